From an optimization exercise on the open Yosys and OpenROAD flow, aimed at small area and a short achievable clock period; shortcuts taken in it are not production practice.
At most, simulation tests tie the RTL to the original design; equivalence was not proved.
Order is by start time. A run may have started before the one above it ended, and the first run may already hold edits.
The series may have gaps, and a smaller design here may also do less where the tests do not look.
Only the layout flow was run in runs 2 and 3; the RTL was not checked for function there.
Power and IR drop assume default switching activity.

## flow/design.v

```verilog
module rv32i_instr_decoder (
    input  wire [31:0] instr,
    output wire [6:0]  opcode,
    output wire [4:0]  rd,
    output wire [2:0]  funct3,
    output wire [4:0]  rs1,
    output wire [4:0]  rs2,
    output wire [6:0]  funct7
);
    assign opcode = instr[6:0];
    assign rd     = instr[11:7];
    assign funct3 = instr[14:12];
    assign rs1    = instr[19:15];
    assign rs2    = instr[24:20];
    assign funct7 = instr[31:25];
endmodule
module rv32i_imm_gen (
    input  wire [31:0] instr,
    input  wire [1:0]  imm_type,     
    output reg  [31:0] imm_out
);
    always @(*) begin
        case (imm_type)
            2'b00: begin  
                imm_out = {{20{instr[31]}}, instr[31:20]};  
            end
            2'b01: begin  
                imm_out = {{20{instr[31]}}, instr[31:25], instr[11:7]};  
            end
            2'b10: begin  
                imm_out = {{20{instr[31]}}, instr[7], instr[30:25], instr[11:8], 1'b0};  
            end
            2'b11: begin  
                imm_out = {{12{instr[31]}},instr[19:12],instr[20],instr[30:21], 1'b0};
            end
            default: begin
                imm_out = 32'b0;  
            end
        endcase
    end
endmodule
module rv32i_control (
    input  wire [6:0]  opcode,
    output reg        alu_src,      
    output reg        mem_read,     
    output reg        mem_write,    
    output reg [1:0]  mem_to_reg,   
    output reg        reg_write,    
    output reg        branch,       
    output reg        jump,         
    output reg        is_jalr,      
    output reg [1:0]  imm_type,     
    output reg [1:0]  alu_op_main   
);
always @(*) begin
    alu_src = 0;
    mem_read = 0;
    mem_write = 0;
    mem_to_reg = 0;
    reg_write = 0;
    branch = 0;
    jump = 0;
    is_jalr = 0;
    imm_type = 0;
    alu_op_main = 0;
    case(opcode)    
        7'b0110011:begin
            alu_src = 0;
            mem_read = 0;
            mem_write = 0;
            mem_to_reg = 2'b01;
            reg_write = 1;
            branch = 0;
            jump = 0;
            is_jalr = 0;
            imm_type = 2'b00;
            alu_op_main = 2'b01;
        end
        7'b0100011:begin
            alu_src = 1;
            mem_read = 0;
            mem_write = 1;
            mem_to_reg = 2'b00;
            reg_write = 0;
            branch = 0;
            jump = 0;
            is_jalr = 0;
            imm_type = 2'b01;
            alu_op_main = 2'b00;
        end
        7'b0010011:begin
            alu_src = 1;
            mem_read = 0;
            mem_write = 0;
            mem_to_reg = 2'b01;
            reg_write = 1;
            branch = 0;
            jump = 0;
            is_jalr = 0;
            imm_type = 2'b00;
            alu_op_main = 2'b01;
        end
        7'b0000011:begin
            alu_src = 1;
            mem_read = 1;
            mem_write = 0;
            mem_to_reg = 2'b00;
            reg_write = 1;
            branch = 0;
            jump = 0;
            is_jalr = 0;
            imm_type = 2'b00;
            alu_op_main = 2'b00;
        end
        7'b1100111:begin
            alu_src = 0;
            mem_read = 0;
            mem_write = 0;
            mem_to_reg = 2'b10;
            reg_write = 1;
            branch = 0;
            jump = 1;
            is_jalr = 1;
            imm_type = 2'b00;
            alu_op_main = 2'b00;
        end
        7'b1100011:begin
            alu_src = 1;
            mem_read = 0;
            mem_write = 0;
            mem_to_reg = 2'b00;  
            reg_write = 0;
            branch = 1;
            jump = 0;
            is_jalr = 0;
            imm_type = 2'b10;
            alu_op_main = 2'b11;
        end
        7'b1101111:begin   
            alu_src = 0;
            mem_read = 0;
            mem_write = 0;
            mem_to_reg = 2'b10;
            reg_write = 1;
            branch = 0;
            jump = 1;
            is_jalr = 0;
            imm_type = 2'b11;
            alu_op_main = 2'b10;
        end
    endcase
end
endmodule
module rv32i_alu_control (
    input  wire [1:0]  alu_op_main,    
    input  wire [2:0]  funct3,         
    input  wire [6:0]  funct7,         
    output reg  [3:0]  alu_op          
);
    localparam ALU_OP_MAIN_S  = 2'b00; 
    localparam ALU_OP_MAIN_RI = 2'b01;
    localparam ALU_OP_MAIN_B  = 2'b10;   
    localparam ALU_OP_MAIN_J  = 2'b11;   
    always @(*) begin
        case (alu_op_main)
            ALU_OP_MAIN_S: 
            begin
                alu_op = 4'd0;
            end
            ALU_OP_MAIN_RI: begin      
                case (funct3)
                    3'b000: begin   
                        alu_op = (funct7 == 7'b0100000) ? 4'd1 : 4'd0;
                    end                      
                    3'b001: begin
                        alu_op = 4'd5;
                    end
                    3'b010: begin
                        alu_op = 4'd8;
                    end
                    3'b100: begin
                        alu_op = 4'd4;
                    end
                    3'b101: begin  
                        alu_op = (funct7 == 7'b0100000) ? 4'd7 : 4'd6;
                    end
                    3'b110: begin
                        alu_op = 4'd3;
                    end
                    3'b111: begin
                        alu_op = 4'd2;
                    end
                    default: begin
                        alu_op = 4'd0;   
                    end
                endcase
            end
            ALU_OP_MAIN_B: begin
                alu_op = 4'd1;    
            end
            ALU_OP_MAIN_J: begin         
                alu_op = 4'd0;    
            end 
            default: begin
                alu_op = 4'd15;
            end
        endcase
    end
endmodule
module rv32i_alu_opb_mux (
    input  wire        alu_src,      
    input  wire [31:0] rs2_data,     
    input  wire [31:0] imm,          
    output wire [31:0] op_b          
);
    assign op_b = (alu_src == 1'b1) ? imm : rs2_data;
endmodule
module rv32i_alu (
    input  wire [31:0] op_a,        
    input  wire [31:0] op_b,        
    input  wire [3:0]  alu_op,      
    output reg  [31:0] result,
    output wire        zero,        
    output wire        eq,          
    output wire        lt,          
    output wire        ltu          
);
    always @(*) begin
        result = 32'b0;
        case(alu_op)
            4'd1: result = op_a - op_b;
            4'd0: result = op_a + op_b;
            4'd2: result = op_a & op_b;
            4'd3 : result = op_a | op_b;
            4'd4: result = op_a ^ op_b;
            4'd5: result = op_a << op_b[4:0];
            4'd6: result = op_a >> op_b[4:0];
            4'd7: result = $signed(op_a) >>> op_b[4:0];
            4'd8: result = ($signed(op_a) < $signed(op_b)) ? 1'b1 : 1'b0;
            4'd15: ;
        endcase
    end
    assign zero = (result == 32'b0);
    assign eq = (op_a == op_b);
    assign lt = $signed(op_a) < $signed(op_b);
    assign ltu = op_a < op_b;
endmodule
module rv32i_branch_unit (
    input  wire        branch,         
    input  wire        jump,           
    input  wire [2:0]  funct3,         
    input  wire [31:0] pc_current,
    input  wire [31:0] rs1_data,
    input  wire [31:0] rs2_data,
    input  wire [31:0] imm,            
    input  wire        is_jalr,        
    output reg  [31:0] pc_next,
    output wire        pc_taken        
);
    reg condition;
    wire [31:0] pc_target;
    assign pc_taken = (branch && condition) || jump; 
    always @(*) begin
        if (branch) begin
            case(funct3)
                3'b000: condition = rs1_data == rs2_data;  
                3'b001: condition = rs1_data != rs2_data;  
                3'b100: condition = $signed(rs1_data) < $signed(rs2_data);     
                3'b101: condition = $signed(rs1_data) >= $signed(rs2_data);    
                default: condition = 0;  
            endcase
        end
        else 
            condition = 0;
    end
    assign pc_target = is_jalr ? ((rs1_data + imm) & ~32'b1) : (pc_current + imm);
    always @(*) begin
        if (pc_taken)
            pc_next = pc_target;  
        else
            pc_next = pc_current + 32'd4;  
    end
endmodule
module rv32i_pc_reg (
    input  wire        clk,
    input  wire        rst_n,       
    input  wire [31:0] next_pc,
    output reg  [31:0] pc   
);
    always @(posedge clk, negedge rst_n) begin
        if (!rst_n)
            pc <= 32'b0;
        else
            pc <= next_pc;
    end
endmodule
module rv32i_reg_file (
    input  wire        clk,
    input  wire        rst_n,
    input  wire [4:0]  rs1_addr,
    input  wire [4:0]  rs2_addr,
    output reg [31:0] rs1_data,
    output reg [31:0] rs2_data,
    input  wire        rd_we,       
    input  wire [4:0]  rd_addr,
    input  wire [31:0] rd_data,
    input                  calc_start,   
    input      [31:0]      gcd_a,        
    input      [31:0]      gcd_b,        
    output reg [31:0]      gcd_result    
);
localparam REG_GCD_A      = 5'd28;
localparam REG_GCD_B      = 5'd29;
localparam REG_GCD_RESULT = 5'd10;
localparam REG_GCD_START  = 5'd31;
    wire [31:0] reg_file [0:31];  
    assign reg_file[0]  = 32'b0;
    assign reg_file[28] = 32'b0;
    assign reg_file[29] = 32'b0;
    assign reg_file[31] = 32'b0;
    genvar g;
    generate
        for (g = 1; g < 31; g = g + 1) begin : gen_reg
            if (g != REG_GCD_A && g != REG_GCD_B) begin : gen_store
                reg [31:0] q;
                always @(negedge rst_n or posedge clk) begin
                    if (!rst_n)
                        q <= 32'b0;
                    else if (rd_we && (rd_addr == g))
                        q <= rd_data;
                end
                assign reg_file[g] = q;
            end
        end
    endgenerate
    always @(negedge rst_n or posedge clk) begin
        if (!rst_n)
            gcd_result <= 32'b0;  
        else if (rd_we && (rd_addr == REG_GCD_RESULT))
            gcd_result <= rd_data;
    end
always @(*) begin
    if(rs1_addr == 5'b0) begin
        rs1_data = 32'b0;  
    end
    else if (rs1_addr == REG_GCD_A) begin
        rs1_data = gcd_a;
    end
    else if (rs1_addr == REG_GCD_B) begin
        rs1_data = gcd_b;
    end
    else if (rs1_addr == REG_GCD_START) begin
        rs1_data = {{31{1'b0}}, calc_start};
    end
    else begin
        rs1_data = reg_file[rs1_addr];
    end
end
always @(*) begin
    if(rs2_addr == 5'b0) begin
        rs2_data = 32'b0;
    end
    else if (rs2_addr == REG_GCD_A) begin
        rs2_data = gcd_a;
    end
    else if (rs2_addr == REG_GCD_B) begin
        rs2_data = gcd_b;
    end
    else if (rs2_addr == REG_GCD_START) begin
        rs2_data = {{31{1'b0}}, calc_start};
    end
    else begin
        rs2_data = reg_file[rs2_addr];
    end
end
endmodule
module rv32i_cpu (
    input  wire        clk,
    input  wire        rst_n,
    input  wire             calc_start,   
    input  wire [31:0]      gcd_a,        
    input  wire [31:0]      gcd_b,        
    output wire [31:0]      gcd_result,   
    output wire [31:0]      imem_addr,    
    input  wire [31:0]      imem_data     
);
wire        pc_taken;
wire [31:0] next_pc;
wire [31:0] pc;
wire [31:0] instr;
wire [6:0]  opcode;
wire [2:0]  funct3;
wire [6:0]  funct7;
wire [4:0]  rs1;
wire [4:0]  rs2;
wire [4:0]  rd;
wire [1:0]  imm_type;
wire [31:0] imm;
wire        alu_src;  
wire        mem_read;  
wire        mem_write; 
wire [1:0]  mem_to_reg;
wire        reg_write; 
wire        branch;    
wire        jump;      
wire        is_jalr;     
wire [1:0]  alu_op_main;
wire [31:0] rs1_data;
wire [31:0] rs2_data;
wire [3:0] alu_op;
wire [31:0] op_b;
wire [31:0] alu_result;
wire        zero;
wire        eq;
wire        lt;
wire        ltu;
wire [31:0] mem_read_data;
wire [31:0] rd_data;
assign rd_data = alu_result;
rv32i_pc_reg rv32i_pc_reg(
    .clk(clk),
    .rst_n(rst_n),
    .next_pc(next_pc),
    .pc(pc)
);
assign imem_addr = pc;
assign instr     = imem_data;
rv32i_instr_decoder rv32i_instr_decoder(
    .instr(instr),
    .opcode(opcode),
    .funct3(funct3),
    .funct7(funct7),
    .rs1(rs1),
    .rs2(rs2),
    .rd(rd)
);
rv32i_imm_gen rv32i_imm_gen(
    .instr(instr),
    .imm_type(imm_type),
    .imm_out(imm)
);
rv32i_control rv32i_control(
    .opcode(opcode),
    .alu_src(alu_src),
    .mem_read(mem_read),
    .mem_write(mem_write),
    .mem_to_reg(mem_to_reg),
    .reg_write(reg_write),
    .branch(branch),
    .jump(jump),
    .is_jalr(is_jalr),
    .imm_type(imm_type),
    .alu_op_main(alu_op_main)
);
rv32i_alu_control rv32i_alu_control(
    .alu_op_main(alu_op_main),
    .funct3(funct3),
    .funct7(funct7),
    .alu_op(alu_op)
);
rv32i_alu_opb_mux rv32i_alu_opb_mux(
    .alu_src(alu_src),
    .rs2_data(rs2_data),
    .imm(imm),
    .op_b(op_b)
);
rv32i_reg_file rv32i_reg_file(
    .clk(clk),
    .rst_n(rst_n),
    .rs1_addr(rs1),
    .rs2_addr(rs2),
    .rs1_data(rs1_data),
    .rs2_data(rs2_data),
    .rd_we(reg_write),
    .rd_addr(rd),
    .rd_data(rd_data),
    .calc_start            (calc_start),
    .gcd_a                 (gcd_a),
    .gcd_b                 (gcd_b),
    .gcd_result            (gcd_result)
);
rv32i_alu rv32i_alu(
    .op_a(rs1_data),
    .op_b(op_b),
    .alu_op(alu_op),
    .result(alu_result),
    .zero(zero),
    .eq(eq),
    .lt(lt),
    .ltu(ltu)
);
rv32i_branch_unit rv32i_branch_unit(
       .branch(branch),
       .jump(jump),
       .funct3(funct3),
       .pc_current(pc),
       .rs1_data(rs1_data),
       .rs2_data(rs2_data),
       .imm(imm),
       .is_jalr(is_jalr),
       .pc_next(next_pc),
       .pc_taken(pc_taken)
);
endmodule
```

## flow/run.sh

```bash
#!/bin/bash
# synth_recipe.tcl (not shown) runs the flow's synth.tcl, then flattens the netlist and writes it again
# the make line also repeats each setting of config.mk as NAME=value (left out here)
make -C /OpenROAD-flow-scripts/flow DESIGN_CONFIG=/design/flow/config.mk WORK_HOME=/design/flow/orfs CLKGATE_MAP_FILE= SYNTH_SCRIPT=/design/flow/synth_recipe.tcl finish
```

## flow/config.mk

```make
export PLATFORM = sky130hd
export DESIGN_NAME = rv32i_cpu
export DESIGN_NICKNAME = rv32i_cpu
export VERILOG_FILES = /design/flow/design.v
export SDC_FILE = /design/flow/constraint.sdc
export NUM_CORES = 4
export LEC_CHECK = 0
export CAP_MARGIN = 20
export CORE_MARGIN = 2
export CORE_UTILIZATION = 40
export SETUP_SLACK_MARGIN = 0.2
export SLEW_MARGIN = 20
```

## flow/constraint.sdc

```tcl
create_clock -name core_clock -period 10.0 [get_ports {clk}]
set_input_delay 2.0000 -clock core_clock [delete_from_list [all_inputs] [get_ports {clk}]]
set_output_delay 2.0000 -clock core_clock [all_outputs]
set_load 0.01 [all_outputs]
```

==> results.json, run 1 <==
{
  "outcome": "complete, no violations",
  "place_congestion": 1.08,
  "drive_above_1_share_pct": 11.6,
  "crit_path_end_kind": "register",
  "met2_length_um": 147000,
  "grt_pass1_wl_um": 492000,
  "clk_latency_ns": 0.77,
  "yosysTopAreaCell": "dfrtp_1",
  "io_pins": 163,
  "port-buffer-count": 162,
  "clockRootBuffer": "clkbuf_16",
  "core_sq_um": 148000,
  "antenna_found_initial": 31,
  "start_util_pct": 40.3,
  "grt_remaining_overflow": 0,
  "setup_viol": 0,
  "synth_edf_count": 0,
  "clock_path_buffers": 3,
  "ys_types": 96,
  "ys_top_cells_by_area": "dfrtp_1 39%, a22oi_1 8.7%, o21ai_0 5.8%",
  "hold_end": "rv32i_reg_file.gen_reg[6].gen_store.q[2]",
  "avgSynthCellArea_sq_um": 8.12,
  "p_leak_nw": 30.3,
  "wl_met1_um": 129000,
  "fmax_mhz": 104,
  "ys_top_cells_by_count": "928 x dfrtp_1, 861 x nand2_1, 703 x nor2_1",
  "worstSetupStartpointType": "input port",
  "clk_pin_slew_ns": 0.06,
  "slew_headroom_pct": 13.9,
  "instances_no_fill": 9499,
  "dieArea_sq_um": 152000,
  "skew_ns": 0.0567,
  "fin_tns_setup_ns": 0,
  "crit_arrival_ns": 10.21,
  "synth_area_sq_um": 59700,
  "syn2layout_area_growth_pct": 17.4,
  "power.density_nw_per_um2": 163,
  "tightest_slew_ns": 1.28,
  "slew_viol_final": 0,
  "grt_use_total_pct": 45.6,
  "vdd_drop_max_mv": 0.120,
  "hold_viol_final": 0,
  "cts.sinks": 928,
  "drt_iter0_markers": 11640,
  "drc": 0,
  "rsz0062_at_grt": "no",
  "grt_max_degree": 180,
  "viasPerCell": 7.11,
  "worstReg2RegStart": "rv32i_reg_file.gen_reg[2].gen_store.q[7]",
  "max_cap_violations": 0,
  "vias": 67518,
  "cts-hold-fix-buffers": 0,
  "finalPower_mw": 11.4,
  "rows": 141,
  "dr_wl_met3_um": 49200,
  "synth.most_common_cell": "dfrtp_1",
  "hold_path.class": "register to register",
  "cts_tree": "built",
  "hold_start": "rv32i_reg_file.gen_reg[6].gen_store.q[2]",
  "first_pass_iters": 12,
  "dp.final_hpwl_um": 247000,
  "numCtsBuffers": 103,
  "routed.top_layer": "met5",
  "cp.required_ns": 10.58,
  "hold_depth": 2,
  "fillers": 14478,
  "fin_crit_sh_pct": 96.3,
  "wl_per_cell_um": 37.8,
  "synth_top_area_share_pct": 38.9,
  "setup.worst_path.class": "input port to register",
  "h-tree-depth": 3,
  "reg2reg_depth": 24,
  "ys_warn_count": 7,
  "period_minus_slack_ns": 9.63,
  "nets": 7766,
  "first_global_vias": 62103,
  "syn_inst": 7346,
  "async_reset_ff_share_pct": 100,
  "dp_cells": 9291,
  "ant_nets": 0,
  "ys_ff_latch": 928,
  "die_w_um": 390,
  "rr_endpoint": "rv32i_reg_file.gen_reg[11].gen_store.q[18]",
  "die_h_um": 390,
  "reg2reg_slack_ns": 2.67,
  "seq_area_frac_synth_pct": 38.9,
  "critPathMaxFanout": 28,
  "wl_um": 359000,
  "synth-main-ff-cell": "dfrtp_1"
}
## how the worst max path moves through the flow
| stage | start | to | slack [ns] | depth (start not counted) |
|---|---|---|---|---|
| 2_1_floorplan | imem_data[24] | rv32i_reg_file.gen_reg[11].gen_store.q[30] | 1.75 | 27 |
| 3_3_place_gp | imem_data[20] | rv32i_reg_file.gen_reg[11].gen_store.q[28] | -0.15 | 30 |
| 3_5_place_dp | imem_data[20] | rv32i_reg_file.gen_reg[8].gen_store.q[28] | -0.24 | 28 |
| 4_1_cts | imem_data[20] | rv32i_reg_file.gen_reg[1].gen_store.q[28] | 0.54 | 28 |
| 5_1_grt | imem_data[21] | rv32i_reg_file.gen_reg[11].gen_store.q[18] | 0.39 | 31 |
| 6_report | imem_data[16] | rv32i_reg_file.gen_reg[11].gen_store.q[18] | 0.37 | 28 |
## sequential cells by signal, indices dropped and copies added (netlist names)
signal / count
rv32i_reg_file.gcd_result: 32
rv32i_pc_reg.pc: 32
rv32i_reg_file.gen.gen_store.q: 864
## worst max-delay path, stage by stage
cell and delay, ns:
clkdlybuf4s50_1 0.63, buf_12 0.28, or3b_2 0.60, nor2_4 0.77, a22o_1 0.28, nor4_1 0.06, a31oi_1 0.63, nor2_1 0.25
inv_1 0.14, ha_1 0.26, fa_1 0.30, nand2b_1 0.07, a21oi_1 0.20, o21bai_1 0.15, a2111oi_1 0.73, buf_4 0.23
o21ai_0 0.09, buf_4 0.16, o21a_1 0.25, buf_4 0.17, o21ai_0 0.39, and3_1 0.28, xnor2_1 0.07, nand2_1 0.07
o221ai_1 0.23, a2111oi_4 0.49, buf_12 0.24, o21ai_0 0.12
## through the flow
stage	hold slack (ns)	setup slack, ns	area, sq um	utilization [%]
finish	0.484	0.370	70100	47.3
global route	0.511	0.390	70000	47.3
CTS	0.482	0.545	69900	47.2
detailed placement	0.470	-0.241	66300	44.8
global placement	0.462	-0.152	66200	44.8
floorplan	0.450	1.75	59700	-
## repair_timing
item	in CTS	in global routing
setup endpoints to repair	0	3
gates resized for setup	0	1
setup buffers	0	2
## routing by layer
metal	vias up	track usage (%)
met2	5847	65.7
met5	-	1.18
met1	32357	55.6
met3	1784	16.7
li1	27512	-
met4	18	34.1
## power breakdown
| part | internal [mW] | switching [mW] |
|---|---|---|
| combinational | 1.10 | 1.98 |
| clock | 2.39 | 1.70 |
| sequential | 3.97 | 0.295 |
| total | 7.46 | 3.97 |
## kinds of logic (layout without fill, tap and decap cells)
| logic type | after synthesis | in the layout | share of synthesized area, % |
|---|---|---|---|
| AO/OA/AOI/OAI | 2838 | 2838 | 30.7 |
| AND/OR/NAND/NOR | 2491 | 2491 | 19.1 |
| flip-flops | 928 | 928 | 38.9 |
| buffers and inverters | 754 | 960 | 5.04 |
| adder cells (fa/ha/maj) | 197 | 197 | 4.18 |
| XOR/XNOR | 109 | 109 | 1.60 |
| multiplexers | 29 | 29 | 0.518 |
| other | 0 | 17 | 0 |
## placed cells by master, fill, tap and decap left out, types with 31 or more instances in the layout
| cell | n |
|---|---|
| nand3_1 | 235 |
| o31ai_1 | 31 |
| nand2b_1 | 40 |
| a211oi_1 | 60 |
| nor3_1 | 111 |
| buf_4 | 427 |
| a21o_1 | 39 |
| xnor2_1 | 61 |
| xor2_1 | 48 |
| o211ai_1 | 86 |
| dfrtp_1 | 928 |
| clkdlybuf4s50_1 | 160 |
| a2111oi_0 | 43 |
| a31oi_1 | 87 |
| and3_1 | 164 |
| nor2_1 | 634 |
| nor2_4 | 57 |
| o21ai_1 | 72 |
| nand2_1 | 853 |
| nor2b_1 | 41 |
| a22oi_1 | 693 |
| ha_1 | 192 |
| a21oi_1 | 667 |
| inv_1 | 124 |
| o21ai_0 | 689 |
| buf_12 | 49 |
| nand4_1 | 153 |
| clkbuf_16 | 104 |
## layout make-up
type | count | area (sq um) | area share [%]
clock buffers | 140 | 2940 | 4.19
clock inverters | 46 | 652 | 0.930
inverters | 130 | 488 | 0.696
diodes | 17 | 42.5 | 0.0607
multi-input cells | 5664 | 34300 | 49.0
flip-flops and latches | 928 | 23200 | 33.1
repair buffers | 644 | 5960 | 8.51
well taps | 1930 | 2410 | 3.45
==> run 2, diff against run 1 <==
==> flow/design.v (replaced) <==
module rv32i_add (
    input  wire [31:0] a,
    input  wire [31:0] b,
    input  wire        cin,
    output wire [31:0] s
);
    wire [31:0] g, p, x, c;
    rv32i_pg  u_pg (.a(a), .b(b), .g(g), .p(p));
    rv32i_xor u_x  (.a(a), .b(b), .y(x));
    rv32i_ks  u_ks (.g(g), .p(p), .cin(cin), .c(c));
    rv32i_xor u_s  (.a(x), .b({c[30:0], cin}), .y(s));
endmodule
module rv32i_pg (
    input  wire [31:0] a,
    input  wire [31:0] b,
    output wire [31:0] g,
    output wire [31:0] p
);
    assign g = a & b;
    assign p = a | b;
endmodule
module rv32i_xor (
    input  wire [31:0] a,
    input  wire [31:0] b,
    output wire [31:0] y
);
    assign y = a ^ b;
endmodule
module rv32i_ks (
    input  wire [31:0] g,
    input  wire [31:0] p,
    input  wire        cin,
    output wire [31:0] c
);
    reg [31:0] G, P, Gn, Pn;
    integer l, i;
    always @(*) begin
        G = g;
        P = p;
        G[0] = g[0] | (p[0] & cin);
        for (l = 1; l < 32; l = l * 2) begin
            Gn = G;
            Pn = P;
            for (i = l; i < 32; i = i + 1) begin
                Gn[i] = G[i] | (P[i] & G[i-l]);
                Pn[i] = P[i] & P[i-l];
            end
            G = Gn;
            P = Pn;
        end
    end
    assign c = G;
endmodule
module rv32i_cmp (
    input  wire [31:0] a,
    input  wire [31:0] b,
    output wire        eq,
    output wire        lt
);
    wire [31:0] x;
    rv32i_xor u_x (.a(a), .b(b), .y(x));
    assign eq = ~|x;
    wire [31:0] aa = {~a[31], a[30:0]};
    wire [31:0] bb = {b[31], ~b[30:0]};
    reg  [31:0] G, P;
    reg  [31:0] Gn, Pn;
    integer l, i;
    always @(*) begin
        G = aa & bb;
        P = aa | bb;
        G[0] = G[0] | P[0];
        for (l = 1; l < 32; l = l * 2) begin
            Gn = G;
            Pn = P;
            for (i = 2*l - 1; i < 32; i = i + 2*l) begin
                Gn[i] = G[i] | (P[i] & G[i-l]);
                Pn[i] = P[i] & P[i-l];
            end
            G = Gn;
            P = Pn;
        end
    end
    assign lt = ~G[31];
endmodule
module rv32i_shr (
    input  wire [31:0] a,
    input  wire        fill,
    input  wire [4:0]  sh,
    output wire [31:0] y
);
    wire [32:0] t = $signed({fill, a}) >>> sh;
    assign y = t[31:0];
endmodule
module rv32i_rf_mux (
    input  wire [30:0] sel,
    input  wire [30:0] d,
    output wire        y
);
    assign y = |(sel & d);
endmodule
module rv32i_cpu (
    input  wire        clk,
    input  wire        rst_n,
    input  wire        calc_start,
    input  wire [31:0] gcd_a,
    input  wire [31:0] gcd_b,
    output wire [31:0] gcd_result,
    output wire [31:0] imem_addr,
    input  wire [31:0] imem_data
);
    wire [31:0] instr = imem_data;
    wire [6:0]  opcode = instr[6:0];
    wire [4:0]  rd     = instr[11:7];
    wire [2:0]  f3     = instr[14:12];
    wire [4:0]  rs1    = instr[19:15];
    wire [4:0]  rs2    = instr[24:20];
    wire        f7sub  = (instr[31:25] == 7'b0100000);
    wire is_op   = (opcode == 7'b0110011);
    wire is_opi  = (opcode == 7'b0010011);
    wire is_load = (opcode == 7'b0000011);
    wire is_br   = (opcode == 7'b1100011);
    wire is_jal  = (opcode == 7'b1101111);
    wire is_jalr = (opcode == 7'b1100111);
    wire is_alu  = is_op | is_opi;
    wire use_imm = is_opi | is_load;
    wire reg_we  = is_alu | is_load | is_jal | is_jalr;
    wire [31:0] imm_i = {{20{instr[31]}}, instr[31:20]};
    wire [31:0] imm_b = {{20{instr[31]}}, instr[7], instr[30:25], instr[11:8], 1'b0};
    wire [31:0] imm_j = {{12{instr[31]}}, instr[19:12], instr[20], instr[30:21], 1'b0};
    reg  [31:1] pc_q;
    wire [31:0] pc = {pc_q, 1'b0};
    wire [31:0] next_pc;
    always @(posedge clk or negedge rst_n) begin
        if (!rst_n)
            pc_q <= 31'b0;
        else
            pc_q <= next_pc[31:1];
    end
    assign imem_addr = pc;
    wire [31:0] rf [0:31];
    wire [31:0] valid;
    wire [31:0] wsel = reg_we ? (32'b1 << rd) : 32'b0;
    wire [31:0] wdata;
    assign rf[0]  = 32'b0;
    assign rf[28] = gcd_a;
    assign rf[29] = gcd_b;
    assign rf[31] = {31'b0, calc_start};
    assign valid[0]  = 1'b0;
    assign valid[28] = 1'b1;
    assign valid[29] = 1'b1;
    assign valid[31] = 1'b1;
    reg [31:0] x10_q;
    always @(posedge clk or negedge rst_n) begin
        if (!rst_n)
            x10_q <= 32'b0;
        else if (wsel[10])
            x10_q <= wdata;
    end
    assign rf[10]    = x10_q;
    assign valid[10] = 1'b1;
    assign gcd_result = x10_q;
    genvar g;
    generate
        for (g = 1; g < 31; g = g + 1) begin : gen_reg
            if (g != 10 && g != 28 && g != 29) begin : gen_store
                reg [31:0] q;
                reg        v;
                always @(posedge clk) begin
                    if (wsel[g])
                        q <= wdata;
                end
                always @(posedge clk or negedge rst_n) begin
                    if (!rst_n)
                        v <= 1'b0;
                    else if (wsel[g])
                        v <= 1'b1;
                end
                assign rf[g]    = q;
                assign valid[g] = v;
            end
        end
    endgenerate
    wire [31:0] sel1 = (32'b1 << rs1) & valid;
    wire [31:0] sel2 = (32'b1 << rs2) & valid;
    wire [31:0] r1, r2;
    genvar bi, ri;
    generate
        for (bi = 0; bi < 32; bi = bi + 1) begin : gen_rd
            wire [30:0] col;
            for (ri = 1; ri < 32; ri = ri + 1) begin : gen_col
                assign col[ri-1] = rf[ri][bi];
            end
            rv32i_rf_mux u_m1 (.sel(sel1[31:1]), .d(col), .y(r1[bi]));
            rv32i_rf_mux u_m2 (.sel(sel2[31:1]), .d(col), .y(r2[bi]));
        end
    endgenerate
    wire        sub = (is_alu & (((f3 == 3'b000) & f7sub) | (f3 == 3'b010)))
                    | is_br | is_jal;
    wire [31:0] b   = use_imm ? imm_i : r2;
    wire [31:0] bx  = use_imm ? (imm_i ^ {32{sub}}) : (r2 ^ {32{sub}});
    wire [31:0] sum;
    rv32i_add u_add (.a(r1), .b(bx), .cin(sub), .s(sum));
    wire        lt  = (r1[31] ^ b[31]) ? r1[31] : sum[31];
    wire        eq;
    wire        lt_br;
    rv32i_cmp u_cmp (.a(r1), .b(r2), .eq(eq), .lt(lt_br));
    wire        shl = (f3 == 3'b001);
    reg  [31:0] a_rev, sr_rev;
    wire [31:0] sh_in = shl ? a_rev : r1;
    wire        fill  = f7sub & r1[31] & ~shl;
    wire [31:0] sr;
    rv32i_shr u_shr (.a(sh_in), .fill(fill), .sh(b[4:0]), .y(sr));
    integer m;
    always @(*) begin
        for (m = 0; m < 32; m = m + 1) begin
            a_rev[m]  = r1[31 - m];
            sr_rev[m] = sr[31 - m];
        end
    end
    reg [31:0] alu_out;
    always @(*) begin
        if (is_alu) begin
            case (f3)
                3'b001:  alu_out = sr_rev;
                3'b010:  alu_out = {31'b0, lt};
                3'b100:  alu_out = r1 ^ b;
                3'b101:  alu_out = sr;
                3'b110:  alu_out = r1 | b;
                3'b111:  alu_out = r1 & b;
                default: alu_out = sum;
            endcase
        end else begin
            alu_out = sum;
        end
    end
    assign wdata = alu_out;
    reg cond;
    always @(*) begin
        case (f3)
            3'b000:  cond = eq;
            3'b001:  cond = ~eq;
            3'b100:  cond = lt_br;
            3'b101:  cond = ~lt_br;
            default: cond = 1'b0;
        endcase
    end
    wire        taken  = is_br & cond;
    wire [31:0] pc4    = pc + 32'd4;
    wire [31:0] tgt    = pc + (is_jal ? imm_j : imm_b);
    wire [31:0] jtgt;
    rv32i_add u_jadd (.a(r1), .b(imm_i), .cin(1'b0), .s(jtgt));
    assign next_pc = is_jalr ? {jtgt[31:1], 1'b0}
                   : (taken | is_jal) ? tgt : pc4;
endmodule
--- a/flow/config.mk
+++ b/flow/config.mk
@@ -7,6 +7,7 @@
 export LEC_CHECK = 0
 export CAP_MARGIN = 20
 export CORE_MARGIN = 2
-export CORE_UTILIZATION = 40
-export SETUP_SLACK_MARGIN = 0.2
+export CORE_UTILIZATION = 30
+export SETUP_SLACK_MARGIN = 4.0
 export SLEW_MARGIN = 20
+export SYNTH_HIERARCHICAL = 1
==> run 2 against run 1 <==
Effect of this change:
- final cell count is 20% lower
- fmax increased by 35%
- worst setup slack gained 2.5 ns
- highest routed layer unchanged
- register-to-register slack improved by 1.3 ns
- clock-buffer cell count is 5 lower
- clock skew increased by 0.0076 ns
- synthesized area shrank 11%
- synthesized cell count decreased by 42%
==> results.json, run 2 <==
{
  "nets": 5356,
  "cts.sinks": 954,
  "place_congestion": 0.954,
  "clock_path_buffers": 3,
  "start_util_pct": 30.1,
  "hold_path.class": "register to register",
  "drc": 0,
  "die_w_um": 424,
  "antenna_found_initial": 39,
  "hold_end": "gen_reg[2].gen_store.v",
  "fin_tns_setup_ns": 0,
  "grt_remaining_overflow": 0,
  "cp_num_buf_inv": 2,
  "rr_endpoint": "gen_reg[27].gen_store.q[13]",
  "finalWorstSetupSlack_ns": 2.89,
  "drive_above_1_share_pct": 32.2,
  "largest_reg_flops": 864,
  "dieArea_sq_um": 180000,
  "hold_viol_final": 0,
  "wl_um": 288000,
  "first_global_vias": 46264,
  "cts-hold-fix-buffers": 0,
  "fin_crit_sh_pct": 71.1,
  "crit_arrival_ns": 7.82,
  "ys_warn_count": 9,
  "dp_slack_ns": 0.827,
  "outcome": "complete, no violations",
  "vias": 50944,
  "synth_area_sq_um": 52900,
  "worstReg2RegStart": "gen_reg[8].gen_store.v",
  "io_pins": 163,
  "period_minus_slack_ns": 7.11,
  "slew_viol_final": 0,
  "viasPerCell": 6.69,
  "dp.final_hpwl_um": 155000,
  "die_h_um": 424,
  "clk_pin_slew_ns": 0.07,
  "rows": 154,
  "clk_latency_ns": 0.81,
  "max_cap_violations": 0,
  "syn_inst": 4290,
  "numCtsBuffers": 102,
  "fmax_mhz": 141,
  "ant_nets": 0,
  "grt_max_degree": 87,
  "drt_iter0_markers": 9446,
  "hold_depth": 1,
  "core_sq_um": 176000,
  "critPathMaxFanout": 28,
  "top_regs": "gen.gen_store.q (864), x10_q (32), pc_q (31)",
  "setup_viol": 0,
  "final_common_cell": "edfxtp_1",
  "max_stage_delay_ns": 0.68,
  "h-tree-depth": 3,
  "crit_path_end_kind": "register",
  "avgSynthCellArea_sq_um": 12.3,
  "vdd_drop_max_mv": 0.160,
  "hold_start": "gen_reg[2].gen_store.v",
  "syn2layout_area_growth_pct": 36.6,
  "clockRootBuffer": "clkbuf_16",
  "critPathTopFamily": "simple AND/OR/NAND/NOR gates",
  "port-buffer-count": 161,
  "crit_chain": "buf_4 -> nor2b_4 -> and3_4 -> a22oi_1 -> nand4_1 -> or4_4 -> inv_1 -> o21ai_1 -> mux2i_1 -> mux4_2 -> and2_0 -> o32ai_2 -> mux4_2 -> a22oi_2 -> o21ai_4 -> mux2_2",
  "cpMostUsedCell": "mux4_2",
  "instances_no_fill": 7620,
  "cp.required_ns": 10.71,
  "dp_cells": 6866,
  "skew_ns": 0.0643,
  "slew_headroom_pct": 36.6,
  "cts_tree": "built",
  "reg2reg_slack_ns": 3.96,
  "grt_use_total_pct": 29.8,
  "setup.worst_path.class": "input port to register",
  "cp_slowest_cell": "o21ai_4",
  "rsz0062_at_grt": "yes",
  "reg2reg_depth": 25,
  "regMostFlops": "gen.gen_store.q",
  "first_pass_iters": 12,
  "tightest_slew_ns": 0.946,
  "final_cell_mix": "864 x edfxtp_1, 765 x a22oi_1, 348 x buf_4",
  "grt_pass1_wl_um": 376000,
  "worstSetupStartpointType": "input port",
  "finalPower_mw": 11.2,
  "wl_per_cell_um": 37.7,
  "power.density_nw_per_um2": 154,
  "p_leak_nw": 26.9
}
[run 2: cell count changes in the layout (fill, tap and decap cells not counted), moves of 92 or more]
cell | before | now
and3_1 | 164 | 9
edfxtp_1 | 0 | 864
a21oi_1 | 667 | 69
nand2_1 | 853 | 149
dfrtp_1 | 928 | 90
nor3_1 | 111 | 19
ha_1 | 192 | 98
nand3_1 | 235 | 127
o21ai_0 | 689 | 52
nor2_1 | 634 | 74
xor2_1 | 48 | 182
[run 2: where the power goes]
group	internal [mW]	switching (mW)
Clock	2.23	1.79
Sequential	4.47	0.142
Combinational	1.05	1.47
[run 2: per-layer routing]
| layer | share of wire, % | up-vias | GRT usage (%) | routed length [um] |
|---|---|---|---|---|
| met2 | 41 | 4890 | 42.8 | 118000 |
| met3 | 16 | 1488 | 13.6 | 46700 |
| met4 | 9.6 | 40 | 21.6 | 27700 |
| met5 | 0.31 | - | 1.56 | 905 |
| met1 | 33 | 24941 | 34.7 | 94400 |
| li1 | - | 19585 | - | - |
[run 2: layout make-up]
type / count / area, sq um
clock buffers: 135 / 2800
clock inverters: 58 / 707
repair buffers: 766 / 8930
flip-flops and latches: 954 / 28200
diodes: 33 / 82.6
multi-input cells: 3184 / 28000
repair inverters: 4 / 32.5
well taps: 2340 / 2930
inverters: 146 / 603
fillers: 16114 / 103000
[run 2: worst max-delay path by stage]
stage                     slack, ns  depth (start not counted)           from                           to
after floorplan                3.35                         22  imem_data[24]                     x10_q[0]
after global placement         0.94                         22  imem_data[20]                     x10_q[0]
after detailed placement       0.83                         23  imem_data[20]                     x10_q[0]
after CTS                      3.09                         26  imem_data[24]                     x10_q[0]
after global routing           2.97                         30  imem_data[24]  gen_reg[27].gen_store.q[13]
final                          2.89                         16  imem_data[17]                     x10_q[8]
[run 2: through the flow]
| step | util (%) | area, sq um | hold WS [ns] |
|---|---|---|---|
| CTS | 39.6 | 69600 | 0.514 |
| floorplan | - | 54700 | 0.438 |
| finish | 41.1 | 72300 | 0.510 |
| detailed placement | 34.0 | 59700 | 0.467 |
| global placement | 34.0 | 59700 | 0.466 |
| global route | 41.1 | 72200 | 0.525 |
[run 2: timing repair]
| action | in CTS | in global routing |
|---|---|---|
| pin swaps | 197 | 122 |
| setup buffers | 295 | 119 |
| endpoints found under the hold margin | 0 | 0 |
| cloned | 85 | 29 |
| gates resized for setup | 614 | 206 |
| endpoints found under the setup margin | 927 | 927 |
--- run 3: outline of the changes from run 2 ---
flow/design.v: 254 -> 3517 lines; modules unchanged: 0
  rv32i_c_inv: new, 3 lines
  rv32i_c_nand2: new, 3 lines
  rv32i_c_nand3: new, 3 lines
  rv32i_c_nand4: new, 3 lines
  rv32i_c_nor2: new, 3 lines
  rv32i_c_nor3: new, 3 lines
  rv32i_c_nor4: new, 3 lines
  rv32i_c_nor2b: new, 3 lines
  rv32i_c_nand2b: new, 3 lines
  rv32i_c_a21oi: new, 3 lines
  rv32i_c_o21ai: new, 3 lines
  rv32i_c_a22oi: new, 3 lines
  rv32i_c_a222oi: new, 3 lines
  rv32i_c_xor2: new, 3 lines
  rv32i_c_xnor2: new, 3 lines
  rv32i_c_mux2i: new, 3 lines
  rv32i_rdport1: new, 802 lines, not shown
  rv32i_rdport2: new, 804 lines, shown in part
  rv32i_add_alu: new, 547 lines, not shown
  rv32i_add_jalr: new, 401 lines, not shown
  rv32i_cmp: edited, 31 -> 193 lines, not shown
  rv32i_shift: new, 290 lines, not shown
  rv32i_wmux: new, 267 lines, not shown
  rv32i_cpu: edited, 154 -> 165 lines
  removed: rv32i_add, rv32i_pg, rv32i_xor, rv32i_ks, rv32i_shr, rv32i_rf_mux
==> module rv32i_c_inv as of run 3 <==
module rv32i_c_inv (input wire a, output wire y);
    assign y = ~a;
endmodule
==> module rv32i_c_nand2 as of run 3 <==
module rv32i_c_nand2 (input wire a, b, output wire y);
    assign y = ~(a & b);
endmodule
==> module rv32i_c_nand3 as of run 3 <==
module rv32i_c_nand3 (input wire a, b, c, output wire y);
    assign y = ~(a & b & c);
endmodule
==> module rv32i_c_nand4 as of run 3 <==
module rv32i_c_nand4 (input wire a, b, c, d, output wire y);
    assign y = ~(a & b & c & d);
endmodule
==> module rv32i_c_nor2 as of run 3 <==
module rv32i_c_nor2 (input wire a, b, output wire y);
    assign y = ~(a | b);
endmodule
==> module rv32i_c_nor3 as of run 3 <==
module rv32i_c_nor3 (input wire a, b, c, output wire y);
    assign y = ~(a | b | c);
endmodule
==> module rv32i_c_nor4 as of run 3 <==
module rv32i_c_nor4 (input wire a, b, c, d, output wire y);
    assign y = ~(a | b | c | d);
endmodule
==> module rv32i_c_nor2b as of run 3 <==
module rv32i_c_nor2b (input wire a, bn, output wire y);
    assign y = ~(a | ~bn);
endmodule
==> module rv32i_c_nand2b as of run 3 <==
module rv32i_c_nand2b (input wire an, b, output wire y);
    assign y = ~(~an & b);
endmodule
==> module rv32i_c_a21oi as of run 3 <==
module rv32i_c_a21oi (input wire a1, a2, b1, output wire y);
    assign y = ~((a1 & a2) | b1);
endmodule
==> module rv32i_c_o21ai as of run 3 <==
module rv32i_c_o21ai (input wire a1, a2, b1, output wire y);
    assign y = ~((a1 | a2) & b1);
endmodule
==> module rv32i_c_a22oi as of run 3 <==
module rv32i_c_a22oi (input wire a1, a2, b1, b2, output wire y);
    assign y = ~((a1 & a2) | (b1 & b2));
endmodule
==> module rv32i_c_a222oi as of run 3 <==
module rv32i_c_a222oi (input wire a1, a2, b1, b2, c1, c2, output wire y);
    assign y = ~((a1 & a2) | (b1 & b2) | (c1 & c2));
endmodule
==> module rv32i_c_xor2 as of run 3 <==
module rv32i_c_xor2 (input wire a, b, output wire y);
    assign y = a ^ b;
endmodule
==> module rv32i_c_xnor2 as of run 3 <==
module rv32i_c_xnor2 (input wire a, b, output wire y);
    assign y = ~(a ^ b);
endmodule
==> module rv32i_c_mux2i as of run 3 <==
module rv32i_c_mux2i (input wire a0, a1, s, output wire y);
    assign y = ~(s ? a1 : a0);
endmodule
==> module rv32i_rdport2 as of run 3, first 35 of 804 lines <==
module rv32i_rdport2 (
    input wire [27:0] sel,
    input wire sel_a,
    input wire sel_b,
    input wire sel_c,
    input wire sel_w,
    input wire [895:0] d,
    input wire [31:0] gcd_a,
    input wire [31:0] gcd_b,
    input wire calc_start,
    input wire [31:0] wb_d,
    input wire sel_i,
    input wire [31:0] imm,
    output wire [31:0] y_n
);
    wire b0_1, b0_3, b0_5, b0_7, b0_9, b0_11, b0_13, b0_15;
    wire b0_17, b0_19, b0_21, b0_23, b0_25, b0_27, b0_29, b0_31;
    wire b0_33, b0_35, b0_37, b0_39, b0_41, b1_43, b1_45, b1_47;
    wire b1_49, b1_51, b1_53, b1_55, b1_57, b1_59, b1_61, b1_63;
    wire b1_65, b1_67, b1_69, b1_71, b1_73, b1_75, b1_77, b1_79;
    wire b1_81, b1_83, b2_85, b2_87, b2_89, b2_91, b2_93, b2_95;
    wire b2_97, b2_99, b2_101, b2_103, b2_105, b2_107, b2_109, b2_111;
    wire b2_113, b2_115, b2_117, b2_119, b2_121, b2_123, b2_125, b3_127;
    wire b3_129, b3_131, b3_133, b3_135, b3_137, b3_139, b3_141, b3_143;
    wire b3_145, b3_147, b3_149, b3_151, b3_153, b3_155, b3_157, b3_159;
    wire b3_161, b3_163, b3_165, b3_167, b4_169, b4_171, b4_173, b4_175;
    wire b4_177, b4_179, b4_181, b4_183, b4_185, b4_187, b4_189, b4_191;
    wire b4_193, b4_195, b4_197, b4_199, b4_201, b4_203, b4_205, b4_207;
    wire b4_209, b5_211, b5_213, b5_215, b5_217, b5_219, b5_221, b5_223;
    wire b5_225, b5_227, b5_229, b5_231, b5_233, b5_235, b5_237, b5_239;
    wire b5_241, b5_243, b5_245, b5_247, b5_249, b5_251, b6_253, b6_255;
    wire b6_257, b6_259, b6_261, b6_263, b6_265, b6_267, b6_269, b6_271;
    wire b6_273, b6_275, b6_277, b6_279, b6_281, b6_283, b6_285, b6_287;
    wire b6_289, b6_291, b6_293, b7_295, b7_297, b7_299, b7_301, b7_303;
    wire b7_305, b7_307, b7_309, b7_311, b7_313, b7_315, b7_317, b7_319;
==> module rv32i_cpu as of run 3 <==
module rv32i_cpu (
    input  wire        clk,
    input  wire        rst_n,
    input  wire        calc_start,
    input  wire [31:0] gcd_a,
    input  wire [31:0] gcd_b,
    output wire [31:0] gcd_result,
    output wire [31:0] imem_addr,
    input  wire [31:0] imem_data
);
    wire [31:0] instr = imem_data;
    wire [6:0]  opcode = instr[6:0];
    wire [4:0]  rd     = instr[11:7];
    wire [2:0]  f3     = instr[14:12];
    wire [4:0]  rs1    = instr[19:15];
    wire [4:0]  rs2    = instr[24:20];
    wire        f7sub  = (instr[31:25] == 7'b0100000);
    wire is_op   = (opcode == 7'b0110011);
    wire is_opi  = (opcode == 7'b0010011);
    wire is_load = (opcode == 7'b0000011);
    wire is_br   = (opcode == 7'b1100011);
    wire is_jal  = (opcode == 7'b1101111);
    wire is_jalr = (opcode == 7'b1100111);
    wire is_alu  = is_op | is_opi;
    wire use_imm = is_opi | is_load;
    wire reg_we  = is_alu | is_load | is_jal | is_jalr;
    wire [31:0] imm_i = {{20{instr[31]}}, instr[31:20]};
    wire [31:0] imm_b = {{20{instr[31]}}, instr[7], instr[30:25], instr[11:8], 1'b0};
    wire [31:0] imm_j = {{12{instr[31]}}, instr[19:12], instr[20], instr[30:21], 1'b0};
    reg  [31:1] pc_q;
    wire [31:0] pc = {pc_q, 1'b0};
    wire [31:0] next_pc;
    always @(posedge clk or negedge rst_n) begin
        if (!rst_n)
            pc_q <= 31'b0;
        else
            pc_q <= next_pc[31:1];
    end
    assign imem_addr = pc;
    localparam [31:0] BUFFERED = 32'h4FFF_FBFE;
    wire [31:0] wdata;
    wire [31:0] x10_d;
    wire        we10 = reg_we && (rd == 5'd10);
    reg [31:0] x10_q;
    always @(posedge clk or negedge rst_n) begin
        if (!rst_n)
            x10_q <= 32'b0;
        else
            x10_q <= x10_d;      
    end
    assign gcd_result = x10_q;
    reg         wb_v;
    reg  [4:0]  wb_rd;
    reg  [31:0] wb_d;
    always @(posedge clk or negedge rst_n) begin
        if (!rst_n)
            wb_v <= 1'b0;
        else
            wb_v <= reg_we && BUFFERED[rd];
    end
    always @(posedge clk) begin
        wb_rd <= rd;
        wb_d  <= wdata;
    end
    wire [31:0] csel = wb_v ? (32'b1 << wb_rd) : 32'b0;
    wire [31:0] rf [0:31];
    wire [31:0] valid;
    assign rf[10]    = x10_q;
    assign valid[10] = 1'b1;
    genvar g;
    generate
        for (g = 0; g < 32; g = g + 1) begin : gen_reg
            if (BUFFERED[g]) begin : gen_store
                reg [31:0] q;
                reg        v;
                always @(posedge clk) begin
                    if (csel[g])
                        q <= wb_d;
                end
                always @(posedge clk or negedge rst_n) begin
                    if (!rst_n)
                        v <= 1'b0;
                    else if (csel[g])
                        v <= 1'b1;
                end
                assign rf[g]    = q;
                assign valid[g] = v;
            end else if (g != 10) begin : gen_none
                assign rf[g]    = 32'b0;
                assign valid[g] = 1'b0;
            end
        end
    endgenerate
    wire [31:0] rmask = valid & ~csel;
    wire [31:0] dec1  = 32'b1 << rs1;
    wire [31:0] dec2  = 32'b1 << rs2;
    wire        byp1  = wb_v && (wb_rd == rs1);
    wire        byp2  = wb_v && (wb_rd == rs2);
    wire [27:0]     sel1, sel2;
    wire [28*32-1:0] dvec;
    genvar r;
    generate
        for (r = 0; r < 28; r = r + 1) begin : gen_sel
            localparam integer X = (r < 27) ? r + 1 : 30;
            assign sel1[r] = dec1[X] & rmask[X];
            assign sel2[r] = dec2[X] & rmask[X] & ~use_imm;
            assign dvec[r*32 +: 32] = rf[X];
        end
    endgenerate
    wire [31:0] r1_n;    
    wire [31:0] b_n;     
    rv32i_rdport1 u_rp1 (
        .sel(sel1), .sel_a(dec1[28]), .sel_b(dec1[29]), .sel_c(dec1[31]), .sel_w(byp1),
        .d(dvec), .gcd_a(gcd_a), .gcd_b(gcd_b), .calc_start(calc_start), .wb_d(wb_d),
        .y_n(r1_n)
    );
    rv32i_rdport2 u_rp2 (
        .sel(sel2), .sel_a(dec2[28] & ~use_imm), .sel_b(dec2[29] & ~use_imm),
        .sel_c(dec2[31] & ~use_imm), .sel_w(byp2 & ~use_imm),
        .d(dvec), .gcd_a(gcd_a), .gcd_b(gcd_b), .calc_start(calc_start), .wb_d(wb_d),
        .sel_i(use_imm), .imm(imm_i),
        .y_n(b_n)
    );
    wire sub = (is_alu & (((f3 == 3'b000) & f7sub) | (f3 == 3'b010))) | is_br | is_jal;
    wire [31:0] sum, lg, lp, lx;     
    rv32i_add_alu u_add (.a_n(r1_n), .b_n(b_n), .cin(sub), .s(sum), .g(lg), .p(lp), .x(lx));
    wire lt = (r1_n[31] ^ b_n[31]) ? ~r1_n[31] : sum[31];
    wire eq, lt_br;
    rv32i_cmp u_cmp (.a_n(r1_n), .b_n(b_n), .eq(eq), .lt(lt_br));
    wire shl  = (f3 == 3'b001);
    wire fill = (f3 == 3'b101) & f7sub & ~r1_n[31];
    wire [31:0] sr, sl;
    rv32i_shift u_sh (.a_n(r1_n), .sh_n(b_n[4:0]), .rev(shl), .fill(fill), .fill_n(~fill),
                      .sr(sr), .sl(sl));
    wire en_s  = ~is_alu | (f3 == 3'b000) | (f3 == 3'b011);
    wire en_sl = is_alu & (f3 == 3'b001);
    wire en_lt = is_alu & (f3 == 3'b010);
    wire en_x  = is_alu & (f3 == 3'b100);
    wire en_sr = is_alu & (f3 == 3'b101);
    wire en_p  = is_alu & (f3 == 3'b110);
    wire en_g  = is_alu & (f3 == 3'b111);
    rv32i_wmux u_wm (
        .s(sum), .sr(sr), .sl(sl), .x(lx), .p(lp), .g(lg), .q10(x10_q),
        .en_s(en_s), .en_sr(en_sr), .en_sl(en_sl), .en_x(en_x), .en_p(en_p), .en_g(en_g),
        .slt(en_lt & lt), .we10(we10), .we10_n(~we10),
        .wd(wdata), .d10(x10_d)
    );
    reg cond;
    always @(*) begin
        case (f3)
            3'b000:  cond = eq;
            3'b001:  cond = ~eq;
            3'b100:  cond = lt_br;
            3'b101:  cond = ~lt_br;
            default: cond = 1'b0;
        endcase
    end
    wire        taken = is_br & cond;
    wire [31:0] pc4   = pc + 32'd4;
    wire [31:0] tgt   = pc + (is_jal ? imm_j : imm_b);
    wire [31:0] jtgt;
    rv32i_add_jalr u_jadd (.a_n(r1_n), .b(imm_i), .s(jtgt));
    wire [31:0] nt    = is_jalr ? {jtgt[31:1], 1'b0} : is_jal ? tgt : pc4;
    assign next_pc = taken ? tgt : nt;
endmodule
removed: flow/run.sh
==> flow/flow/run.sh (new file) <==
#!/bin/bash
# Layout flow: the standard synthesis, then every combinational cell is
# set to the smallest cell of its family (the synthesis maps many small
# hierarchical blocks and sizes their outputs for a generic load), then the
# standard flow from floorplan on, whose timing repair sizes cells up again
# where the timing needs it.
set -euo pipefail
W=$(pwd)
bash standard.sh synth > "$W/log_synth.txt" 2>&1
ODB=$W/orfs/results/$FLOW_PLATFORM/rv32i_cpu/base/1_synth.odb
OR=$(command -v openroad || echo /OpenROAD-flow-scripts/tools/install/OpenROAD/bin/openroad)
ODB=$ODB "$OR" -no_splash -exit "$W/flow/downsize.tcl" > "$W/log_downsize.txt" 2>&1
bash standard.sh > "$W/log_finish.txt" 2>&1
==> flow/flow/downsize.tcl (new file) <==
# Set every combinational standard cell to the smallest cell of its family
# (same function and pins, drive strength suffix _N); at equal area take the
# stronger one.  Flip-flops keep the cell synthesis gave them.
read_db $::env(ODB)
set db [ord::get_db]
set block [ord::get_db_block]
set n 0
foreach inst [$block getInsts] {
  set m [$inst getMaster]
  set name [$m getName]
  if {![regexp {^(sky130_fd_sc_hd__[a-z0-9]+)_([0-9]+)$} $name -> base sz]} { continue }
  if {[regexp {__(df|dl|sdf|edf|sedf|conb|tap|fill|decap|clk)} $base]} { continue }
  set best $m
  set bw [$m getWidth]
  foreach s {0 1 2 3 4 6 8 12 16} {
    set c [$db findMaster "${base}_$s"]
    if {$c eq "NULL"} { continue }
    set w [$c getWidth]
    if {$w < $bw || ($w == $bw && $s > [regsub {.*_} [$best getName] {}])} {
      set best $c
      set bw $w
    }
  }
  if {$best ne $m} {
    $inst swapMaster $best
    incr n
  }
}
puts "downsize: swapped $n instances"
write_db $::env(ODB)
==> flow/standard.sh (new file) <==
#!/bin/bash
# synth_recipe.tcl (not shown) runs the flow's synth.tcl, then flattens the netlist and writes it again
# the make line also repeats each setting of config.mk as NAME=value (left out here)
make -C /OpenROAD-flow-scripts/flow DESIGN_CONFIG=/design/flow/config.mk WORK_HOME=/design/flow/orfs CLKGATE_MAP_FILE= SYNTH_SCRIPT=/design/flow/synth_recipe.tcl "${@:-finish}"
==> run 3 against run 2 <==
Effect of this change:
- still clean
- critical path depth grew 16
- worst setup slack gained 0.52 ns
- sequential share of layout area grew 3.7 points
- synthesized cell count grew 8.4%
- fmax grew 8.0%
- clock-buffer cell count grew 2
- power shrank 6.7%
- sequential cell count grew 38
- largest power group unchanged
==> results.json, run 3 <==
{
  "dieArea_sq_um": 177000,
  "wl_um": 229000,
  "synth_area_sq_um": 52200,
  "drive_above_1_share_pct": 25.1,
  "dp.final_hpwl_um": 159000,
  "rows": 153,
  "wl_per_cell_um": 30.1,
  "skew_ns": 0.0282,
  "crit_arrival_ns": 7.16,
  "vias": 46657,
  "placed_area_sq_um": 59000,
  "die_w_um": 421,
  "period_minus_slack_ns": 6.59,
  "ant_nets": 0,
  "clk_latency_ns": 0.72,
  "tightest_slew_ns": 1.16,
  "syn_inst": 4650,
  "cts_tree": "built",
  "drt_iter0_markers": 6849,
  "intPower_mw": 7.51,
  "hold_path.class": "register to register",
  "holdWs_ns": 0.466,
  "start_util_pct": 30.1,
  "pwr-share-seq_pct": 46.2,
  "h-tree-depth": 3,
  "clk_pin_slew_ns": 0.06,
  "clock_path_buffers": 3,
  "top_regs": "gen.gen_store.q (864), wb_d (32), x10_q (32)",
  "syn2layout_area_growth_pct": 30.1,
  "finalWorstSetupSlack_ns": 3.41,
  "avgSynthCellArea_sq_um": 11.2,
  "crit_path_end_kind": "register",
  "cp.required_ns": 10.57,
  "first_pass_iters": 12,
  "setup_viol": 0,
  "instances_no_fill": 7590,
  "p_leak_nw": 23.7,
  "power.density_nw_per_um2": 153,
  "clkPwrFrac_pct": 36.8,
  "dp_slack_ns": 1.18,
  "max_cap_violations": 0,
  "core_sq_um": 173000,
  "switchingPower_mw": 2.90,
  "viasPerCell": 6.15,
  "met2_length_um": 106000,
  "vdd_drop_max_mv": 0.135,
  "critPathMaxFanout": 6,
  "fin_tns_setup_ns": 0,
  "place_congestion": 0.999,
  "stdcell_area_sq_um": 67900,
  "drc": 0,
  "worstSetupStartpointType": "input port",
  "numCtsBuffers": 101,
  "post-route-util_pct": 39.2,
  "cts-hold-fix-buffers": 0,
  "port-buffer-count": 161,
  "fmax_mhz": 152,
  "p_comb_share_pct": 17.0,
  "fin_crit_sh_pct": 65.9,
  "first_global_vias": 43995,
  "routed.top_layer": "met4",
  "cpMostUsedCell": "buf_6",
  "swShare_pct": 27.9,
  "hold_viol_final": 0,
  "die_h_um": 421,
  "regMostFlops": "gen.gen_store.q",
  "dr_wl_met3_um": 22900,
  "nets": 5312,
  "largest_reg_flops": 864,
  "setup.worst_path.class": "input port to register",
  "ys_warn_count": 7,
  "final_common_cell": "a22oi_1",
  "clockRootBuffer": "clkbuf_16",
  "dp_cells": 7118,
  "cts.sinks": 992,
  "wl_met1_um": 82900,
  "grt_max_degree": 73,
  "rsz0062_at_grt": "yes",
  "final_cell_mix": "965 x a22oi_1, 864 x edfxtp_1, 387 x buf_4",
  "grt_use_total_pct": 24.4,
  "outcome": "complete, no violations",
  "slew_headroom_pct": 21.9,
  "antenna_found_initial": 3,
  "max_stage_delay_ns": 0.38,
  "grt_remaining_overflow": 0,
  "io_pins": 163,
  "finalPower_mw": 10.4,
  "cp_slowest_cell": "mux2_4",
  "grt_pass1_wl_um": 319000,
  "slew_viol_final": 0
}
run 3: cell types whose count changed in the layout (fill, tap and decap cells not counted), moves of 104 or more:
cell | previous run | this run
o21ai_1 | 42 | 151
nand2_1 | 149 | 361
nand3_1 | 127 | 23
a22oi_1 | 765 | 965
inv_1 | 137 | 0
nand4_1 | 150 | 277
mux2i_1 | 24 | 140
run 3: metal layers:
| layer | track usage (%) | vias to the layer above |
|---|---|---|
| met2 | 39.4 | 3151 |
| met3 | 4.51 | 636 |
| met5 | 0 | - |
| li1 | - | 19678 |
| met4 | 15.8 | 0 |
| met1 | 30.1 | 23192 |
run 3: layout make-up:
type	instances	area, sq um
multi-input cells	3320	25600
fillers	16348	105000
inverters	75	297
diodes	3	7.51
flip-flops and latches	992	29000
clock buffers	137	2820
clock inverters	50	483
repair buffers	688	6780
well taps	2325	2910
run 3: critical path: cells and delay by family:
kind / cells / cell delay [ns]
muxes: 2 / 0.59
buffers and inverters: 11 / 1.57
and+or+nand+nor: 11 / 1.92
AOI/OAI and AO/OA: 8 / 1.00
run 3: power groups by stage:
stage	clock, mW	sequential (mW)	combinational (mW)
2_1_floorplan	0	4.88	0.888
3_3_place_gp	0	4.89	1.53
3_5_place_dp	0	4.89	1.54
4_1_cts	3.86	4.81	1.65
5_1_grt	4.02	4.82	1.87
6_report	3.83	4.81	1.77
run 3: repair_timing:
action                                  CTS  global route
gates resized for setup                 335           282
endpoints found under the setup margin   95            95
cloned                                   10             2
pin swaps                               135           160
hold endpoints to repair                  0             0
setup buffers                           209            60
run 3: final timing paths:
check	startpoint	endpoint	slack (ns)	cells past startpoint
max	imem_data[2]	pc_q[25]	3.41	32
min	gen_reg[18].gen_store.v	gen_reg[18].gen_store.v	0.47	1
max reg2reg	wb_rd[1]	pc_q[25]	3.71	26
min reg2reg	gen_reg[18].gen_store.v	gen_reg[18].gen_store.v	0.47	1
max in group asynchronous	rst_n	gen_reg[18].gen_store.v	7.36	2
min in group asynchronous	rst_n	x10_q[20]	1.25	1
--- run 4: outline of the changes from run 3 ---
flow/design.v: 3517 -> 4365 lines; modules unchanged: 20
  rv32i_c_o2111ai: new, 3 lines
  rv32i_rdport1: edited, 802 -> 871 lines, not shown
  rv32i_rdport2: edited, 804 -> 873 lines, shown in part
  rv32i_add_pc: new, 401 lines, not shown
  rv32i_cmp: edited, 193 -> 197 lines, not shown
  rv32i_dec: new, 178 lines, not shown
  rv32i_branch: new, 17 lines
  rv32i_npc: new, 111 lines
  rv32i_cpu: edited, 165 -> 161 lines
==> module rv32i_c_o2111ai as of run 4 <==
module rv32i_c_o2111ai (input wire a1, a2, b1, c1, d1, output wire y);
    assign y = ~((a1 | a2) & b1 & c1 & d1);
endmodule
==> module rv32i_rdport2, changes in run 4, first 30 of 1603 lines <==
@@ -11,92 +11,97 @@
     input wire [31:0] wb_d,
     input wire sel_i,
     input wire [31:0] imm,
-    output wire [31:0] y_n
+    output wire [31:0] y_n,
+    output wire [31:0] z_n
 );
     wire b0_1, b0_3, b0_5, b0_7, b0_9, b0_11, b0_13, b0_15;
     wire b0_17, b0_19, b0_21, b0_23, b0_25, b0_27, b0_29, b0_31;
-    wire b0_33, b0_35, b0_37, b0_39, b0_41, b1_43, b1_45, b1_47;
+    wire b0_33, b0_35, b0_37, b0_39, b0_41, b0_43, b1_45, b1_47;
     wire b1_49, b1_51, b1_53, b1_55, b1_57, b1_59, b1_61, b1_63;
     wire b1_65, b1_67, b1_69, b1_71, b1_73, b1_75, b1_77, b1_79;
-    wire b1_81, b1_83, b2_85, b2_87, b2_89, b2_91, b2_93, b2_95;
+    wire b1_81, b1_83, b1_85, b1_87, b2_89, b2_91, b2_93, b2_95;
     wire b2_97, b2_99, b2_101, b2_103, b2_105, b2_107, b2_109, b2_111;
-    wire b2_113, b2_115, b2_117, b2_119, b2_121, b2_123, b2_125, b3_127;
-    wire b3_129, b3_131, b3_133, b3_135, b3_137, b3_139, b3_141, b3_143;
+    wire b2_113, b2_115, b2_117, b2_119, b2_121, b2_123, b2_125, b2_127;
+    wire b2_129, b2_131, b3_133, b3_135, b3_137, b3_139, b3_141, b3_143;
     wire b3_145, b3_147, b3_149, b3_151, b3_153, b3_155, b3_157, b3_159;
-    wire b3_161, b3_163, b3_165, b3_167, b4_169, b4_171, b4_173, b4_175;
+    wire b3_161, b3_163, b3_165, b3_167, b3_169, b3_171, b3_173, b3_175;
     wire b4_177, b4_179, b4_181, b4_183, b4_185, b4_187, b4_189, b4_191;
     wire b4_193, b4_195, b4_197, b4_199, b4_201, b4_203, b4_205, b4_207;
-    wire b4_209, b5_211, b5_213, b5_215, b5_217, b5_219, b5_221, b5_223;
+    wire b4_209, b4_211, b4_213, b4_215, b4_217, b4_219, b5_221, b5_223;
     wire b5_225, b5_227, b5_229, b5_231, b5_233, b5_235, b5_237, b5_239;
-    wire b5_241, b5_243, b5_245, b5_247, b5_249, b5_251, b6_253, b6_255;
==> module rv32i_branch as of run 4 <==
module rv32i_branch (
    input wire eq,
    input wire eq_n,
    input wire lt,
    input wire lt_n,
    input wire sel_eq,
    input wire sel_ne,
    input wire sel_lt,
    input wire sel_ge,
    input wire jal_n,
    output wire taken
);
    wire t_1, t_3;
    rv32i_c_a22oi g2 (.a1(sel_eq), .a2(eq), .b1(sel_ne), .b2(eq_n), .y(t_1));
    rv32i_c_a22oi g4 (.a1(sel_lt), .a2(lt), .b1(sel_ge), .b2(lt_n), .y(t_3));
    rv32i_c_nand3 g5 (.a(t_1), .b(t_3), .c(jal_n), .y(taken));
endmodule
==> module rv32i_npc as of run 4 <==
module rv32i_npc (
    input wire [31:0] jt,
    input wire [31:0] tgt,
    input wire [31:0] alt,
    input wire jalr,
    input wire taken,
    output wire [31:0] pc
);
    wire m_1, j_3, m_6, j_8, m_11, j_13, m_16, j_18;
    wire m_21, j_23, m_26, j_28, m_31, j_33, m_36, j_38;
    wire m_41, j_43, m_46, j_48, m_51, j_53, m_56, j_58;
    wire m_61, j_63, m_66, j_68, m_71, j_73, m_76, j_78;
    wire m_81, j_83, m_86, j_88, m_91, j_93, m_96, j_98;
    wire m_101, j_103, m_106, j_108, m_111, j_113, m_116, j_118;
    wire m_121, j_123, m_126, j_128, m_131, j_133, m_136, j_138;
    wire m_141, j_143, m_146, j_148, m_151, j_153;
    assign pc[0] = 1'b0;
    rv32i_c_mux2i g2 (.a0(alt[1]), .a1(tgt[1]), .s(taken), .y(m_1));
    rv32i_c_nand2 g4 (.a(jalr), .b(jt[1]), .y(j_3));
    rv32i_c_o21ai g5 (.a1(jalr), .a2(m_1), .b1(j_3), .y(pc[1]));
    rv32i_c_mux2i g7 (.a0(alt[2]), .a1(tgt[2]), .s(taken), .y(m_6));
    rv32i_c_nand2 g9 (.a(jalr), .b(jt[2]), .y(j_8));
    rv32i_c_o21ai g10 (.a1(jalr), .a2(m_6), .b1(j_8), .y(pc[2]));
    rv32i_c_mux2i g12 (.a0(alt[3]), .a1(tgt[3]), .s(taken), .y(m_11));
    rv32i_c_nand2 g14 (.a(jalr), .b(jt[3]), .y(j_13));
    rv32i_c_o21ai g15 (.a1(jalr), .a2(m_11), .b1(j_13), .y(pc[3]));
    rv32i_c_mux2i g17 (.a0(alt[4]), .a1(tgt[4]), .s(taken), .y(m_16));
    rv32i_c_nand2 g19 (.a(jalr), .b(jt[4]), .y(j_18));
    rv32i_c_o21ai g20 (.a1(jalr), .a2(m_16), .b1(j_18), .y(pc[4]));
    rv32i_c_mux2i g22 (.a0(alt[5]), .a1(tgt[5]), .s(taken), .y(m_21));
    rv32i_c_nand2 g24 (.a(jalr), .b(jt[5]), .y(j_23));
    rv32i_c_o21ai g25 (.a1(jalr), .a2(m_21), .b1(j_23), .y(pc[5]));
    rv32i_c_mux2i g27 (.a0(alt[6]), .a1(tgt[6]), .s(taken), .y(m_26));
    rv32i_c_nand2 g29 (.a(jalr), .b(jt[6]), .y(j_28));
    rv32i_c_o21ai g30 (.a1(jalr), .a2(m_26), .b1(j_28), .y(pc[6]));
    rv32i_c_mux2i g32 (.a0(alt[7]), .a1(tgt[7]), .s(taken), .y(m_31));
    rv32i_c_nand2 g34 (.a(jalr), .b(jt[7]), .y(j_33));
    rv32i_c_o21ai g35 (.a1(jalr), .a2(m_31), .b1(j_33), .y(pc[7]));
    rv32i_c_mux2i g37 (.a0(alt[8]), .a1(tgt[8]), .s(taken), .y(m_36));
    rv32i_c_nand2 g39 (.a(jalr), .b(jt[8]), .y(j_38));
    rv32i_c_o21ai g40 (.a1(jalr), .a2(m_36), .b1(j_38), .y(pc[8]));
    rv32i_c_mux2i g42 (.a0(alt[9]), .a1(tgt[9]), .s(taken), .y(m_41));
    rv32i_c_nand2 g44 (.a(jalr), .b(jt[9]), .y(j_43));
    rv32i_c_o21ai g45 (.a1(jalr), .a2(m_41), .b1(j_43), .y(pc[9]));
    rv32i_c_mux2i g47 (.a0(alt[10]), .a1(tgt[10]), .s(taken), .y(m_46));
    rv32i_c_nand2 g49 (.a(jalr), .b(jt[10]), .y(j_48));
    rv32i_c_o21ai g50 (.a1(jalr), .a2(m_46), .b1(j_48), .y(pc[10]));
    rv32i_c_mux2i g52 (.a0(alt[11]), .a1(tgt[11]), .s(taken), .y(m_51));
    rv32i_c_nand2 g54 (.a(jalr), .b(jt[11]), .y(j_53));
    rv32i_c_o21ai g55 (.a1(jalr), .a2(m_51), .b1(j_53), .y(pc[11]));
    rv32i_c_mux2i g57 (.a0(alt[12]), .a1(tgt[12]), .s(taken), .y(m_56));
    rv32i_c_nand2 g59 (.a(jalr), .b(jt[12]), .y(j_58));
    rv32i_c_o21ai g60 (.a1(jalr), .a2(m_56), .b1(j_58), .y(pc[12]));
    rv32i_c_mux2i g62 (.a0(alt[13]), .a1(tgt[13]), .s(taken), .y(m_61));
    rv32i_c_nand2 g64 (.a(jalr), .b(jt[13]), .y(j_63));
    rv32i_c_o21ai g65 (.a1(jalr), .a2(m_61), .b1(j_63), .y(pc[13]));
    rv32i_c_mux2i g67 (.a0(alt[14]), .a1(tgt[14]), .s(taken), .y(m_66));
    rv32i_c_nand2 g69 (.a(jalr), .b(jt[14]), .y(j_68));
    rv32i_c_o21ai g70 (.a1(jalr), .a2(m_66), .b1(j_68), .y(pc[14]));
    rv32i_c_mux2i g72 (.a0(alt[15]), .a1(tgt[15]), .s(taken), .y(m_71));
    rv32i_c_nand2 g74 (.a(jalr), .b(jt[15]), .y(j_73));
    rv32i_c_o21ai g75 (.a1(jalr), .a2(m_71), .b1(j_73), .y(pc[15]));
    rv32i_c_mux2i g77 (.a0(alt[16]), .a1(tgt[16]), .s(taken), .y(m_76));
    rv32i_c_nand2 g79 (.a(jalr), .b(jt[16]), .y(j_78));
    rv32i_c_o21ai g80 (.a1(jalr), .a2(m_76), .b1(j_78), .y(pc[16]));
    rv32i_c_mux2i g82 (.a0(alt[17]), .a1(tgt[17]), .s(taken), .y(m_81));
    rv32i_c_nand2 g84 (.a(jalr), .b(jt[17]), .y(j_83));
    rv32i_c_o21ai g85 (.a1(jalr), .a2(m_81), .b1(j_83), .y(pc[17]));
    rv32i_c_mux2i g87 (.a0(alt[18]), .a1(tgt[18]), .s(taken), .y(m_86));
    rv32i_c_nand2 g89 (.a(jalr), .b(jt[18]), .y(j_88));
    rv32i_c_o21ai g90 (.a1(jalr), .a2(m_86), .b1(j_88), .y(pc[18]));
    rv32i_c_mux2i g92 (.a0(alt[19]), .a1(tgt[19]), .s(taken), .y(m_91));
    rv32i_c_nand2 g94 (.a(jalr), .b(jt[19]), .y(j_93));
    rv32i_c_o21ai g95 (.a1(jalr), .a2(m_91), .b1(j_93), .y(pc[19]));
    rv32i_c_mux2i g97 (.a0(alt[20]), .a1(tgt[20]), .s(taken), .y(m_96));
    rv32i_c_nand2 g99 (.a(jalr), .b(jt[20]), .y(j_98));
    rv32i_c_o21ai g100 (.a1(jalr), .a2(m_96), .b1(j_98), .y(pc[20]));
    rv32i_c_mux2i g102 (.a0(alt[21]), .a1(tgt[21]), .s(taken), .y(m_101));
    rv32i_c_nand2 g104 (.a(jalr), .b(jt[21]), .y(j_103));
    rv32i_c_o21ai g105 (.a1(jalr), .a2(m_101), .b1(j_103), .y(pc[21]));
    rv32i_c_mux2i g107 (.a0(alt[22]), .a1(tgt[22]), .s(taken), .y(m_106));
    rv32i_c_nand2 g109 (.a(jalr), .b(jt[22]), .y(j_108));
    rv32i_c_o21ai g110 (.a1(jalr), .a2(m_106), .b1(j_108), .y(pc[22]));
    rv32i_c_mux2i g112 (.a0(alt[23]), .a1(tgt[23]), .s(taken), .y(m_111));
    rv32i_c_nand2 g114 (.a(jalr), .b(jt[23]), .y(j_113));
    rv32i_c_o21ai g115 (.a1(jalr), .a2(m_111), .b1(j_113), .y(pc[23]));
    rv32i_c_mux2i g117 (.a0(alt[24]), .a1(tgt[24]), .s(taken), .y(m_116));
    rv32i_c_nand2 g119 (.a(jalr), .b(jt[24]), .y(j_118));
    rv32i_c_o21ai g120 (.a1(jalr), .a2(m_116), .b1(j_118), .y(pc[24]));
    rv32i_c_mux2i g122 (.a0(alt[25]), .a1(tgt[25]), .s(taken), .y(m_121));
    rv32i_c_nand2 g124 (.a(jalr), .b(jt[25]), .y(j_123));
    rv32i_c_o21ai g125 (.a1(jalr), .a2(m_121), .b1(j_123), .y(pc[25]));
    rv32i_c_mux2i g127 (.a0(alt[26]), .a1(tgt[26]), .s(taken), .y(m_126));
    rv32i_c_nand2 g129 (.a(jalr), .b(jt[26]), .y(j_128));
    rv32i_c_o21ai g130 (.a1(jalr), .a2(m_126), .b1(j_128), .y(pc[26]));
    rv32i_c_mux2i g132 (.a0(alt[27]), .a1(tgt[27]), .s(taken), .y(m_131));
    rv32i_c_nand2 g134 (.a(jalr), .b(jt[27]), .y(j_133));
    rv32i_c_o21ai g135 (.a1(jalr), .a2(m_131), .b1(j_133), .y(pc[27]));
    rv32i_c_mux2i g137 (.a0(alt[28]), .a1(tgt[28]), .s(taken), .y(m_136));
    rv32i_c_nand2 g139 (.a(jalr), .b(jt[28]), .y(j_138));
    rv32i_c_o21ai g140 (.a1(jalr), .a2(m_136), .b1(j_138), .y(pc[28]));
    rv32i_c_mux2i g142 (.a0(alt[29]), .a1(tgt[29]), .s(taken), .y(m_141));
    rv32i_c_nand2 g144 (.a(jalr), .b(jt[29]), .y(j_143));
    rv32i_c_o21ai g145 (.a1(jalr), .a2(m_141), .b1(j_143), .y(pc[29]));
    rv32i_c_mux2i g147 (.a0(alt[30]), .a1(tgt[30]), .s(taken), .y(m_146));
    rv32i_c_nand2 g149 (.a(jalr), .b(jt[30]), .y(j_148));
    rv32i_c_o21ai g150 (.a1(jalr), .a2(m_146), .b1(j_148), .y(pc[30]));
    rv32i_c_mux2i g152 (.a0(alt[31]), .a1(tgt[31]), .s(taken), .y(m_151));
    rv32i_c_nand2 g154 (.a(jalr), .b(jt[31]), .y(j_153));
    rv32i_c_o21ai g155 (.a1(jalr), .a2(m_151), .b1(j_153), .y(pc[31]));
endmodule
==> module rv32i_cpu as of run 4 <==
module rv32i_cpu (
    input  wire        clk,
    input  wire        rst_n,
    input  wire        calc_start,
    input  wire [31:0] gcd_a,
    input  wire [31:0] gcd_b,
    output wire [31:0] gcd_result,
    output wire [31:0] imem_addr,
    input  wire [31:0] imem_data
);
    wire [31:0] instr = imem_data;
    wire [6:0]  opcode = instr[6:0];
    wire [4:0]  rd     = instr[11:7];
    wire [2:0]  f3     = instr[14:12];
    wire [4:0]  rs1    = instr[19:15];
    wire [4:0]  rs2    = instr[24:20];
    wire        f7sub  = (instr[31:25] == 7'b0100000);
    wire is_op   = (opcode == 7'b0110011);
    wire is_opi  = (opcode == 7'b0010011);
    wire is_load = (opcode == 7'b0000011);
    wire is_br   = (opcode == 7'b1100011);
    wire is_jal  = (opcode == 7'b1101111);
    wire is_jalr = (opcode == 7'b1100111);
    wire is_alu  = is_op | is_opi;
    wire use_imm;    
    wire reg_we  = is_alu | is_load | is_jal | is_jalr;
    wire [31:0] imm_i = {{20{instr[31]}}, instr[31:20]};
    wire [31:0] imm_b = {{20{instr[31]}}, instr[7], instr[30:25], instr[11:8], 1'b0};
    wire [31:0] imm_j = {{12{instr[31]}}, instr[19:12], instr[20], instr[30:21], 1'b0};
    reg  [31:1] pc_q;
    wire [31:0] pc = {pc_q, 1'b0};
    wire [31:0] next_pc;
    always @(posedge clk or negedge rst_n) begin
        if (!rst_n)
            pc_q <= 31'b0;
        else
            pc_q <= next_pc[31:1];
    end
    assign imem_addr = pc;
    localparam [31:0] BUFFERED = 32'h4FFF_FBFE;
    wire [31:0] wdata;
    wire [31:0] x10_d;
    wire        we10 = reg_we && (rd == 5'd10);
    reg [31:0] x10_q;
    always @(posedge clk or negedge rst_n) begin
        if (!rst_n)
            x10_q <= 32'b0;
        else
            x10_q <= x10_d;      
    end
    assign gcd_result = x10_q;
    reg         wb_v;
    reg  [4:0]  wb_rd;
    reg  [31:0] wb_d;
    always @(posedge clk or negedge rst_n) begin
        if (!rst_n)
            wb_v <= 1'b0;
        else
            wb_v <= reg_we && BUFFERED[rd];
    end
    always @(posedge clk) begin
        wb_rd <= rd;
        wb_d  <= wdata;
    end
    wire [31:0] csel = wb_v ? (32'b1 << wb_rd) : 32'b0;
    wire [31:0] rf [0:31];
    wire [31:0] valid;
    assign rf[10]    = x10_q;
    assign valid[10] = 1'b1;
    genvar g;
    generate
        for (g = 0; g < 32; g = g + 1) begin : gen_reg
            if (BUFFERED[g]) begin : gen_store
                reg [31:0] q;
                reg        v;
                always @(posedge clk) begin
                    if (csel[g])
                        q <= wb_d;
                end
                always @(posedge clk or negedge rst_n) begin
                    if (!rst_n)
                        v <= 1'b0;
                    else if (csel[g])
                        v <= 1'b1;
                end
                assign rf[g]    = q;
                assign valid[g] = v;
            end else if (g != 10) begin : gen_none
                assign rf[g]    = 32'b0;
                assign valid[g] = 1'b0;
            end
        end
    endgenerate
    wire [31:0] rmask = valid & ~csel;
    wire [27:0]      rmask_s, sel1, sel2;
    wire [28*32-1:0] dvec;
    genvar r;
    generate
        for (r = 0; r < 28; r = r + 1) begin : gen_sel
            localparam integer X = (r < 27) ? r + 1 : 30;
            assign rmask_s[r] = rmask[X];
            assign dvec[r*32 +: 32] = rf[X];
        end
    endgenerate
    wire sel1_a, sel1_b, sel1_c, sel1_w, sel2_a, sel2_b, sel2_c, sel2_w;
    rv32i_dec u_dec (
        .rs1(rs1), .rs2(rs2), .rmask(rmask_s), .op(opcode), .use_imm(use_imm), .wb_v(wb_v), .wb_rd(wb_rd),
        .sel1(sel1), .sel1_a(sel1_a), .sel1_b(sel1_b), .sel1_c(sel1_c), .sel1_w(sel1_w),
        .sel2(sel2), .sel2_a(sel2_a), .sel2_b(sel2_b), .sel2_c(sel2_c), .sel2_w(sel2_w)
    );
    wire [31:0] r1_n, r1z_n;     
    wire [31:0] b_n, bz_n;       
    rv32i_rdport1 u_rp1 (
        .sel(sel1), .sel_a(sel1_a), .sel_b(sel1_b), .sel_c(sel1_c), .sel_w(sel1_w),
        .d(dvec), .gcd_a(gcd_a), .gcd_b(gcd_b), .calc_start(calc_start), .wb_d(wb_d),
        .y_n(r1_n), .z_n(r1z_n)
    );
    rv32i_rdport2 u_rp2 (
        .sel(sel2), .sel_a(sel2_a), .sel_b(sel2_b), .sel_c(sel2_c), .sel_w(sel2_w),
        .d(dvec), .gcd_a(gcd_a), .gcd_b(gcd_b), .calc_start(calc_start), .wb_d(wb_d),
        .sel_i(use_imm), .imm(imm_i),
        .y_n(b_n), .z_n(bz_n)
    );
    wire sub = (is_alu & (f3 == 3'b000) & f7sub) | is_jal;
    wire [31:0] sum, lg, lp, lx;     
    rv32i_add_alu u_add (.a_n(r1_n), .b_n(b_n), .cin(sub), .s(sum), .g(lg), .p(lp), .x(lx));
    wire eq, eq_n, lt_br, lt_br_n;
    rv32i_cmp u_cmp (.a_n(r1_n), .b_n(b_n), .eq(eq), .eq_n(eq_n), .lt(lt_br), .lt_n(lt_br_n));
    wire shl  = (f3 == 3'b001);
    wire fill = (f3 == 3'b101) & f7sub & ~r1z_n[31];
    wire [31:0] sr, sl;
    rv32i_shift u_sh (.a_n(r1z_n), .sh_n(bz_n[4:0]), .rev(shl), .fill(fill), .fill_n(~fill),
                      .sr(sr), .sl(sl));
    wire en_s  = ~is_alu | (f3 == 3'b000) | (f3 == 3'b011);
    wire en_sl = is_alu & (f3 == 3'b001);
    wire en_lt = is_alu & (f3 == 3'b010);
    wire en_x  = is_alu & (f3 == 3'b100);
    wire en_sr = is_alu & (f3 == 3'b101);
    wire en_p  = is_alu & (f3 == 3'b110);
    wire en_g  = is_alu & (f3 == 3'b111);
    rv32i_wmux u_wm (
        .s(sum), .sr(sr), .sl(sl), .x(lx), .p(lp), .g(lg), .q10(x10_q),
        .en_s(en_s), .en_sr(en_sr), .en_sl(en_sl), .en_x(en_x), .en_p(en_p), .en_g(en_g),
        .slt(en_lt & lt_br), .we10(we10), .we10_n(~we10),
        .wd(wdata), .d10(x10_d)
    );
    wire taken;      
    rv32i_branch u_br (
        .eq(eq), .eq_n(eq_n), .lt(lt_br), .lt_n(lt_br_n),
        .sel_eq(is_br & (f3 == 3'b000)), .sel_ne(is_br & (f3 == 3'b001)),
        .sel_lt(is_br & (f3 == 3'b100)), .sel_ge(is_br & (f3 == 3'b101)),
        .jal_n(~is_jal), .taken(taken)
    );
    wire [31:0] pc4   = pc + 32'd4;
    wire [31:0] tgt;
    rv32i_add_pc u_tadd (.a(pc), .b(is_jal ? imm_j : imm_b), .s(tgt));
    wire [31:0] jtgt;
    rv32i_add_jalr u_jadd (.a_n(r1z_n), .b(imm_i), .s(jtgt));
    rv32i_npc u_npc (.jt(jtgt), .tgt(tgt), .alt(pc4), .jalr(is_jalr),
                     .taken(taken), .pc(next_pc));
endmodule
--- a/flow/config.mk
+++ b/flow/config.mk
@@ -8,6 +8,7 @@
 export CAP_MARGIN = 20
 export CORE_MARGIN = 2
 export CORE_UTILIZATION = 30
-export SETUP_SLACK_MARGIN = 4.0
+export SETUP_SLACK_MARGIN = 4.5
 export SLEW_MARGIN = 20
 export SYNTH_HIERARCHICAL = 1
+export TNS_END_PERCENT = 10
==> run 4 against run 3 <==
Effect of this change:
- critical endpoint is now pc_q[4]
- non-clock buffer count decreased by 91
- sequential power is 2% higher
- highest routed layer is now met5
- clock-buffer cell count fell by 13
- final cell count rose by 1.5%
- hold slack lost 0.0043 ns
- largest power group unchanged
- still clean
- synthesized cell count increased by 4.4%
- clock power is 9.4% higher
- register-to-register slack better by 0.43 ns
- synthesized area grew 1.1%
==> results.json, run 4 <==
{
  "reg2reg_depth": 24,
  "slew_headroom_pct": 18.8,
  "cp.required_ns": 10.59,
  "hold_path.class": "register to register",
  "final_cell_mix": "990 x a22oi_1, 864 x edfxtp_1, 437 x nand2_1",
  "nets": 5388,
  "clock_path_buffers": 3,
  "clk_pin_slew_ns": 0.06,
  "max_cap_violations": 0,
  "tightest_slew_ns": 1.22,
  "setup.worst_path.class": "input port to register",
  "clk_latency_ns": 0.76,
  "ys_warn_count": 7,
  "synth_area_sq_um": 52700,
  "intPower_mw": 7.71,
  "cts-hold-fix-buffers": 0,
  "dieArea_sq_um": 179000,
  "fin_tns_setup_ns": 0,
  "swShare_pct": 29.2,
  "skew_ns": 0.0753,
  "grt_max_degree": 63,
  "reg2reg_slack_ns": 4.14,
  "cts.sinks": 992,
  "slew_viol_final": 0,
  "final_common_cell": "a22oi_1",
  "viasPerCell": 6.24,
  "place_congestion": 1.03,
  "regMostFlops": "gen.gen_store.q",
  "largest_reg_flops": 864,
  "critPathMaxFanout": 13,
  "wl_per_cell_um": 32.7,
  "setup_viol": 0,
  "vdd_drop_max_mv": 0.147,
  "grt_use_total_pct": 26.8,
  "fmax_mhz": 165,
  "grt_pass1_wl_um": 345000,
  "power.density_nw_per_um2": 162,
  "crit_path_end_kind": "register",
  "port-buffer-count": 161,
  "avgSynthCellArea_sq_um": 10.9,
  "drc": 0,
  "worstReg2RegStart": "wb_v",
  "grt_remaining_overflow": 0,
  "fin_crit_sh_pct": 60.5,
  "crit_arrival_ns": 6.63,
  "p_comb_share_pct": 16.5,
  "syn2layout_area_growth_pct": 27.9,
  "rr_endpoint": "pc_q[4]",
  "period_minus_slack_ns": 6.05,
  "holdWs_ns": 0.461,
  "crit_start": "imem_data[18]",
  "rsz0062_at_grt": "yes",
  "clockRootBuffer": "clkbuf_16",
  "start_util_pct": 30.3,
  "p_leak_nw": 23.6,
  "ant_nets": 0,
  "vias": 48115,
  "die_w_um": 423,
  "core_sq_um": 174000,
  "antenna_found_initial": 8,
  "dp.final_hpwl_um": 177000,
  "io_pins": 163,
  "first_pass_iters": 10,
  "outcome": "complete, no violations",
  "syn_inst": 4853,
  "numCtsBuffers": 105,
  "drive_above_1_share_pct": 21.2,
  "worstSetupStartpointType": "input port",
  "switchingPower_mw": 3.18,
  "rows": 153,
  "first_global_vias": 45320,
  "top_regs": "gen.gen_store.q (864), wb_d (32), x10_q (32)",
  "wl_um": 252000,
  "dp_cells": 7305,
  "die_h_um": 423,
  "pwr-share-seq_pct": 45.0,
  "cts_tree": "built",
  "instances_no_fill": 7706,
  "hold_viol_final": 0,
  "num_antenna_cells": 0,
  "drt_iter0_markers": 8079,
  "clkPwrFrac_pct": 38.4,
  "h-tree-depth": 3,
  "endpoint": "pc_q[4]"
}
[run 4: stage by stage]
| stage | area (sq um) | util [%] | setup WS [ns] | total power [mW] |
|---|---|---|---|---|
| final | 67400 | 38.7 | 3.96 | 10.9 |
| after global routing | 67400 | 38.7 | 3.99 | 11.2 |
| after CTS | 66400 | 38.1 | 4.22 | 10.8 |
| after detailed placement | 59500 | 34.2 | 1.40 | 6.62 |
| after global placement | 59500 | 34.1 | 1.47 | 6.60 |
| after floorplan | 53700 | - | 4.37 | 5.87 |
[run 4: worst min-delay path by stage]
| stage | end | depth (start not counted) | start | slack [ns] |
|---|---|---|---|---|
| after floorplan | gen_reg[12].gen_store.v | 1 | gen_reg[12].gen_store.v | 0.43 |
| after global placement | gen_reg[2].gen_store.v | 1 | gen_reg[2].gen_store.v | 0.44 |
| after detailed placement | gen_reg[9].gen_store.v | 1 | gen_reg[9].gen_store.v | 0.44 |
| after CTS | gen_reg[1].gen_store.v | 1 | gen_reg[1].gen_store.v | 0.46 |
| after global routing | gen_reg[1].gen_store.v | 1 | gen_reg[1].gen_store.v | 0.46 |
| final | gen_reg[1].gen_store.v | 1 | gen_reg[1].gen_store.v | 0.46 |
[run 4: worst max-delay path, cell delays in order]
cell and delay [ns]:
clkdlybuf4s18_2 0.34, nand3_2 0.31, nor2_4 0.48, buf_4 0.41, buf_4 0.25, a22oi_1 0.10
nand4_1 0.23, nor4_4 0.10, buf_4 0.20, xor2_1 0.16, nor4_2 0.38, nand4_1 0.38
nor2_4 0.32, inv_2 0.05, a22oi_2 0.13, buf_6 0.16, nand3_4 0.13, buf_12 0.19
mux2i_2 0.19, o21ai_1 0.08
[run 4: metal layers]
layer	GRT usage [%]	vias to the layer above	share of wire, %
met5	0	-	0.012
met4	17.8	4	8.2
met3	7.55	833	12
met2	41.9	3625	44
met1	32.2	23655	35
li1	-	19998	-
[run 4: power groups by stage]
stage	Sequential [mW]	Combinational [mW]	Clock, mW
floorplan	4.92	0.952	0
global placement	4.98	1.62	0
detailed placement	4.98	1.63	0
CTS	4.90	1.73	4.20
global route	4.92	1.92	4.37
finish	4.91	1.80	4.19
[run 4: final cells by class]
cell class                 instances  area [sq um]
clock buffer                     124          2730
clock inverter                    76           958
timing repair buffer             597          5910
multi-input combinational       3471         25500
sequential                       992         29000
inverter                         121           482
tap                             2325          2910
fill                           16691        107000
[run 4: what timing repair did]
item                                    4_1_cts  5_1_grt
resized for setup                           311      163
endpoints found under the hold margin         0        0
cloned                                        5        2
endpoints found under the setup margin       95       95
pin swaps                                   125       91
buffers inserted                            145       49
## Run 5: large edit since run 4, in outline
flow/design.v: 4365 -> 4462 lines; modules unchanged: 24
  rv32i_rdport1: edited, 871 -> 871 lines, not shown
  rv32i_rdport2: edited, 873 -> 873 lines, shown in part
  rv32i_shift: edited, 290 -> 293 lines, not shown
  rv32i_dec: edited, 178 -> 270 lines, not shown
  rv32i_cpu: edited, 161 -> 163 lines
==> module rv32i_rdport2, changes in run 5, first 37 of 824 lines <==
@@ -1,15 +1,15 @@
 module rv32i_rdport2 (
-    input wire [27:0] sel,
-    input wire sel_a,
-    input wire sel_b,
-    input wire sel_c,
-    input wire sel_w,
+    input wire [55:0] sel,
+    input wire [1:0] sel_a,
+    input wire [1:0] sel_b,
+    input wire [1:0] sel_c,
+    input wire [1:0] sel_w,
     input wire [895:0] d,
     input wire [31:0] gcd_a,
     input wire [31:0] gcd_b,
     input wire calc_start,
     input wire [31:0] wb_d,
-    input wire sel_i,
+    input wire [1:0] sel_i,
     input wire [31:0] imm,
     output wire [31:0] y_n,
     output wire [31:0] z_n
@@ -115,9 +115,9 @@
     rv32i_c_a22oi g22 (.a1(sel[21]), .a2(d[672]), .b1(sel[22]), .b2(d[704]), .y(b0_21));
     rv32i_c_a22oi g24 (.a1(sel[23]), .a2(d[736]), .b1(sel[24]), .b2(d[768]), .y(b0_23));
     rv32i_c_a22oi g26 (.a1(sel[25]), .a2(d[800]), .b1(sel[26]), .b2(d[832]), .y(b0_25));
-    rv32i_c_a22oi g28 (.a1(sel[27]), .a2(d[864]), .b1(sel_a), .b2(gcd_a[0]), .y(b0_27));
-    rv32i_c_a22oi g30 (.a1(sel_b), .a2(gcd_b[0]), .b1(sel_w), .b2(wb_d[0]), .y(b0_29));
-    rv32i_c_a22oi g32 (.a1(sel_c), .a2(calc_start), .b1(sel_i), .b2(imm[0]), .y(b0_31));
+    rv32i_c_a22oi g28 (.a1(sel[27]), .a2(d[864]), .b1(sel_a[0]), .b2(gcd_a[0]), .y(b0_27));
+    rv32i_c_a22oi g30 (.a1(sel_b[0]), .a2(gcd_b[0]), .b1(sel_w[0]), .b2(wb_d[0]), .y(b0_29));
+    rv32i_c_a22oi g32 (.a1(sel_c[0]), .a2(calc_start), .b1(sel_i[0]), .b2(imm[0]), .y(b0_31));
     rv32i_c_nand4 g34 (.a(b0_1), .b(b0_3), .c(b0_5), .d(b0_7), .y(b0_33));
     rv32i_c_nand4 g36 (.a(b0_9), .b(b0_11), .c(b0_13), .d(b0_15), .y(b0_35));
     rv32i_c_nand4 g38 (.a(b0_17), .b(b0_19), .c(b0_21), .d(b0_23), .y(b0_37));
@@ -140,8 +140,8 @@
     rv32i_c_a22oi g68 (.a1(sel[22]), .a2(d[705]), .b1(sel[23]), .b2(d[737]), .y(b1_67));
==> module rv32i_cpu, changes in run 5 <==
@@ -22,7 +22,8 @@
     wire is_jal  = (opcode == 7'b1101111);
     wire is_jalr = (opcode == 7'b1100111);
     wire is_alu  = is_op | is_opi;
-    wire use_imm;    
+    wire [1:0] use_imm2;     
+    wire use_imm = use_imm2[0];
     wire reg_we  = is_alu | is_load | is_jal | is_jalr;
     wire [31:0] imm_i = {{20{instr[31]}}, instr[31:20]};
     wire [31:0] imm_b = {{20{instr[31]}}, instr[7], instr[30:25], instr[11:8], 1'b0};
@@ -92,7 +93,8 @@
         end
     endgenerate
     wire [31:0] rmask = valid & ~csel;
-    wire [27:0]      rmask_s, sel1, sel2;
+    wire [27:0]      rmask_s;
+    wire [55:0]      sel1, sel2;
     wire [28*32-1:0] dvec;
     genvar r;
     generate
@@ -102,9 +104,9 @@
             assign dvec[r*32 +: 32] = rf[X];
         end
     endgenerate
-    wire sel1_a, sel1_b, sel1_c, sel1_w, sel2_a, sel2_b, sel2_c, sel2_w;
+    wire [1:0] sel1_a, sel1_b, sel1_c, sel1_w, sel2_a, sel2_b, sel2_c, sel2_w;
     rv32i_dec u_dec (
-        .rs1(rs1), .rs2(rs2), .rmask(rmask_s), .op(opcode), .use_imm(use_imm), .wb_v(wb_v), .wb_rd(wb_rd),
+        .rs1(rs1), .rs2(rs2), .rmask(rmask_s), .op(opcode), .use_imm(use_imm2), .wb_v(wb_v), .wb_rd(wb_rd),
         .sel1(sel1), .sel1_a(sel1_a), .sel1_b(sel1_b), .sel1_c(sel1_c), .sel1_w(sel1_w),
         .sel2(sel2), .sel2_a(sel2_a), .sel2_b(sel2_b), .sel2_c(sel2_c), .sel2_w(sel2_w)
     );
@@ -118,7 +120,7 @@
     rv32i_rdport2 u_rp2 (
         .sel(sel2), .sel_a(sel2_a), .sel_b(sel2_b), .sel_c(sel2_c), .sel_w(sel2_w),
         .d(dvec), .gcd_a(gcd_a), .gcd_b(gcd_b), .calc_start(calc_start), .wb_d(wb_d),
-        .sel_i(use_imm), .imm(imm_i),
+        .sel_i(use_imm2), .imm(imm_i),
         .y_n(b_n), .z_n(bz_n)
     );
     wire sub = (is_alu & (f3 == 3'b000) & f7sub) | is_jal;
@@ -127,9 +129,9 @@
     wire eq, eq_n, lt_br, lt_br_n;
     rv32i_cmp u_cmp (.a_n(r1_n), .b_n(b_n), .eq(eq), .eq_n(eq_n), .lt(lt_br), .lt_n(lt_br_n));
     wire shl  = (f3 == 3'b001);
-    wire fill = (f3 == 3'b101) & f7sub & ~r1z_n[31];
+    wire arith = (f3 == 3'b101) & f7sub;     
     wire [31:0] sr, sl;
-    rv32i_shift u_sh (.a_n(r1z_n), .sh_n(bz_n[4:0]), .rev(shl), .fill(fill), .fill_n(~fill),
+    rv32i_shift u_sh (.a_n(r1z_n), .sh_n(bz_n[4:0]), .rev(shl), .arith(arith), .arith_n(~arith),
                       .sr(sr), .sl(sl));
     wire en_s  = ~is_alu | (f3 == 3'b000) | (f3 == 3'b011);
     wire en_sl = is_alu & (f3 == 3'b001);
==> run 5 against run 4 <==
Effect of this change:
- power down 1.1%
- sequential share of layout area down 1.3 points
- global-route usage down 0.39 points
- fmax up 0.29%
- combinational power up 5%
- critical endpoint is now x10_q[31]
==> results.json, run 5 <==
{
  "cts_tree": "built",
  "numCtsBuffers": 100,
  "avgSynthCellArea_sq_um": 10.8,
  "endpoint": "x10_q[31]",
  "hold_depth": 1,
  "regMostFlops": "gen.gen_store.q",
  "worstReg2RegStart": "wb_rd[0]",
  "first_global_vias": 47105,
  "start_util_pct": 30.2,
  "nets": 5623,
  "hold_viol_final": 0,
  "drc": 0,
  "crit_arrival_ns": 6.71,
  "setup_viol": 0,
  "crit_start": "imem_data[2]",
  "power.density_nw_per_um2": 155,
  "io_pins": 163,
  "cts.sinks": 992,
  "first_pass_iters": 14,
  "period_minus_slack_ns": 6.03,
  "fin_crit_sh_pct": 60.3,
  "wl_um": 250000,
  "grt_max_degree": 67,
  "syn2layout_area_growth_pct": 30.8,
  "crit_path_end_kind": "register",
  "rr_endpoint": "x10_q[6]",
  "setup.worst_path.class": "input port to register",
  "grt_pass1_wl_um": 347000,
  "hold_start": "gen_reg[6].gen_store.v",
  "core_sq_um": 176000,
  "clock_path_buffers": 3,
  "fin_tns_setup_ns": 0,
  "hold_path.class": "register to register",
  "reg2reg_slack_ns": 4.07,
  "skew_ns": 0.0799,
  "reg2reg_depth": 22,
  "ant_nets": 0,
  "worstSetupStartpointType": "input port",
  "synth_area_sq_um": 53200,
  "grt_remaining_overflow": 0,
  "vdd_drop_max_mv": 0.135,
  "port-buffer-count": 161,
  "fmax_mhz": 166,
  "dp.final_hpwl_um": 168000,
  "slew_headroom_pct": 21.3,
  "grt_use_total_pct": 26.4,
  "fillers": 16777,
  "syn_inst": 4942,
  "vias": 50110,
  "post-route-util_pct": 39.5,
  "slew_viol_final": 0,
  "wl_per_cell_um": 31.5,
  "largest_reg_flops": 864,
  "h-tree-depth": 3,
  "rsz0062_at_grt": "yes",
  "clk_latency_ns": 0.77,
  "outcome": "complete, no violations",
  "place_congestion": 1.01,
  "rows": 154,
  "clk_pin_slew_ns": 0.06,
  "cp.required_ns": 10.68,
  "top_regs": "gen.gen_store.q (864), wb_d (32), x10_q (32)",
  "drive_above_1_share_pct": 24.3,
  "die_w_um": 425,
  "viasPerCell": 6.30,
  "clockRootBuffer": "clkbuf_16",
  "final_cell_mix": "975 x a22oi_1, 864 x edfxtp_1, 453 x nand2_1",
  "tightest_slew_ns": 1.18,
  "dieArea_sq_um": 181000,
  "p_leak_nw": 24.6,
  "final_common_cell": "a22oi_1",
  "cts-hold-fix-buffers": 0,
  "critPathMaxFanout": 8,
  "drt_iter0_markers": 8167,
  "finalPower_mw": 10.8,
  "max_cap_violations": 0,
  "die_h_um": 425,
  "ys_warn_count": 7,
  "antenna_found_initial": 3
}
==> run 5: changes by cell type in the layout (fill, tap and decap cells not counted), sizes merged, moves of 8 or more <==
cell     previous run  this run
o2111ai             8        16
nand2             453       474
buf               444       588
clkbuf            130       118
nor3               67       125
==> run 5: report_power, final <==
part / switching [mW] / internal (mW) / total (mW)
Sequential: 0.244 / 4.65 / 4.89
Combinational: 1.19 / 0.696 / 1.89
Clock: 1.77 / 2.23 / 4.00
Total: 3.20 / 7.57 / 10.8
==> run 5: worst min path at each step <==
stage                              end  slack (ns)
6_report        gen_reg[6].gen_store.v        0.46
3_3_place_gp   gen_reg[24].gen_store.v        0.44
5_1_grt         gen_reg[6].gen_store.v        0.47
2_1_floorplan  gen_reg[12].gen_store.v        0.43
4_1_cts        gen_reg[14].gen_store.v        0.46
3_5_place_dp   gen_reg[24].gen_store.v        0.44
==> run 5: stage by stage <==
step | worst slack (ns) | hold slack (ns) | area, sq um | instances
6_report | 3.97 | 0.460 | 69500 | 7950
5_1_grt | 3.98 | 0.470 | 69500 | 7948
4_1_cts | 4.20 | 0.460 | 68600 | 7897
3_5_place_dp | 1.58 | 0.444 | 59800 | 7399
3_3_place_gp | 1.39 | 0.441 | 59700 | 7396
2_1_floorplan | 4.12 | 0.425 | 53600 | 4944
==> run 5: per-layer routing <==
layer  global-route usage [%]  share of wire [%]
met1                     33.2                 36
met2                     40.9                 44
met3                     7.25                 13
met4                     15.1                6.8
met5                        0                  0
==> run 5: area by class of cell <==
type | instances | area, sq um | area share, %
Clock inverter | 73 | 896 | 1.29
Clock buffer | 114 | 2590 | 3.72
Tap cell | 2340 | 2930 | 4.21
Inverter | 115 | 457 | 0.657
Multi-Input combinational cell | 3572 | 26500 | 38.1
Timing Repair Buffer | 742 | 7200 | 10.4
Antenna cell | 2 | 5.00 | 0.00720
Sequential cell | 992 | 29000 | 41.7
==> run 5: what timing repair did <==
| action | CTS | global route |
|---|---|---|
| buffers inserted | 293 | 50 |
| resized for setup | 447 | 106 |
| gates cloned | 18 | 1 |
| pin swaps | 185 | 84 |
| endpoints found under the setup margin | 95 | 95 |
==> run 5: critical path, stage by stage <==
cell and delay, ns:
buf_8 0.10, inv_4 0.05, nand3_4 0.16, buf_12 0.20, buf_16 0.14, o2111ai_4 0.21
buf_12 0.16, nor3_2 0.05, buf_6 0.16, buf_4 0.14, a22oi_1 0.21, nand4_1 0.37
nor4_2 0.45, buf_4 0.20, buf_4 0.12, xor2_1 0.30, nand2_1 0.22, a21oi_1 0.28
o21ai_1 0.14, a21oi_1 0.17, o21ai_1 0.13, a21oi_4 0.20, xnor2_1 0.14, nand2_1 0.08
nand3_1 0.13, nand2_1 0.07, nand2_1 0.08
## Run 6: large edit since run 5, in outline
flow/design.v: 4462 -> 4661 lines; modules unchanged: 24
  rv32i_c_or2: new, 3 lines
  rv32i_rdport1: edited, 871 -> 871 lines, not shown
  rv32i_rdport2: edited, 873 -> 873 lines, shown in part
  rv32i_cmp: edited, 197 -> 210 lines
  rv32i_dec: edited, 270 -> 454 lines, not shown
  rv32i_cpu: edited, 163 -> 162 lines
==> module rv32i_c_or2 as of run 6 <==
module rv32i_c_or2 (input wire a, b, output wire y);
    assign y = a | b;
endmodule
==> module rv32i_rdport2, changes in run 6, first 37 of 958 lines <==
@@ -1,15 +1,15 @@
 module rv32i_rdport2 (
-    input wire [55:0] sel,
-    input wire [1:0] sel_a,
-    input wire [1:0] sel_b,
-    input wire [1:0] sel_c,
-    input wire [1:0] sel_w,
+    input wire [111:0] sel,
+    input wire [3:0] sel_a,
+    input wire [3:0] sel_b,
+    input wire [3:0] sel_c,
+    input wire [3:0] sel_w,
     input wire [895:0] d,
     input wire [31:0] gcd_a,
     input wire [31:0] gcd_b,
     input wire calc_start,
     input wire [31:0] wb_d,
-    input wire [1:0] sel_i,
+    input wire [3:0] sel_i,
     input wire [31:0] imm,
     output wire [31:0] y_n,
     output wire [31:0] z_n
@@ -294,22 +294,22 @@
     rv32i_c_nor4 g352 (.a(b7_341), .b(b7_343), .c(b7_345), .d(b7_347), .y(b7_351));
     assign y_n[7] = b7_349;
     assign z_n[7] = b7_351;
-    rv32i_c_a22oi g354 (.a1(sel[0]), .a2(d[8]), .b1(sel[1]), .b2(d[40]), .y(b8_353));
-    rv32i_c_a22oi g356 (.a1(sel[2]), .a2(d[72]), .b1(sel[3]), .b2(d[104]), .y(b8_355));
-    rv32i_c_a22oi g358 (.a1(sel[4]), .a2(d[136]), .b1(sel[5]), .b2(d[168]), .y(b8_357));
-    rv32i_c_a22oi g360 (.a1(sel[6]), .a2(d[200]), .b1(sel[7]), .b2(d[232]), .y(b8_359));
-    rv32i_c_a22oi g362 (.a1(sel[8]), .a2(d[264]), .b1(sel[9]), .b2(d[296]), .y(b8_361));
-    rv32i_c_a22oi g364 (.a1(sel[10]), .a2(d[328]), .b1(sel[11]), .b2(d[360]), .y(b8_363));
-    rv32i_c_a22oi g366 (.a1(sel[12]), .a2(d[392]), .b1(sel[13]), .b2(d[424]), .y(b8_365));
-    rv32i_c_a22oi g368 (.a1(sel[14]), .a2(d[456]), .b1(sel[15]), .b2(d[488]), .y(b8_367));
-    rv32i_c_a22oi g370 (.a1(sel[16]), .a2(d[520]), .b1(sel[17]), .b2(d[552]), .y(b8_369));
-    rv32i_c_a22oi g372 (.a1(sel[18]), .a2(d[584]), .b1(sel[19]), .b2(d[616]), .y(b8_371));
-    rv32i_c_a22oi g374 (.a1(sel[20]), .a2(d[648]), .b1(sel[21]), .b2(d[680]), .y(b8_373));
==> module rv32i_cmp as of run 6 <==
module rv32i_cmp (
    input wire [31:0] a_n,
    input wire [31:0] b_n,
    output wire eq,
    output wire eq_n,
    output wire lt,
    output wire lt_n
);
    wire e_1, e_3, e_5, e_7, e_9, e_11, e_13, e_15;
    wire e_17, e_19, e_21, e_23, e_25, e_27, e_29, e_31;
    wire e_33, e_35, e_37, e_39, e_41, e_43, e_45, e_47;
    wire e_49, e_51, e_53, e_55, e_57, e_59, e_61, e_63;
    wire e_65, e_67, e_69, e_71, e_73, e_75, e_77, e_79;
    wire e_81, e_83, e_85, e_87, e_89, e_91, e_93, e_95;
    wire e_97, e_99, e_101, e_103, e_105, e_107, cg_111, cp_113;
    wire cg_115, cp_117, cg_119, cp_121, cg_123, cp_125, cg_127, cp_129;
    wire cg_131, cp_133, cg_135, cp_137, cg_139, cp_141, cg_143, cp_145;
    wire cg_147, cp_149, cg_151, cp_153, cg_155, cp_157, cg_159, cp_161;
    wire cg_163, cp_165, cg_167, cp_169, cg_171, cp_173, cg_175, cp_177;
    wire cg_179, cp_181, cg_183, cp_185, cg_187, cp_189, cg_191, cp_193;
    wire cg_195, cp_197, cg_199, cp_201, cg_203, cp_205, cg_207, cp_209;
    wire cg_211, cp_213, cg_215, cp_217, cg_219, cp_221, cg_223, cp_225;
    wire cg_227, cp_229, cg_231, cp_233, cg_235, cp_237, g_239, g_241;
    wire p_243, g_245, p_247, g_249, p_251, g_253, p_255, g_257;
    wire p_259, g_261, p_263, g_265, p_267, g_269, p_271, g_273;
    wire p_275, g_277, p_279, g_281, p_283, g_285, p_287, g_289;
    wire p_291, g_293, p_295, g_297, p_299, g_301, g_303, p_305;
    wire g_307, p_309, g_311, p_313, g_315, p_317, g_319, p_321;
    wire g_323, p_325, g_327, p_329, g_331, g_333, p_335, g_337;
    wire p_339, g_341, p_343, g_345, g_347, p_349, g_351;
    rv32i_c_xnor2 g2 (.a(a_n[0]), .b(b_n[0]), .y(e_1));
    rv32i_c_xnor2 g4 (.a(a_n[1]), .b(b_n[1]), .y(e_3));
    rv32i_c_xnor2 g6 (.a(a_n[2]), .b(b_n[2]), .y(e_5));
    rv32i_c_xnor2 g8 (.a(a_n[3]), .b(b_n[3]), .y(e_7));
    rv32i_c_xnor2 g10 (.a(a_n[4]), .b(b_n[4]), .y(e_9));
    rv32i_c_xnor2 g12 (.a(a_n[5]), .b(b_n[5]), .y(e_11));
    rv32i_c_xnor2 g14 (.a(a_n[6]), .b(b_n[6]), .y(e_13));
    rv32i_c_xnor2 g16 (.a(a_n[7]), .b(b_n[7]), .y(e_15));
    rv32i_c_xnor2 g18 (.a(a_n[8]), .b(b_n[8]), .y(e_17));
    rv32i_c_xnor2 g20 (.a(a_n[9]), .b(b_n[9]), .y(e_19));
    rv32i_c_xnor2 g22 (.a(a_n[10]), .b(b_n[10]), .y(e_21));
    rv32i_c_xnor2 g24 (.a(a_n[11]), .b(b_n[11]), .y(e_23));
    rv32i_c_xnor2 g26 (.a(a_n[12]), .b(b_n[12]), .y(e_25));
    rv32i_c_xnor2 g28 (.a(a_n[13]), .b(b_n[13]), .y(e_27));
    rv32i_c_xnor2 g30 (.a(a_n[14]), .b(b_n[14]), .y(e_29));
    rv32i_c_xnor2 g32 (.a(a_n[15]), .b(b_n[15]), .y(e_31));
    rv32i_c_xnor2 g34 (.a(a_n[16]), .b(b_n[16]), .y(e_33));
    rv32i_c_xnor2 g36 (.a(a_n[17]), .b(b_n[17]), .y(e_35));
    rv32i_c_xnor2 g38 (.a(a_n[18]), .b(b_n[18]), .y(e_37));
    rv32i_c_xnor2 g40 (.a(a_n[19]), .b(b_n[19]), .y(e_39));
    rv32i_c_xnor2 g42 (.a(a_n[20]), .b(b_n[20]), .y(e_41));
    rv32i_c_xnor2 g44 (.a(a_n[21]), .b(b_n[21]), .y(e_43));
    rv32i_c_xnor2 g46 (.a(a_n[22]), .b(b_n[22]), .y(e_45));
    rv32i_c_xnor2 g48 (.a(a_n[23]), .b(b_n[23]), .y(e_47));
    rv32i_c_xnor2 g50 (.a(a_n[24]), .b(b_n[24]), .y(e_49));
    rv32i_c_xnor2 g52 (.a(a_n[25]), .b(b_n[25]), .y(e_51));
    rv32i_c_xnor2 g54 (.a(a_n[26]), .b(b_n[26]), .y(e_53));
    rv32i_c_xnor2 g56 (.a(a_n[27]), .b(b_n[27]), .y(e_55));
    rv32i_c_xnor2 g58 (.a(a_n[28]), .b(b_n[28]), .y(e_57));
    rv32i_c_xnor2 g60 (.a(a_n[29]), .b(b_n[29]), .y(e_59));
    rv32i_c_xnor2 g62 (.a(a_n[30]), .b(b_n[30]), .y(e_61));
    rv32i_c_xnor2 g64 (.a(a_n[31]), .b(b_n[31]), .y(e_63));
    rv32i_c_nand2 g66 (.a(e_1), .b(e_3), .y(e_65));
    rv32i_c_nand2 g68 (.a(e_5), .b(e_7), .y(e_67));
    rv32i_c_nand2 g70 (.a(e_9), .b(e_11), .y(e_69));
    rv32i_c_nand2 g72 (.a(e_13), .b(e_15), .y(e_71));
    rv32i_c_nand2 g74 (.a(e_17), .b(e_19), .y(e_73));
    rv32i_c_nand2 g76 (.a(e_21), .b(e_23), .y(e_75));
    rv32i_c_nand2 g78 (.a(e_25), .b(e_27), .y(e_77));
    rv32i_c_nand2 g80 (.a(e_29), .b(e_31), .y(e_79));
    rv32i_c_nand2 g82 (.a(e_33), .b(e_35), .y(e_81));
    rv32i_c_nand2 g84 (.a(e_37), .b(e_39), .y(e_83));
    rv32i_c_nand2 g86 (.a(e_41), .b(e_43), .y(e_85));
    rv32i_c_nand2 g88 (.a(e_45), .b(e_47), .y(e_87));
    rv32i_c_nand2 g90 (.a(e_49), .b(e_51), .y(e_89));
    rv32i_c_nand2 g92 (.a(e_53), .b(e_55), .y(e_91));
    rv32i_c_nand2 g94 (.a(e_57), .b(e_59), .y(e_93));
    rv32i_c_nand2 g96 (.a(e_61), .b(e_63), .y(e_95));
    rv32i_c_nor4 g98 (.a(e_65), .b(e_67), .c(e_69), .d(e_71), .y(e_97));
    rv32i_c_nor4 g100 (.a(e_73), .b(e_75), .c(e_77), .d(e_79), .y(e_99));
    rv32i_c_nor4 g102 (.a(e_81), .b(e_83), .c(e_85), .d(e_87), .y(e_101));
    rv32i_c_nor4 g104 (.a(e_89), .b(e_91), .c(e_93), .d(e_95), .y(e_103));
    rv32i_c_nand2 g106 (.a(e_97), .b(e_99), .y(e_105));
    rv32i_c_nand2 g108 (.a(e_101), .b(e_103), .y(e_107));
    rv32i_c_nor2 g109 (.a(e_105), .b(e_107), .y(eq));
    rv32i_c_or2 g110 (.a(e_105), .b(e_107), .y(eq_n));
    rv32i_c_nor2b g112 (.a(a_n[0]), .bn(b_n[0]), .y(cg_111));
    rv32i_c_nand2b g114 (.an(b_n[0]), .b(a_n[0]), .y(cp_113));
    rv32i_c_nor2b g116 (.a(a_n[1]), .bn(b_n[1]), .y(cg_115));
    rv32i_c_nand2b g118 (.an(b_n[1]), .b(a_n[1]), .y(cp_117));
    rv32i_c_nor2b g120 (.a(a_n[2]), .bn(b_n[2]), .y(cg_119));
    rv32i_c_nand2b g122 (.an(b_n[2]), .b(a_n[2]), .y(cp_121));
    rv32i_c_nor2b g124 (.a(a_n[3]), .bn(b_n[3]), .y(cg_123));
    rv32i_c_nand2b g126 (.an(b_n[3]), .b(a_n[3]), .y(cp_125));
    rv32i_c_nor2b g128 (.a(a_n[4]), .bn(b_n[4]), .y(cg_127));
    rv32i_c_nand2b g130 (.an(b_n[4]), .b(a_n[4]), .y(cp_129));
    rv32i_c_nor2b g132 (.a(a_n[5]), .bn(b_n[5]), .y(cg_131));
    rv32i_c_nand2b g134 (.an(b_n[5]), .b(a_n[5]), .y(cp_133));
    rv32i_c_nor2b g136 (.a(a_n[6]), .bn(b_n[6]), .y(cg_135));
    rv32i_c_nand2b g138 (.an(b_n[6]), .b(a_n[6]), .y(cp_137));
    rv32i_c_nor2b g140 (.a(a_n[7]), .bn(b_n[7]), .y(cg_139));
    rv32i_c_nand2b g142 (.an(b_n[7]), .b(a_n[7]), .y(cp_141));
    rv32i_c_nor2b g144 (.a(a_n[8]), .bn(b_n[8]), .y(cg_143));
    rv32i_c_nand2b g146 (.an(b_n[8]), .b(a_n[8]), .y(cp_145));
    rv32i_c_nor2b g148 (.a(a_n[9]), .bn(b_n[9]), .y(cg_147));
    rv32i_c_nand2b g150 (.an(b_n[9]), .b(a_n[9]), .y(cp_149));
    rv32i_c_nor2b g152 (.a(a_n[10]), .bn(b_n[10]), .y(cg_151));
    rv32i_c_nand2b g154 (.an(b_n[10]), .b(a_n[10]), .y(cp_153));
    rv32i_c_nor2b g156 (.a(a_n[11]), .bn(b_n[11]), .y(cg_155));
    rv32i_c_nand2b g158 (.an(b_n[11]), .b(a_n[11]), .y(cp_157));
    rv32i_c_nor2b g160 (.a(a_n[12]), .bn(b_n[12]), .y(cg_159));
    rv32i_c_nand2b g162 (.an(b_n[12]), .b(a_n[12]), .y(cp_161));
    rv32i_c_nor2b g164 (.a(a_n[13]), .bn(b_n[13]), .y(cg_163));
    rv32i_c_nand2b g166 (.an(b_n[13]), .b(a_n[13]), .y(cp_165));
    rv32i_c_nor2b g168 (.a(a_n[14]), .bn(b_n[14]), .y(cg_167));
    rv32i_c_nand2b g170 (.an(b_n[14]), .b(a_n[14]), .y(cp_169));
    rv32i_c_nor2b g172 (.a(a_n[15]), .bn(b_n[15]), .y(cg_171));
    rv32i_c_nand2b g174 (.an(b_n[15]), .b(a_n[15]), .y(cp_173));
    rv32i_c_nor2b g176 (.a(a_n[16]), .bn(b_n[16]), .y(cg_175));
    rv32i_c_nand2b g178 (.an(b_n[16]), .b(a_n[16]), .y(cp_177));
    rv32i_c_nor2b g180 (.a(a_n[17]), .bn(b_n[17]), .y(cg_179));
    rv32i_c_nand2b g182 (.an(b_n[17]), .b(a_n[17]), .y(cp_181));
    rv32i_c_nor2b g184 (.a(a_n[18]), .bn(b_n[18]), .y(cg_183));
    rv32i_c_nand2b g186 (.an(b_n[18]), .b(a_n[18]), .y(cp_185));
    rv32i_c_nor2b g188 (.a(a_n[19]), .bn(b_n[19]), .y(cg_187));
    rv32i_c_nand2b g190 (.an(b_n[19]), .b(a_n[19]), .y(cp_189));
    rv32i_c_nor2b g192 (.a(a_n[20]), .bn(b_n[20]), .y(cg_191));
    rv32i_c_nand2b g194 (.an(b_n[20]), .b(a_n[20]), .y(cp_193));
    rv32i_c_nor2b g196 (.a(a_n[21]), .bn(b_n[21]), .y(cg_195));
    rv32i_c_nand2b g198 (.an(b_n[21]), .b(a_n[21]), .y(cp_197));
    rv32i_c_nor2b g200 (.a(a_n[22]), .bn(b_n[22]), .y(cg_199));
    rv32i_c_nand2b g202 (.an(b_n[22]), .b(a_n[22]), .y(cp_201));
    rv32i_c_nor2b g204 (.a(a_n[23]), .bn(b_n[23]), .y(cg_203));
    rv32i_c_nand2b g206 (.an(b_n[23]), .b(a_n[23]), .y(cp_205));
    rv32i_c_nor2b g208 (.a(a_n[24]), .bn(b_n[24]), .y(cg_207));
    rv32i_c_nand2b g210 (.an(b_n[24]), .b(a_n[24]), .y(cp_209));
    rv32i_c_nor2b g212 (.a(a_n[25]), .bn(b_n[25]), .y(cg_211));
    rv32i_c_nand2b g214 (.an(b_n[25]), .b(a_n[25]), .y(cp_213));
    rv32i_c_nor2b g216 (.a(a_n[26]), .bn(b_n[26]), .y(cg_215));
    rv32i_c_nand2b g218 (.an(b_n[26]), .b(a_n[26]), .y(cp_217));
    rv32i_c_nor2b g220 (.a(a_n[27]), .bn(b_n[27]), .y(cg_219));
    rv32i_c_nand2b g222 (.an(b_n[27]), .b(a_n[27]), .y(cp_221));
    rv32i_c_nor2b g224 (.a(a_n[28]), .bn(b_n[28]), .y(cg_223));
    rv32i_c_nand2b g226 (.an(b_n[28]), .b(a_n[28]), .y(cp_225));
    rv32i_c_nor2b g228 (.a(a_n[29]), .bn(b_n[29]), .y(cg_227));
    rv32i_c_nand2b g230 (.an(b_n[29]), .b(a_n[29]), .y(cp_229));
    rv32i_c_nor2b g232 (.a(a_n[30]), .bn(b_n[30]), .y(cg_231));
    rv32i_c_nand2b g234 (.an(b_n[30]), .b(a_n[30]), .y(cp_233));
    rv32i_c_nor2b g236 (.a(b_n[31]), .bn(a_n[31]), .y(cg_235));
    rv32i_c_nand2b g238 (.an(a_n[31]), .b(b_n[31]), .y(cp_237));
    rv32i_c_a21oi g240 (.a1(cp_117), .a2(cp_113), .b1(cg_115), .y(g_239));
    rv32i_c_a21oi g242 (.a1(cp_125), .a2(cg_119), .b1(cg_123), .y(g_241));
    rv32i_c_nand2 g244 (.a(cp_125), .b(cp_121), .y(p_243));
    rv32i_c_a21oi g246 (.a1(cp_133), .a2(cg_127), .b1(cg_131), .y(g_245));
    rv32i_c_nand2 g248 (.a(cp_133), .b(cp_129), .y(p_247));
    rv32i_c_a21oi g250 (.a1(cp_141), .a2(cg_135), .b1(cg_139), .y(g_249));
    rv32i_c_nand2 g252 (.a(cp_141), .b(cp_137), .y(p_251));
    rv32i_c_a21oi g254 (.a1(cp_149), .a2(cg_143), .b1(cg_147), .y(g_253));
    rv32i_c_nand2 g256 (.a(cp_149), .b(cp_145), .y(p_255));
    rv32i_c_a21oi g258 (.a1(cp_157), .a2(cg_151), .b1(cg_155), .y(g_257));
    rv32i_c_nand2 g260 (.a(cp_157), .b(cp_153), .y(p_259));
    rv32i_c_a21oi g262 (.a1(cp_165), .a2(cg_159), .b1(cg_163), .y(g_261));
    rv32i_c_nand2 g264 (.a(cp_165), .b(cp_161), .y(p_263));
    rv32i_c_a21oi g266 (.a1(cp_173), .a2(cg_167), .b1(cg_171), .y(g_265));
    rv32i_c_nand2 g268 (.a(cp_173), .b(cp_169), .y(p_267));
    rv32i_c_a21oi g270 (.a1(cp_181), .a2(cg_175), .b1(cg_179), .y(g_269));
    rv32i_c_nand2 g272 (.a(cp_181), .b(cp_177), .y(p_271));
    rv32i_c_a21oi g274 (.a1(cp_189), .a2(cg_183), .b1(cg_187), .y(g_273));
    rv32i_c_nand2 g276 (.a(cp_189), .b(cp_185), .y(p_275));
    rv32i_c_a21oi g278 (.a1(cp_197), .a2(cg_191), .b1(cg_195), .y(g_277));
    rv32i_c_nand2 g280 (.a(cp_197), .b(cp_193), .y(p_279));
    rv32i_c_a21oi g282 (.a1(cp_205), .a2(cg_199), .b1(cg_203), .y(g_281));
    rv32i_c_nand2 g284 (.a(cp_205), .b(cp_201), .y(p_283));
    rv32i_c_a21oi g286 (.a1(cp_213), .a2(cg_207), .b1(cg_211), .y(g_285));
    rv32i_c_nand2 g288 (.a(cp_213), .b(cp_209), .y(p_287));
    rv32i_c_a21oi g290 (.a1(cp_221), .a2(cg_215), .b1(cg_219), .y(g_289));
    rv32i_c_nand2 g292 (.a(cp_221), .b(cp_217), .y(p_291));
    rv32i_c_a21oi g294 (.a1(cp_229), .a2(cg_223), .b1(cg_227), .y(g_293));
    rv32i_c_nand2 g296 (.a(cp_229), .b(cp_225), .y(p_295));
    rv32i_c_a21oi g298 (.a1(cp_237), .a2(cg_231), .b1(cg_235), .y(g_297));
    rv32i_c_nand2 g300 (.a(cp_237), .b(cp_233), .y(p_299));
    rv32i_c_o21ai g302 (.a1(p_243), .a2(g_239), .b1(g_241), .y(g_301));
    rv32i_c_o21ai g304 (.a1(p_251), .a2(g_245), .b1(g_249), .y(g_303));
    rv32i_c_nor2 g306 (.a(p_251), .b(p_247), .y(p_305));
    rv32i_c_o21ai g308 (.a1(p_259), .a2(g_253), .b1(g_257), .y(g_307));
    rv32i_c_nor2 g310 (.a(p_259), .b(p_255), .y(p_309));
    rv32i_c_o21ai g312 (.a1(p_267), .a2(g_261), .b1(g_265), .y(g_311));
    rv32i_c_nor2 g314 (.a(p_267), .b(p_263), .y(p_313));
    rv32i_c_o21ai g316 (.a1(p_275), .a2(g_269), .b1(g_273), .y(g_315));
    rv32i_c_nor2 g318 (.a(p_275), .b(p_271), .y(p_317));
    rv32i_c_o21ai g320 (.a1(p_283), .a2(g_277), .b1(g_281), .y(g_319));
    rv32i_c_nor2 g322 (.a(p_283), .b(p_279), .y(p_321));
    rv32i_c_o21ai g324 (.a1(p_291), .a2(g_285), .b1(g_289), .y(g_323));
    rv32i_c_nor2 g326 (.a(p_291), .b(p_287), .y(p_325));
    rv32i_c_o21ai g328 (.a1(p_299), .a2(g_293), .b1(g_297), .y(g_327));
    rv32i_c_nor2 g330 (.a(p_299), .b(p_295), .y(p_329));
    rv32i_c_a21oi g332 (.a1(p_305), .a2(g_301), .b1(g_303), .y(g_331));
    rv32i_c_a21oi g334 (.a1(p_313), .a2(g_307), .b1(g_311), .y(g_333));
    rv32i_c_nand2 g336 (.a(p_313), .b(p_309), .y(p_335));
    rv32i_c_a21oi g338 (.a1(p_321), .a2(g_315), .b1(g_319), .y(g_337));
    rv32i_c_nand2 g340 (.a(p_321), .b(p_317), .y(p_339));
    rv32i_c_a21oi g342 (.a1(p_329), .a2(g_323), .b1(g_327), .y(g_341));
    rv32i_c_nand2 g344 (.a(p_329), .b(p_325), .y(p_343));
    rv32i_c_o21ai g346 (.a1(p_335), .a2(g_331), .b1(g_333), .y(g_345));
    rv32i_c_o21ai g348 (.a1(p_343), .a2(g_337), .b1(g_341), .y(g_347));
    rv32i_c_nor2 g350 (.a(p_343), .b(p_339), .y(p_349));
    rv32i_c_a21oi g352 (.a1(p_349), .a2(g_345), .b1(g_347), .y(g_351));
    assign lt = g_351;
    rv32i_c_inv g353 (.a(g_351), .y(lt_n));
endmodule
==> module rv32i_cpu, changes in run 6 <==
@@ -22,8 +22,7 @@
     wire is_jal  = (opcode == 7'b1101111);
     wire is_jalr = (opcode == 7'b1100111);
     wire is_alu  = is_op | is_opi;
-    wire [1:0] use_imm2;     
-    wire use_imm = use_imm2[0];
+    wire [3:0] use_imm4;     
     wire reg_we  = is_alu | is_load | is_jal | is_jalr;
     wire [31:0] imm_i = {{20{instr[31]}}, instr[31:20]};
     wire [31:0] imm_b = {{20{instr[31]}}, instr[7], instr[30:25], instr[11:8], 1'b0};
@@ -94,7 +93,7 @@
     endgenerate
     wire [31:0] rmask = valid & ~csel;
     wire [27:0]      rmask_s;
-    wire [55:0]      sel1, sel2;
+    wire [111:0]     sel1, sel2;
     wire [28*32-1:0] dvec;
     genvar r;
     generate
@@ -104,9 +103,9 @@
             assign dvec[r*32 +: 32] = rf[X];
         end
     endgenerate
-    wire [1:0] sel1_a, sel1_b, sel1_c, sel1_w, sel2_a, sel2_b, sel2_c, sel2_w;
+    wire [3:0] sel1_a, sel1_b, sel1_c, sel1_w, sel2_a, sel2_b, sel2_c, sel2_w;
     rv32i_dec u_dec (
-        .rs1(rs1), .rs2(rs2), .rmask(rmask_s), .op(opcode), .use_imm(use_imm2), .wb_v(wb_v), .wb_rd(wb_rd),
+        .rs1(rs1), .rs2(rs2), .rmask(rmask_s), .op(opcode), .use_imm(use_imm4), .wb_v(wb_v), .wb_rd(wb_rd),
         .sel1(sel1), .sel1_a(sel1_a), .sel1_b(sel1_b), .sel1_c(sel1_c), .sel1_w(sel1_w),
         .sel2(sel2), .sel2_a(sel2_a), .sel2_b(sel2_b), .sel2_c(sel2_c), .sel2_w(sel2_w)
     );
@@ -120,7 +119,7 @@
     rv32i_rdport2 u_rp2 (
         .sel(sel2), .sel_a(sel2_a), .sel_b(sel2_b), .sel_c(sel2_c), .sel_w(sel2_w),
         .d(dvec), .gcd_a(gcd_a), .gcd_b(gcd_b), .calc_start(calc_start), .wb_d(wb_d),
-        .sel_i(use_imm2), .imm(imm_i),
+        .sel_i(use_imm4), .imm(imm_i),
         .y_n(b_n), .z_n(bz_n)
     );
     wire sub = (is_alu & (f3 == 3'b000) & f7sub) | is_jal;
==> flow/flow/run.sh (replaced) <==
#!/bin/bash
# Layout flow: the standard synthesis, then every combinational cell is
# set to the smallest cell of its family (the synthesis maps many small
# hierarchical blocks and sizes their outputs for a generic load), then the
# standard flow from floorplan on, whose timing repair sizes cells up again
# where the timing needs it.  Port buffers are plain buffers.
set -euo pipefail
W=$(pwd)
bash standard.sh synth > "$W/log_synth.txt" 2>&1
ODB=$W/orfs/results/$FLOW_PLATFORM/rv32i_cpu/base/1_synth.odb
OR=$(command -v openroad || echo /OpenROAD-flow-scripts/tools/install/OpenROAD/bin/openroad)
ODB=$ODB "$OR" -no_splash -exit "$W/flow/downsize.tcl" > "$W/log_downsize.txt" 2>&1
# port buffers: a plain buffer (the default pick is a slow delay cell); the
# timing repair sizes them up where needed
bash standard.sh "BUFFER_PORTS_ARGS=-buffer_cell sky130_fd_sc_hd__buf_2" finish > "$W/log_finish.txt" 2>&1
==> run 6 against run 5 <==
Effect of this change:
- largest cell class unchanged
- routed wire length grew 3.4%
- critical path depth fell by 7
- die area is 1.7% higher
- first-iteration DRC count increased by 5.5%
- final cell count about the same
- synthesized cell count rose by 3.8%
- worst setup slack improved by 0.12 ns
- synthesized area is 1.7% higher
- sequential share of layout area grew 1.6 points
- critical endpoint is now x10_q[7]
- core utilization is 2.0 points lower
- sequential cell count is the same
- register-to-register slack improved by 0.10 ns
==> results.json, run 6 <==
{
  "vdd_drop_max_mv": 0.140,
  "cts.sinks": 992,
  "syn2layout_area_growth_pct": 23.8,
  "wl_um": 259000,
  "vias": 50672,
  "grt_use_total_pct": 27.0,
  "critPathMaxFanout": 10,
  "fin_tns_setup_ns": 0,
  "skew_ns": 0.0743,
  "dp.final_hpwl_um": 180000,
  "syn_inst": 5128,
  "place_congestion": 1.03,
  "tightest_slew_ns": 1.01,
  "regMostFlops": "gen.gen_store.q",
  "cp.required_ns": 10.67,
  "rows": 155,
  "multi_input_area_sq_um": 27100,
  "largest_reg_flops": 864,
  "drt_iter0_markers": 8615,
  "numCtsBuffers": 106,
  "final_cell_mix": "1,002 x a22oi_1, 864 x edfxtp_1, 477 x nand2_1",
  "grt_pass1_wl_um": 359000,
  "slew_headroom_pct": 32.8,
  "setup.worst_path.class": "input port to register",
  "clockRootBuffer": "clkbuf_16",
  "seqCellArea_sq_um": 29000,
  "h-tree-depth": 3,
  "drc": 0,
  "cts_tree": "built",
  "clk_pin_slew_ns": 0.06,
  "crit_arrival_ns": 6.58,
  "dp_cells": 7641,
  "die_h_um": 429,
  "fillers": 17422,
  "cts-hold-fix-buffers": 0,
  "grt_remaining_overflow": 0,
  "port-buffer-count": 161,
  "max_cap_violations": 0,
  "fin_crit_sh_pct": 59.1,
  "holdWs_ns": 0.458,
  "clock_path_buffers": 3,
  "core_sq_um": 179000,
  "first_global_vias": 48174,
  "ys_warn_count": 7,
  "io_pins": 163,
  "power.density_nw_per_um2": 160,
  "wl_per_cell_um": 32.5,
  "first_pass_iters": 12,
  "fmax_mhz": 169,
  "instances_no_fill": 7954,
  "worstSetupStartpointType": "input port",
  "dieArea_sq_um": 184000,
  "crit_path_end_kind": "register",
  "final_common_cell": "a22oi_1",
  "top_regs": "gen.gen_store.q (864), wb_d (32), x10_q (32)",
  "slew_viol_final": 0,
  "hold_path.class": "register to register",
  "dp_slack_ns": 1.87,
  "nets": 5603,
  "ant_nets": 0,
  "period_minus_slack_ns": 5.91,
  "start_util_pct": 30.2,
  "antenna_found_initial": 11,
  "clk_latency_ns": 0.78,
  "die_w_um": 429,
  "outcome": "complete, no violations",
  "synth_area_sq_um": 54100,
  "setup_viol": 0,
  "grt_max_degree": 88,
  "rsz0062_at_grt": "yes",
  "drive_above_1_share_pct": 22.1,
  "avgSynthCellArea_sq_um": 10.5,
  "viasPerCell": 6.37,
  "hold_viol_final": 0,
  "p_leak_nw": 23.4,
  "finalWorstSetupSlack_ns": 4.09
}
## run 6: layout make-up
cell class,instances,area share [%]
Antenna cell,6,0.0224
Clock buffer,127,4.19
Clock inverter,71,1.06
Inverter,114,0.688
Multi-Input combinational cell,3756,40.5
Sequential cell,992,43.3
Tap cell,2355,4.40
Timing Repair Buffer,533,5.87
## run 6: metrics by stage
| step | instance area (sq um) | power, mW | utilization [%] |
|---|---|---|---|
| detailed placement | 59600 | 6.61 | 33.3 |
| floorplan | 54200 | 5.90 | - |
| global route | 66900 | 11.1 | 37.4 |
| finish | 66900 | 10.7 | 37.4 |
| CTS | 66700 | 10.7 | 37.3 |
| global placement | 59500 | 6.60 | 33.2 |
## run 6: critical path, stage by stage
cell     delay [ns]
buf_2          0.18
buf_4          0.27
nand2_1        0.47
nor3_1         0.13
buf_4          0.21
a22oi_1        0.23
nand4_1        0.36
nor4_1         0.43
buf_4          0.27
mux2i_1        0.13
mux2i_1        0.23
mux2i_1        0.14
mux2i_1        0.23
mux2i_1        0.15
mux2i_1        0.23
inv_2          0.06
a22oi_1        0.37
nand3_1        0.28
nand2_1        0.13
nand2_1        0.06
## run 6: final timing paths
| kind | start | slack, ns | to | cells after the start |
|---|---|---|---|---|
| setup reg to reg | wb_rd[0] | 4.17 | x10_q[8] | 21 |
| hold / removal | gen_reg[18].gen_store.v | 0.46 | gen_reg[18].gen_store.v | 1 |
| hold reg to reg | gen_reg[18].gen_store.v | 0.46 | gen_reg[18].gen_store.v | 1 |
| setup / recovery | imem_data[16] | 4.09 | x10_q[7] | 20 |
| max in group asynchronous | rst_n | 7.38 | x10_q[23] | 2 |
| min in group asynchronous | rst_n | 1.22 | pc_q[5] | 1 |
## run 6: report_power, final
part           leakage [nW]  internal (mW)  switching [mW]
registers              9.48           4.65           0.179
logic                  12.2          0.607            1.29
clock network          1.71           2.27            1.74
## run 6: metal layers
layer | global-route usage [%] | share of wire [%]
met1 | 33.4 | 37
met2 | 40.3 | 43
met3 | 9.33 | 13
met4 | 16.4 | 7.0
met5 | 0 | 0.062
## run 6: repair_timing
action,CTS,global route
setup endpoints to repair,95,95
gates cloned,4,0
pin swaps,85,19
setup buffers,101,4
endpoints found under the hold margin,0,0
gates resized for setup,454,44
==> run 7, diff against run 6 <==
--- a/flow/design.v
+++ b/flow/design.v
@@ -4379,19 +4379,28 @@
     input wire sel_lt,
     input wire sel_ge,
     input wire jal_n,
-    output wire taken
+    output wire [3:0] taken
 );
-    wire t_1, t_3;
+    wire t_1, t_3, t_6, t_8, t_11, t_13, t_16, t_18;
     rv32i_c_a22oi g2 (.a1(sel_eq), .a2(eq), .b1(sel_ne), .b2(eq_n), .y(t_1));
     rv32i_c_a22oi g4 (.a1(sel_lt), .a2(lt), .b1(sel_ge), .b2(lt_n), .y(t_3));
-    rv32i_c_nand3 g5 (.a(t_1), .b(t_3), .c(jal_n), .y(taken));
+    rv32i_c_nand3 g5 (.a(t_1), .b(t_3), .c(jal_n), .y(taken[0]));
+    rv32i_c_a22oi g7 (.a1(sel_eq), .a2(eq), .b1(sel_ne), .b2(eq_n), .y(t_6));
+    rv32i_c_a22oi g9 (.a1(sel_lt), .a2(lt), .b1(sel_ge), .b2(lt_n), .y(t_8));
+    rv32i_c_nand3 g10 (.a(t_6), .b(t_8), .c(jal_n), .y(taken[1]));
+    rv32i_c_a22oi g12 (.a1(sel_eq), .a2(eq), .b1(sel_ne), .b2(eq_n), .y(t_11));
+    rv32i_c_a22oi g14 (.a1(sel_lt), .a2(lt), .b1(sel_ge), .b2(lt_n), .y(t_13));
+    rv32i_c_nand3 g15 (.a(t_11), .b(t_13), .c(jal_n), .y(taken[2]));
+    rv32i_c_a22oi g17 (.a1(sel_eq), .a2(eq), .b1(sel_ne), .b2(eq_n), .y(t_16));
+    rv32i_c_a22oi g19 (.a1(sel_lt), .a2(lt), .b1(sel_ge), .b2(lt_n), .y(t_18));
+    rv32i_c_nand3 g20 (.a(t_16), .b(t_18), .c(jal_n), .y(taken[3]));
 endmodule
 module rv32i_npc (
     input wire [31:0] jt,
     input wire [31:0] tgt,
     input wire [31:0] alt,
     input wire jalr,
-    input wire taken,
+    input wire [3:0] taken,
     output wire [31:0] pc
 );
     wire m_1, j_3, m_6, j_8, m_11, j_13, m_16, j_18;
@@ -4403,97 +4412,97 @@
     wire m_121, j_123, m_126, j_128, m_131, j_133, m_136, j_138;
     wire m_141, j_143, m_146, j_148, m_151, j_153;
     assign pc[0] = 1'b0;
-    rv32i_c_mux2i g2 (.a0(alt[1]), .a1(tgt[1]), .s(taken), .y(m_1));
+    rv32i_c_mux2i g2 (.a0(alt[1]), .a1(tgt[1]), .s(taken[0]), .y(m_1));
     rv32i_c_nand2 g4 (.a(jalr), .b(jt[1]), .y(j_3));
     rv32i_c_o21ai g5 (.a1(jalr), .a2(m_1), .b1(j_3), .y(pc[1]));
-    rv32i_c_mux2i g7 (.a0(alt[2]), .a1(tgt[2]), .s(taken), .y(m_6));
+    rv32i_c_mux2i g7 (.a0(alt[2]), .a1(tgt[2]), .s(taken[0]), .y(m_6));
     rv32i_c_nand2 g9 (.a(jalr), .b(jt[2]), .y(j_8));
     rv32i_c_o21ai g10 (.a1(jalr), .a2(m_6), .b1(j_8), .y(pc[2]));
-    rv32i_c_mux2i g12 (.a0(alt[3]), .a1(tgt[3]), .s(taken), .y(m_11));
+    rv32i_c_mux2i g12 (.a0(alt[3]), .a1(tgt[3]), .s(taken[0]), .y(m_11));
     rv32i_c_nand2 g14 (.a(jalr), .b(jt[3]), .y(j_13));
     rv32i_c_o21ai g15 (.a1(jalr), .a2(m_11), .b1(j_13), .y(pc[3]));
-    rv32i_c_mux2i g17 (.a0(alt[4]), .a1(tgt[4]), .s(taken), .y(m_16));
+    rv32i_c_mux2i g17 (.a0(alt[4]), .a1(tgt[4]), .s(taken[0]), .y(m_16));
     rv32i_c_nand2 g19 (.a(jalr), .b(jt[4]), .y(j_18));
     rv32i_c_o21ai g20 (.a1(jalr), .a2(m_16), .b1(j_18), .y(pc[4]));
-    rv32i_c_mux2i g22 (.a0(alt[5]), .a1(tgt[5]), .s(taken), .y(m_21));
+    rv32i_c_mux2i g22 (.a0(alt[5]), .a1(tgt[5]), .s(taken[0]), .y(m_21));
     rv32i_c_nand2 g24 (.a(jalr), .b(jt[5]), .y(j_23));
     rv32i_c_o21ai g25 (.a1(jalr), .a2(m_21), .b1(j_23), .y(pc[5]));
-    rv32i_c_mux2i g27 (.a0(alt[6]), .a1(tgt[6]), .s(taken), .y(m_26));
+    rv32i_c_mux2i g27 (.a0(alt[6]), .a1(tgt[6]), .s(taken[0]), .y(m_26));
     rv32i_c_nand2 g29 (.a(jalr), .b(jt[6]), .y(j_28));
     rv32i_c_o21ai g30 (.a1(jalr), .a2(m_26), .b1(j_28), .y(pc[6]));
-    rv32i_c_mux2i g32 (.a0(alt[7]), .a1(tgt[7]), .s(taken), .y(m_31));
+    rv32i_c_mux2i g32 (.a0(alt[7]), .a1(tgt[7]), .s(taken[0]), .y(m_31));
     rv32i_c_nand2 g34 (.a(jalr), .b(jt[7]), .y(j_33));
     rv32i_c_o21ai g35 (.a1(jalr), .a2(m_31), .b1(j_33), .y(pc[7]));
-    rv32i_c_mux2i g37 (.a0(alt[8]), .a1(tgt[8]), .s(taken), .y(m_36));
+    rv32i_c_mux2i g37 (.a0(alt[8]), .a1(tgt[8]), .s(taken[1]), .y(m_36));
     rv32i_c_nand2 g39 (.a(jalr), .b(jt[8]), .y(j_38));
     rv32i_c_o21ai g40 (.a1(jalr), .a2(m_36), .b1(j_38), .y(pc[8]));
-    rv32i_c_mux2i g42 (.a0(alt[9]), .a1(tgt[9]), .s(taken), .y(m_41));
+    rv32i_c_mux2i g42 (.a0(alt[9]), .a1(tgt[9]), .s(taken[1]), .y(m_41));
     rv32i_c_nand2 g44 (.a(jalr), .b(jt[9]), .y(j_43));
     rv32i_c_o21ai g45 (.a1(jalr), .a2(m_41), .b1(j_43), .y(pc[9]));
-    rv32i_c_mux2i g47 (.a0(alt[10]), .a1(tgt[10]), .s(taken), .y(m_46));
+    rv32i_c_mux2i g47 (.a0(alt[10]), .a1(tgt[10]), .s(taken[1]), .y(m_46));
     rv32i_c_nand2 g49 (.a(jalr), .b(jt[10]), .y(j_48));
     rv32i_c_o21ai g50 (.a1(jalr), .a2(m_46), .b1(j_48), .y(pc[10]));
-    rv32i_c_mux2i g52 (.a0(alt[11]), .a1(tgt[11]), .s(taken), .y(m_51));
+    rv32i_c_mux2i g52 (.a0(alt[11]), .a1(tgt[11]), .s(taken[1]), .y(m_51));
     rv32i_c_nand2 g54 (.a(jalr), .b(jt[11]), .y(j_53));
     rv32i_c_o21ai g55 (.a1(jalr), .a2(m_51), .b1(j_53), .y(pc[11]));
-    rv32i_c_mux2i g57 (.a0(alt[12]), .a1(tgt[12]), .s(taken), .y(m_56));
+    rv32i_c_mux2i g57 (.a0(alt[12]), .a1(tgt[12]), .s(taken[1]), .y(m_56));
     rv32i_c_nand2 g59 (.a(jalr), .b(jt[12]), .y(j_58));
     rv32i_c_o21ai g60 (.a1(jalr), .a2(m_56), .b1(j_58), .y(pc[12]));
-    rv32i_c_mux2i g62 (.a0(alt[13]), .a1(tgt[13]), .s(taken), .y(m_61));
+    rv32i_c_mux2i g62 (.a0(alt[13]), .a1(tgt[13]), .s(taken[1]), .y(m_61));
     rv32i_c_nand2 g64 (.a(jalr), .b(jt[13]), .y(j_63));
     rv32i_c_o21ai g65 (.a1(jalr), .a2(m_61), .b1(j_63), .y(pc[13]));
-    rv32i_c_mux2i g67 (.a0(alt[14]), .a1(tgt[14]), .s(taken), .y(m_66));
+    rv32i_c_mux2i g67 (.a0(alt[14]), .a1(tgt[14]), .s(taken[1]), .y(m_66));
     rv32i_c_nand2 g69 (.a(jalr), .b(jt[14]), .y(j_68));
     rv32i_c_o21ai g70 (.a1(jalr), .a2(m_66), .b1(j_68), .y(pc[14]));
-    rv32i_c_mux2i g72 (.a0(alt[15]), .a1(tgt[15]), .s(taken), .y(m_71));
+    rv32i_c_mux2i g72 (.a0(alt[15]), .a1(tgt[15]), .s(taken[1]), .y(m_71));
     rv32i_c_nand2 g74 (.a(jalr), .b(jt[15]), .y(j_73));
     rv32i_c_o21ai g75 (.a1(jalr), .a2(m_71), .b1(j_73), .y(pc[15]));
-    rv32i_c_mux2i g77 (.a0(alt[16]), .a1(tgt[16]), .s(taken), .y(m_76));
+    rv32i_c_mux2i g77 (.a0(alt[16]), .a1(tgt[16]), .s(taken[2]), .y(m_76));
     rv32i_c_nand2 g79 (.a(jalr), .b(jt[16]), .y(j_78));
     rv32i_c_o21ai g80 (.a1(jalr), .a2(m_76), .b1(j_78), .y(pc[16]));
-    rv32i_c_mux2i g82 (.a0(alt[17]), .a1(tgt[17]), .s(taken), .y(m_81));
+    rv32i_c_mux2i g82 (.a0(alt[17]), .a1(tgt[17]), .s(taken[2]), .y(m_81));
     rv32i_c_nand2 g84 (.a(jalr), .b(jt[17]), .y(j_83));
     rv32i_c_o21ai g85 (.a1(jalr), .a2(m_81), .b1(j_83), .y(pc[17]));
-    rv32i_c_mux2i g87 (.a0(alt[18]), .a1(tgt[18]), .s(taken), .y(m_86));
+    rv32i_c_mux2i g87 (.a0(alt[18]), .a1(tgt[18]), .s(taken[2]), .y(m_86));
     rv32i_c_nand2 g89 (.a(jalr), .b(jt[18]), .y(j_88));
     rv32i_c_o21ai g90 (.a1(jalr), .a2(m_86), .b1(j_88), .y(pc[18]));
-    rv32i_c_mux2i g92 (.a0(alt[19]), .a1(tgt[19]), .s(taken), .y(m_91));
+    rv32i_c_mux2i g92 (.a0(alt[19]), .a1(tgt[19]), .s(taken[2]), .y(m_91));
     rv32i_c_nand2 g94 (.a(jalr), .b(jt[19]), .y(j_93));
     rv32i_c_o21ai g95 (.a1(jalr), .a2(m_91), .b1(j_93), .y(pc[19]));
-    rv32i_c_mux2i g97 (.a0(alt[20]), .a1(tgt[20]), .s(taken), .y(m_96));
+    rv32i_c_mux2i g97 (.a0(alt[20]), .a1(tgt[20]), .s(taken[2]), .y(m_96));
     rv32i_c_nand2 g99 (.a(jalr), .b(jt[20]), .y(j_98));
     rv32i_c_o21ai g100 (.a1(jalr), .a2(m_96), .b1(j_98), .y(pc[20]));
-    rv32i_c_mux2i g102 (.a0(alt[21]), .a1(tgt[21]), .s(taken), .y(m_101));
+    rv32i_c_mux2i g102 (.a0(alt[21]), .a1(tgt[21]), .s(taken[2]), .y(m_101));
     rv32i_c_nand2 g104 (.a(jalr), .b(jt[21]), .y(j_103));
     rv32i_c_o21ai g105 (.a1(jalr), .a2(m_101), .b1(j_103), .y(pc[21]));
-    rv32i_c_mux2i g107 (.a0(alt[22]), .a1(tgt[22]), .s(taken), .y(m_106));
+    rv32i_c_mux2i g107 (.a0(alt[22]), .a1(tgt[22]), .s(taken[2]), .y(m_106));
     rv32i_c_nand2 g109 (.a(jalr), .b(jt[22]), .y(j_108));
     rv32i_c_o21ai g110 (.a1(jalr), .a2(m_106), .b1(j_108), .y(pc[22]));
-    rv32i_c_mux2i g112 (.a0(alt[23]), .a1(tgt[23]), .s(taken), .y(m_111));
+    rv32i_c_mux2i g112 (.a0(alt[23]), .a1(tgt[23]), .s(taken[2]), .y(m_111));
     rv32i_c_nand2 g114 (.a(jalr), .b(jt[23]), .y(j_113));
     rv32i_c_o21ai g115 (.a1(jalr), .a2(m_111), .b1(j_113), .y(pc[23]));
-    rv32i_c_mux2i g117 (.a0(alt[24]), .a1(tgt[24]), .s(taken), .y(m_116));
+    rv32i_c_mux2i g117 (.a0(alt[24]), .a1(tgt[24]), .s(taken[3]), .y(m_116));
     rv32i_c_nand2 g119 (.a(jalr), .b(jt[24]), .y(j_118));
     rv32i_c_o21ai g120 (.a1(jalr), .a2(m_116), .b1(j_118), .y(pc[24]));
-    rv32i_c_mux2i g122 (.a0(alt[25]), .a1(tgt[25]), .s(taken), .y(m_121));
+    rv32i_c_mux2i g122 (.a0(alt[25]), .a1(tgt[25]), .s(taken[3]), .y(m_121));
     rv32i_c_nand2 g124 (.a(jalr), .b(jt[25]), .y(j_123));
     rv32i_c_o21ai g125 (.a1(jalr), .a2(m_121), .b1(j_123), .y(pc[25]));
-    rv32i_c_mux2i g127 (.a0(alt[26]), .a1(tgt[26]), .s(taken), .y(m_126));
+    rv32i_c_mux2i g127 (.a0(alt[26]), .a1(tgt[26]), .s(taken[3]), .y(m_126));
     rv32i_c_nand2 g129 (.a(jalr), .b(jt[26]), .y(j_128));
     rv32i_c_o21ai g130 (.a1(jalr), .a2(m_126), .b1(j_128), .y(pc[26]));
-    rv32i_c_mux2i g132 (.a0(alt[27]), .a1(tgt[27]), .s(taken), .y(m_131));
+    rv32i_c_mux2i g132 (.a0(alt[27]), .a1(tgt[27]), .s(taken[3]), .y(m_131));
     rv32i_c_nand2 g134 (.a(jalr), .b(jt[27]), .y(j_133));
     rv32i_c_o21ai g135 (.a1(jalr), .a2(m_131), .b1(j_133), .y(pc[27]));
-    rv32i_c_mux2i g137 (.a0(alt[28]), .a1(tgt[28]), .s(taken), .y(m_136));
+    rv32i_c_mux2i g137 (.a0(alt[28]), .a1(tgt[28]), .s(taken[3]), .y(m_136));
     rv32i_c_nand2 g139 (.a(jalr), .b(jt[28]), .y(j_138));
     rv32i_c_o21ai g140 (.a1(jalr), .a2(m_136), .b1(j_138), .y(pc[28]));
-    rv32i_c_mux2i g142 (.a0(alt[29]), .a1(tgt[29]), .s(taken), .y(m_141));
+    rv32i_c_mux2i g142 (.a0(alt[29]), .a1(tgt[29]), .s(taken[3]), .y(m_141));
     rv32i_c_nand2 g144 (.a(jalr), .b(jt[29]), .y(j_143));
     rv32i_c_o21ai g145 (.a1(jalr), .a2(m_141), .b1(j_143), .y(pc[29]));
-    rv32i_c_mux2i g147 (.a0(alt[30]), .a1(tgt[30]), .s(taken), .y(m_146));
+    rv32i_c_mux2i g147 (.a0(alt[30]), .a1(tgt[30]), .s(taken[3]), .y(m_146));
     rv32i_c_nand2 g149 (.a(jalr), .b(jt[30]), .y(j_148));
     rv32i_c_o21ai g150 (.a1(jalr), .a2(m_146), .b1(j_148), .y(pc[30]));
-    rv32i_c_mux2i g152 (.a0(alt[31]), .a1(tgt[31]), .s(taken), .y(m_151));
+    rv32i_c_mux2i g152 (.a0(alt[31]), .a1(tgt[31]), .s(taken[3]), .y(m_151));
     rv32i_c_nand2 g154 (.a(jalr), .b(jt[31]), .y(j_153));
     rv32i_c_o21ai g155 (.a1(jalr), .a2(m_151), .b1(j_153), .y(pc[31]));
 endmodule
@@ -4644,7 +4653,7 @@
         .slt(en_lt & lt_br), .we10(we10), .we10_n(~we10),
         .wd(wdata), .d10(x10_d)
     );
-    wire taken;      
+    wire [3:0] taken;    
     rv32i_branch u_br (
         .eq(eq), .eq_n(eq_n), .lt(lt_br), .lt_n(lt_br_n),
         .sel_eq(is_br & (f3 == 3'b000)), .sel_ne(is_br & (f3 == 3'b001)),
--- a/flow/config.mk
+++ b/flow/config.mk
@@ -8,6 +8,7 @@
 export CAP_MARGIN = 20
 export CORE_MARGIN = 2
 export CORE_UTILIZATION = 30
+export PLACE_DENSITY = 0.75
 export SETUP_SLACK_MARGIN = 4.5
 export SLEW_MARGIN = 20
 export SYNTH_HIERARCHICAL = 1
==> run 7 against run 6 <==
Effect of this change:
- sequential power increased by 1%
- still clean
- final cell count decreased by 0.41%
- die area up 0.11%
- critical endpoint is now pc_q[29]
- highest routed layer unchanged
==> results.json, run 7 <==
{
  "die_h_um": 429,
  "clk_pin_slew_ns": 0.06,
  "critPathMaxFanout": 13,
  "numCtsBuffers": 101,
  "wl_per_cell_um": 32.7,
  "cp_slowest_cell": "nor4_4",
  "hold_depth": 1,
  "place_congestion": 1.03,
  "setup_viol": 0,
  "nets": 5574,
  "grt_pass1_wl_um": 358000,
  "largest_reg_flops": 864,
  "slew_viol_final": 0,
  "hold_start": "gen_reg[7].gen_store.v",
  "cp.required_ns": 10.63,
  "period_minus_slack_ns": 6.00,
  "stdcell_area_sq_um": 66600,
  "setup.worst_path.class": "input port to register",
  "die_w_um": 429,
  "port-buffer-count": 161,
  "drt_iter0_markers": 8695,
  "syn_inst": 5137,
  "hold_path.class": "register to register",
  "regMostFlops": "gen.gen_store.q",
  "grt_use_total_pct": 26.8,
  "clockRootBuffer": "clkbuf_16",
  "placed_area_sq_um": 59500,
  "reg2reg_slack_ns": 4.11,
  "p_leak_nw": 23.1,
  "rsz0062_at_grt": "yes",
  "avgSynthCellArea_sq_um": 10.5,
  "ys_warn_count": 7,
  "viasPerCell": 6.49,
  "grt_remaining_overflow": 0,
  "top_regs": "gen.gen_store.q (864), wb_d (32), x10_q (32)",
  "core_sq_um": 179000,
  "cpMostUsedCell": "buf_4",
  "rows": 155,
  "cts_tree": "built",
  "synth_area_sq_um": 54100,
  "wl_um": 259000,
  "finalWorstSetupSlack_ns": 4.00,
  "grt_max_degree": 63,
  "cts-hold-fix-buffers": 0,
  "clock_path_buffers": 3,
  "worstSetupStartpointType": "input port",
  "hold_end": "gen_reg[7].gen_store.v",
  "syn2layout_area_growth_pct": 22.9,
  "ant_nets": 0,
  "dp.final_hpwl_um": 179000,
  "final_cell_mix": "1,002 x a22oi_1, 864 x edfxtp_1, 477 x nand2_1",
  "skew_ns": 0.0497,
  "crit_chain": "buf_4 -> inv_2 -> nand2_2 -> nor3_1 -> buf_4 -> a22oi_1 -> nand4_1 -> nor4_4 -> xnor2_1 -> nand2_1 -> nor4_4 -> buf_4 -> nand2_2 -> or2_4 -> a22oi_2 -> nand3_4 -> mux2i_1 -> o21ai_1",
  "crit_arrival_ns": 6.64,
  "antenna_found_initial": 6,
  "cts.sinks": 992,
  "max_stage_delay_ns": 0.61,
  "drc": 0,
  "h-tree-depth": 3,
  "post-route-util_pct": 37.2,
  "rr_endpoint": "x10_q[26]",
  "clk_latency_ns": 0.78,
  "slew_headroom_pct": 24.0,
  "final_common_cell": "a22oi_1",
  "hold_viol_final": 0,
  "drive_above_1_share_pct": 22.2,
  "fmax_mhz": 167,
  "fin_tns_setup_ns": 0,
  "fin_crit_sh_pct": 60.0,
  "worstReg2RegStart": "wb_rd[1]",
  "outcome": "complete, no violations",
  "vias": 51385,
  "dp_slack_ns": 1.13,
  "start_util_pct": 30.3,
  "dieArea_sq_um": 184000,
  "vdd_drop_max_mv": 0.140,
  "first_global_vias": 48719,
  "max_cap_violations": 0,
  "holdWs_ns": 0.459,
  "crit_path_end_kind": "register",
  "tightest_slew_ns": 1.14,
  "io_pins": 163,
  "reg2reg_depth": 21,
  "first_pass_iters": 13,
  "power.density_nw_per_um2": 161
}
==> run 7: area by class of cell <==
type	instances	area, sq um
diodes	4	10.0
clock buffers	127	2700
clock inverters	64	722
fillers	17350	112000
inverters	114	465
multi-input cells	3764	27100
flip-flops and latches	992	29000
well taps	2355	2950
repair buffers	501	3680
==> run 7: worst max-delay path by stage <==
stage | from | to
2_1_floorplan | imem_data[28] | x10_q[31]
3_3_place_gp | imem_data[3] | pc_q[28]
3_5_place_dp | imem_data[3] | pc_q[26]
4_1_cts | imem_data[3] | pc_q[26]
5_1_grt | imem_data[3] | pc_q[27]
6_report | imem_data[20] | pc_q[29]
==> run 7: metal layers <==
| metal | vias to the layer above | track usage [%] | share of wire [%] |
|---|---|---|---|
| met1 | 24963 | 32.4 | 36 |
| li1 | 20948 | - | - |
| met2 | 4412 | 40.0 | 42 |
| met3 | 1045 | 9.81 | 14 |
| met5 | - | 1.01 | 0.20 |
| met4 | 17 | 17.4 | 7.9 |
==> run 7: per-stage QoR <==
step	std cells	total power [mW]
after floorplan	5139	5.91
after global placement	7636	6.59
after detailed placement	7640	6.61
after CTS	7894	10.6
after global routing	7919	11.0
final	7921	10.7
==> run 7: where the power goes <==
group	total [mW]	internal (mW)	switching (mW)
sequential	4.88	4.65	0.233
clock	3.95	2.22	1.73
combinational	1.87	0.605	1.26
==> run 7: worst max-delay path: cells and delay by family <==
kind	cells	cell delay (ns)
simple gates	9	2.62
buf+inv	4	1.05
mux	1	0.22
compound gates	3	0.52
xor+xnor	1	0.18
==> run 7: timing repair <==
| item | 4_1_cts | 5_1_grt |
|---|---|---|
| setup buffers | 61 | 22 |
| gates resized for setup | 469 | 49 |
| gates cloned | 2 | 1 |
| endpoints found under the setup margin | 95 | 95 |
| pin swaps | 69 | 34 |
==> run 8, diff against run 7 <==
--- a/flow/config.mk
+++ b/flow/config.mk
@@ -8,7 +8,6 @@
 export CAP_MARGIN = 20
 export CORE_MARGIN = 2
 export CORE_UTILIZATION = 30
-export PLACE_DENSITY = 0.75
 export SETUP_SLACK_MARGIN = 4.5
 export SLEW_MARGIN = 20
 export SYNTH_HIERARCHICAL = 1
==> run 8 against run 7 <==
Effect of this change:
- still clean
- first-iteration DRC count fell by 7.5%
- clock-buffer cell count up 5
- power is 2.2% higher
- final area up 3.8%
- final cell count up 1.7%
- sequential share of layout area shrank 1.6 points
- sequential cell count did not move
- critical path depth increased by 2
- hold slack worse by 0.0025 ns
- largest cell class unchanged
- largest power group unchanged
==> results.json, run 8 <==
{
  "outcome": "complete, no violations",
  "final_common_cell": "a22oi_1",
  "hold_viol_final": 0,
  "tightest_slew_ns": 1.15,
  "setup.worst_path.class": "input port to register",
  "drive_above_1_share_pct": 25.6,
  "reg2reg_slack_ns": 4.23,
  "skew_ns": 0.0584,
  "clock_path_buffers": 3,
  "drt_iter0_markers": 8042,
  "clk_pin_slew_ns": 0.06,
  "die_w_um": 429,
  "crit_arrival_ns": 6.49,
  "vdd_drop_max_mv": 0.140,
  "cts.sinks": 992,
  "drc": 0,
  "crit_path_end_kind": "register",
  "h-tree-depth": 3,
  "core_sq_um": 179000,
  "ant_nets": 0,
  "worstSetupStartpointType": "input port",
  "power.density_nw_per_um2": 158,
  "hold_path.class": "register to register",
  "finalPower_mw": 10.9,
  "syn2layout_area_growth_pct": 27.6,
  "hold_end": "gen_reg[18].gen_store.v",
  "io_pins": 163,
  "antenna_found_initial": 5,
  "synth_area_sq_um": 54100,
  "grt_pass1_wl_um": 360000,
  "die_h_um": 429,
  "hold_start": "gen_reg[18].gen_store.v",
  "wl_um": 260000,
  "slew_headroom_pct": 23.5,
  "numCtsBuffers": 105,
  "p_leak_nw": 24.5,
  "clk_latency_ns": 0.78,
  "reg2reg_depth": 20,
  "fmax_mhz": 171,
  "first_global_vias": 48141,
  "first_pass_iters": 10,
  "syn_inst": 5137,
  "vias": 51123,
  "final_cell_mix": "955 x a22oi_1, 864 x edfxtp_1, 469 x nand2_1",
  "cts_tree": "built",
  "multi_input_area_sq_um": 28100,
  "fin_tns_setup_ns": 0,
  "largest_reg_flops": 864,
  "port-buffer-count": 161,
  "fin_crit_sh_pct": 58.6,
  "dp.final_hpwl_um": 182000,
  "rsz0062_at_grt": "yes",
  "period_minus_slack_ns": 5.86,
  "seqCellArea_sq_um": 29000,
  "ys_warn_count": 7,
  "hold_depth": 1,
  "clockRootBuffer": "clkbuf_16",
  "rows": 155,
  "grt_remaining_overflow": 0,
  "avgSynthCellArea_sq_um": 10.5,
  "nets": 5704,
  "worstReg2RegStart": "wb_rd[1]",
  "place_congestion": 1.04,
  "dieArea_sq_um": 184000,
  "setup_viol": 0,
  "start_util_pct": 30.3,
  "max_cap_violations": 0,
  "top_regs": "gen.gen_store.q (864), wb_d (32), x10_q (32)",
  "cp.required_ns": 10.63,
  "grt_max_degree": 63,
  "rr_endpoint": "x10_q[10]",
  "wl_per_cell_um": 32.3,
  "slew_viol_final": 0,
  "fillers": 17173,
  "cts-hold-fix-buffers": 0,
  "viasPerCell": 6.35,
  "critPathMaxFanout": 8,
  "grt_use_total_pct": 27.1,
  "regMostFlops": "gen.gen_store.q"
}
run 8: routing by layer:
layer / part of all wire (%) / track usage, % / vias to the layer above
li1: - / - / 21211
met1: 37 / 33.7 / 25203
met2: 43 / 40.4 / 3848
met3: 13 / 8.79 / 859
met4: 7.4 / 17.2 / 2
met5: 0.0050 / 0 / -
run 8: metrics by stage:
stage / std cells / util (%) / area, sq um / worst slack [ns] / hold slack [ns]
after global routing: 8051 / 38.6 / 69100 / 4.18 / 0.464
after floorplan: 5139 / - / 54300 / 4.14 / 0.425
after detailed placement: 7653 / 33.3 / 59600 / 1.68 / 0.443
after global placement: 7646 / 33.2 / 59400 / 1.20 / 0.441
after CTS: 7998 / 37.9 / 67700 / 4.45 / 0.457
final: 8056 / 38.6 / 69100 / 4.14 / 0.456
run 8: critical path: stages:
cell and delay, ns:
buf_2 0.23, inv_2 0.28, nand2_2 0.42, nor3_2 0.14
buf_4 0.21, a22oi_1 0.18, nand4_1 0.35, nor4_2 0.44
buf_4 0.23, mux2i_1 0.10, mux2i_1 0.26, mux2i_1 0.16
mux2i_1 0.24, mux2i_1 0.14, mux2i_1 0.25, inv_2 0.08
a22oi_2 0.38, nand3_2 0.20, nand2_1 0.11, nand2_1 0.06
run 8: area by class of cell:
| type | instances | area share [%] |
|---|---|---|
| antenna | 5 | 0.0181 |
| clock buffer | 132 | 4.12 |
| clock inverter | 67 | 1.10 |
| inverter | 114 | 0.693 |
| multi-input combinational | 3762 | 40.6 |
| sequential | 992 | 41.9 |
| tap | 2355 | 4.26 |
| timing repair buffer | 629 | 7.24 |
run 8: where the power goes:
group | switching (mW) | total, mW | internal [mW] | leakage (nW)
Combinational | 1.35 | 2.00 | 0.647 | 13.3
Clock | 1.75 | 4.12 | 2.36 | 1.73
Sequential | 0.172 | 4.82 | 4.65 | 9.48
run 8: worst max-delay path by stage:
stage | depth (start not counted) | slack [ns] | end | startpoint
final | 20 | 4.14 | x10_q[10] | imem_data[15]
after global routing | 20 | 4.18 | x10_q[10] | imem_data[15]
after CTS | 24 | 4.45 | x10_q[11] | imem_data[3]
after detailed placement | 19 | 1.68 | pc_q[29] | imem_data[3]
after global placement | 19 | 1.20 | pc_q[25] | imem_data[3]
after floorplan | 16 | 4.14 | x10_q[31] | imem_data[28]
run 8: what timing repair did:
action	4_1_cts	5_1_grt
endpoints found under the setup margin	95	95
pin swaps	134	91
cloned	2	3
setup buffers	144	50
resized for setup	579	169
==> run 9, diff against run 8 <==
--- a/flow/config.mk
+++ b/flow/config.mk
@@ -11,4 +11,4 @@
 export SETUP_SLACK_MARGIN = 4.5
 export SLEW_MARGIN = 20
 export SYNTH_HIERARCHICAL = 1
-export TNS_END_PERCENT = 10
+export TNS_END_PERCENT = 100
==> run 9 against run 8 <==
Effect of this change:
- power is 0.14% higher
- clock skew is 0.034 ns higher
- synthesized cell count stayed put
- critical endpoint is now pc_q[8]
- largest power group unchanged
- highest routed layer unchanged
==> results.json, run 9 <==
{
  "grt_busiest_layer": "met2",
  "numCtsBuffers": 107,
  "syn2layout_area_growth_pct": 27.8,
  "wl_per_cell_um": 32.7,
  "setup.worst_path.class": "input port to register",
  "grt_remaining_overflow": 0,
  "power.density_nw_per_um2": 158,
  "crit_path_end_kind": "register",
  "ys_warn_count": 7,
  "hold_path.class": "register to register",
  "dp_cells": 7629,
  "avgSynthCellArea_sq_um": 10.5,
  "vias": 51230,
  "grt_util_met3_pct": 8.60,
  "hold_viol_final": 0,
  "first_pass_iters": 14,
  "largest_reg_flops": 864,
  "final_common_cell": "a22oi_1",
  "tightest_slew_ns": 1.16,
  "critPathMaxFanout": 15,
  "cp_slowest_cell": "nor4_4",
  "crit_chain": "buf_2 -> inv_6 -> nand3_4 -> buf_12 -> o2111ai_4 -> nor3_1 -> buf_4 -> a22oi_1 -> nand4_1 -> nor4_4 -> nand2b_1 -> nand2_1 -> nor2_2 -> nand2_2 -> o21ai_4 -> a21oi_1 -> buf_4 -> a22oi_2 -> nand3_4 -> mux2i_2 -> o21ai_1",
  "outcome": "complete, no violations",
  "max_cap_violations": 0,
  "grt_pass1_wl_um": 360000,
  "place_congestion": 1.05,
  "max_stage_delay_ns": 0.47,
  "stdcell_area_sq_um": 69200,
  "reg2reg_slack_ns": 4.29,
  "core_sq_um": 179000,
  "placed_area_sq_um": 59600,
  "syn_inst": 5137,
  "cts_tree": "built",
  "grt_max_degree": 69,
  "start_util_pct": 30.3,
  "dieArea_sq_um": 184000,
  "h-tree-depth": 3,
  "rsz0062_at_grt": "yes",
  "fin_tns_setup_ns": 0,
  "fin_crit_sh_pct": 58.5,
  "clockRootBuffer": "clkbuf_16",
  "cts-hold-fix-buffers": 0,
  "top_regs": "gen.gen_store.q (864), wb_d (32), x10_q (32)",
  "drc": 0,
  "cp.required_ns": 10.55,
  "synth_area_sq_um": 54100,
  "worstSetupStartpointType": "input port",
  "skew_ns": 0.0926,
  "finalPower_mw": 11.0,
  "io_pins": 163,
  "slew_headroom_pct": 22.6,
  "wl_um": 262000,
  "viasPerCell": 6.39,
  "clk_latency_ns": 0.78,
  "grtUsageMet1_pct": 34.5,
  "ant_nets": 0,
  "regMostFlops": "gen.gen_store.q",
  "cts.sinks": 992,
  "dp.final_hpwl_um": 182000,
  "die_h_um": 429,
  "drive_above_1_share_pct": 26.2,
  "antenna_found_initial": 4,
  "period_minus_slack_ns": 5.85,
  "met2_usage_pct": 39.7,
  "first_global_vias": 48239,
  "clk_pin_slew_ns": 0.06,
  "setup_viol": 0,
  "fmax_mhz": 171,
  "final_cell_mix": "989 x a22oi_1, 864 x edfxtp_1, 455 x nand2_1",
  "instances_no_fill": 8018,
  "crit_arrival_ns": 6.41,
  "drt_iter0_markers": 8911,
  "rows": 155,
  "grt_use_total_pct": 27.1,
  "slew_viol_final": 0,
  "vdd_drop_max_mv": 0.123,
  "p_leak_nw": 24.3,
  "nets": 5667,
  "clock_path_buffers": 3,
  "die_w_um": 429,
  "port-buffer-count": 161
}
## run 9: per-stage QoR
| stage | setup WS, ns | hold slack, ns | utilization, % |
|---|---|---|---|
| 2_1_floorplan | 4.14 | 0.425 | - |
| 3_3_place_gp | 1.34 | 0.440 | 33.2 |
| 3_5_place_dp | 1.79 | 0.444 | 33.4 |
| 4_1_cts | 4.45 | 0.459 | 37.7 |
| 5_1_grt | 4.14 | 0.473 | 38.7 |
| 6_report | 4.15 | 0.460 | 38.7 |
## run 9: repair_timing
item,CTS,global route
setup buffers,118,58
pin swaps,123,43
gates resized for setup,541,247
cloned,3,5
endpoints found under the setup margin,95,95
## run 9: worst paths after layout
| path | from | endpoint | cells after the start |
|---|---|---|---|
| worst max-delay path | imem_data[2] | pc_q[8] | 21 |
| worst min-delay path | gen_reg[24].gen_store.v | gen_reg[24].gen_store.v | 1 |
| worst max register to register | wb_v | pc_q[8] | 23 |
| worst min register to register | gen_reg[24].gen_store.v | gen_reg[24].gen_store.v | 1 |
| max in group asynchronous | rst_n | x10_q[23] | 2 |
| min in group asynchronous | rst_n | wb_v | 1 |
## run 9: worst max-delay path: cells and delay by family
family	cells	cell delay (ns)
AO/OA/AOI/OAI	6	1.43
buffers and inverters	5	0.84
AND/OR/NAND/NOR	9	1.78
multiplexers	1	0.26
## run 9: area by class of cell
class / count / area [sq um]
fillers: 17205 / 110000
flip-flops and latches: 992 / 29000
multi-input cells: 3765 / 28400
repair buffers: 587 / 4640
well taps: 2355 / 2950
clock buffers: 128 / 2860
clock inverters: 74 / 776
inverters: 114 / 533
diodes: 3 / 7.51
## run 9: per-layer routing
layer | routed length [um] | vias up
met5 | 117 | -
met4 | 19700 | 10
met3 | 35600 | 891
met2 | 110000 | 4161
met1 | 96800 | 25046
li1 | - | 21122
## run 9: report_power, final
| part | switching (mW) | internal (mW) | leakage, nW |
|---|---|---|---|
| clock network | 1.77 | 2.34 | 1.75 |
| registers | 0.202 | 4.65 | 9.48 |
| logic | 1.35 | 0.644 | 13.0 |
==> run 10, diff against run 9 <==
==> flow/flow/downsize.tcl (replaced) <==
# Set every combinational standard cell to the smallest cell of its family
# (same function and pins, drive strength suffix _N); at equal area take the
# stronger one.  Flip-flops keep the cell synthesis gave them.
# The read-select decoder (nets u_dec.*) drives the whole register file: its
# predecode gates get drive 4 and its final gates drive 2.
read_db $::env(ODB)
set db [ord::get_db]
set block [ord::get_db_block]
set n 0
proc out_net {inst} {
  foreach it [$inst getITerms] {
    if {[$it isOutputSignal] && [$it getNet] ne "NULL"} { return [[$it getNet] getName] }
  }
  return ""
}
foreach inst [$block getInsts] {
  set m [$inst getMaster]
  set name [$m getName]
  if {![regexp {^(sky130_fd_sc_hd__[a-z0-9]+)_([0-9]+)$} $name -> base sz]} { continue }
  if {[regexp {__(df|dl|sdf|edf|sedf|conb|tap|fill|decap|clk)} $base]} { continue }
  set want 0
  if {[string match "u_dec.*" [out_net $inst]]} {
    if {[regexp {__(nor2|nor3)$} $base]} { set want 2 } else { set want 4 }
  }
  set best ""
  set bw 0
  foreach s {0 1 2 3 4 6 8 12 16} {
    if {$s < $want} { continue }
    set c [$db findMaster "${base}_$s"]
    if {$c eq "NULL"} { continue }
    set w [$c getWidth]
    if {$best eq "" || $w < $bw || ($w == $bw && $s > [regsub {.*_} [$best getName] {}])} {
      set best $c
      set bw $w
    }
  }
  if {$best ne "" && $best ne $m} {
    $inst swapMaster $best
    incr n
  }
}
puts "downsize: swapped $n instances"
write_db $::env(ODB)
--- a/flow/config.mk
+++ b/flow/config.mk
@@ -8,7 +8,8 @@
 export CAP_MARGIN = 20
 export CORE_MARGIN = 2
 export CORE_UTILIZATION = 30
+export PLACE_DENSITY = 0.75
 export SETUP_SLACK_MARGIN = 4.5
 export SLEW_MARGIN = 20
 export SYNTH_HIERARCHICAL = 1
-export TNS_END_PERCENT = 100
+export TNS_END_PERCENT = 10
==> run 10 against run 9 <==
Effect of this change:
- still clean on timing, DRC and antenna
- final area up 1.1%
- sequential cell count unchanged
- via count up 1.2%
==> results.json, run 10 <==
{
  "outcome": "complete, no violations",
  "crit_path_end_kind": "register",
  "port-buffer-count": 161,
  "period_minus_slack_ns": 5.83,
  "cp.required_ns": 10.68,
  "first_global_vias": 48929,
  "p_leak_nw": 24.6,
  "fin_tns_setup_ns": 0,
  "slew_headroom_pct": 22.3,
  "hold_viol_final": 0,
  "fmax_mhz": 172,
  "vias": 51843,
  "cts_tree": "built",
  "h-tree-depth": 3,
  "start_util_pct": 30.1,
  "clk_pin_slew_ns": 0.06,
  "critPathMaxFanout": 16,
  "first_pass_iters": 9,
  "post-route-util_pct": 37.8,
  "instances_no_fill": 8171,
  "ys_warn_count": 7,
  "clockRootBuffer": "clkbuf_16",
  "ant_nets": 0,
  "nets": 5700,
  "fin_crit_sh_pct": 58.3,
  "reg2reg_slack_ns": 4.33,
  "drt_iter0_markers": 9195,
  "rsz0062_at_grt": "yes",
  "hold_path.class": "register to register",
  "core_sq_um": 185000,
  "grt_pass1_wl_um": 362000,
  "stdcell_area_sq_um": 69900,
  "switchingPower_mw": 3.30,
  "viasPerCell": 6.34,
  "pwr-share-seq_pct": 44.2,
  "grt_max_degree": 73,
  "intPower_mw": 7.70,
  "worstSetupStartpointType": "input port",
  "rows": 158,
  "clkPwrFrac_pct": 37.7,
  "vdd_drop_max_mv": 0.148,
  "avgSynthCellArea_sq_um": 10.8,
  "fillers": 17794,
  "syn2layout_area_growth_pct": 25.5,
  "clk_latency_ns": 0.76,
  "final_common_cell": "a22oi_1",
  "holdWs_ns": 0.457,
  "top_regs": "gen.gen_store.q (864), wb_d (32), x10_q (32)",
  "dp_cells": 7774,
  "p_comb_share_pct": 18.2,
  "wl_per_cell_um": 32.0,
  "slew_viol_final": 0,
  "die_h_um": 435,
  "cts.sinks": 992,
  "setup.worst_path.class": "input port to register",
  "final_cell_mix": "993 x a22oi_1, 864 x edfxtp_1, 462 x nand2_1",
  "numCtsBuffers": 103,
  "wl_um": 261000,
  "crit_arrival_ns": 6.51,
  "syn_inst": 5137,
  "dp_slack_ns": 1.70,
  "antenna_found_initial": 7,
  "setup_viol": 0,
  "clock_path_buffers": 3,
  "grt_use_total_pct": 26.2,
  "skew_ns": 0.0629,
  "io_pins": 163,
  "placed_area_sq_um": 61300,
  "finalWorstSetupSlack_ns": 4.17,
  "drive_above_1_share_pct": 25.9,
  "regMostFlops": "gen.gen_store.q",
  "dp.final_hpwl_um": 180000,
  "place_congestion": 1.03,
  "synth_area_sq_um": 55700,
  "tightest_slew_ns": 1.16,
  "max_cap_violations": 0,
  "grt_remaining_overflow": 0,
  "drc": 0,
  "finalPower_mw": 11.0,
  "largest_reg_flops": 864,
  "die_w_um": 435,
  "power.density_nw_per_um2": 157,
  "dieArea_sq_um": 189000,
  "swShare_pct": 30.0
}
[run 10: worst paths after layout]
path | start | end | cells after the start
setup / recovery | imem_data[17] | x10_q[9] | 20
hold / removal | gen_reg[19].gen_store.v | gen_reg[19].gen_store.v | 1
setup reg to reg | wb_v | x10_q[16] | 23
hold reg to reg | gen_reg[19].gen_store.v | gen_reg[19].gen_store.v | 1
max in group asynchronous | rst_n | x10_q[20] | 2
min in group asynchronous | rst_n | x10_q[3] | 1
[run 10: metal layers]
metal  track usage, %  up-vias  part of all wire (%)
met5            0.554        -                 0.060
met3             8.88     1042                    13
met1             31.9    25405                    36
li1                 -    21229                     -
met2             38.9     4161                    43
met4             18.4        6                   8.6
[run 10: what timing repair did]
| item | in CTS | in global routing |
|---|---|---|
| gates cloned | 3 | 3 |
| hold buffers | 0 | 0 |
| pin swaps | 112 | 149 |
| gates resized for setup | 405 | 198 |
| setup buffers | 109 | 86 |
| setup endpoints to repair | 95 | 95 |
[run 10: cell type report]
class / instances / area [sq um] / share of cell area [%]
inverters: 114 / 596 / 0.852
repair buffers: 625 / 4980 / 7.12
clock inverters: 71 / 878 / 1.26
multi-input cells: 3764 / 28700 / 41.0
diodes: 2 / 5.00 / 0.00716
well taps: 2480 / 3100 / 4.44
clock buffers: 123 / 2740 / 3.91
flip-flops and latches: 992 / 29000 / 41.4
[run 10: power groups by stage]
stage / combinational [mW] / sequential, mW / clock [mW]
6_report: 2.00 / 4.85 / 4.14
5_1_grt: 2.10 / 4.87 / 4.33
4_1_cts: 1.87 / 4.85 / 4.17
3_5_place_dp: 1.75 / 4.93 / 0
3_3_place_gp: 1.74 / 4.93 / 0
2_1_floorplan: 1.03 / 4.93 / 0
[run 10: worst max-delay path: stages]
cell and delay, ns:
buf_2 0.16, inv_4 0.54, nand3_4 0.19, nor3_4 0.61, a22oi_1 0.26, nand4_1 0.31
nor4_2 0.10, buf_4 0.21, mux2i_1 0.37, mux2i_4 0.12, mux2i_1 0.27, mux2i_1 0.17
buf_4 0.18, mux2i_1 0.21, mux2i_1 0.12, inv_2 0.10, a22oi_2 0.11, nand3_1 0.22
nand2_1 0.09, nand2_1 0.10
==> run 11, diff against run 10 <==
--- a/flow/config.mk
+++ b/flow/config.mk
@@ -8,8 +8,7 @@
 export CAP_MARGIN = 20
 export CORE_MARGIN = 2
 export CORE_UTILIZATION = 30
-export PLACE_DENSITY = 0.75
-export SETUP_SLACK_MARGIN = 4.5
+export SETUP_SLACK_MARGIN = 3.5
 export SLEW_MARGIN = 20
 export SYNTH_HIERARCHICAL = 1
 export TNS_END_PERCENT = 10
==> run 11 against run 10 <==
Effect of this change:
- still clean
- fmax is 11% lower
- synthesized cell count stayed put
- die area stayed put
- register-to-register slack worse by 0.77 ns
- first-iteration DRC count is 10% lower
- critical path depth is 3 lower
- non-clock buffer count is 201 lower
- sequential power hardly changed
- clock power is 2% lower
- clock skew is 0.0034 ns lower
- final area is 5.5% lower
- critical endpoint is now pc_q[28]
==> results.json, run 11 <==
{
  "nets": 5500,
  "wl_um": 265000,
  "wl_per_cell_um": 33.2,
  "vdd_drop_max_mv": 0.135,
  "port-buffer-count": 161,
  "slew_headroom_pct": 19.2,
  "first_pass_iters": 10,
  "largest_reg_flops": 864,
  "fillers": 18345,
  "grt_pass1_wl_um": 366000,
  "slew_viol_final": 0,
  "drc": 0,
  "synth_area_sq_um": 55700,
  "setup_viol": 0,
  "critPathTopFamily": "simple AND/OR/NAND/NOR gates",
  "cts-hold-fix-buffers": 0,
  "critPathMaxFanout": 12,
  "p_leak_nw": 22.5,
  "numCtsBuffers": 106,
  "rsz0062_at_grt": "yes",
  "grt_remaining_overflow": 0,
  "clk_pin_slew_ns": 0.06,
  "dp_cells": 7751,
  "skew_ns": 0.0595,
  "cp.required_ns": 10.62,
  "drt_iter0_markers": 8274,
  "h-tree-depth": 3,
  "cp_num_buf_inv": 3,
  "cts_tree": "built",
  "finalPower_mw": 10.8,
  "fin_crit_sh_pct": 65.6,
  "hold_viol_final": 0,
  "finalWorstSetupSlack_ns": 3.44,
  "io_pins": 163,
  "place_congestion": 1.06,
  "regMostFlops": "gen.gen_store.q",
  "syn_inst": 5137,
  "dieArea_sq_um": 189000,
  "fin_tns_setup_ns": 0,
  "ys_warn_count": 7,
  "hold_path.class": "register to register",
  "viasPerCell": 6.25,
  "die_w_um": 435,
  "grt_use_total_pct": 26.9,
  "period_minus_slack_ns": 6.56,
  "max_cap_violations": 0,
  "clk_latency_ns": 0.78,
  "max_stage_delay_ns": 1.02,
  "start_util_pct": 30.1,
  "crit_path_end_kind": "register",
  "final_cell_mix": "1,032 x a22oi_1, 864 x edfxtp_1, 475 x nand2_1",
  "crit_arrival_ns": 7.18,
  "dp.final_hpwl_um": 189000,
  "fmax_mhz": 152,
  "die_h_um": 435,
  "ant_nets": 0,
  "clockRootBuffer": "clkbuf_16",
  "crit_chain": "buf_2 -> buf_4 -> nand3_4 -> nor3_1 -> a22oi_1 -> nand4_1 -> nor4_1 -> buf_4 -> xnor2_1 -> nand2_1 -> nor4_1 -> nand2_1 -> or2_2 -> a22oi_1 -> nand3_2 -> mux2i_1 -> o21ai_1",
  "drive_above_1_share_pct": 20.0,
  "core_sq_um": 185000,
  "vias": 49820,
  "antenna_found_initial": 9,
  "outcome": "complete, no violations",
  "top_regs": "gen.gen_store.q (864), wb_d (32), x10_q (32)",
  "setup.worst_path.class": "input port to register",
  "avgSynthCellArea_sq_um": 10.8,
  "final_common_cell": "a22oi_1",
  "grt_max_degree": 66,
  "dp_slack_ns": 1.37,
  "syn2layout_area_growth_pct": 18.6,
  "power.density_nw_per_um2": 164,
  "cp_slowest_cell": "nor3_1",
  "clock_path_buffers": 3,
  "rows": 158,
  "cts.sinks": 992,
  "worstSetupStartpointType": "input port",
  "first_global_vias": 47149,
  "instances_no_fill": 7977,
  "tightest_slew_ns": 1.20
}
[run 11: path summary, 6_finish.rpt]
| path | end | cells after the start | startpoint | slack, ns |
|---|---|---|---|---|
| worst min-delay path | gen_reg[19].gen_store.v | 1 | gen_reg[19].gen_store.v | 0.46 |
| worst max register to register | pc_q[28] | 21 | wb_rd[3] | 3.56 |
| worst max-delay path | pc_q[28] | 17 | imem_data[17] | 3.44 |
| max in group asynchronous | x10_q[17] | 2 | rst_n | 7.42 |
| min in group asynchronous | x10_q[5] | 1 | rst_n | 1.25 |
| worst min register to register | gen_reg[19].gen_store.v | 1 | gen_reg[19].gen_store.v | 0.46 |
[run 11: power breakdown]
group	switching (mW)	internal, mW
sequential	0.208	4.65
clock	1.78	2.28
combinational	1.30	0.589
total	3.29	7.51
[run 11: per-stage QoR]
stage / cell area [sq um] / hold WS (ns) / util, %
final: 66100 / 0.460 / 35.7
after floorplan: 55800 / 0.425 / -
after global placement: 60900 / 0.440 / 32.9
after global routing: 66000 / 0.472 / 35.7
after CTS: 65400 / 0.463 / 35.3
after detailed placement: 61100 / 0.445 / 33.0
[run 11: repair_timing]
item,4_1_cts,5_1_grt
buffers inserted,11,8
gates resized for setup,113,87
pin swaps,4,7
endpoints found under the setup margin,95,84
[run 11: metal layers]
layer  global-route usage (%)  vias up  routed length [um]
li1                         -    20809                   -
met1                     34.6    24770              102000
met2                     41.1     3509              116000
met3                     7.14      722               29400
met4                     14.9       10               17300
met5                        0        -                 167
[run 11: layout make-up]
type / count / area, sq um / area share, %
Multi-Input combinational cell: 3762 / 27000 / 40.8
Tap cell: 2480 / 3100 / 4.70
Clock inverter: 75 / 776 / 1.17
Sequential cell: 992 / 29000 / 43.9
Antenna cell: 10 / 25.0 / 0.0379
Timing Repair Buffer: 424 / 2920 / 4.41
Clock buffer: 120 / 2750 / 4.16
Inverter: 114 / 541 / 0.818
==> run 12, diff against run 11 <==
==> flow/design.v: back to that of run 6 <==
==> flow/flow/downsize.tcl (replaced) <==
# Set every combinational standard cell to the smallest cell of its family
# (same function and pins, drive strength suffix _N); at equal area take the
# stronger one.  Flip-flops keep the cell synthesis gave them.
read_db $::env(ODB)
set db [ord::get_db]
set block [ord::get_db_block]
set n 0
foreach inst [$block getInsts] {
  set m [$inst getMaster]
  set name [$m getName]
  if {![regexp {^(sky130_fd_sc_hd__[a-z0-9]+)_([0-9]+)$} $name -> base sz]} { continue }
  if {[regexp {__(df|dl|sdf|edf|sedf|conb|tap|fill|decap|clk)} $base]} { continue }
  set best $m
  set bw [$m getWidth]
  foreach s {0 1 2 3 4 6 8 12 16} {
    set c [$db findMaster "${base}_$s"]
    if {$c eq "NULL"} { continue }
    set w [$c getWidth]
    if {$w < $bw || ($w == $bw && $s > [regsub {.*_} [$best getName] {}])} {
      set best $c
      set bw $w
    }
  }
  if {$best ne $m} {
    $inst swapMaster $best
    incr n
  }
}
puts "downsize: swapped $n instances"
write_db $::env(ODB)
--- a/flow/config.mk
+++ b/flow/config.mk
@@ -7,8 +7,8 @@
 export LEC_CHECK = 0
 export CAP_MARGIN = 20
 export CORE_MARGIN = 2
-export CORE_UTILIZATION = 30
-export SETUP_SLACK_MARGIN = 3.5
+export CORE_UTILIZATION = 45
+export SETUP_SLACK_MARGIN = 4.5
 export SLEW_MARGIN = 20
 export SYNTH_HIERARCHICAL = 1
 export TNS_END_PERCENT = 10
==> run 12 against run 11 <==
Effect of this change:
- still clean on timing, DRC and antenna
- routed wire length is 2.4% lower
- global-route usage is 14 points higher
- non-clock buffer count is 117 higher
- sequential cell count stayed put
- core utilization is 20 points higher
- first-iteration DRC count is 3.4% higher
- die area is 35% lower
- synthesized cell count is 0.18% lower
- clock power is 5% higher
==> results.json, run 12 <==
{
  "outcome": "complete, no violations",
  "final_cell_mix": "989 x a22oi_1, 864 x edfxtp_1, 480 x nand2_1",
  "wl_um": 259000,
  "regMostFlops": "gen.gen_store.q",
  "largest_reg_flops": 864,
  "worstSetupStartpointType": "input port",
  "period_minus_slack_ns": 5.89,
  "fillers": 10393,
  "numCtsBuffers": 107,
  "synth_area_sq_um": 54100,
  "vias": 50824,
  "first_pass_iters": 9,
  "stdcell_area_sq_um": 66500,
  "die_h_um": 351,
  "avgSynthCellArea_sq_um": 10.5,
  "cp.required_ns": 10.64,
  "grt_pass1_wl_um": 356000,
  "cts.sinks": 992,
  "post-route-util_pct": 55.6,
  "die_w_um": 351,
  "start_util_pct": 45.3,
  "crit_start": "imem_data[15]",
  "rr_endpoint": "x10_q[2]",
  "finalPower_mw": 11.0,
  "dp_slack_ns": 1.83,
  "slew_viol_final": 0,
  "top_regs": "gen.gen_store.q (864), wb_d (32), x10_q (32)",
  "reg2reg_slack_ns": 4.18,
  "wl_per_cell_um": 35.8,
  "power.density_nw_per_um2": 166,
  "clockRootBuffer": "clkbuf_16",
  "finalWorstSetupSlack_ns": 4.11,
  "final_common_cell": "a22oi_1",
  "critPathMaxFanout": 11,
  "grt_use_total_pct": 41.0,
  "drc": 0,
  "max_cap_violations": 0,
  "fin_crit_sh_pct": 58.9,
  "syn2layout_area_growth_pct": 22.9,
  "syn_inst": 5128,
  "drt_iter0_markers": 8558,
  "dp.final_hpwl_um": 178000,
  "hold_viol_final": 0,
  "crit_path_end_kind": "register",
  "place_congestion": 1.06,
  "antenna_found_initial": 9,
  "ys_warn_count": 7,
  "grt_max_degree": 73,
  "placed_area_sq_um": 58700,
  "fmax_mhz": 170,
  "dp_cells": 6913,
  "skew_ns": 0.0635,
  "endpoint": "x10_q[2]",
  "setup.worst_path.class": "input port to register",
  "dieArea_sq_um": 123000,
  "crit_arrival_ns": 6.53,
  "h-tree-depth": 3,
  "clk_pin_slew_ns": 0.06,
  "worstReg2RegStart": "wb_v",
  "rsz0062_at_grt": "yes",
  "reg2reg_depth": 23,
  "core_sq_um": 119000,
  "viasPerCell": 7.04,
  "io_pins": 163,
  "nets": 5612,
  "ant_nets": 0,
  "grt_remaining_overflow": 0,
  "clk_latency_ns": 0.78,
  "first_global_vias": 47331,
  "drive_above_1_share_pct": 23.1,
  "clock_path_buffers": 3,
  "rows": 127,
  "p_leak_nw": 23.5,
  "fin_tns_setup_ns": 0,
  "holdWs_ns": 0.461,
  "hold_path.class": "register to register",
  "cts_tree": "built",
  "port-buffer-count": 161,
  "slew_headroom_pct": 17.4,
  "setup_viol": 0,
  "instances_no_fill": 7223,
  "tightest_slew_ns": 1.24,
  "vdd_drop_max_mv": 0.144
}
-- run 12: cell count changes in the layout (fill, tap and decap cells not counted), sizes merged --
cell	delta
clkinv	+8
clkdlybuf4s15	+1
a22oi	-6
diode	-3
bufinv	+6
inv	-7
clkinvlp	+2
buf	+116
clkbuf	-3
-- run 12: worst min-delay path by stage --
stage                                  from                       to  slack [ns]  cells past startpoint
floorplan           gen_reg[12].gen_store.v  gen_reg[12].gen_store.v        0.43                      1
global placement     gen_reg[1].gen_store.v   gen_reg[1].gen_store.v        0.44                      1
detailed placement  gen_reg[24].gen_store.v  gen_reg[24].gen_store.v        0.44                      1
CTS                 gen_reg[24].gen_store.v  gen_reg[24].gen_store.v        0.46                      1
global route         gen_reg[9].gen_store.v   gen_reg[9].gen_store.v        0.47                      1
finish              gen_reg[20].gen_store.v  gen_reg[20].gen_store.v        0.46                      1
-- run 12: per-layer routing --
metal,GRT usage (%),up-vias,share of wire [%]
met4,23.5,10,7.2
met5,0,-,0.14
li1,-,21008,-
met1,52.4,24959,37
met3,14.4,882,13
met2,60.3,3965,42
-- run 12: power by group --
| part | leakage [nW] | switching [mW] | internal, mW | total (mW) |
|---|---|---|---|---|
| logic | 12.2 | 1.32 | 0.609 | 1.93 |
| clock network | 1.81 | 1.82 | 2.44 | 4.25 |
| registers | 9.48 | 0.202 | 4.65 | 4.85 |
-- run 12: cell type report --
cell class / instances / area, sq um / share of cell area (%)
sequential: 992 / 29000 / 43.6
timing repair buffer: 541 / 4040 / 6.07
clock inverter: 84 / 1060 / 1.59
multi-input combinational: 3756 / 27200 / 40.9
antenna: 7 / 17.5 / 0.0263
clock buffer: 117 / 2720 / 4.08
inverter: 114 / 483 / 0.726
tap: 1612 / 2020 / 3.03
-- run 12: worst max-delay path: stages --
cell	delay, ns
buf_4	0.31
inv_2	0.26
nand2_4	0.30
nor3_1	0.09
buf_4	0.20
a22oi_1	0.21
nand4_1	0.49
nor4_2	0.48
buf_4	0.26
mux2i_1	0.11
mux2i_1	0.22
mux2i_1	0.14
mux2i_1	0.24
mux2i_1	0.15
mux2i_1	0.22
inv_2	0.06
a22oi_2	0.26
nand3_2	0.23
nand2_1	0.16
nand2_1	0.06
-- run 12: what timing repair did --
item,CTS,global route
cloned,4,1
buffers inserted,62,35
hold buffers,0,0
setup endpoints to repair,95,95
resized for setup,430,146
hold endpoints to repair,0,0
pin swaps,79,57
==> run 13, diff against run 12 <==
--- a/flow/config.mk
+++ b/flow/config.mk
@@ -7,8 +7,8 @@
 export LEC_CHECK = 0
 export CAP_MARGIN = 20
 export CORE_MARGIN = 2
-export CORE_UTILIZATION = 45
-export SETUP_SLACK_MARGIN = 4.5
+export CORE_UTILIZATION = 30
+export SETUP_SLACK_MARGIN = 5.0
 export SLEW_MARGIN = 20
 export SYNTH_HIERARCHICAL = 1
-export TNS_END_PERCENT = 10
+export TNS_END_PERCENT = 100
==> run 13 against run 12 <==
Effect of this change:
- still clean
- global-route usage fell by 14 points
- combinational power grew 2%
- fmax is 2.0% higher
- largest cell class unchanged
- sequential power barely moved
==> results.json, run 13 <==
{
  "wl_um": 258000,
  "nets": 5651,
  "ant_nets": 0,
  "rsz0062_at_grt": "yes",
  "critPathMaxFanout": 16,
  "post-route-util_pct": 39.0,
  "final_common_cell": "a22oi_1",
  "avgSynthCellArea_sq_um": 10.5,
  "hold_path.class": "register to register",
  "drc": 0,
  "setup.worst_path.class": "input port to register",
  "skew_ns": 0.0482,
  "fillers": 17052,
  "drt_iter0_markers": 8230,
  "port-buffer-count": 161,
  "finalWorstSetupSlack_ns": 4.22,
  "dp_slack_ns": 1.78,
  "clk_pin_slew_ns": 0.07,
  "cts_tree": "built",
  "numCtsBuffers": 108,
  "place_congestion": 1.05,
  "final_cell_mix": "967 x a22oi_1, 864 x edfxtp_1, 461 x nand2_1",
  "dp.final_hpwl_um": 178000,
  "worstSetupStartpointType": "input port",
  "syn_inst": 5128,
  "cts.sinks": 992,
  "cp.required_ns": 10.65,
  "viasPerCell": 6.39,
  "die_h_um": 429,
  "worstReg2RegStart": "wb_v",
  "grt_remaining_overflow": 0,
  "vdd_drop_max_mv": 0.135,
  "grt_pass1_wl_um": 357000,
  "crit_start": "imem_data[17]",
  "power.density_nw_per_um2": 159,
  "crit_arrival_ns": 6.43,
  "antenna_found_initial": 12,
  "syn2layout_area_growth_pct": 29.0,
  "period_minus_slack_ns": 5.78,
  "slew_headroom_pct": 24.9,
  "crit_path_end_kind": "register",
  "synth_area_sq_um": 54100,
  "dp_cells": 7613,
  "max_cap_violations": 0,
  "grt_use_total_pct": 26.7,
  "finalPower_mw": 11.1,
  "clock_path_buffers": 3,
  "regMostFlops": "gen.gen_store.q",
  "clk_latency_ns": 0.79,
  "h-tree-depth": 3,
  "p_leak_nw": 24.5,
  "drive_above_1_share_pct": 26.9,
  "die_w_um": 429,
  "ys_warn_count": 7,
  "largest_reg_flops": 864,
  "io_pins": 163,
  "endpoint": "pc_q[13]",
  "vias": 51145,
  "cts-hold-fix-buffers": 0,
  "top_regs": "gen.gen_store.q (864), wb_d (32), x10_q (32)",
  "hold_viol_final": 0,
  "wl_per_cell_um": 32.2,
  "fin_tns_setup_ns": 0,
  "core_sq_um": 179000,
  "slew_viol_final": 0,
  "setup_viol": 0,
  "start_util_pct": 30.2,
  "reg2reg_slack_ns": 4.31,
  "instances_no_fill": 8007,
  "fmax_mhz": 173,
  "first_global_vias": 48141,
  "clockRootBuffer": "clkbuf_16",
  "grt_max_degree": 63,
  "dieArea_sq_um": 184000,
  "fin_crit_sh_pct": 57.8,
  "rows": 155,
  "reg2reg_depth": 25,
  "rr_endpoint": "pc_q[13]",
  "first_pass_iters": 10,
  "tightest_slew_ns": 1.12,
  "outcome": "complete, no violations"
}
==> run 13: power breakdown <==
group / leakage [nW] / switching, mW / internal (mW)
combinational: 13.2 / 1.32 / 0.653
sequential: 9.48 / 0.212 / 4.65
clock: 1.84 / 1.81 / 2.47
==> run 13: worst min-delay path by stage <==
| stage | start | to | depth (start not counted) | slack [ns] |
|---|---|---|---|---|
| after global routing | gen_reg[3].gen_store.v | gen_reg[3].gen_store.v | 1 | 0.47 |
| final | gen_reg[14].gen_store.v | gen_reg[14].gen_store.v | 1 | 0.46 |
| after floorplan | gen_reg[12].gen_store.v | gen_reg[12].gen_store.v | 1 | 0.43 |
| after CTS | gen_reg[14].gen_store.v | gen_reg[14].gen_store.v | 1 | 0.46 |
| after detailed placement | gen_reg[14].gen_store.v | gen_reg[14].gen_store.v | 1 | 0.44 |
| after global placement | gen_reg[4].gen_store.v | gen_reg[4].gen_store.v | 1 | 0.44 |
==> run 13: per-layer routing <==
layer  vias to the layer above  global-route usage [%]  part of all wire (%)
met1                     25376                    32.8                    36
li1                      21104                       -                     -
met3                       890                    9.14                    13
met5                         -                       0                 0.039
met2                      3761                    40.7                    43
met4                        14                    15.7                   7.2
==> run 13: final cells by class <==
cell class	count	area, sq um	share of cell area [%]
diodes	6	15.0	0.0215
clock buffers	130	2880	4.12
clock inverters	75	898	1.29
inverters	114	512	0.733
multi-input cells	3756	28800	41.2
flip-flops and latches	992	29000	41.5
well taps	2355	2950	4.22
repair buffers	579	4780	6.85
==> run 13: timing repair <==
| action | 4_1_cts | 5_1_grt |
|---|---|---|
| endpoints found under the setup margin | 95 | 95 |
| setup buffers | 123 | 51 |
| gates cloned | 5 | 4 |
| hold endpoints to repair | 0 | 0 |
| pin swaps | 132 | 78 |
| resized for setup | 620 | 181 |
==> run 13: per-stage QoR <==
step / instance area [sq um] / hold slack, ns
2_1_floorplan: 54700 / 0.425
3_3_place_gp: 59600 / 0.440
3_5_place_dp: 59800 / 0.443
4_1_cts: 68300 / 0.458
5_1_grt: 69800 / 0.470
6_report: 69800 / 0.458
==> run 13: critical path: stages <==
cell	delay (ns)
buf_4	0.32
inv_4	0.28
nand3_1	0.29
nor3_1	0.09
buf_4	0.21
a22oi_1	0.22
nand4_1	0.31
nor4_2	0.50
buf_4	0.26
nand2b_1	0.10
a21oi_1	0.18
o21ai_1	0.10
a21oi_1	0.19
o21ai_2	0.12
a21oi_2	0.28
inv_2	0.06
a22oi_2	0.14
buf_4	0.17
nand3_4	0.10
clkbuf_16	0.20
mux2i_1	0.18
o21ai_1	0.07
==> run 14, diff against run 13 <==
--- a/flow/config.mk
+++ b/flow/config.mk
@@ -7,8 +7,8 @@
 export LEC_CHECK = 0
 export CAP_MARGIN = 20
 export CORE_MARGIN = 2
-export CORE_UTILIZATION = 30
-export SETUP_SLACK_MARGIN = 5.0
+export CORE_UTILIZATION = 55
+export SETUP_SLACK_MARGIN = 4.5
 export SLEW_MARGIN = 20
 export SYNTH_HIERARCHICAL = 1
-export TNS_END_PERCENT = 100
+export TNS_END_PERCENT = 10
==> run 14 against run 13 <==
Effect of this change:
- still clean
- sequential cell count did not move
- sequential share of layout area rose by 2.9 points
- clock power fell by 5.4%
- die area fell by 45%
- first-iteration DRC count rose by 17%
- combinational power fell by 8%
- core utilization rose by 27 points
- critical path depth fell by 1
- register-to-register slack got worse by 0.36 ns
- worst setup slack got worse by 0.32 ns
- non-clock buffer count fell by 87
- via count rose by 1.1%
- largest power group unchanged
==> results.json, run 14 <==
{
  "numCtsBuffers": 102,
  "ys_warn_count": 7,
  "rr_endpoint": "pc_q[30]",
  "drc": 0,
  "hold_path.class": "register to register",
  "swShare_pct": 29.4,
  "crit_chain": "buf_2 -> inv_4 -> nand3_4 -> buf_12 -> o2111ai_2 -> nor2_1 -> a22oi_1 -> nand4_1 -> nor4_4 -> xor2_1 -> nand2_1 -> a21oi_2 -> o21ai_2 -> a21oi_4 -> o21ai_2 -> a21oi_2 -> xnor2_1 -> nand2_1 -> nand3_1 -> nand2_1 -> nand2_1",
  "cp_num_buf_inv": 3,
  "grt_use_total_pct": 47.1,
  "fmax_mhz": 164,
  "start_util_pct": 55.2,
  "vias": 51705,
  "clkPwrFrac_pct": 37.7,
  "grt_remaining_overflow": 0,
  "syn_inst": 5128,
  "period_minus_slack_ns": 6.10,
  "port-buffer-count": 161,
  "nets": 5558,
  "post-route-util_pct": 66.5,
  "cp.depth": 21,
  "tightest_slew_ns": 1.23,
  "first_global_vias": 48141,
  "worstSetupStartpointType": "input port",
  "critPathTopFamily": "compound AO/OA/AOI/OAI gates",
  "avgSynthCellArea_sq_um": 10.5,
  "ant_nets": 0,
  "dp_cells": 6552,
  "regMostFlops": "gen.gen_store.q",
  "hold_viol_final": 0,
  "antenna_found_initial": 11,
  "outcome": "complete, no violations",
  "crit_path_end_kind": "register",
  "setup_viol": 0,
  "finalWorstSetupSlack_ns": 3.90,
  "clk_latency_ns": 0.75,
  "h-tree-depth": 3,
  "wl_um": 246000,
  "final_cell_mix": "1,006 x a22oi_1, 864 x edfxtp_1, 479 x nand2_1",
  "clockRootBuffer": "clkbuf_16",
  "endpoint": "x10_q[30]",
  "reg2reg_depth": 22,
  "synth_area_sq_um": 54100,
  "pwr-share-seq_pct": 45.4,
  "dieArea_sq_um": 101000,
  "power.density_nw_per_um2": 164,
  "wl_per_cell_um": 35.9,
  "place_congestion": 1.06,
  "rows": 115,
  "grt_pass1_wl_um": 341000,
  "top_regs": "gen.gen_store.q (864), wb_d (32), x10_q (32)",
  "slew_headroom_pct": 18.3,
  "fin_crit_sh_pct": 61.0,
  "first_pass_iters": 11,
  "clk_pin_slew_ns": 0.06,
  "multi_input_area_sq_um": 26800,
  "drt_iter0_markers": 9632,
  "die_w_um": 318,
  "syn2layout_area_growth_pct": 20.5,
  "skew_ns": 0.0711,
  "fin_tns_setup_ns": 0,
  "instances_no_fill": 6843,
  "switchingPower_mw": 3.15,
  "dp.final_hpwl_um": 166000,
  "cts_tree": "built",
  "dp_slack_ns": 1.32,
  "cpMostUsedCell": "nand2_1",
  "setup.worst_path.class": "input port to register",
  "critPathMaxFanout": 11,
  "final_common_cell": "a22oi_1",
  "viasPerCell": 7.56,
  "p_leak_nw": 23.3,
  "core_sq_um": 98000,
  "reg2reg_slack_ns": 3.95,
  "crit_start": "imem_data[6]",
  "p_comb_share_pct": 16.9,
  "rsz0062_at_grt": "yes",
  "grt_max_degree": 49,
  "worstReg2RegStart": "wb_v",
  "clock_path_buffers": 3,
  "largest_reg_flops": 864,
  "max_stage_delay_ns": 0.48,
  "cts.sinks": 992,
  "max_cap_violations": 0,
  "intPower_mw": 7.56,
  "vdd_drop_max_mv": 0.154,
  "crit_arrival_ns": 6.75,
  "drive_above_1_share_pct": 21.2,
  "die_h_um": 318,
  "cp_slowest_cell": "nor4_4",
  "fillers": 7439,
  "cp.required_ns": 10.65,
  "io_pins": 163,
  "seqCellArea_sq_um": 29000,
  "slew_viol_final": 0
}
run 14: layout make-up:
class / count / area share, %
antenna: 10 / 0.0384
clock buffer: 126 / 4.18
clock inverter: 66 / 1.27
inverter: 114 / 0.733
multi-input combinational: 3756 / 41.2
sequential: 992 / 44.5
tap: 1287 / 2.47
timing repair buffer: 492 / 5.67
run 14: repair_timing:
action	CTS	global route
cloned	3	1
setup endpoints to repair	95	95
gates resized for setup	401	95
hold buffers	0	0
hold endpoints to repair	0	0
pin swaps	61	40
setup buffers	52	33
run 14: worst min path at each step:
stage / startpoint / to / slack (ns) / cells past startpoint
after floorplan: gen_reg[12].gen_store.v / gen_reg[12].gen_store.v / 0.43 / 1
after global placement: gen_reg[12].gen_store.v / gen_reg[12].gen_store.v / 0.44 / 1
after detailed placement: gen_reg[27].gen_store.v / gen_reg[27].gen_store.v / 0.44 / 1
after CTS: gen_reg[15].gen_store.v / gen_reg[15].gen_store.v / 0.46 / 1
after global routing: gen_reg[15].gen_store.v / gen_reg[15].gen_store.v / 0.47 / 1
final: gen_reg[27].gen_store.v / gen_reg[27].gen_store.v / 0.46 / 1
run 14: metal layers:
metal / global-route usage (%) / part of all wire [%]
met4: 27.9 / 7.7
met5: 0 / 0.10
met2: 67.3 / 41
met1: 59.7 / 35
met3: 19.7 / 16
run 14: power groups by stage:
stage                     clock [mW]  combinational, mW  sequential, mW
after detailed placement           0               1.61            4.94
final                           4.04               1.81            4.86
after floorplan                    0              0.972            4.93
after global placement             0               1.59            4.94
after global routing            4.19               1.89            4.87
after CTS                       4.04               1.71            4.85
run 14: metrics by stage:
| step | instance area [sq um] | total power, mW | hold slack (ns) |
|---|---|---|---|
| 2_1_floorplan | 54200 | 5.90 | 0.425 |
| 3_3_place_gp | 57800 | 6.53 | 0.440 |
| 3_5_place_dp | 58000 | 6.54 | 0.444 |
| 4_1_cts | 64300 | 10.6 | 0.459 |
| 5_1_grt | 65100 | 10.9 | 0.467 |
| 6_report | 65200 | 10.7 | 0.458 |
==> run 15, diff against run 14 <==
--- a/flow/config.mk
+++ b/flow/config.mk
@@ -7,8 +7,8 @@
 export LEC_CHECK = 0
 export CAP_MARGIN = 20
 export CORE_MARGIN = 2
-export CORE_UTILIZATION = 55
+export CORE_UTILIZATION = 45
 export SETUP_SLACK_MARGIN = 4.5
 export SLEW_MARGIN = 20
 export SYNTH_HIERARCHICAL = 1
-export TNS_END_PERCENT = 10
+export TNS_END_PERCENT = 25
==> run 15 against run 14 <==
Effect of this change:
- fmax up 3.6%
- sequential cell count unchanged
- combinational power is 6% higher
- clock-buffer cell count fell by 2
- die area rose by 22%
- worst setup slack improved by 0.21 ns
- critical endpoint is now pc_q[23]
- non-clock buffer count grew 85
- core utilization is 11 points lower
- sequential share of layout area down 1.0 points
- synthesized cell count unchanged
- register-to-register slack better by 0.27 ns
- largest power group unchanged
- first-iteration DRC count is 6.5% lower
==> results.json, run 15 <==
{
  "die_h_um": 351,
  "cpMostUsedCell": "buf_4",
  "critPathTopFamily": "simple AND/OR/NAND/NOR gates",
  "ant_nets": 0,
  "vdd_drop_max_mv": 0.162,
  "period_minus_slack_ns": 5.88,
  "cts_tree": "built",
  "vias": 51397,
  "clockRootBuffer": "clkbuf_16",
  "crit_arrival_ns": 6.47,
  "fin_tns_setup_ns": 0,
  "grt_remaining_overflow": 0,
  "wl_um": 261000,
  "slew_viol_final": 0,
  "reg2reg_slack_ns": 4.22,
  "dp.final_hpwl_um": 177000,
  "cts-hold-fix-buffers": 0,
  "wl_per_cell_um": 35.9,
  "die_w_um": 351,
  "clk_latency_ns": 0.79,
  "hold_start": "gen_reg[19].gen_store.v",
  "nets": 5648,
  "dieArea_sq_um": 123000,
  "reg2reg_depth": 23,
  "clock_path_buffers": 3,
  "cts.sinks": 992,
  "synth_area_sq_um": 54100,
  "first_pass_iters": 13,
  "hold_viol_final": 0,
  "ys_warn_count": 7,
  "io_pins": 163,
  "avgSynthCellArea_sq_um": 10.5,
  "rows": 127,
  "rr_endpoint": "x10_q[10]",
  "grt_max_degree": 78,
  "max_stage_delay_ns": 0.47,
  "seqCellArea_sq_um": 29000,
  "antenna_found_initial": 7,
  "fillers": 10301,
  "drc": 0,
  "multi_input_area_sq_um": 27200,
  "worstSetupStartpointType": "input port",
  "final_common_cell": "a22oi_1",
  "top_regs": "gen.gen_store.q (864), wb_d (32), x10_q (32)",
  "setup_viol": 0,
  "viasPerCell": 7.08,
  "start_util_pct": 45.3,
  "place_congestion": 1.06,
  "power.density_nw_per_um2": 165,
  "skew_ns": 0.0773,
  "h-tree-depth": 3,
  "regMostFlops": "gen.gen_store.q",
  "core_sq_um": 119000,
  "numCtsBuffers": 107,
  "cp_slowest_cell": "nor4_4",
  "setup.worst_path.class": "input port to register",
  "fmax_mhz": 170,
  "first_global_vias": 47354,
  "p_leak_nw": 23.7,
  "largest_reg_flops": 864,
  "grt_pass1_wl_um": 358000,
  "hold_depth": 1,
  "cp_num_buf_inv": 6,
  "fin_crit_sh_pct": 58.8,
  "syn_inst": 5128,
  "critPathMaxFanout": 16,
  "cp.required_ns": 10.58,
  "post-route-util_pct": 55.8,
  "syn2layout_area_growth_pct": 23.4,
  "hold_path.class": "register to register",
  "clk_pin_slew_ns": 0.06,
  "crit_chain": "buf_4 -> inv_4 -> nand3_1 -> nor3_1 -> buf_4 -> a22oi_1 -> nand4_1 -> nor4_2 -> buf_4 -> xnor2_1 -> nand2_1 -> nor4_4 -> nand2_1 -> or2_2 -> a22oi_2 -> buf_6 -> nand3_4 -> buf_12 -> mux2i_1 -> o21ai_1",
  "rsz0062_at_grt": "yes",
  "drive_above_1_share_pct": 23.7,
  "tightest_slew_ns": 1.17,
  "port-buffer-count": 161,
  "drt_iter0_markers": 9003,
  "slew_headroom_pct": 22.1,
  "grt_use_total_pct": 41.3,
  "final_cell_mix": "993 x a22oi_1, 864 x edfxtp_1, 471 x nand2_1",
  "hold_end": "gen_reg[19].gen_store.v",
  "max_cap_violations": 0,
  "outcome": "complete, no violations",
  "crit_path_end_kind": "register",
  "worstReg2RegStart": "wb_rd[3]"
}
==> run 15: cell count changes in the layout (fill, tap and decap cells not counted), sizes merged <==
cell,before,now
clkinvlp,5,10
clkbuf,130,125
inv,114,120
bufbuf,1,0
diode,10,5
buf,487,576
==> run 15: repair_timing <==
action / CTS / global route
setup buffers: 103 / 25
resized for setup: 454 / 98
cloned: 4 / 0
pin swaps: 97 / 50
endpoints found under the setup margin: 95 / 95
==> run 15: final cells by class <==
| type | count | share of cell area [%] |
|---|---|---|
| antenna | 5 | 0.0188 |
| clock buffer | 124 | 4.19 |
| clock inverter | 77 | 1.44 |
| inverter | 114 | 0.720 |
| multi-input combinational | 3756 | 40.8 |
| sequential | 992 | 43.4 |
| tap | 1612 | 3.02 |
| timing repair buffer | 577 | 6.38 |
==> run 15: how the worst max path moves through the flow <==
stage | from | end | slack [ns] | depth (start not counted)
after global routing | imem_data[3] | x10_q[23] | 4.15 | 23
after detailed placement | imem_data[3] | pc_q[23] | 1.49 | 18
after CTS | imem_data[3] | x10_q[26] | 4.40 | 23
after global placement | imem_data[3] | pc_q[31] | 0.93 | 17
final | imem_data[18] | pc_q[23] | 4.12 | 20
after floorplan | imem_data[28] | x10_q[31] | 4.14 | 16
==> run 15: through the flow <==
step	setup slack, ns	instances	hold WS [ns]	area [sq um]	power, mW
global placement	0.930	6916	0.440	58600	6.63
global route	4.15	7252	0.471	66700	11.3
detailed placement	1.49	6918	0.444	58800	6.64
CTS	4.40	7226	0.462	66000	10.9
finish	4.12	7257	0.460	66700	11.0
floorplan	4.14	5130	0.425	54300	5.90
==> run 15: power by group <==
group / internal [mW] / total, mW / switching [mW]
Clock: 2.40 / 4.22 / 1.82
Sequential: 4.65 / 4.87 / 0.221
Combinational: 0.609 / 1.92 / 1.31
==> run 15: metal layers <==
| layer | global-route usage [%] | up-vias | routed length [um] | share of wire (%) |
|---|---|---|---|---|
| met5 | 0 | - | 160 | 0.061 |
| li1 | - | 21061 | - | - |
| met1 | 53.5 | 25165 | 96100 | 37 |
| met2 | 60.0 | 4181 | 108000 | 42 |
| met3 | 13.1 | 986 | 35600 | 14 |
| met4 | 25.8 | 4 | 20400 | 7.8 |

[port drivers added, routing unchanged]
The flow's constraints put no driver on any port. The routed layouts listed below were extracted and timed again, unchanged, in two steps.
Step 1 (the two cells are an assumption about what drives the block):
set clk [get_ports {clk}]
set_driving_cell -lib_cell sky130_fd_sc_hd__clkbuf_16 $clk
set_driving_cell -lib_cell sky130_fd_sc_hd__buf_2 [delete_from_list [all_inputs] $clk]
Step 2 moves the port delays by t, midway between the first and last clock arrival at a register: inputs arrive t later, outputs are due t later. That takes back most of the time a late clock gives input paths.
a / b / c = ideal ports / drivers / drivers and shift; a / b = the first two.
| run | t, ns | setup WS [ns] | clock arrival spread, ns | worst slew at a driven data input, ns | pins driven straight from the clock port |
|---|---|---|---|---|---|
| run 1 | 0.818 | 0.370 / 0.424 / -0.393 | 0.056 / 0.057 | 0.16 | 1 |
| run 2 | 0.854 | 2.888 / 2.857 / 2.003 | 0.064 / 0.064 | 0.25 | 1 |
| run 3 | 0.786 | 3.412 / 3.455 / 2.669 | 0.029 / 0.029 | 0.10 | 1 |
| run 4 | 0.798 | 3.955 / 3.977 / 3.178 | 0.077 / 0.077 | 0.08 | 1 |
| run 5 | 0.804 | 3.973 / 4.006 / 3.202 | 0.080 / 0.080 | 0.08 | 1 |
| run 6 | 0.838 | 4.089 / 4.001 / 3.163 | 0.075 / 0.076 | 0.22 | 1 |
| run 7 | 0.845 | 3.996 / 4.002 / 3.157 | 0.050 / 0.049 | 0.14 | 1 |
| run 8 | 0.841 | 4.142 / 4.181 / 3.340 | 0.058 / 0.059 | 0.07 | 1 |
| run 9 | 0.818 | 4.146 / 4.201 / 3.383 | 0.092 / 0.093 | 0.08 | 1 |
| run 10 | 0.810 | 4.174 / 4.235 / 3.424 | 0.063 / 0.063 | 0.07 | 1 |
| run 11 | 0.832 | 3.439 / 3.493 / 2.661 | 0.060 / 0.060 | 0.18 | 1 |
| run 12 | 0.837 | 4.108 / 4.164 / 3.327 | 0.064 / 0.064 | 0.10 | 1 |
| run 13 | 0.855 | 4.223 / 4.217 / 3.362 | 0.049 / 0.049 | 0.23 | 1 |
| run 14 | 0.787 | 3.903 / 3.948 / 3.162 | 0.071 / 0.071 | 0.14 | 1 |
| run 15 | 0.835 | 4.117 / 4.118 / 3.283 | 0.077 / 0.077 | 0.11 | 1 |
With both steps, setup timing fails in run 1, where it was met with ideal ports. For run 6, which loses most, drivers alone change the setup slack by -0.088 ns; drivers and shift together by -0.926 ns.
